Source: an optimization exercise on an open RTL-to-GDS flow (aim: a short achievable clock period and few clock cycles). Production flows keep margins and buffers that such runs may drop.
The RTL was checked by simulation tests, not by an equivalence proof against the original design.
Order is by start time. A run may have started before the one above it ended, and the first run may already hold edits.
Some runs may be left out. An edit can pass the tests and still lose a function that they never use.
Power figures rest on the tool's default switching activity, not on a simulated workload.

==> design/flow/design.v <==
module alu(srca, srcb, alucontrol, aluresult, zero);
  input [31:0] srca, srcb;
  input [2:0] alucontrol;
  output reg[31:0] aluresult;
  output reg zero;
  reg [32:0] a, b, c;
  always @ (*) begin
    a = srca;
    b = srcb;
    a[32] = a[31];
    b[32] = b[31];
    c = a-b;
    case(alucontrol)
      0:aluresult = srca & srcb;
      1:aluresult = srca | srcb;
      2:aluresult = srca + srcb;
      4:aluresult = srca & (~srcb);
      5:aluresult = srca | (~srcb);
      6:aluresult = srca - srcb;
      7:aluresult = c[32];
      default:aluresult = srca + srcb;
    endcase
    zero = aluresult == 0 ? 1'b1:1'b0;
  end
endmodule
module control_unit(opcode, funct, memtoreg, memwrite, branch, alusrc, regdst, regwrite, alucontrol);
  input [5:0] opcode, funct;
  output reg memtoreg, memwrite, branch, alusrc, regdst, regwrite;
  output reg [2:0] alucontrol;
  always @ (*) begin
    regdst = 0;
    regwrite = 0;
    alusrc = 0;
    memwrite = 0;
    memtoreg = 0;
    branch = 0;
    alucontrol = 3'b010;
    case(opcode)
      6'b100011: begin
        regdst = 0;
        regwrite = 1;
        alusrc = 1;
        memwrite = 0;
        memtoreg = 1;
        branch = 0; 
        alucontrol = 3'b010;
      end
      6'b001000: begin
        regwrite = 1;  
        regdst = 0;  
        alusrc = 1;  
        branch = 0;  
        memwrite = 0;  
        memtoreg = 0;  
        alucontrol = 3'b010;  
      end
      6'b101011: begin
        regdst = 0;
        regwrite = 0;
        alusrc = 1;
        memwrite = 1;
        memtoreg = 0;
        branch = 0; 
      	alucontrol = 3'b010;
      end
      6'b000100: begin
        regdst = 0;
        regwrite = 0;
        alusrc = 0;
        memwrite = 0;
        memtoreg = 0;
        branch = 1; 
      	alucontrol = 3'b110;
      end
      6'b000000: begin
        regdst = 1;
        regwrite = 1;
        alusrc = 0;
        memwrite = 0;
        memtoreg = 0;
        branch = 0; 
        case(funct)
          6'b100000: alucontrol = 3'b010; 
          6'b100010: alucontrol = 3'b110; 
          6'b100100: alucontrol = 3'b000; 
          6'b100101: alucontrol = 3'b001; 
          6'b101010: alucontrol = 3'b111; 
          default: alucontrol = 3'b010;
        endcase
        end
    endcase
  end
endmodule
module sign_extend(in, out);
  input [15:0] in;
  output [31:0] out;
  assign out = {{16{in[15]}}, in};
endmodule
module shl_2(in, out);
  input [31:0] in;
  output [31:0] out;
  assign out = {in[29:0], 2'b00};
endmodule
module adder(a, b, out);
  input [31:0] a, b;
  output [31:0] out;
  assign out = a + b;
endmodule
module d_flop(d, clk, rst, q);
  input [31:0] d;
  input clk, rst;
  output reg [31:0] q;
  always @ (posedge clk)
    if (rst)
      q <= 32'b0;
    else
      q <= d;
endmodule
module mux2_32(d0, d1, a, out);
  input [31:0] d0, d1;
  input a;
  output [31:0] out;
  assign out = a ? d1 : d0;
endmodule
module mux2_5(d0, d1, a, out);
  input [4:0] d0, d1;
  input a;
  output [4:0] out;
  assign out = a ? d1 : d0;
endmodule
module register_file(clk, we3, a1, a2, a3, wd3, rd1, rd2);
  input clk, we3;
  input [4:0] a1, a2, a3;
  input [31:0] wd3;
  output reg [31:0] rd1, rd2;
  reg [31:0] adress[31:0];
  always @ (posedge clk) begin
    if(we3) begin
      adress[a3] <= wd3;
    end  
  end
  always @(*) begin
    rd1 = a1 ? adress[a1] : 0;
  end
  always @(*) begin
    rd2 = a2 ? adress[a2] : 0;
  end
endmodule
module mips_cpu(clk, rst, instruction_memory_a, instruction_memory_rd, data_memory_a, data_memory_rd, data_memory_we, data_memory_wd,
                register_a1, register_a2, register_a3, register_we3, register_wd3, register_rd1, register_rd2);
  input clk, rst;
  output data_memory_we;
  output wire [31:0] instruction_memory_a, data_memory_a, data_memory_wd;
    input [31:0] instruction_memory_rd, data_memory_rd;
  output register_we3;
  output wire [4:0] register_a1, register_a2, register_a3;
  output [31:0] register_wd3;
  input [31:0] register_rd1, register_rd2;
  wire [31:0] d, q;
  wire [31:0] pcplus4, pcbranch; 
  wire [31:0] four = 4;
  wire [31:0] sign_imm, shift_imm, srca, srcb, aluresult, result;
  wire memtoreg, memwrite, branch, alusrc, regdst, regwrite, zero, pcsrc;
  wire [2:0] alucontrol;
  wire [4:0] writereg;
  adder add4(four, q, pcplus4);
  sign_extend ext(instruction_memory_rd[15:0], sign_imm);
  shl_2 shift(sign_imm, shift_imm);
  adder add_branch(shift_imm, pcplus4, pcbranch);
  mux2_32 mux_d(pcplus4, pcbranch, pcsrc, d);
  d_flop flop(d, clk, rst, q);
  control_unit unit(instruction_memory_rd[31:26],instruction_memory_rd[5:0], memtoreg, memwrite, branch, alusrc, regdst, regwrite, alucontrol);
  assign register_we3 = regwrite;
  assign instruction_memory_a = q;
  assign register_a1 = instruction_memory_rd[25:21];
  assign register_a2 = instruction_memory_rd[20:16];
  mux2_5 mux_writereg(instruction_memory_rd[20:16], instruction_memory_rd[15:11], regdst, writereg);
  assign register_a3 = writereg;
  mux2_32 mux_res(aluresult, data_memory_rd, memtoreg, result);
  assign register_wd3 = result;
  assign data_memory_we = memwrite;
  assign data_memory_wd = register_rd2 ? register_rd2 : 0;
  assign data_memory_a = aluresult;
  assign srca = register_rd1 ? register_rd1 : 0;
  mux2_32 mux_srcb(register_rd2, sign_imm, alusrc, srcb);
  alu alu1(srca, srcb, alucontrol, aluresult, zero);
  assign pcsrc = branch & zero;
endmodule
module mips_top(clk, rst, imem_addr, imem_rdata, dmem_addr, dmem_we, dmem_wdata, dmem_rdata);
  input clk, rst;
  output [31:0] imem_addr;
  input [31:0] imem_rdata;
  output [31:0] dmem_addr;
  output dmem_we;
  output [31:0] dmem_wdata;
  input [31:0] dmem_rdata;
  wire [4:0] a1, a2, a3;
  wire we3;
  wire [31:0] wd3, rd1, rd2;
  mips_cpu cpu(clk, rst, imem_addr, imem_rdata, dmem_addr, dmem_rdata, dmem_we, dmem_wdata,
               a1, a2, a3, we3, wd3, rd1, rd2);
  register_file rf(clk, we3, a1, a2, a3, wd3, rd1, rd2);
endmodule
==> design/flow/run.sh <==
#!/bin/bash
# synth_recipe.tcl (not shown) runs the flow's synth.tcl, then flattens the netlist and writes it again
# the make line also repeats each setting of config.mk as NAME=value (left out here)
make -C /OpenROAD-flow-scripts/flow DESIGN_CONFIG=/design/flow/config.mk WORK_HOME=/design/flow/orfs CLKGATE_MAP_FILE= SYNTH_SCRIPT=/design/flow/synth_recipe.tcl finish
==> design/flow/config.mk <==
export PLATFORM = sky130hd
export DESIGN_NAME = mips_top
export DESIGN_NICKNAME = mips_top
export VERILOG_FILES = /design/flow/design.v
export SDC_FILE = /design/flow/constraint.sdc
export NUM_CORES = 4
export LEC_CHECK = 0
export CAP_MARGIN = 20
export CORE_MARGIN = 2
export CORE_UTILIZATION = 40
export PLACE_DENSITY = 0.6
export SLEW_MARGIN = 20
==> design/flow/constraint.sdc <==
create_clock -name core_clock -period 10.5 [get_ports {clk}]
set_input_delay 2.1000 -clock core_clock [delete_from_list [all_inputs] [get_ports {clk}]]
set_output_delay 2.1000 -clock core_clock [all_outputs]
set_load 0.01 [all_outputs]
==> results of run 1 <==
synth_stat cells, drive strengths merged (6+ instances only):
library cell,n,area (um2)
buf,162,1089
or3,18,117.6
nand2,175,656.9
a31oi,33,206.5
and4,10,87.58
nand3,67,340.3
a21oi,142,733.2
nor3,41,215.2
a221oi,32,286.5
xnor2,82,718.2
o211a,6,60.06
a31o,8,70.07
o21a,16,120.1
and3,29,181.4
ha,93,1164
mux2,77,870.8
o21bai,7,52.55
a22oi,114,855.8
a21o,44,330.3
a211oi,27,202.7
o22ai,49,306.5
clkbuf,95,357.8
xor2,40,350.3
o21ai,89,486.7
o31ai,10,75.07
nor2b,26,162.7
nand2b,22,137.6
inv,37,138.9
nor4,16,106.4
a22o,21,183.9
nand3b,12,90.09
o221ai,19,166.4
a211o,6,52.55
mux2i,340,3403
nor3b,10,75.07
nand4,39,244.0
or2,13,81.34
dfxtp,30,600.6
a2111oi,9,78.83
o211ai,17,127.6
mux4,374,8427
nor2,160,600.6
edfxtp,1024,30750
and2,36,227.7
layout make-up:
type                    instances  area share [%]
diodes                          4         0.01524
clock buffers                 133           4.258
clock inverters                64           1.052
inverters                      37          0.2115
multi-input cells            2400           36.25
flip-flops and latches       1054           47.74
well taps                    1876           3.574
repair buffers                498           6.904
critical path: cells and delay by family:
family,cells,cell delay (ps)
muxes,2,810
and+or+nand+nor,6,1590
AOI/OAI and AO/OA,9,2400
xor gates and xnor gates,1,150
buffers and inverters,2,740
adders and majority gates,1,310
placed cells by master (no fill, tap or decap), types with 30 or more instances in the layout:
master           count
a21o_1              44
a21oi_1            131
a22oi_1            113
and2_1              33
buf_4              311
clkbuf_16          110
clkdlybuf4s50_1    149
dfxtp_1             30
edfxtp_1          1024
ha_1                93
inv_1               36
mux2_2              76
mux2i_1            339
mux4_2             373
nand2_1            174
nand3_1             66
nand4_1             39
nor2_1             126
nor2_4              33
nor3_1              36
o21ai_0             69
o22ai_1             49
xnor2_1             82
xor2_1              40
how the worst max path moves through the flow:
stage / cells after the start / end / slack [ps] / startpoint
final: 21 / dmem_addr[25] / 250 / imem_rdata[16]
after global routing: 22 / dmem_addr[26] / 10 / imem_rdata[16]
after CTS: 23 / dmem_addr[30] / 90 / imem_rdata[16]
after detailed placement: 24 / dmem_addr[30] / 130 / imem_rdata[16]
after global placement: 22 / dmem_addr[25] / 130 / imem_rdata[16]
after floorplan: 24 / dmem_addr[25] / 1060 / imem_rdata[16]
cell families after synthesis:
logic type	after synthesis	synth area share, %
compound gates	687	8.460
xor+xnor	122	1.899
fa+ha+maj	98	2.192
buf+inv	294	2.817
flops	1054	55.71
mux	791	22.57
other cells	1	0.006664
simple gates	700	6.346
power groups by stage:
stage / Clock [W] / Combinational (W) / Sequential [W]
after floorplan: 0 / 0.00142 / 0.00544
after global placement: 0 / 0.00268 / 0.00544
after detailed placement: 0 / 0.00270 / 0.00544
after CTS: 0.00389 / 0.00271 / 0.00535
after global routing: 0.00404 / 0.00294 / 0.00535
final: 0.00385 / 0.00278 / 0.00535
what timing repair did:
item | CTS | global route
endpoints found under the setup margin | 0 | 9
setup buffers | 0 | 0
gates resized for setup | 0 | 27
metal layers:
layer / vias up / share of wire (%) / GRT usage, %
li1: 16059 / - / -
met1: 20259 / 38 / 37.86
met2: 2659 / 46 / 44.18
met3: 453 / 11 / 5.695
met4: 12 / 4.1 / 10.62
met5: - / 0.066 / 0.4117
stage by stage:
step | utilization, % | cells | total power (W) | cell area, um2
after floorplan | - | 3748 | 0.006854 | 56280
after global placement | 44.42 | 5863 | 0.008120 | 61980
after detailed placement | 44.43 | 5863 | 0.008142 | 61990
after CTS | 46.92 | 6060 | 0.01195 | 65470
after global routing | 47.06 | 6062 | 0.01233 | 65660
final | 47.07 | 6066 | 0.01198 | 65670
flip-flops by register name (all words and copies together), names as in the netlist:
| signal | flops |
|---|---|
| rf.adress | 1024 |
| cpu.flop.q | 30 |
==> impl_metrics.tcl, run 1 <==
set metrics [dict create \
    antenna_found_initial 15 \
    switching_share_pct 29.39 \
    cts_buffer_depth 3 \
    crit_top_cell "a31o_2" \
    ys.flop_type "edfxtp_1" \
    die_w_um 379.1 \
    syn_area_um2 56270 \
    ys_seq_elements 1054 \
    grt_use_total_pct 27.92 \
    max_stage_delay_ps 650 \
    rr_startpoint "rf.adress[11][8]$_DFFE_PP_" \
    worstSetupPathType "input pin to primary output" \
    tns_ps 0 \
    powerDensity_nw_per_um2 182.4 \
    nets 4259 \
    crit_fanout 19 \
    hp-start "cpu.flop.q[2]$_SDFF_PP0_" \
    first_pass_iters 8 \
    cp_data_required_time_ps 8400 \
    p_clk_share_pct 32.1 \
    rows 137 \
    drc_errors 0 \
    grt_max_degree 73 \
    share_comb_of_total_power_pct 23.2 \
    r2r-end "cpu.flop.q[24]$_SDFF_PP0_" \
    slew_headroom_pct 12.86 \
    cts_tree "done" \
    switching_power_w 0.003519 \
    seqPwrFrac_pct 44.7 \
    maxCapViolCount 0 \
    grt_pass1_vias 37544 \
    fill_cells 12075 \
    finalCritPeriodShare_pct 97.59 \
    cts_root_buffer "clkbuf_16" \
    first_iter_violations 5366 \
    cts-buffers-inserted 107 \
    r2r_cells 28 \
    hold_viol 0 \
    num_vias 39442 \
    routed_via_density 6.502 \
    finalCriticalPeriod_ps 10250 \
    worst_setup_path_start_kind "input pin" \
    cellLeakagePower_nw 22.57 \
    max_freq_ghz 0.09759 \
    drive_gt1_share_pct 25.63 \
    vdd_drop_max_mv 0.1639 \
    dpl_worst_slack_ps 125.8 \
    grt_pass1_wl_um 282500 \
    die_y_um 379.1 \
    cp_slowest_cell "or4b_2" \
    final-max-slew-violation-count 0 \
    crit_chain "buf_12 -> mux4_2 -> mux2_2 -> a221oi_1 -> o41a_1 -> o211a_1 -> nand4_1 -> nor2b_2 -> nor2_1 -> xor2_1 -> ha_1 -> a21o_1 -> a31o_2 -> a221o_1 -> or3_1 -> o21ai_2 -> o21ai_0 -> or4b_2 -> a31o_2 -> nand2_1 -> clkdlybuf4s50_1" \
    wire_per_inst_um 33.76 \
    grt-ovfl-total 0 \
    hold_ws_ps 599.2 \
    clkLatencyLatePin_ps 740 \
    finalWeightedCongestion 0.9292 \
    r2r_slack_ps 3060 \
    run_status "complete, no violations" \
    synthArstFlopShare_pct 0 \
    io_pins 163 \
    die_area_um2 143700 \
    seqCellArea_um2 31350 \
    syn_area_per_cell_um2 15.02 \
    crit_path_end_kind "primary output" \
    port_buffers 160 \
    area_growth_pct 16.70 \
    rsz0062_at_grt "no" \
    yosysWarningCount 4 \
    finalWorstSetupSlack_ps 252.9 \
    core-area_um2 139500 \
    hpwl_um 130900 \
    drt-total-wl_um 204800 \
    synth_edf_count 1024 \
    holdPathStages 1 \
    skew_ps 33.19 \
    crit_arrival_ps 8150 \
    clkSlewWorstSetupHoldPaths_ps 70 \
    seq_area_frac_synth_pct 55.71 \
    synth_cells 3747 \
    htree_num_levels 3 \
    tightest_slew_ps 1307 \
    start_util_pct 40.33 \
    setup_viol 0 \
    clock-sinks 1054 \
    internal_power_w 0.008457 \
    synthDistinctLibCells 102 \
    ant_nets 0 \
    hold_buffers 0 \
    worstHoldPathType "register to register" \
    hold-path-endpoint "cpu.flop.q[2]$_SDFF_PP0_" \
    multi_input_area_um2 23810 \
]
Testbench counts, summed over its fixed seeds: cycles 11,713.
==> run 2: changes to the inputs <==
==> design/flow/design.v (replaced) <==
module alu(srca, srcb, sub, sel_and, sel_or, sel_slt, aluresult);
  input [31:0] srca, srcb;
  input sub, sel_and, sel_or, sel_slt;
  output [31:0] aluresult;
  wire [31:0] sum = srca + (srcb ^ {32{sub}}) + {31'd0, sub};
  wire lt = (srca[31] ^ srcb[31]) ? srca[31] : sum[31];
  assign aluresult = sel_and ? (srca & srcb) :
                     sel_or  ? (srca | srcb) :
                     sel_slt ? {31'd0, lt} : sum;
endmodule
module control_unit(opcode, funct, is_r, is_addi, is_lw, is_sw, is_beq, sub, sel_and, sel_or, sel_slt);
  input [5:0] opcode, funct;
  output is_r, is_addi, is_lw, is_sw, is_beq;
  output sub, sel_and, sel_or, sel_slt;
  assign is_r    = opcode == 6'b000000;
  assign is_addi = opcode == 6'b001000;
  assign is_lw   = opcode == 6'b100011;
  assign is_sw   = opcode == 6'b101011;
  assign is_beq  = opcode == 6'b000100;
  assign sub     = is_r && (funct == 6'b100010 || funct == 6'b101010);
  assign sel_and = is_r && funct == 6'b100100;
  assign sel_or  = is_r && funct == 6'b100101;
  assign sel_slt = is_r && funct == 6'b101010;
endmodule
module register_file(clk, we3, a1, a2, a3, wd3, rd1, rd2);
  input clk, we3;
  input [4:0] a1, a2, a3;
  input [31:0] wd3;
  output [31:0] rd1, rd2;
  reg [31:0] regs [1:31];
  always @(posedge clk)
    if (we3 && a3 != 5'd0)
      regs[a3] <= wd3;
  assign rd1 = (a1 == 5'd0) ? 32'd0 : regs[a1];
  assign rd2 = (a2 == 5'd0) ? 32'd0 : regs[a2];
endmodule
module mips_cpu(clk, rst, instruction_memory_a, instruction_memory_rd, data_memory_a, data_memory_rd, data_memory_we, data_memory_wd,
                register_a1, register_a2, register_a3, register_we3, register_wd3, register_rd1, register_rd2);
  input clk, rst;
  output data_memory_we;
  output [31:0] instruction_memory_a, data_memory_a, data_memory_wd;
  input [31:0] instruction_memory_rd, data_memory_rd;
  output register_we3;
  output [4:0] register_a1, register_a2, register_a3;
  output [31:0] register_wd3;
  input [31:0] register_rd1, register_rd2;
  reg  [31:0] pc;
  wire [31:0] pc4 = pc + 32'd4;
  assign instruction_memory_a = pc;
  reg         v_d;
  reg  [31:0] ir_d;
  reg  [31:0] pc4_d;
  wire [4:0]  rs = ir_d[25:21], rt = ir_d[20:16], rd = ir_d[15:11];
  wire is_r, is_addi, is_lw, is_sw, is_beq, sub_d, and_d, or_d, slt_d;
  control_unit cu(ir_d[31:26], ir_d[5:0], is_r, is_addi, is_lw, is_sw, is_beq, sub_d, and_d, or_d, slt_d);
  wire [31:0] imm_d = {{16{ir_d[15]}}, ir_d[15:0]};
  wire [31:0] tgt_d = pc4_d + {imm_d[29:0], 2'b00};
  wire [4:0]  dst_d = is_r ? rd : rt;
  wire        wr_d  = v_d & (is_r | is_addi | is_lw) & (dst_d != 5'd0);
  wire        beq_static = v_d & is_beq & (rs == rt);
  wire        beq_dyn    = v_d & is_beq & (rs != rt);
  wire        use_rs = is_r | is_addi | is_lw | is_sw | (is_beq & (rs != rt));
  wire        use_rt = is_r | is_sw | (is_beq & (rs != rt));
  reg  [31:0] a_e, b_e, sd_e, tgt_e;
  reg         wr_e, ld_e, st_e, br_e, mem_e;
  reg  [4:0]  rd_e;
  reg         sub_e, and_e, or_e, slt_e;
  reg  [31:0] res_m, addr_m, sd_m;
  reg         wr_m, ld_m, st_m;
  reg  [4:0]  rd_m;
  wire [31:0] alu_e;
  alu alu1(a_e, b_e, sub_e, and_e, or_e, slt_e, alu_e);
  wire taken_e = br_e & (a_e == b_e);
  wire [31:0] res_m_val = ld_m ? data_memory_rd : res_m;
  assign data_memory_a  = addr_m;
  assign data_memory_wd = sd_m;
  assign data_memory_we = st_m;
  assign register_we3 = wr_m;
  assign register_a3  = rd_m;
  assign register_wd3 = res_m_val;
  assign register_a1 = rs;
  assign register_a2 = rt;
  wire [31:0] rs_val = (wr_e && rd_e == rs) ? alu_e :
                       (wr_m && rd_m == rs) ? res_m_val : register_rd1;
  wire [31:0] rt_val = (wr_e && rd_e == rt) ? alu_e :
                       (wr_m && rd_m == rt) ? res_m_val : register_rd2;
  wire stall = ld_e & wr_e & v_d & ((use_rs & rd_e == rs) | (use_rt & rd_e == rt));
  always @(posedge clk) begin
    if (rst) begin
      pc <= 32'd0;
      v_d <= 1'b0;
      wr_e <= 1'b0; ld_e <= 1'b0; st_e <= 1'b0; br_e <= 1'b0; mem_e <= 1'b0;
      wr_m <= 1'b0; ld_m <= 1'b0; st_m <= 1'b0;
    end else begin
      if (taken_e) begin
        pc <= tgt_e;
        v_d <= 1'b0;
      end else if (stall) begin
        pc <= pc;
      end else if (beq_static) begin
        pc <= tgt_d;
        v_d <= 1'b0;
      end else begin
        pc <= pc4;
        v_d <= 1'b1;
      end
      if (taken_e || stall) begin
        wr_e <= 1'b0; ld_e <= 1'b0; st_e <= 1'b0; br_e <= 1'b0; mem_e <= 1'b0;
      end else begin
        wr_e <= wr_d;
        ld_e <= v_d & is_lw;
        st_e <= v_d & is_sw;
        br_e <= beq_dyn;
        mem_e <= v_d & (is_lw | is_sw);
      end
      wr_m <= wr_e;
      ld_m <= ld_e;
      st_m <= st_e;
    end
  end
  always @(posedge clk) begin
    if (!stall) begin
      ir_d  <= instruction_memory_rd;
      pc4_d <= pc4;
    end
    a_e   <= rs_val;
    b_e   <= (is_addi | is_lw | is_sw) ? imm_d : rt_val;
    sd_e  <= rt_val;
    tgt_e <= tgt_d;
    rd_e  <= dst_d;
    sub_e <= sub_d | is_beq;
    and_e <= and_d;
    or_e  <= or_d;
    slt_e <= slt_d;
    res_m <= alu_e;
    rd_m  <= rd_e;
    sd_m  <= sd_e;
    if (mem_e) addr_m <= alu_e;
  end
endmodule
module mips_top(clk, rst, imem_addr, imem_rdata, dmem_addr, dmem_we, dmem_wdata, dmem_rdata);
  input clk, rst;
  output [31:0] imem_addr;
  input [31:0] imem_rdata;
  output [31:0] dmem_addr;
  output dmem_we;
  output [31:0] dmem_wdata;
  input [31:0] dmem_rdata;
  wire [4:0] a1, a2, a3;
  wire we3;
  wire [31:0] wd3, rd1, rd2;
  mips_cpu cpu(clk, rst, imem_addr, imem_rdata, dmem_addr, dmem_rdata, dmem_we, dmem_wdata,
               a1, a2, a3, we3, wd3, rd1, rd2);
  register_file rf(clk, we3, a1, a2, a3, wd3, rd1, rd2);
endmodule
--- a/design/flow/config.mk
+++ b/design/flow/config.mk
@@ -5,8 +5,10 @@
 export SDC_FILE = /design/flow/constraint.sdc
 export NUM_CORES = 4
 export LEC_CHECK = 0
+export ABC_CLOCK_PERIOD_IN_PS = 2500
 export CAP_MARGIN = 20
 export CORE_MARGIN = 2
 export CORE_UTILIZATION = 40
 export PLACE_DENSITY = 0.6
+export SETUP_SLACK_MARGIN = 5
 export SLEW_MARGIN = 20
==> run 2 against run 1 <==
Synthesized cell count rose by 4.5%. Largest power group unchanged. Sequential power is 24% higher. Fmax rose by 130%. Critical path type is now register to register. Still clean. Total power increased by 13%. Utilization shrank 1.2 points. Sequential cell count rose by 291. Clock power is 27% higher. Via count down 2.4%. Highest routed layer unchanged. Largest cell class unchanged.
==> impl_metrics.tcl, run 2 <==
set metrics [dict create \
    run_status "complete, no violations" \
    die_area_um2 161400 \
    tightest_slew_ps 1198 \
    crit_fanout 32 \
    crit_arrival_ps 5110 \
    cts_setup_buffers 0 \
    finalCriticalPeriod_ps 4393 \
    hold_viol 0 \
    routed_via_density 6.178 \
    hold-path-endpoint "cpu.sd_m[20]$_DFF_P_" \
    core-area_um2 156800 \
    setup_viol 0 \
    antenna_found_initial 2 \
    drive_gt1_share_pct 23.27 \
    port_buffers 162 \
    largest_reg_flops 992 \
    vdd_drop_max_mv 0.1807 \
    hold_buffers 0 \
    cts_buffer_depth 3 \
    ys_top_cells_by_count "edfxtp_1 (1088), mux4_2 (543), dfxtp_1 (257)" \
    worstHoldPathType "register to register" \
    finalCritPeriodShare_pct 41.84 \
    first_pass_iters 6 \
    tns_ps 0 \
    finalWeightedCongestion 0.9117 \
    final_cell_mix "edfxtp_1 (1088), mux4_2 (543), dfxtp_1 (244)" \
    start_util_pct 40.37 \
    r2r_slack_ps 6110 \
    rr_startpoint "cpu.sub_e$_DFF_P_" \
    syn_area_per_cell_um2 16.16 \
    synth_top_area_share_pct 51.63 \
    synth_edf_count 1088 \
    syn_area_um2 63280 \
    final-max-slew-violation-count 0 \
    skew_ps 31.11 \
    holdPathStages 0 \
    nets 4244 \
    dpl_worst_slack_ps 5923 \
    finalWorstSetupSlack_ps 6107 \
    maxCapViolCount 0 \
    drc_errors 0 \
    ys.flop_type "edfxtp_1" \
    grt_pass1_wl_um 275100 \
    synthArstFlopShare_pct 0 \
    yosysWarningCount 2 \
    die_w_um 401.8 \
    final_common_cell "edfxtp_1" \
    grt-ovfl-total 0 \
    grt_pass1_vias 38106 \
    synth.most_common_cell "edfxtp_1" \
    top_register "rf.regs" \
    clkLatencyLatePin_ps 790 \
    ant_nets 0 \
    yosys.area.top_type "edfxtp_1" \
    grt_max_degree 117 \
    clkSlewWorstSetupHoldPaths_ps 60 \
    grt_use_total_pct 23.58 \
    seq_area_frac_synth_pct 59.76 \
    cts_root_buffer "clkbuf_16" \
    power_w 0.01357 \
    cellLeakagePower_nw 24.47 \
    synthDistinctLibCells 89 \
    cts_resized 0 \
    powerDensity_nw_per_um2 188.7 \
    worstSetupPathType "register to register" \
    clock-sinks 1345 \
    synthTopCellsByArea "edfxtp_1 (52%), mux4_2 (19%), dfxtp_1 (8.1%)" \
    io_pins 163 \
    rsz0062_at_grt "no" \
    num_vias 38479 \
    wire_per_inst_um 30.84 \
    htree_num_levels 4 \
    hp-start "cpu.sd_e[20]$_DFF_P_" \
    ys_seq_elements 1345 \
    cts_tree "done" \
    synth_cells 3915 \
    hpwl_um 113200 \
    crit_path_end_kind "register" \
    r2r_cells 14 \
    area_growth_pct 13.70 \
    die_y_um 401.8 \
    drt-total-wl_um 192100 \
    worst_setup_path_start_kind "register" \
    rows 145 \
    first_iter_violations 4659 \
    slew_headroom_pct 19.27 \
    max_freq_ghz 0.2276 \
    cts-buffers-inserted 142 \
    cp_data_required_time_ps 11220 \
    r2r-end "cpu.b_e[30]$_DFF_P_" \
]
-- run 2: final cells by class --
type | count | area (um2)
clock buffer | 193 | 3869
sequential | 1345 | 37860
antenna | 1 | 2.502
timing repair buffer | 256 | 2410
inverter | 122 | 459.2
fill | 13441 | 84800
tap | 2058 | 2575
clock inverter | 69 | 619.3
multi-input combinational | 2184 | 24160
-- run 2: worst max-delay path by stage --
stage,end,depth (start not counted),startpoint,slack [ps]
2_1_floorplan,register,10,cpu.ir_d[19]$_DFFE_PN_,6420
3_3_place_gp,rf.regs[10][6]$_DFFE_PP_,3,dmem_rdata[6],5960
3_5_place_dp,rf.regs[13][6]$_DFFE_PP_,3,dmem_rdata[6],5920
4_1_cts,cpu.a_e[6]$_DFF_P_,7,register,6030
5_1_grt,cpu.a_e[6]$_DFF_P_,7,register,5820
6_report,cpu.b_e[30]$_DFF_P_,14,cpu.sub_e$_DFF_P_,6110
-- run 2: power breakdown --
part | total [W] | internal [W] | switching [W]
Clock | 0.00490 | 0.00277 | 0.00212
Sequential | 0.00665 | 0.00652 | 0.000134
Combinational | 0.00202 | 0.000629 | 0.00140
Total | 0.0136 | 0.00992 | 0.00365
-- run 2: cells by family (layout without fill, tap and decap cells) --
group | Yosys count | in the layout | synth area share [%]
simple gates | 550 | 550 | 4.014
mux | 760 | 760 | 22.87
compound gates | 613 | 613 | 6.477
flops | 1345 | 1345 | 59.76
other cells | 0 | 1 | 0
buf+inv | 386 | 640 | 2.489
fa+ha+maj | 127 | 127 | 2.535
xor+xnor | 134 | 134 | 1.855
-- run 2: critical path: stages, from the launching register on --
cell       delay, ps
dfxtp_2          310
buf_4            490
xor2_1           250
inv_1             80
fa_1             380
nor2b_1          230
o311ai_1         160
a21oi_1          300
o21a_1           300
o21ai_0          180
a2111oi_0        550
nor3_1            90
a21oi_1          580
o21a_1           280
a21o_1           120
-- run 2: metal layers --
| metal | wire length [um] | vias to the layer above | global-route usage, % |
|---|---|---|---|
| li1 | - | 16104 | - |
| met1 | 76790 | 20259 | 31.83 |
| met2 | 93120 | 1804 | 38.59 |
| met3 | 16530 | 310 | 4.638 |
| met4 | 5608 | 2 | 7.334 |
| met5 | 13 | - | 0 |
-- run 2: stage by stage --
| step | hold WS, ps | cells | utilization, % | cell area [um2] |
|---|---|---|---|---|
| after floorplan | 309.6 | 3915 | - | 63280 |
| after global placement | 312.6 | 5964 | 43.02 | 67430 |
| after detailed placement | 312.1 | 5964 | 43.02 | 67430 |
| after CTS | 325.5 | 6226 | 45.88 | 71920 |
| after global routing | 333.2 | 6227 | 45.90 | 71950 |
| final | 325.3 | 6228 | 45.90 | 71950 |
Testbench counts for the RTL of run 2, summed over its fixed seeds: cycles 13,220.
==> run 3: changes to the inputs <==
==> design/flow/flow/run.sh (new file) <==
#!/bin/bash
set -euo pipefail
MARGIN=$(cat flow/margin.txt)
bash standard.sh synth > synth_make.log 2>&1
bash standard.sh SETUP_SLACK_MARGIN=$MARGIN finish > layout_make.log 2>&1
==> design/flow/flow/margin.txt (new file) <==
7.0
==> design/flow/standard.sh (new file) <==
#!/bin/bash
# synth_recipe.tcl (not shown) runs the flow's synth.tcl, then flattens the netlist and writes it again
# the make line also repeats each setting of config.mk as NAME=value (left out here)
make -C /OpenROAD-flow-scripts/flow DESIGN_CONFIG=/design/flow/config.mk WORK_HOME=/design/flow/orfs CLKGATE_MAP_FILE= SYNTH_SCRIPT=/design/flow/synth_recipe.tcl "${@:-finish}"
removed: design/flow/run.sh
==> run 3 against run 2 <==
Register-to-register slack improved by 900 ps. Still clean. Synthesized area unchanged. Largest power group unchanged. Critical endpoint is now dmem_addr[15]. Synthesized cell count did not move. Critical path type is now register to primary output. Fmax increased by 23%. Worst setup slack better by 810 ps. Sequential power barely moved. Final area up 1.9%. Global-route usage increased by 1.1 points. Non-clock buffer count rose by 64. Highest routed layer unchanged. Clock power is 1% lower.
==> impl_metrics.tcl, run 3 <==
set metrics [dict create \
    maxCapViolCount 0 \
    synth-compound-area-share_pct 6.477 \
    first_pass_iters 6 \
    rows 145 \
    ant_nets 0 \
    finalWeightedCongestion 0.9124 \
    synth_edf_count 1088 \
    port_buffers 162 \
    vdd_drop_max_mv 0.1819 \
    ys_seq_elements 1345 \
    seq_area_frac_synth_pct 59.76 \
    hpwl_um 113000 \
    slew_headroom_pct 25.35 \
    worst-path-buf-inv 1 \
    dp_cells 5957 \
    die_w_um 401.8 \
    synthAdderAreaFrac_pct 2.535 \
    r2r_cells 14 \
    ys.flop_type "edfxtp_1" \
    cts-buffers-inserted 138 \
    final-max-slew-violation-count 0 \
    cp_slowest_cell "edfxtp_1" \
    antenna_found_initial 3 \
    r2r_slack_ps 7010 \
    r2r-end "cpu.b_e[26]$_DFF_P_" \
    rsz0062_at_grt "yes" \
    hp-start "cpu.sd_e[25]$_DFF_P_" \
    crit_chain "buf_2" \
    crit_family "flip-flops" \
    final_cell_mix "edfxtp_1 (1088), mux4_2 (543), dfxtp_1 (213)" \
    synth_top_area_share_pct 51.63 \
    synthTopCellsByArea "edfxtp_1 (52%), mux4_2 (19%), dfxtp_1 (8.1%)" \
    cp_data_required_time_ps 8400 \
    powerDensity_nw_per_um2 187.5 \
    syn_area_per_cell_um2 16.16 \
    ys_top_cells_by_count "edfxtp_1 (1088), mux4_2 (543), dfxtp_1 (257)" \
    finalCritPeriodShare_pct 34.09 \
    tightest_slew_ps 1117 \
    largest_reg_flops 992 \
    drc_errors 0 \
    hold_viol 0 \
    synthDistinctLibCells 89 \
    synth_xor_area_share_pct 1.855 \
    power_w 0.01374 \
    start_util_pct 40.37 \
    worstHoldPathType "register to register" \
    drive_gt1_share_pct 28.46 \
    die_area_um2 161400 \
    area_growth_pct 15.81 \
    nets 4306 \
    drt-total-wl_um 201300 \
    rr_startpoint "cpu.sub_e$_DFF_P_" \
    grt_pass1_wl_um 285700 \
    yosysWarningCount 2 \
    synth_top_family_by_area "multiplexers" \
    cts_buffer_depth 3 \
    hold-path-endpoint "cpu.sd_m[25]$_DFF_P_" \
    synth_cells 3915 \
    crit_path_end_kind "primary output" \
    core-area_um2 156800 \
    synth-simple-area-share_pct 4.014 \
    cts_tree "done" \
    grt_max_degree 71 \
    synth.most_common_cell "edfxtp_1" \
    synthArstFlopShare_pct 0 \
    io_pins 163 \
    num_vias 39414 \
    htree_num_levels 4 \
    max_stage_delay_ps 500 \
    clock-sinks 1345 \
    final_common_cell "edfxtp_1" \
    cts_root_buffer "clkbuf_16" \
    routed_via_density 6.274 \
    skew_ps 38.45 \
    grt-ovfl-total 0 \
    hold_buffers 0 \
    first_iter_violations 5036 \
    fin_util_pct 46.75 \
    grt_use_total_pct 24.63 \
    wire_per_inst_um 32.05 \
    muxShareOfSynthArea_pct 22.87 \
    grt_pass1_vias 38916 \
    worstSetupPathType "register to primary output" \
    top_register "rf.regs" \
    yosys.area.top_type "edfxtp_1" \
    run_status "complete, no violations" \
    hold_ws_ps 325.2 \
    die_y_um 401.8 \
    clkLatencyLatePin_ps 790 \
    cellLeakagePower_nw 25.15 \
    finalCriticalPeriod_ps 3579 \
    crit_arrival_ps 1480 \
    tns_ps 0 \
    syn_area_um2 63280 \
    max_freq_ghz 0.2794 \
    finalNonFillerCells 6282 \
    clkSlewWorstSetupHoldPaths_ps 60 \
    worst_setup_path_start_kind "register" \
    setup_viol 0 \
    crit_fanout 1 \
    holdPathStages 0 \
]
-- run 3: cell counts after synthesis --
No cell type changed its count.
-- run 3: worst max-delay path by stage --
stage	start	to	slack, ps	cells after the start
6_report	cpu.addr_m[15]$_DFFE_PP_	dmem_addr[15]	6920	1
5_1_grt	cpu.sub_e$_DFF_P_	cpu.b_e[26]$_DFF_P_	6900	14
4_1_cts	cpu.addr_m[15]$_DFFE_PP_	dmem_addr[15]	6900	1
3_5_place_dp	cpu.sub_e$_DFF_P_	cpu.b_e[28]$_DFF_P_	6000	13
3_3_place_gp	cpu.rd_m[4]$_DFF_P_	cpu.a_e[7]$_DFF_P_	5620	7
2_1_floorplan	cpu.wr_m$_SDFF_PP0_	rf.regs[5][0]$_DFFE_PP_	7000	3
-- run 3: final cells by class --
cell class,count,area [um2]
clock inverters,73,648.1
multi-input cells,2184,24630
inverters,122,478.0
flip-flops and latches,1345,37950
well taps,2058,2575
diodes,1,2.502
fillers,13361,83460
repair buffers,320,3241
repair inverters,2,15.01
clock buffers,177,3744
-- run 3: stage by stage --
step / cell area [um2] / setup slack [ps]
finish: 73290 / 6921
global route: 73290 / 6897
CTS: 72770 / 6895
detailed placement: 67490 / 5996
global placement: 67330 / 5618
floorplan: 63280 / 6998
-- run 3: repair_timing --
item	in CTS	in global routing
hold endpoints to repair	0	0
pin swaps	7	23
cloned	9	3
endpoints found under the setup margin	330	147
gates resized for setup	401	82
buffers inserted	34	28
-- run 3: worst reg2reg max path, cell delays in order, from the launching register on --
cell      delay [ps]
dfxtp_4          350
buf_12           150
buf_4            140
xor2_2           180
ha_4             250
a21o_1           160
a21o_1           200
a21o_1           200
o21a_2           250
o21a_1           240
or3_1            380
a311oi_2         280
a21oi_2          160
o21a_1           300
a21o_1           170
-- run 3: power by group --
part,total [W],internal [W],switching (W)
combinational,0.00225,0.000730,0.00152
sequential,0.00665,0.00651,0.000137
clock,0.00485,0.00275,0.00210
-- run 3: kinds of logic (layout without fill, tap and decap cells) --
group	after synthesis	in the layout
XOR/XNOR	134	134
multiplexers	760	760
AND/OR/NAND/NOR	550	550
adder cells (fa/ha/maj)	127	127
buffers and inverters	386	694
other	0	1
flip-flops	1345	1345
AO/OA/AOI/OAI	613	613
-- run 3: layer usage --
layer | vias to the layer above | share of wire (%) | wire (um) | track usage, %
met5 | - | 0.0065 | 13 | 0
met4 | 2 | 4.0 | 8055 | 9.412
li1 | 16197 | - | - | -
met2 | 2074 | 48 | 96020 | 40.03
met1 | 20716 | 39 | 79140 | 32.77
met3 | 425 | 9.0 | 18080 | 4.861
==> run 4: changes to the inputs <==
--- a/design/flow/design.v
+++ b/design/flow/design.v
@@ -47,6 +47,15 @@
   reg  [31:0] pc;
   wire [31:0] pc4 = pc + 32'd4;
   assign instruction_memory_a = pc;
+  wire [31:0] ins_f = instruction_memory_rd;
+  wire        static_f = (ins_f[31:26] == 6'b000100) && (ins_f[25:21] == ins_f[20:16]);
+  wire [16:0] lo_f = {1'b0, pc4[17:2]} + {1'b0, ins_f[15:0]};
+  wire [13:0] hi_f = pc4[31:18];
+  wire [13:0] hi_inc = hi_f + 14'd1;
+  wire [13:0] hi_dec = hi_f - 14'd1;
+  wire [13:0] hi_sel = (lo_f[16] & ~ins_f[15]) ? hi_inc :
+                       (~lo_f[16] & ins_f[15]) ? hi_dec : hi_f;
+  wire [31:0] tgt_f = {hi_sel, lo_f[15:0], 2'b00};
   reg         v_d;
   reg  [31:0] ir_d;
   reg  [31:0] pc4_d;
@@ -57,7 +66,6 @@
   wire [31:0] tgt_d = pc4_d + {imm_d[29:0], 2'b00};
   wire [4:0]  dst_d = is_r ? rd : rt;
   wire        wr_d  = v_d & (is_r | is_addi | is_lw) & (dst_d != 5'd0);
-  wire        beq_static = v_d & is_beq & (rs == rt);
   wire        beq_dyn    = v_d & is_beq & (rs != rt);
   wire        use_rs = is_r | is_addi | is_lw | is_sw | (is_beq & (rs != rt));
   wire        use_rt = is_r | is_sw | (is_beq & (rs != rt));
@@ -97,9 +105,9 @@
         v_d <= 1'b0;
       end else if (stall) begin
         pc <= pc;
-      end else if (beq_static) begin
-        pc <= tgt_d;
-        v_d <= 1'b0;
+      end else if (static_f) begin
+        pc <= tgt_f;
+        v_d <= 1'b1;
       end else begin
         pc <= pc4;
         v_d <= 1'b1;
@@ -135,7 +143,7 @@
     res_m <= alu_e;
     rd_m  <= rd_e;
     sd_m  <= sd_e;
-    if (mem_e) addr_m <= alu_e;
+    addr_m <= mem_e ? alu_e : 32'd0;
   end
 endmodule
 module mips_top(clk, rst, imem_addr, imem_rdata, dmem_addr, dmem_we, dmem_wdata, dmem_rdata);
==> design/flow/flow/margin.txt (replaced) <==
7.4
==> run 4 against run 3 <==
Fmax is 20% lower. Sequential cell count unchanged. Critical path type is now input pin to register. Critical path depth is 13 higher. Wire length grew 9.5%. Die area rose by 1.8%.
==> impl_metrics.tcl, run 4 <==
set metrics [dict create \
    cellLeakagePower_nw 27.73 \
    io_pins 163 \
    grt_pass1_wl_um 304900 \
    seq_area_frac_synth_pct 58.18 \
    grt_pass1_vias 41545 \
    final_common_cell "edfxtp_1" \
    worstHoldPathType "register to register" \
    htree_num_levels 4 \
    slew_headroom_pct 32.91 \
    finalCritPeriodShare_pct 42.51 \
    crit_fanout 3 \
    ys.flop_type "edfxtp_1" \
    crit_path_end_kind "register" \
    ys_top_cells_by_count "edfxtp_1 (1056), mux4_2 (539), dfxtp_1 (289)" \
    syn_area_per_cell_um2 15.37 \
    cp_slowest_cell "or4_4" \
    die_area_um2 164400 \
    drt-total-wl_um 220400 \
    ant_nets 0 \
    run_status "complete, no violations" \
    wire_per_inst_um 32.04 \
    synthDistinctLibCells 82 \
    synth.most_common_cell "edfxtp_1" \
    drc_errors 0 \
    die_y_um 405.4 \
    clock-sinks 1345 \
    maxCapViolCount 0 \
    synth_cells 4192 \
    cts_tree "done" \
    seqCellArea_um2 37740 \
    fill_cells 13199 \
    worst_setup_path_start_kind "input pin" \
    hold_ws_ps 324.3 \
    vdd_drop_max_mv 0.1766 \
    syn_area_um2 64450 \
    yosys.area.top_type "edfxtp_1" \
    start_util_pct 40.23 \
    first_iter_violations 5508 \
    synth_top_area_share_pct 49.20 \
    ys_seq_elements 1345 \
    rsz0062_at_grt "yes" \
    synthTopCellsByArea "edfxtp_1 (49%), mux4_2 (19%), dfxtp_1 (9.0%)" \
    crit_family "compound AO/OA/AOI/OAI gates" \
    grt_max_degree 72 \
    finalWeightedCongestion 0.9527 \
    core-area_um2 160200 \
    rows 147 \
    final-max-slew-violation-count 0 \
    crit_chain "buf_8 -> ha_4 -> inv_2 -> fa_2 -> and2b_2 -> o31ai_4 -> a211o_4 -> a211oi_4 -> o21ai_4 -> or4_4 -> a221o_1 -> o21bai_4 -> xnor2_1 -> o21a_1" \
    grt_use_total_pct 26.02 \
    hold_viol 0 \
    top_register "rf.regs" \
    num_vias 42966 \
    max_freq_ghz 0.2240 \
    antenna_found_initial 13 \
    nets 4810 \
    hold_buffers 0 \
    powerDensity_nw_per_um2 181.3 \
    setup_viol 0 \
    multi_input_area_um2 28320 \
    finalCriticalPeriod_ps 4464 \
    max_stage_delay_ps 490 \
    port_buffers 162 \
    cp_data_required_time_ps 11200 \
    cts-buffers-inserted 143 \
    hpwl_um 123500 \
    cts_buffer_depth 3 \
    first_pass_iters 7 \
    skew_ps 27.80 \
    synthArstFlopShare_pct 0 \
    clkLatencyLatePin_ps 810 \
    synth_edf_count 1056 \
    cts_root_buffer "clkbuf_16" \
    die_w_um 405.4 \
    worstSetupPathType "input pin to register" \
    clkSlewWorstSetupHoldPaths_ps 70 \
    tns_ps 0 \
    drive_gt1_share_pct 38.36 \
    area_growth_pct 23.48 \
    worst-path-buf-inv 2 \
    tightest_slew_ps 1004 \
    crit_arrival_ps 5160 \
    yosysWarningCount 2 \
    largest_reg_flops 992 \
    grt-ovfl-total 0 \
    routed_via_density 6.247 \
    final_cell_mix "edfxtp_1 (1056), mux4_2 (539), buf_4 (215)" \
]
run 4: cell types whose count changed after synthesis, sizes merged, moves of 19 or more:
cell / delta
nand2: +59
clkbuf: +33
a211oi: +27
xnor2: +24
dfxtp: +32
mux2i: -20
edfxtp: -32
nand3: +19
run 4: cell type report:
class,count,share of cell area (%)
Sequential cell,1345,47.42
Multi-Input combinational cell,2433,35.59
Timing Repair Buffer,529,7.281
Clock buffer,190,4.904
Tap cell,2160,3.396
Inverter,137,0.7012
Clock inverter,68,0.6100
Timing Repair inverter,9,0.08175
Antenna cell,7,0.02201
run 4: final timing paths:
kind / slack (ps) / from / to / depth (start not counted)
worst max-delay path: 6040 / imem_rdata[0] / cpu.pc[29]$_SDFFE_PP0P_ / 14
worst min-delay path: 320 / cpu.sd_e[1]$_DFF_P_ / cpu.sd_m[1]$_DFF_P_ / 0
worst max register to register: 6300 / cpu.pc[8]$_SDFFE_PP0P_ / cpu.pc[29]$_SDFFE_PP0P_ / 15
worst min register to register: 320 / cpu.sd_e[1]$_DFF_P_ / cpu.sd_m[1]$_DFF_P_ / 0
run 4: where the power goes:
part,switching [W],internal [W]
clock network,0.00217,0.00268
logic,0.00184,0.00114
registers,0.000139,0.00646
run 4: logic make-up (layout without fill, tap and decap cells):
group / Yosys count / after routing / share of synthesized area (%)
AND/OR/NAND/NOR: 712 / 712 / 5.288
AO/OA/AOI/OAI: 681 / 683 / 7.020
flip-flops: 1345 / 1345 / 58.18
other: 0 / 7 / 0
XOR/XNOR: 159 / 159 / 2.190
adder cells (fa/ha/maj): 146 / 146 / 2.869
buffers and inverters: 418 / 933 / 2.535
multiplexers: 731 / 733 / 21.92
run 4: routing by layer:
layer / share of wire (%) / vias to the layer above / GRT usage, %
met5: 0.017 / - / 0
met4: 4.8 / 6 / 11.40
met3: 9.8 / 517 / 5.672
met2: 47 / 2396 / 41.39
met1: 38 / 22438 / 34.40
li1: - / 17609 / -
run 4: metrics by stage:
| step | cell area, um2 | power [W] | instances | setup WS [ps] | utilization, % |
|---|---|---|---|---|---|
| after floorplan | 64850 | 0.007959 | 4192 | 5410 | - |
| after global placement | 68990 | 0.008785 | 6318 | 4535 | 43.06 |
| after detailed placement | 69010 | 0.008815 | 6319 | 4550 | 43.08 |
| after CTS | 77400 | 0.01408 | 6766 | 6018 | 48.31 |
| after global routing | 79580 | 0.01488 | 6877 | 6005 | 49.68 |
| final | 79590 | 0.01443 | 6878 | 6036 | 49.68 |
run 4: what timing repair did:
item                                    in CTS  in global routing
endpoints found under the hold margin        0                  0
endpoints found under the setup margin     651                437
pin swaps                                  129                155
gates resized for setup                   1070                288
cloned                                      30                 11
setup buffers                              159                 94
Testbench counts for the RTL of run 4, summed over its fixed seeds: cycles 12,311.
==> run 5: changes to the inputs <==
==> design/flow/run.sh (new file) <==
#!/bin/bash
# synth_recipe.tcl (not shown) runs the flow's synth.tcl, then flattens the netlist and writes it again
# the make line also repeats each setting of config.mk as NAME=value (left out here)
make -C /OpenROAD-flow-scripts/flow DESIGN_CONFIG=/design/flow/config.mk WORK_HOME=/design/flow/orfs CLKGATE_MAP_FILE= SYNTH_SCRIPT=/design/flow/synth_recipe.tcl finish
removed: design/flow/flow/run.sh
removed: design/flow/flow/margin.txt
removed: design/flow/standard.sh
==> run 5 against run 4 <==
First-iteration DRC count down 14%. Non-clock buffer count down 268. Clock skew up 4.9 ps. Die area unchanged. Wire length down 9.5%. Worst setup slack worse by 810 ps. Via count down 6.0%. Utilization down 3.8 points. Hold slack worse by 20 ps. Final cell count down 4.1%. Synthesized cell count unchanged. Critical path type unchanged. Largest power group unchanged.
==> impl_metrics.tcl, run 5 <==
set metrics [dict create \
    vdd_drop_max_mv 0.1473 \
    die_w_um 405.4 \
    clkLatencyLatePin_ps 810 \
    area_growth_pct 13.95 \
    die_y_um 405.4 \
    final-max-slew-violation-count 0 \
    syn_area_um2 64450 \
    synthArstFlopShare_pct 0 \
    crit_arrival_ps 5950 \
    worstHoldPathType "register to register" \
    max_freq_ghz 0.1898 \
    grt-ovfl-total 0 \
    top_register "rf.regs" \
    crit_start "imem_rdata[0]" \
    cts_tree "done" \
    drt-total-wl_um 199500 \
    synth_edf_count 1056 \
    synth_cells 4192 \
    final_common_cell "edfxtp_1" \
    finalWorstSetupSlack_ps 5230 \
    setup_viol 0 \
    clkSlewWorstSetupHoldPaths_ps 60 \
    cp_data_required_time_ps 11180 \
    cts_root_buffer "clkbuf_16" \
    die_area_um2 164400 \
    worst_setup_path_start_kind "input pin" \
    rsz0062_at_grt "no" \
    tns_ps 0 \
    crit_fanout 8 \
    seq_area_frac_synth_pct 58.18 \
    ant_nets 0 \
    syn_area_per_cell_um2 15.37 \
    ys.flop_type "edfxtp_1" \
    grt_use_total_pct 24.17 \
    dpl_worst_slack_ps 4336 \
    grt_pass1_vias 39754 \
    grt_pass1_wl_um 285800 \
    final_cell_mix "edfxtp_1 (1056), mux4_2 (539), dfxtp_1 (277)" \
    yosysWarningCount 2 \
    slew_headroom_pct 23.87 \
    r2r-end "cpu.pc[26]$_SDFFE_PP0P_" \
    synth.most_common_cell "edfxtp_1" \
    wire_per_inst_um 30.25 \
    htree_num_levels 4 \
    maxCapViolCount 0 \
    drc_errors 0 \
    tightest_slew_ps 1139 \
    synthDistinctLibCells 82 \
    cts_resized 0 \
    yosys.area.top_type "edfxtp_1" \
    r2r_cells 15 \
    drive_gt1_share_pct 21.74 \
    cts_buffer_depth 3 \
    finalCritPeriodShare_pct 50.19 \
    io_pins 163 \
    num_vias 40371 \
    cp-endpoint "cpu.pc[29]$_SDFFE_PP0P_" \
    clock-sinks 1345 \
    antenna_found_initial 10 \
    synth_top_area_share_pct 49.20 \
    powerDensity_nw_per_um2 188.2 \
    nets 4531 \
    skew_ps 32.75 \
    ys_seq_elements 1345 \
    r2r_slack_ps 5500 \
    ys_top_cells_by_count "edfxtp_1 (1056), mux4_2 (539), dfxtp_1 (289)" \
    rr_startpoint "cpu.pc[8]$_SDFFE_PP0P_" \
    hpwl_um 122600 \
    dp_cells 6330 \
    worstSetupPathType "input pin to register" \
    synthTopCellsByArea "edfxtp_1 (49%), mux4_2 (19%), dfxtp_1 (9.0%)" \
    rows 147 \
    port_buffers 162 \
    routed_via_density 6.120 \
    cts-buffers-inserted 145 \
    finalNonFillerCells 6597 \
    finalWeightedCongestion 0.9291 \
    holdPathStages 0 \
    crit_path_end_kind "register" \
    first_iter_violations 4728 \
    largest_reg_flops 992 \
    hold_viol 0 \
    finalCriticalPeriod_ps 5270 \
    cellLeakagePower_nw 25.15 \
    core-area_um2 160200 \
    grt_max_degree 108 \
    start_util_pct 40.23 \
    run_status "complete, no violations" \
    power_w 0.01382 \
    first_pass_iters 6 \
]
## run 5: cell counts after synthesis
Identical to the previous run, type by type.
## run 5: timing repair
item,4_1_cts,5_1_grt
hold buffers,0,0
buffers inserted,0,1
setup endpoints to repair,0,1
## run 5: worst max-delay path, cell delays in order
cell,delay (ps)
clkdlybuf4s50_1,470
ha_1,170
inv_1,60
fa_1,420
and2b_1,230
o31ai_1,130
a211o_1,390
a211o_1,350
a21oi_1,530
nand3_1,150
a221o_1,440
o21bai_1,190
xnor2_1,130
o21a_1,180
## run 5: cell families after synthesis
group	share of synthesized area, %
fa+ha+maj	2.869
xor+xnor	2.190
simple gates	5.288
compound gates	7.020
mux	21.92
flops	58.18
buf+inv	2.535
## run 5: power breakdown
group	internal, W	switching [W]
sequential	0.00647	0.000136
combinational	0.000667	0.00145
clock	0.00295	0.00215
## run 5: area by class of cell
| class | count | area [um2] |
|---|---|---|
| antenna | 7 | 17.52 |
| clock buffer | 182 | 3901 |
| clock inverter | 76 | 762.0 |
| fill | 13914 | 86750 |
| inverter | 137 | 514.2 |
| multi-input combinational | 2429 | 25590 |
| sequential | 1345 | 37540 |
| tap | 2160 | 2703 |
| timing repair buffer | 261 | 2422 |
## run 5: through the flow
| stage | hold WS (ps) | utilization, % | instance area, um2 |
|---|---|---|---|
| floorplan | 309.6 | - | 64450 |
| global placement | 310.7 | 42.90 | 68720 |
| detailed placement | 312.1 | 42.90 | 68720 |
| CTS | 304.9 | 45.81 | 73380 |
| global route | 312.9 | 45.84 | 73440 |
| finish | 304.4 | 45.85 | 73450 |
## run 5: worst min path at each step
stage / from / slack, ps / to
floorplan: cpu.sd_e[0]$_DFF_P_ / 310 / cpu.sd_m[0]$_DFF_P_
global placement: cpu.sd_e[0]$_DFF_P_ / 310 / cpu.sd_m[0]$_DFF_P_
detailed placement: cpu.sd_e[2]$_DFF_P_ / 310 / cpu.sd_m[2]$_DFF_P_
CTS: cpu.sd_e[8]$_DFF_P_ / 300 / cpu.sd_m[8]$_DFF_P_
global route: cpu.sd_e[8]$_DFF_P_ / 310 / cpu.sd_m[8]$_DFF_P_
finish: cpu.sd_e[8]$_DFF_P_ / 300 / cpu.sd_m[8]$_DFF_P_
## run 5: metal layers
metal  vias to the layer above  global-route usage (%)  part of all wire (%)
li1                      17041                       -                     -
met4                         2                   9.313                   4.0
met3                       373                   4.395                   7.8
met1                     21137                   32.84                    41
met2                      1818                   38.70                    47
met5                         -                       0                0.0065
==> run 6: changes to the inputs <==
--- a/design/flow/design.v
+++ b/design/flow/design.v
@@ -2,8 +2,8 @@
   input [31:0] srca, srcb;
   input sub, sel_and, sel_or, sel_slt;
   output [31:0] aluresult;
-  wire [31:0] sum = srca + (srcb ^ {32{sub}}) + {31'd0, sub};
-  wire lt = (srca[31] ^ srcb[31]) ? srca[31] : sum[31];
+  wire [31:0] sum = srca + srcb + {31'd0, sub};
+  wire lt = (srca[31] == srcb[31]) ? srca[31] : sum[31];
   assign aluresult = sel_and ? (srca & srcb) :
                      sel_or  ? (srca | srcb) :
                      sel_slt ? {31'd0, lt} : sum;
@@ -21,6 +21,22 @@
   assign sel_and = is_r && funct == 6'b100100;
   assign sel_or  = is_r && funct == 6'b100101;
   assign sel_slt = is_r && funct == 6'b101010;
+endmodule
+module hi_adjust(hi, hi_inc, hi_dec);
+  input  [13:0] hi;
+  output [13:0] hi_inc, hi_dec;
+  assign hi_inc = hi + 14'd1;
+  assign hi_dec = hi - 14'd1;
+endmodule
+module branch_target(pc, imm, hi_inc, hi_dec, tgt);
+  input  [31:2] pc;
+  input  [15:0] imm;
+  input  [13:0] hi_inc, hi_dec;
+  output [31:2] tgt;
+  wire [16:0] lo = {1'b0, pc[17:2]} + {1'b0, imm} + 17'd1;
+  wire up   = lo[16] & ~imm[15];
+  wire down = ~lo[16] & imm[15];
+  assign tgt = {up ? hi_inc : down ? hi_dec : pc[31:18], lo[15:0]};
 endmodule
 module register_file(clk, we3, a1, a2, a3, wd3, rd1, rd2);
   input clk, we3;
@@ -49,13 +65,10 @@
   assign instruction_memory_a = pc;
   wire [31:0] ins_f = instruction_memory_rd;
   wire        static_f = (ins_f[31:26] == 6'b000100) && (ins_f[25:21] == ins_f[20:16]);
-  wire [16:0] lo_f = {1'b0, pc4[17:2]} + {1'b0, ins_f[15:0]};
-  wire [13:0] hi_f = pc4[31:18];
-  wire [13:0] hi_inc = hi_f + 14'd1;
-  wire [13:0] hi_dec = hi_f - 14'd1;
-  wire [13:0] hi_sel = (lo_f[16] & ~ins_f[15]) ? hi_inc :
-                       (~lo_f[16] & ins_f[15]) ? hi_dec : hi_f;
-  wire [31:0] tgt_f = {hi_sel, lo_f[15:0], 2'b00};
+  wire [13:0] hi_inc, hi_dec;
+  wire [31:2] tgt_f;
+  hi_adjust hadj(pc[31:18], hi_inc, hi_dec);
+  branch_target btf(pc[31:2], ins_f[15:0], hi_inc, hi_dec, tgt_f);
   reg         v_d;
   reg  [31:0] ir_d;
   reg  [31:0] pc4_d;
@@ -106,7 +119,7 @@
       end else if (stall) begin
         pc <= pc;
       end else if (static_f) begin
-        pc <= tgt_f;
+        pc <= {tgt_f, 2'b00};
         v_d <= 1'b1;
       end else begin
         pc <= pc4;
@@ -132,11 +145,11 @@
       pc4_d <= pc4;
     end
     a_e   <= rs_val;
-    b_e   <= (is_addi | is_lw | is_sw) ? imm_d : rt_val;
+    b_e   <= ((is_addi | is_lw | is_sw) ? imm_d : rt_val) ^ {32{sub_d}};
     sd_e  <= rt_val;
     tgt_e <= tgt_d;
     rd_e  <= dst_d;
-    sub_e <= sub_d | is_beq;
+    sub_e <= sub_d;
     and_e <= and_d;
     or_e  <= or_d;
     slt_e <= slt_d;
==> design/flow/flow/run.sh (new file) <==
#!/bin/bash
set -euo pipefail
MARGIN=$(cat flow/margin.txt)
bash standard.sh synth > synth_make.log 2>&1
bash standard.sh SETUP_SLACK_MARGIN=$MARGIN finish > layout_make.log 2>&1
==> design/flow/flow/margin.txt (new file) <==
7.4
==> design/flow/standard.sh (new file) <==
#!/bin/bash
# synth_recipe.tcl (not shown) runs the flow's synth.tcl, then flattens the netlist and writes it again
# the make line also repeats each setting of config.mk as NAME=value (left out here)
make -C /OpenROAD-flow-scripts/flow DESIGN_CONFIG=/design/flow/config.mk WORK_HOME=/design/flow/orfs CLKGATE_MAP_FILE= SYNTH_SCRIPT=/design/flow/synth_recipe.tcl "${@:-finish}"
--- a/design/flow/config.mk
+++ b/design/flow/config.mk
@@ -12,3 +12,4 @@
 export PLACE_DENSITY = 0.6
 export SETUP_SLACK_MARGIN = 5
 export SLEW_MARGIN = 20
+export SYNTH_HIERARCHICAL = 1
removed: design/flow/run.sh
==> run 6 against run 5 <==
Sequential cell count shrank 10. Via count grew 16%. Still clean on timing, DRC and antenna. Global-route usage grew 2.8 points. Total power grew 2.1%. Non-clock buffer count grew 286.
==> impl_metrics.tcl, run 6 <==
set metrics [dict create \
    hold_buffers 0 \
    worst_setup_path_start_kind "input pin" \
    synth_cells 4724 \
    worstHoldPathType "register to register" \
    crit_top_cell "a211oi_2" \
    setup_viol 0 \
    synth_edf_count 1056 \
    cts_root_buffer "clkbuf_16" \
    cp_data_required_time_ps 11120 \
    crit_arrival_ps 4590 \
    grt_pass1_wl_um 326100 \
    ys.flop_type "edfxtp_1" \
    yosysWarningCount 8 \
    finalCritPeriodShare_pct 37.84 \
    crit_start "imem_rdata[7]" \
    ys_seq_elements 1335 \
    synthTopCellsByArea "edfxtp_1 (48%), mux4_2 (12%), dfxtp_1 (8.4%)" \
    maxCapViolCount 0 \
    r2r-end "cpu.b_e[26]$_DFF_P_" \
    cp_slowest_cell "ha_4" \
    vdd_drop_max_mv 0.1891 \
    grt-ovfl-total 0 \
    hold_viol 0 \
    hold_ws_ps 325.8 \
    wire_per_inst_um 32.06 \
    final-max-slew-violation-count 0 \
    final_cell_mix "edfxtp_1 (1056), mux2i_1 (369), mux4_2 (339)" \
    multi_input_area_um2 29240 \
    cts_buffer_depth 3 \
    first_iter_violations 6531 \
    num_vias 46724 \
    ant_nets 0 \
    die_area_um2 169200 \
    synthDistinctLibCells 101 \
    r2r_cells 14 \
    syn_area_per_cell_um2 14.05 \
    rr_startpoint "cpu.a_e[0]$_DFF_P_" \
    die_y_um 411.4 \
    rows 149 \
    seqCellArea_um2 37460 \
    finalCriticalPeriod_ps 3973 \
    synthArstFlopShare_pct 0 \
    synth.most_common_cell "edfxtp_1" \
    slew_headroom_pct 24.15 \
    grt_max_degree 65 \
    yosys.area.top_type "edfxtp_1" \
    synth_top_area_share_pct 47.77 \
    io_pins 163 \
    cts-buffers-inserted 141 \
    largest_reg_flops 992 \
    holdPathStages 0 \
    drt-total-wl_um 237400 \
    clock-sinks 1335 \
    syn_area_um2 66380 \
    finalNonFillerCells 7405 \
    grt_pass1_vias 45111 \
    finalWorstSetupSlack_ps 6527 \
    clkSlewWorstSetupHoldPaths_ps 60 \
    nets 5287 \
    rsz0062_at_grt "yes" \
    core-area_um2 164800 \
    drc_errors 0 \
    drive_gt1_share_pct 30.68 \
    ys_top_cells_by_count "edfxtp_1 (1056), mux2i_1 (381), mux4_2 (339)" \
    max_stage_delay_ps 340 \
    skew_ps 32.90 \
    final_common_cell "edfxtp_1" \
    r2r_slack_ps 6830 \
    routed_via_density 6.310 \
    crit_fanout 8 \
    tightest_slew_ps 1138 \
    crit_path_end_kind "register" \
    dr_wl_met3_um 24540 \
    first_pass_iters 7 \
    antenna_found_initial 1 \
    clkLatencyLatePin_ps 800 \
    fill_cells 14038 \
    crit_chain "dlygate4sd2_1 -> ha_4 -> nand2_1 -> o21ai_2 -> a41oi_4 -> buf_12 -> buf_8 -> o21bai_4 -> buf_4 -> a211oi_2 -> a311o_1 -> mux2i_1 -> mux2_4 -> a211oi_2" \
    cts_tree "done" \
    max_freq_ghz 0.2517 \
    tns_ps 0 \
    powerDensity_nw_per_um2 174.8 \
    cp-endpoint "cpu.pc[19]$_SDFFE_PP0P_" \
    seq_area_frac_synth_pct 56.18 \
    grt_use_total_pct 26.94 \
    die_w_um 411.4 \
    htree_num_levels 4 \
    run_status "complete, no violations" \
    top_layer_used "met5" \
    start_util_pct 40.28 \
    wl_met2_um 107300 \
    port_buffers 162 \
    fin_util_pct 49.01 \
    area_growth_pct 21.67 \
    dpl_worst_slack_ps 4990 \
    worstSetupPathType "input pin to register" \
    wl_met1_um 94150 \
    hpwl_um 133700 \
    top_register "rf.regs" \
    finalWeightedCongestion 0.9080 \
    dp_cells 6866 \
    cellLeakagePower_nw 29.28 \
]
[run 6: cell count changes in the layout (fill, tap and decap cells not counted), moves of 51 or more]
cell / delta
buf_6: +120
a211oi_1: -108
ha_1: -62
buf_4: +133
mux2i_1: +231
clkdlybuf4s50_1: -136
dfxtp_1: -76
mux2_4: +107
mux4_2: -200
nand2_1: +51
a22oi_1: +84
[run 6: logic make-up (layout without fill, tap and decap cells)]
logic type / Yosys count / after routing / share of synthesized area, %
AND/OR/NAND/NOR: 929 / 933 / 7.123
flip-flops: 1335 / 1335 / 56.18
AO/OA/AOI/OAI: 807 / 808 / 8.393
buffers and inverters: 458 / 932 / 3.278
adder cells (fa/ha/maj): 116 / 116 / 2.232
XOR/XNOR: 205 / 205 / 2.727
multiplexers: 874 / 886 / 20.06
other: 0 / 1 / 0
[run 6: worst max-delay path, delay by kind of cell]
kind	cells	cell delay [ps]
AOI/OAI and AO/OA	6	1000
adders and majority gates	1	340
buffers and inverters	4	740
muxes	2	320
and+or+nand+nor	1	90
[run 6: layout make-up]
type | instances | share of cell area, %
Sequential cell | 1335 | 46.38
Multi-Input combinational cell | 2948 | 36.21
Timing Repair Buffer | 547 | 7.992
Clock buffer | 188 | 4.829
Tap cell | 2189 | 3.391
Inverter | 131 | 0.6367
Clock inverter | 65 | 0.5546
Timing Repair inverter | 1 | 0.006197
Antenna cell | 1 | 0.003098
[run 6: how the worst min path moves through the flow]
| stage | start | slack (ps) | end |
|---|---|---|---|
| 6_report | cpu.sd_e[17]$_DFF_P_ | 330 | cpu.sd_m[17]$_DFF_P_ |
| 3_5_place_dp | cpu.sd_e[0]$_DFF_P_ | 310 | cpu.sd_m[0]$_DFF_P_ |
| 2_1_floorplan | cpu.sd_e[0]$_DFF_P_ | 310 | cpu.sd_m[0]$_DFF_P_ |
| 4_1_cts | cpu.sd_e[0]$_DFF_P_ | 310 | cpu.sd_m[0]$_DFF_P_ |
| 5_1_grt | cpu.sd_e[28]$_DFF_P_ | 330 | cpu.sd_m[28]$_DFF_P_ |
| 3_3_place_gp | cpu.sd_e[1]$_DFF_P_ | 310 | cpu.sd_m[1]$_DFF_P_ |
[run 6: metrics by stage]
step           total power (W)  cell area [um2]
3_5_place_dp          0.008804            70830
2_1_floorplan         0.007910            66920
6_report               0.01412            80770
4_1_cts                0.01388            79050
5_1_grt                0.01449            80770
3_3_place_gp          0.008775            70780
[run 6: layer usage]
metal	vias up	track usage (%)
met5	-	0.2826
met4	4	12.11
met3	500	5.018
met2	2882	41.50
met1	24046	37.05
li1	19292	-
[run 6: what timing repair did]
item,in CTS,in global routing
setup endpoints to repair,330,237
setup buffers,150,71
endpoints found under the hold margin,0,0
resized for setup,966,205
pin swaps,114,106
gates cloned,48,16
[run 6: where the power goes]
| group | total [W] | switching (W) | internal, W |
|---|---|---|---|
| combinational | 0.00278 | 0.00176 | 0.00103 |
| clock | 0.00481 | 0.00212 | 0.00269 |
| sequential | 0.00653 | 0.000129 | 0.00640 |
| total | 0.0141 | 0.00401 | 0.0101 |
[run 6: Yosys stat by module, one instance, submodules excluded, excerpt]
module	cells inside	times used	cell area, um2
control_unit	17	1	120.1
mips_cpu	1316	1	14430
hi_adjust	75	1	550.5
register_file	2601	1	46500
alu	510	1	3301
branch_target	205	1	1486
Testbench counts for the RTL of run 6, summed over its fixed seeds: cycles 12,311.
==> run 7: changes to the inputs <==
--- a/design/flow/design.v
+++ b/design/flow/design.v
@@ -22,21 +22,14 @@
   assign sel_or  = is_r && funct == 6'b100101;
   assign sel_slt = is_r && funct == 6'b101010;
 endmodule
-module hi_adjust(hi, hi_inc, hi_dec);
-  input  [13:0] hi;
-  output [13:0] hi_inc, hi_dec;
-  assign hi_inc = hi + 14'd1;
-  assign hi_dec = hi - 14'd1;
-endmodule
-module branch_target(pc, imm, hi_inc, hi_dec, tgt);
-  input  [31:2] pc;
+module branch_target(pc_lo, imm, tgt_lo, outside);
+  input  [15:0] pc_lo;
   input  [15:0] imm;
-  input  [13:0] hi_inc, hi_dec;
-  output [31:2] tgt;
-  wire [16:0] lo = {1'b0, pc[17:2]} + {1'b0, imm} + 17'd1;
-  wire up   = lo[16] & ~imm[15];
-  wire down = ~lo[16] & imm[15];
-  assign tgt = {up ? hi_inc : down ? hi_dec : pc[31:18], lo[15:0]};
+  output [15:0] tgt_lo;
+  output outside;
+  wire [16:0] lo = {1'b0, pc_lo} + {1'b0, imm} + 17'd1;
+  assign tgt_lo = lo[15:0];
+  assign outside = lo[16] ^ imm[15];
 endmodule
 module register_file(clk, we3, a1, a2, a3, wd3, rd1, rd2);
   input clk, we3;
@@ -65,11 +58,11 @@
   assign instruction_memory_a = pc;
   wire [31:0] ins_f = instruction_memory_rd;
   wire        static_f = (ins_f[31:26] == 6'b000100) && (ins_f[25:21] == ins_f[20:16]);
-  wire [13:0] hi_inc, hi_dec;
-  wire [31:2] tgt_f;
-  hi_adjust hadj(pc[31:18], hi_inc, hi_dec);
-  branch_target btf(pc[31:2], ins_f[15:0], hi_inc, hi_dec, tgt_f);
+  wire [15:0] tgt_lo_f;
+  wire        cross_f;
+  branch_target btf(pc[17:2], ins_f[15:0], tgt_lo_f, cross_f);
   reg         v_d;
+  reg         fix_d;    
   reg  [31:0] ir_d;
   reg  [31:0] pc4_d;
   wire [4:0]  rs = ir_d[25:21], rt = ir_d[20:16], rd = ir_d[15:11];
@@ -80,10 +73,11 @@
   wire [4:0]  dst_d = is_r ? rd : rt;
   wire        wr_d  = v_d & (is_r | is_addi | is_lw) & (dst_d != 5'd0);
   wire        beq_dyn    = v_d & is_beq & (rs != rt);
+  wire        sum_d      = is_addi | (is_r & (ir_d[5:0] == 6'b100000 || ir_d[5:0] == 6'b100010));
   wire        use_rs = is_r | is_addi | is_lw | is_sw | (is_beq & (rs != rt));
   wire        use_rt = is_r | is_sw | (is_beq & (rs != rt));
   reg  [31:0] a_e, b_e, sd_e, tgt_e;
-  reg         wr_e, ld_e, st_e, br_e, mem_e;
+  reg         wr_e, ld_e, st_e, br_e, mem_e, sum_e;
   reg  [4:0]  rd_e;
   reg         sub_e, and_e, or_e, slt_e;
   reg  [31:0] res_m, addr_m, sd_m;
@@ -92,6 +86,7 @@
   wire [31:0] alu_e;
   alu alu1(a_e, b_e, sub_e, and_e, or_e, slt_e, alu_e);
   wire taken_e = br_e & (a_e == b_e);
+  wire zero_e = ((a_e ^ b_e) == {a_e[30:0] | b_e[30:0], sub_e});
   wire [31:0] res_m_val = ld_m ? data_memory_rd : res_m;
   assign data_memory_a  = addr_m;
   assign data_memory_wd = sd_m;
@@ -105,33 +100,38 @@
                        (wr_m && rd_m == rs) ? res_m_val : register_rd1;
   wire [31:0] rt_val = (wr_e && rd_e == rt) ? alu_e :
                        (wr_m && rd_m == rt) ? res_m_val : register_rd2;
+  wire fast_d  = beq_dyn & wr_e & sum_e & (((rt == 5'd0) & (rs == rd_e)) | ((rs == 5'd0) & (rt == rd_e)));
+  wire taken_d = fast_d & zero_e;
   wire stall = ld_e & wr_e & v_d & ((use_rs & rd_e == rs) | (use_rt & rd_e == rt));
+  wire fix_now = v_d & fix_d;
+  wire take_f = static_f & ~rst & ~taken_e & ~stall & ~taken_d & ~fix_now;
+  wire [31:0] pc_other = rst ? 32'd0 :
+                         taken_e ? tgt_e :
+                         stall ? pc :
+                         (taken_d | fix_now) ? tgt_d : pc4;
+  wire [31:0] pc_next = take_f ? {pc[31:18], tgt_lo_f, 2'b00} : pc_other;
+  always @(posedge clk) pc <= pc_next;
   always @(posedge clk) begin
     if (rst) begin
-      pc <= 32'd0;
       v_d <= 1'b0;
-      wr_e <= 1'b0; ld_e <= 1'b0; st_e <= 1'b0; br_e <= 1'b0; mem_e <= 1'b0;
+      fix_d <= 1'b0;
+      wr_e <= 1'b0; ld_e <= 1'b0; st_e <= 1'b0; br_e <= 1'b0; mem_e <= 1'b0; sum_e <= 1'b0;
       wr_m <= 1'b0; ld_m <= 1'b0; st_m <= 1'b0;
     end else begin
-      if (taken_e) begin
-        pc <= tgt_e;
+      if (taken_e || taken_d || fix_now) begin
         v_d <= 1'b0;
-      end else if (stall) begin
-        pc <= pc;
-      end else if (static_f) begin
-        pc <= {tgt_f, 2'b00};
-        v_d <= 1'b1;
-      end else begin
-        pc <= pc4;
+      end else if (!stall) begin
         v_d <= 1'b1;
       end
+      fix_d <= take_f & cross_f;
       if (taken_e || stall) begin
-        wr_e <= 1'b0; ld_e <= 1'b0; st_e <= 1'b0; br_e <= 1'b0; mem_e <= 1'b0;
+        wr_e <= 1'b0; ld_e <= 1'b0; st_e <= 1'b0; br_e <= 1'b0; mem_e <= 1'b0; sum_e <= 1'b0;
       end else begin
         wr_e <= wr_d;
         ld_e <= v_d & is_lw;
         st_e <= v_d & is_sw;
-        br_e <= beq_dyn;
+        br_e <= beq_dyn & ~fast_d;
+        sum_e <= v_d & sum_d;
         mem_e <= v_d & (is_lw | is_sw);
       end
       wr_m <= wr_e;
==> run 7 against run 6 <==
Total power up 2.5%. Register-to-register slack better by 120 ps. Critical path depth up 2. Final cell count up 0.59%. Synthesized area down 0.33%. Final area about the same. Wire length up 1.0%. Clock-buffer cell count up 2. Sequential power up 0.6%.
==> impl_metrics.tcl, run 7 <==
set metrics [dict create \
    worst_setup_path_start_kind "register" \
    synthArstFlopShare_pct 0 \
    syn_area_um2 66160 \
    dpl_worst_slack_ps 5433 \
    cellLeakagePower_nw 29.31 \
    max_freq_ghz 0.2813 \
    hp-start "cpu.sd_e[25]$_DFF_P_" \
    busiest_layer "met2" \
    routed_via_density 6.266 \
    start_util_pct 40.19 \
    clock-sinks 1337 \
    slew_headroom_pct 28.93 \
    setup_viol 0 \
    maxCapViolCount 0 \
    place_area_um2 70480 \
    first_pass_iters 8 \
    multi_input_area_um2 28900 \
    port_buffers 162 \
    crit_path_end_kind "register" \
    yosys.area.top_type "edfxtp_1" \
    grt_use_total_pct 27.11 \
    ant_nets 0 \
    skew_ps 36.83 \
    die_area_um2 168700 \
    finalWeightedCongestion 0.9185 \
    largest_reg_flops 992 \
    cp_data_required_time_ps 11150 \
    drt-total-wl_um 239800 \
    crit_start "cpu.b_e[0]$_DFF_P_" \
    worstSetupPathType "register to register" \
    synth_cells 4713 \
    finalCriticalPeriod_ps 3555 \
    fin_area_um2 80750 \
    num_vias 46674 \
    cts_tree "done" \
    cts_root_buffer "clkbuf_16" \
    grt_max_degree 65 \
    yosysWarningCount 8 \
    finalCritPeriodShare_pct 33.86 \
    nets 5359 \
    htree_num_levels 4 \
    grt_use_met3_pct 5.811 \
    tightest_slew_ps 1064 \
    seq_area_frac_synth_pct 56.88 \
    synthDistinctLibCells 93 \
    fin_util_pct 49.05 \
    grt-ovfl-total 0 \
    ys_seq_elements 1337 \
    rsz0062_at_grt "yes" \
    wire_per_inst_um 32.19 \
    cts_buffer_depth 3 \
    hold_viol 0 \
    rr_startpoint "cpu.b_e[0]$_DFF_P_" \
    first_iter_violations 6453 \
    crit_fanout 3 \
    hold_ws_ps 325.4 \
    drc_errors 0 \
    synthTopCellsByArea "edfxtp_1 (49%), mux4_2 (12%), dfxtp_1 (7.6%)" \
    hpwl_um 135000 \
    die_w_um 410.7 \
    syn_area_per_cell_um2 14.04 \
    ys_top_cells_by_count "edfxtp_1 (1086), mux2i_1 (417), mux4_2 (339)" \
    clkLatencyLatePin_ps 790 \
    final_cell_mix "edfxtp_1 (1086), mux2i_1 (403), mux4_2 (339)" \
    cts-buffers-inserted 142 \
    fill_cells 14006 \
    synth_edf_count 1086 \
    tns_ps 0 \
    final_common_cell "edfxtp_1" \
    vdd_drop_max_mv 0.1784 \
    met2_usage_pct 41.49 \
    run_status "complete, no violations" \
    final-max-slew-violation-count 0 \
    core-area_um2 164600 \
    seqCellArea_um2 37740 \
    die_y_um 410.7 \
    grt_pass1_wl_um 326600 \
    antenna_found_initial 8 \
    ys.flop_type "edfxtp_1" \
    powerDensity_nw_per_um2 179.2 \
    clkSlewWorstSetupHoldPaths_ps 60 \
    finalWorstSetupSlack_ps 6945 \
    area_growth_pct 22.04 \
    rows 149 \
    synth.most_common_cell "edfxtp_1" \
    synth_top_area_share_pct 49.29 \
    top_register "rf.regs" \
    grt_pass1_vias 44407 \
    crit_arrival_ps 4200 \
    use_met1_pct 37.33 \
    worstHoldPathType "register to register" \
    drive_gt1_share_pct 30.16 \
    io_pins 163 \
]
run 7: cell count changes after synthesis, moves of 28 or more:
cell,previous run,this run
dfxtp_1,279,251
edfxtp_1,1056,1086
inv_1,130,185
ha_1,112,141
o21ai_0,101,155
mux2i_1,381,417
mux2_2,144,79
run 7: path summary, 6_finish.rpt:
path / end / slack [ps] / cells after the start
worst min-delay path: cpu.sd_m[25]$_DFF_P_ / 330 / 0
worst max register to register: cpu.b_e[26]$_DFF_P_ / 6950 / 16
worst max-delay path: cpu.b_e[26]$_DFF_P_ / 6950 / 16
worst min register to register: cpu.sd_m[25]$_DFF_P_ / 330 / 0
run 7: where the power goes:
| part | internal (W) | total [W] | switching, W |
|---|---|---|---|
| clock | 0.00290 | 0.00503 | 0.00213 |
| sequential | 0.00643 | 0.00657 | 0.000142 |
| combinational | 0.00101 | 0.00287 | 0.00186 |
run 7: worst max-delay path: stages, from the launching register on:
cell and delay (ps):
dfxtp_2 340, inv_2 70, fa_2 260, inv_2 50, fa_2 350, a21o_1 220, a221oi_4 370, o211ai_4 150
a2111oi_4 300, buf_4 200, nor3_4 50, or3_4 390, a31o_4 270, nand2_4 70, o21ai_4 90, o21ai_2 160
xnor2_1 90
run 7: Yosys stat by module, one instance, submodules excluded, excerpt:
module,copies in the design,flops+latches,area [um2],cells
control_unit,1,0,120.1,17
register_file,1,992,46500,2601
mips_cpu,1,345,15360,1467
branch_target,1,0,882.1,118
alu,1,0,3301,510
run 7: cell type report:
class,count,area share (%)
Antenna cell,2,0.006198
Timing Repair inverter,1,0.009297
Multi-Input combinational cell,2905,35.78
Clock inverter,64,0.7655
Tap cell,2189,3.392
Inverter,185,0.8848
Clock buffer,190,4.910
Timing Repair Buffer,576,7.514
Sequential cell,1337,46.73
run 7: cells by family after synthesis:
logic type | after synthesis | share of synthesized area [%]
flip-flops | 1337 | 56.88
AND/OR/NAND/NOR | 932 | 7.029
multiplexers | 845 | 19.57
AO/OA/AOI/OAI | 793 | 8.043
buffers and inverters | 486 | 3.362
XOR/XNOR | 175 | 2.328
adder cells (fa/ha/maj) | 145 | 2.787
run 7: what timing repair did:
item	in CTS	in global routing
cloned	44	14
endpoints found under the setup margin	454	358
pin swaps	114	106
setup buffers	152	119
hold buffers	0	0
gates resized for setup	886	248
run 7: per-stage QoR:
| step | std cells | total power (W) |
|---|---|---|
| after floorplan | 4713 | 0.007955 |
| final | 7449 | 0.01447 |
| after global placement | 6864 | 0.008866 |
| after CTS | 7314 | 0.01426 |
| after global routing | 7447 | 0.01485 |
| after detailed placement | 6864 | 0.008889 |
run 7: routing by layer:
metal  share of wire, %  vias to the layer above
li1                   -                    19301
met1                 40                    24127
met2                 45                     2721
met3                 11                      515
met4                4.7                       10
met5              0.030                        -
Testbench counts for the RTL of run 7, summed over its fixed seeds: cycles 12,158.
==> run 8: changes to the inputs <==
--- a/design/flow/config.mk
+++ b/design/flow/config.mk
@@ -8,8 +8,8 @@
 export ABC_CLOCK_PERIOD_IN_PS = 2500
 export CAP_MARGIN = 20
 export CORE_MARGIN = 2
-export CORE_UTILIZATION = 40
-export PLACE_DENSITY = 0.6
+export CORE_UTILIZATION = 60
+export PLACE_DENSITY = 0.7
 export SETUP_SLACK_MARGIN = 5
 export SLEW_MARGIN = 20
 export SYNTH_HIERARCHICAL = 1
==> run 8 against run 7 <==
Sequential power hardly changed. Die area fell by 33%. Clock power is 2% higher. Worst setup slack got worse by 130 ps. Largest power group unchanged. Combinational power is 7.7% lower. Non-clock buffer count decreased by 82. Sequential cell count stayed put. Global-route usage rose by 10 points. Highest routed layer is now met4. Via count down 1.9%. Synthesized cell count unchanged. Utilization rose by 23 points.
==> impl_metrics.tcl, run 8 <==
set metrics [dict create \
    worstSetupPathType "register to register" \
    routed_via_density 6.890 \
    r2r_slack_ps 6820 \
    tightest_slew_ps 1232 \
    clock-sinks 1337 \
    syn_area_per_cell_um2 14.04 \
    crit_chain "inv_2 -> fa_2 -> inv_2 -> fa_2 -> a21o_4 -> a221oi_4 -> o211ai_4 -> a2111oi_4 -> buf_4 -> nor3_2 -> or3_1 -> a31o_4 -> nand2_2 -> o21ai_2 -> o21ai_2 -> xnor2_1" \
    cp_slowest_cell "a221oi_4" \
    wl_met2_um 100900 \
    finalCriticalPeriod_ps 3682 \
    crit_arrival_ps 4300 \
    finalNonFillerCells 6647 \
    core-area_um2 109200 \
    seq_area_frac_synth_pct 56.88 \
    final_common_cell "edfxtp_1" \
    skew_ps 28.31 \
    num_vias 45801 \
    top_layer_used "met4" \
    synthTopCellsByArea "edfxtp_1 (49%), mux4_2 (12%), dfxtp_1 (7.6%)" \
    yosys.area.top_type "edfxtp_1" \
    worst-path-buf-inv 3 \
    cp-endpoint "cpu.b_e[26]$_DFF_P_" \
    first_iter_violations 5997 \
    r2r_cells 16 \
    wl_met1_um 77040 \
    final_cell_mix "edfxtp_1 (1086), mux2i_1 (415), mux4_2 (339)" \
    ys.flop_type "edfxtp_1" \
    worstHoldPathType "register to register" \
    seqCellArea_um2 37690 \
    hpwl_um 122900 \
    synthDistinctLibCells 93 \
    crit_family "compound AO/OA/AOI/OAI gates" \
    dr_wl_met3_um 22930 \
    max_stage_delay_ps 390 \
    io_pins 163 \
    cp_data_required_time_ps 11120 \
    largest_reg_flops 992 \
    ys_seq_elements 1337 \
    grt_max_degree 73 \
    crit_path_end_kind "register" \
    slew_headroom_pct 17.81 \
    dp_cells 6143 \
    hold_buffers 0 \
    clkLatencyLatePin_ps 770 \
    cts_root_buffer "clkbuf_16" \
    drc_errors 0 \
    syn_area_um2 66160 \
    tns_ps 0 \
    hp-start "cpu.sd_e[25]$_DFF_P_" \
    synth_edf_count 1086 \
    multi_input_area_um2 28430 \
    cp.depth 16 \
    cellLeakagePower_nw 28.70 \
    ys_top_cells_by_count "edfxtp_1 (1086), mux2i_1 (417), mux4_2 (339)" \
    yosysWarningCount 8 \
    synthArstFlopShare_pct 0 \
    holdPathStages 0 \
    max_freq_ghz 0.2716 \
    htree_num_levels 4 \
    maxCapViolCount 0 \
    rr_startpoint "cpu.b_e[0]$_DFF_P_" \
    grt_use_total_pct 37.29 \
    rows 121 \
    cts_tree "done" \
    cts_buffer_depth 3 \
    die_y_um 336.1 \
    antenna_found_initial 1 \
    drive_gt1_share_pct 27.69 \
    cts-buffers-inserted 140 \
    area_growth_pct 18.76 \
    first_pass_iters 5 \
    hold_viol 0 \
    worst_setup_path_start_kind "register" \
    place_area_um2 69500 \
    port_buffers 162 \
    fill_cells 7121 \
    finalCritPeriodShare_pct 35.07 \
    fin_area_um2 78580 \
    top_register "rf.regs" \
    finalWeightedCongestion 0.9397 \
    rsz0062_at_grt "yes" \
    grt-ovfl-total 0 \
    ant_nets 0 \
    run_status "complete, no violations" \
    grt_pass1_vias 44470 \
    powerDensity_nw_per_um2 182.0 \
    crit_start "cpu.b_e[0]$_DFF_P_" \
    crit_fanout 4 \
    r2r-end "cpu.b_e[26]$_DFF_P_" \
    start_util_pct 60.61 \
    setup_viol 0 \
    synth_top_area_share_pct 49.29 \
    wire_per_inst_um 32.47 \
    final-max-slew-violation-count 0 \
    die_area_um2 112900 \
    grt_pass1_wl_um 300900 \
    clkSlewWorstSetupHoldPaths_ps 60 \
    nets 5270 \
    synth_cells 4713 \
    die_w_um 336.1 \
    drt-total-wl_um 215800 \
    vdd_drop_max_mv 0.1440 \
    synth.most_common_cell "edfxtp_1" \
]
## run 8: Yosys stat by module, one instance, submodules excluded, excerpt
| module | flip-flops and latches | area (um2) | cells inside | copies in the design |
|---|---|---|---|---|
| register_file | 992 | 46500 | 2601 | 1 |
| alu | 0 | 3301 | 510 | 1 |
| mips_cpu | 345 | 15360 | 1467 | 1 |
| branch_target | 0 | 882.1 | 118 | 1 |
| control_unit | 0 | 120.1 | 17 | 1 |
## run 8: per-stage QoR
stage / total power [W] / utilization [%] / setup WS, ps / hold WS [ps]
2_1_floorplan: 0.007955 / - / 6359 / 309.6
3_3_place_gp: 0.008786 / 63.66 / 5575 / 312.5
3_5_place_dp: 0.008818 / 63.67 / 5555 / 312.1
4_1_cts: 0.01405 / 70.29 / 6877 / 325.9
5_1_grt: 0.01465 / 71.98 / 6703 / 327.4
6_report: 0.01430 / 71.99 / 6818 / 326.1
## run 8: how the worst min path moves through the flow
stage	to	slack, ps
3_5_place_dp	cpu.sd_m[23]$_DFF_P_	310
5_1_grt	cpu.sd_m[9]$_DFF_P_	330
3_3_place_gp	cpu.sd_m[23]$_DFF_P_	310
4_1_cts	cpu.sd_m[25]$_DFF_P_	330
6_report	cpu.sd_m[25]$_DFF_P_	330
2_1_floorplan	cpu.sd_m[0]$_DFF_P_	310
## run 8: power by group
group | switching, W | internal [W]
Sequential | 0.000118 | 0.00643
Combinational | 0.00174 | 0.000904
Clock | 0.00210 | 0.00301
## run 8: area by class of cell
cell class / count / share of cell area [%]
tap: 1476 / 2.350
timing repair inverter: 2 / 0.01911
sequential: 1337 / 47.97
antenna: 3 / 0.009554
clock inverter: 73 / 0.9952
multi-input combinational: 2899 / 36.18
clock buffer: 178 / 4.984
timing repair buffer: 494 / 6.575
inverter: 185 / 0.9140
## run 8: repair_timing
item,CTS,global route
endpoints found under the hold margin,0,0
pin swaps,78,93
gates cloned,28,14
setup endpoints to repair,350,418
setup buffers,123,85
gates resized for setup,734,230
## run 8: kinds of logic (layout without fill, tap and decap cells)
kind of cell | count (synthesis) | in the layout | share of synthesized area, %
adders and majority gates | 145 | 145 | 2.787
AOI/OAI and AO/OA | 793 | 793 | 8.043
other | 0 | 3 | 0
xor gates and xnor gates | 175 | 175 | 2.328
DFF | 1337 | 1337 | 56.88
and+or+nand+nor | 932 | 936 | 7.029
buffers and inverters | 486 | 932 | 3.362
muxes | 845 | 850 | 19.57
## run 8: layer usage
metal | GRT usage (%) | up-vias
li1 | - | 19082
met4 | 22.79 | 0
met2 | 58.88 | 2922
met3 | 7.313 | 691
met5 | 0 | -
met1 | 48.08 | 23106
==> run 9: changes to the inputs <==
--- a/design/flow/design.v
+++ b/design/flow/design.v
@@ -1,12 +1,13 @@
-module alu(srca, srcb, sub, sel_and, sel_or, sel_slt, aluresult);
+module alu(srca, srcb, sub, sel_sum, sel_and, sel_or, sel_slt, aluresult);
   input [31:0] srca, srcb;
-  input sub, sel_and, sel_or, sel_slt;
+  input sub, sel_sum, sel_and, sel_or, sel_slt;
   output [31:0] aluresult;
   wire [31:0] sum = srca + srcb + {31'd0, sub};
   wire lt = (srca[31] == srcb[31]) ? srca[31] : sum[31];
-  assign aluresult = sel_and ? (srca & srcb) :
-                     sel_or  ? (srca | srcb) :
-                     sel_slt ? {31'd0, lt} : sum;
+  assign aluresult = ({32{sel_sum}} & sum) |
+                     ({32{sel_and}} & (srca & srcb)) |
+                     ({32{sel_or}}  & (srca | srcb)) |
+                     {31'd0, sel_slt & lt};
 endmodule
 module control_unit(opcode, funct, is_r, is_addi, is_lw, is_sw, is_beq, sub, sel_and, sel_or, sel_slt);
   input [5:0] opcode, funct;
@@ -22,12 +23,12 @@
   assign sel_or  = is_r && funct == 6'b100101;
   assign sel_slt = is_r && funct == 6'b101010;
 endmodule
-module branch_target(pc_lo, imm, tgt_lo, outside);
-  input  [15:0] pc_lo;
+module branch_target(pc4_lo, imm, tgt_lo, outside);
+  input  [15:0] pc4_lo;
   input  [15:0] imm;
   output [15:0] tgt_lo;
   output outside;
-  wire [16:0] lo = {1'b0, pc_lo} + {1'b0, imm} + 17'd1;
+  wire [16:0] lo = {1'b0, pc4_lo} + {1'b0, imm};
   assign tgt_lo = lo[15:0];
   assign outside = lo[16] ^ imm[15];
 endmodule
@@ -60,7 +61,7 @@
   wire        static_f = (ins_f[31:26] == 6'b000100) && (ins_f[25:21] == ins_f[20:16]);
   wire [15:0] tgt_lo_f;
   wire        cross_f;
-  branch_target btf(pc[17:2], ins_f[15:0], tgt_lo_f, cross_f);
+  branch_target btf(pc4[17:2], ins_f[15:0], tgt_lo_f, cross_f);
   reg         v_d;
   reg         fix_d;    
   reg  [31:0] ir_d;
@@ -79,12 +80,12 @@
   reg  [31:0] a_e, b_e, sd_e, tgt_e;
   reg         wr_e, ld_e, st_e, br_e, mem_e, sum_e;
   reg  [4:0]  rd_e;
-  reg         sub_e, and_e, or_e, slt_e;
+  reg         sub_e, and_e, or_e, slt_e, add_e;
   reg  [31:0] res_m, addr_m, sd_m;
   reg         wr_m, ld_m, st_m;
   reg  [4:0]  rd_m;
   wire [31:0] alu_e;
-  alu alu1(a_e, b_e, sub_e, and_e, or_e, slt_e, alu_e);
+  alu alu1(a_e, b_e, sub_e, add_e, and_e, or_e, slt_e, alu_e);
   wire taken_e = br_e & (a_e == b_e);
   wire zero_e = ((a_e ^ b_e) == {a_e[30:0] | b_e[30:0], sub_e});
   wire [31:0] res_m_val = ld_m ? data_memory_rd : res_m;
@@ -96,10 +97,15 @@
   assign register_wd3 = res_m_val;
   assign register_a1 = rs;
   assign register_a2 = rt;
-  wire [31:0] rs_val = (wr_e && rd_e == rs) ? alu_e :
-                       (wr_m && rd_m == rs) ? res_m_val : register_rd1;
-  wire [31:0] rt_val = (wr_e && rd_e == rt) ? alu_e :
-                       (wr_m && rd_m == rt) ? res_m_val : register_rd2;
+  wire        fwd_e_rs = wr_e && rd_e == rs;
+  wire        fwd_e_rt = wr_e && rd_e == rt;
+  wire [31:0] rs_old = (wr_m && rd_m == rs) ? res_m_val : register_rd1;
+  wire [31:0] rt_old = (wr_m && rd_m == rt) ? res_m_val : register_rd2;
+  wire        use_imm = is_addi | is_lw | is_sw;
+  wire [31:0] a_next  = fwd_e_rs ? alu_e : rs_old;
+  wire [31:0] sd_next = fwd_e_rt ? alu_e : rt_old;
+  wire [31:0] b_other = (use_imm ? imm_d : rt_old) ^ {32{sub_d}};
+  wire [31:0] b_next  = (fwd_e_rt & ~use_imm) ? (alu_e ^ {32{sub_d}}) : b_other;
   wire fast_d  = beq_dyn & wr_e & sum_e & (((rt == 5'd0) & (rs == rd_e)) | ((rs == 5'd0) & (rt == rd_e)));
   wire taken_d = fast_d & zero_e;
   wire stall = ld_e & wr_e & v_d & ((use_rs & rd_e == rs) | (use_rt & rd_e == rt));
@@ -107,9 +113,9 @@
   wire take_f = static_f & ~rst & ~taken_e & ~stall & ~taken_d & ~fix_now;
   wire [31:0] pc_other = rst ? 32'd0 :
                          taken_e ? tgt_e :
-                         stall ? pc :
+                         stall ? pc4_d :    
                          (taken_d | fix_now) ? tgt_d : pc4;
-  wire [31:0] pc_next = take_f ? {pc[31:18], tgt_lo_f, 2'b00} : pc_other;
+  wire [31:0] pc_next = take_f ? {pc4[31:18], tgt_lo_f, 2'b00} : pc_other;
   always @(posedge clk) pc <= pc_next;
   always @(posedge clk) begin
     if (rst) begin
@@ -144,15 +150,16 @@
       ir_d  <= instruction_memory_rd;
       pc4_d <= pc4;
     end
-    a_e   <= rs_val;
-    b_e   <= ((is_addi | is_lw | is_sw) ? imm_d : rt_val) ^ {32{sub_d}};
-    sd_e  <= rt_val;
+    a_e   <= a_next;
+    b_e   <= b_next;
+    sd_e  <= sd_next;
     tgt_e <= tgt_d;
     rd_e  <= dst_d;
     sub_e <= sub_d;
     and_e <= and_d;
     or_e  <= or_d;
     slt_e <= slt_d;
+    add_e <= ~(and_d | or_d | slt_d);
     res_m <= alu_e;
     rd_m  <= rd_e;
     sd_m  <= sd_e;
--- a/design/flow/config.mk
+++ b/design/flow/config.mk
@@ -8,8 +8,8 @@
 export ABC_CLOCK_PERIOD_IN_PS = 2500
 export CAP_MARGIN = 20
 export CORE_MARGIN = 2
-export CORE_UTILIZATION = 60
-export PLACE_DENSITY = 0.7
+export CORE_UTILIZATION = 40
+export PLACE_DENSITY = 0.6
 export SETUP_SLACK_MARGIN = 5
 export SLEW_MARGIN = 20
 export SYNTH_HIERARCHICAL = 1
==> run 9 against run 8 <==
Clock power decreased by 2%. Synthesized area down 1.2%. Wire length up 9.4%. Combinational power up 4%. Sequential share of layout area shrank 1.0 points. Total power fell by 0.20%. First-iteration DRC count up 3.7%. Utilization shrank 23 points. Clock-buffer cell count up 15. Critical endpoint is now cpu.b_e[31]$_DFF_P_.
==> impl_metrics.tcl, run 9 <==
set metrics [dict create \
    run_status "complete, no violations" \
    synthArstFlopShare_pct 0 \
    seq_area_frac_synth_pct 57.13 \
    hold-path-endpoint "cpu.sd_m[23]$_DFF_P_" \
    setup_viol 0 \
    nets 5238 \
    tightest_slew_ps 1090 \
    cp_data_required_time_ps 11130 \
    largest_reg_flops 992 \
    cts_tree "done" \
    max_stage_delay_ps 430 \
    slew_headroom_pct 27.15 \
    synth-simple-area-share_pct 6.782 \
    synth.most_common_cell "edfxtp_1" \
    ys.flop_type "edfxtp_1" \
    drive_gt1_share_pct 30.34 \
    drc_errors 0 \
    ys_top_cells_by_count "edfxtp_1 (1056), mux2i_1 (407), mux4_2 (339)" \
    synthDistinctLibCells 97 \
    ant_nets 0 \
    holdPathStages 0 \
    fin_area_um2 79980 \
    skew_ps 38.21 \
    syn_area_per_cell_um2 14.13 \
    synth_top_family_by_area "multiplexers" \
    port_buffers 162 \
    worst-path-buf-inv 1 \
    grt_use_total_pct 27.54 \
    ys_seq_elements 1338 \
    synth_cells 4627 \
    worst_setup_path_start_kind "register" \
    drt-total-wl_um 236100 \
    start_util_pct 40.22 \
    r2r_slack_ps 6980 \
    htree_num_levels 4 \
    n_antenna_cell 0 \
    synthTopCellsByArea "edfxtp_1 (48%), mux4_2 (12%), dfxtp_1 (8.6%)" \
    synth-compound-area-share_pct 8.033 \
    area_growth_pct 22.32 \
    clkSlewWorstSetupHoldPaths_ps 60 \
    grt-ovfl-total 0 \
    crit_family "compound AO/OA/AOI/OAI gates" \
    hold_buffers 0 \
    core-area_um2 162600 \
    die_y_um 408.3 \
    tns_ps 0 \
    rr_startpoint "cpu.a_e[0]$_DFF_P_" \
    rows 148 \
    r2r_cells 14 \
    routed_via_density 6.233 \
    vdd_drop_max_mv 0.1993 \
    final_common_cell "edfxtp_1" \
    yosysWarningCount 8 \
    hpwl_um 126100 \
    num_vias 45608 \
    crit_path_end_kind "register" \
    r2r-end "cpu.b_e[31]$_DFF_P_" \
    finalWeightedCongestion 0.8845 \
    yosys.area.top_type "edfxtp_1" \
    synth_xor_area_share_pct 2.438 \
    powerDensity_nw_per_um2 178.5 \
    final_cell_mix "edfxtp_1 (1056), mux2i_1 (397), mux4_2 (339)" \
    die_w_um 408.3 \
    die_area_um2 166700 \
    cellLeakagePower_nw 28.98 \
    power_w 0.01427 \
    cts_root_buffer "clkbuf_16" \
    rsz0062_at_grt "yes" \
    syn_area_um2 65380 \
    wire_per_inst_um 32.27 \
    crit_arrival_ps 4150 \
    crit_fanout 4 \
    cts-buffers-inserted 141 \
    synthAdderAreaFrac_pct 2.821 \
    grt_pass1_vias 44219 \
    cp_slowest_cell "fa_2" \
    maxCapViolCount 0 \
    cts_buffer_depth 3 \
    top_register "rf.regs" \
    grt_pass1_wl_um 329000 \
    synth_top_area_share_pct 48.50 \
    max_freq_ghz 0.2840 \
    final-max-slew-violation-count 0 \
    fin_util_pct 49.19 \
    place_area_um2 69640 \
    worstSetupPathType "register to register" \
    clock-sinks 1338 \
    finalCriticalPeriod_ps 3521 \
    grt_max_degree 65 \
    first_iter_violations 6219 \
    hp-start "cpu.sd_e[23]$_DFF_P_" \
    antenna_found_initial 4 \
    io_pins 163 \
    muxShareOfSynthArea_pct 19.54 \
    hold_viol 0 \
    clkLatencyLatePin_ps 790 \
    first_pass_iters 6 \
    synth_edf_count 1056 \
    worstHoldPathType "register to register" \
    finalCritPeriodShare_pct 33.53 \
    crit_chain "fa_2 -> a211oi_2 -> o211ai_1 -> a31o_4 -> o21a_1 -> o31a_1 -> a311oi_4 -> buf_6 -> xor2_2 -> o221ai_2 -> nand2_1 -> o21ai_2 -> o21ai_1 -> xnor2_1" \
]
run 9: cell types whose count changed in the layout (fill, tap and decap cells not counted), sizes merged, moves of 13 or more:
cell,previous run,this run
o221ai,4,29
a21oi,180,154
nand2,253,266
inv,188,165
edfxtp,1086,1056
o21ai,194,178
xnor2,96,132
xor2,79,50
nand4,49,33
dfxtp,251,282
buf,408,459
run 9: routing by layer:
| layer | up-vias | GRT usage, % | part of all wire (%) |
|---|---|---|---|
| li1 | 18907 | - | - |
| met1 | 23476 | 36.94 | 39 |
| met2 | 2696 | 43.99 | 46 |
| met3 | 527 | 4.562 | 9.6 |
| met4 | 2 | 12.40 | 5.3 |
| met5 | - | 0 | 0.0047 |
run 9: worst max-delay path by stage:
stage | cells past startpoint | endpoint | start
2_1_floorplan | 8 | cpu.fix_d$_SDFF_PP0_ | imem_rdata[0]
3_3_place_gp | 8 | cpu.pc[12]$_DFF_P_ | imem_rdata[29]
6_report | 14 | cpu.b_e[31]$_DFF_P_ | cpu.a_e[0]$_DFF_P_
3_5_place_dp | 8 | cpu.pc[12]$_DFF_P_ | imem_rdata[29]
4_1_cts | 15 | cpu.b_e[20]$_DFF_P_ | cpu.sub_e$_DFF_P_
5_1_grt | 15 | cpu.b_e[31]$_DFF_P_ | cpu.b_e[5]$_DFF_P_
run 9: kinds of logic (layout without fill, tap and decap cells):
logic type	Yosys count	after routing
multiplexers	828	836
AO/OA/AOI/OAI	770	770
buffers and inverters	458	964
flip-flops	1338	1338
AND/OR/NAND/NOR	906	907
adder cells (fa/ha/maj)	145	145
XOR/XNOR	182	182
run 9: through the flow:
step	instances	setup slack [ps]	hold slack (ps)
finish	7317	6979	326.8
global route	7317	6914	331.6
CTS	7236	7030	326.4
detailed placement	6773	5566	312.1
global placement	6773	5579	311.3
floorplan	4627	6615	309.6
run 9: repair_timing:
| item | CTS | global route |
|---|---|---|
| setup endpoints to repair | 345 | 339 |
| setup buffers | 160 | 76 |
| pin swaps | 98 | 97 |
| resized for setup | 976 | 234 |
| cloned | 45 | 4 |
run 9: cell type report:
| cell class | instances | area, um2 |
|---|---|---|
| sequential | 1338 | 37560 |
| inverter | 158 | 623.1 |
| multi-input combinational | 2840 | 28090 |
| tap | 2175 | 2721 |
| timing repair buffer | 548 | 6401 |
| clock inverter | 65 | 573.1 |
| clock buffer | 193 | 4001 |
| fill | 13801 | 82610 |
run 9: report_power, final:
group	total [W]	internal (W)	switching, W
Sequential	0.00653	0.00640	0.000127
Combinational	0.00275	0.00101	0.00174
Clock	0.00499	0.00283	0.00216
run 9: worst register-to-register path: cells and delay by family, from the launching register on:
kind	cells	cell delay, ps
flip-flops	1	360
XOR/XNOR	2	250
buffers and inverters	1	170
AND/OR/NAND/NOR	1	100
AO/OA/AOI/OAI	9	2070
adder cells (fa/ha/maj)	1	430
run 9: Yosys stat by module (local to each module, per instance), a selection:
module	area, um2	flops+latches	cells
register_file	46500	992	2601
mips_cpu	15050	346	1465
alu	2872	0	429
branch_target	844.6	0	115
control_unit	120.1	0	17
Testbench counts for the RTL of run 9, summed over its fixed seeds: cycles 12,158.
==> run 10: changes to the inputs <==
--- a/design/flow/design.v
+++ b/design/flow/design.v
@@ -2,7 +2,24 @@
   input [31:0] srca, srcb;
   input sub, sel_sum, sel_and, sel_or, sel_slt;
   output [31:0] aluresult;
-  wire [31:0] sum = srca + srcb + {31'd0, sub};
+  reg [31:0] g, p, gn, pn, sum;
+  integer i, d;
+  always @(*) begin
+    p = srca ^ srcb;
+    g = srca & srcb;
+    g[0] = g[0] | (p[0] & sub);
+    for (d = 1; d < 32; d = d * 2) begin
+      gn = g;
+      pn = p;
+      for (i = d; i < 32; i = i + 1) begin
+        gn[i] = g[i] | (p[i] & g[i - d]);
+        pn[i] = p[i] & p[i - d];
+      end
+      g = gn;
+      p = pn;
+    end
+    sum = (srca ^ srcb) ^ {g[30:0], sub};
+  end
   wire lt = (srca[31] == srcb[31]) ? srca[31] : sum[31];
   assign aluresult = ({32{sel_sum}} & sum) |
                      ({32{sel_and}} & (srca & srcb)) |
==> run 10 against run 9 <==
Utilization shrank 0.30 points. Sequential share of layout area increased by 0.26 points. Clock skew is 8.3 ps lower. Sequential power barely moved. Register-to-register slack improved by 160 ps. Critical path depth fell by 6. Clock power increased by 2%. Combinational power shrank 3%. Hold slack barely moved. Worst setup slack improved by 130 ps. Die area about the same. Sequential cell count is the same. Critical endpoint is now cpu.fix_d$_SDFF_PP0_. Largest power group unchanged.
==> impl_metrics.tcl, run 10 <==
set metrics [dict create \
    synth.most_common_cell "edfxtp_1" \
    yosys.area.top_type "edfxtp_1" \
    clkLatencyLatePin_ps 810 \
    synthDistinctLibCells 100 \
    syn_area_um2 65440 \
    die_area_um2 166800 \
    ys_top_cells_by_count "edfxtp_1 (1056), mux2i_1 (407), mux4_2 (339)" \
    slew_headroom_pct 14.49 \
    synth_cells 4635 \
    die_w_um 408.5 \
    worstSetupPathType "input pin to register" \
    maxCapViolCount 0 \
    fill_cells 13878 \
    finalWorstSetupSlack_ps 7105 \
    cts_root_buffer "clkbuf_16" \
    cts_tree "done" \
    crit_path_end_kind "register" \
    clock-sinks 1338 \
    clkSlewWorstSetupHoldPaths_ps 60 \
    drc_errors 0 \
    io_pins 163 \
    hold_buffers 0 \
    hpwl_um 129100 \
    synth_top_area_share_pct 48.46 \
    grt-ovfl-total 0 \
    tightest_slew_ps 1283 \
    final_common_cell "edfxtp_1" \
    synth_top_family_by_area "multiplexers" \
    htree_num_levels 4 \
    muxShareOfSynthArea_pct 19.52 \
    finalWeightedCongestion 0.9496 \
    first_pass_iters 6 \
    cts-buffers-inserted 144 \
    grt_pass1_wl_um 321800 \
    port_buffers 162 \
    routed_via_density 6.210 \
    final_cell_mix "edfxtp_1 (1056), mux2i_1 (399), mux4_2 (339)" \
    crit_arrival_ps 4120 \
    cellLeakagePower_nw 28.58 \
    wire_per_inst_um 31.78 \
    drive_gt1_share_pct 29.57 \
    place_area_um2 69590 \
    nets 5205 \
    synth-simple-area-share_pct 6.853 \
    run_status "complete, no violations" \
    tns_ps 0 \
    synthArstFlopShare_pct 0 \
    drt-total-wl_um 231700 \
    grt_use_total_pct 26.77 \
    final-max-slew-violation-count 0 \
    ys.flop_type "edfxtp_1" \
    synth-compound-area-share_pct 7.912 \
    start_util_pct 40.25 \
    core-area_um2 162600 \
    die_y_um 408.5 \
    ys_seq_elements 1338 \
    max_freq_ghz 0.2946 \
    rsz0062_at_grt "yes" \
    area_growth_pct 21.47 \
    largest_reg_flops 992 \
    hold_ws_ps 326.7 \
    synth_xor_area_share_pct 2.476 \
    ant_nets 0 \
    vdd_drop_max_mv 0.1775 \
    cts_buffer_depth 3 \
    hold_viol 0 \
    setup_viol 0 \
    synth_edf_count 1056 \
    synthTopCellsByArea "edfxtp_1 (48%), mux4_2 (12%), dfxtp_1 (8.6%)" \
    num_vias 45271 \
    fin_area_um2 79490 \
    yosysWarningCount 9 \
    grt_pass1_vias 43730 \
    worst_setup_path_start_kind "input pin" \
    syn_area_per_cell_um2 14.12 \
    antenna_found_initial 6 \
    grt_max_degree 82 \
    crit_fanout 8 \
    worstHoldPathType "register to register" \
    seq_area_frac_synth_pct 57.09 \
    fin_util_pct 48.89 \
    powerDensity_nw_per_um2 179.6 \
    top_register "rf.regs" \
    synthAdderAreaFrac_pct 2.818 \
    skew_ps 29.91 \
    cp_data_required_time_ps 11230 \
    rows 148 \
    dpl_worst_slack_ps 5416 \
    first_iter_violations 5998 \
    finalCritPeriodShare_pct 32.33 \
    finalCriticalPeriod_ps 3395 \
]
==> run 10: changes by cell type in the layout (fill, tap and decap cells not counted), moves of 8 or more <==
| cell | delta |
|---|---|
| buf_2 | +12 |
| buf_16 | -10 |
| nand2_1 | +9 |
| buf_6 | -38 |
| nand4_1 | +10 |
| o21ai_1 | -8 |
| o21ai_0 | +13 |
| nand2_2 | -8 |
==> run 10: area by class of cell <==
type	count	area [um2]	share of cell area (%)
Tap cell	2175	2721	3.424
Clock inverter	69	625.6	0.7871
Inverter	155	594.3	0.7477
Antenna cell	2	5.005	0.006296
Sequential cell	1338	37540	47.23
Clock buffer	196	4026	5.065
Timing Repair Buffer	508	5747	7.230
Multi-Input combinational cell	2847	28230	35.51
==> run 10: critical path: stages <==
cell             delay (ps)
clkdlybuf4s50_1         450
ha_2                    420
a21oi_1                 120
o21ai_2                 200
mux2i_1                 210
o211ai_1                110
a311oi_2                310
and3_1                  200
==> run 10: what timing repair did <==
action / CTS / global route
gates resized for setup: 907 / 219
buffers inserted: 131 / 72
pin swaps: 82 / 74
endpoints found under the hold margin: 0 / 0
setup endpoints to repair: 322 / 278
cloned: 45 / 9
==> run 10: where the power goes <==
part           total (W)  internal (W)  leakage [nW]  switching [W]
clock            0.00507       0.00290          2.28        0.00217
combinational    0.00266      0.000952          14.3        0.00171
sequential       0.00655       0.00641          12.0       0.000136
total             0.0143        0.0103          28.6        0.00401
==> run 10: cell families after synthesis <==
| family | Yosys count |
|---|---|
| mux | 828 |
| fa+ha+maj | 145 |
| compound gates | 760 |
| flops | 1338 |
| buf+inv | 468 |
| xor+xnor | 185 |
| simple gates | 911 |
==> run 10: final timing paths <==
| path | depth (start not counted) | endpoint | startpoint | slack [ps] |
|---|---|---|---|---|
| max | 8 | cpu.fix_d$_SDFF_PP0_ | imem_rdata[13] | 7110 |
| min | 0 | cpu.sd_m[30]$_DFF_P_ | cpu.sd_e[30]$_DFF_P_ | 330 |
| max reg2reg | 16 | cpu.addr_m[25]$_SDFF_PN0_ | cpu.b_e[0]$_DFF_P_ | 7140 |
| min reg2reg | 0 | cpu.sd_m[30]$_DFF_P_ | cpu.sd_e[30]$_DFF_P_ | 330 |
==> run 10: modules after synthesis, one instance, submodules excluded, a selection <==
module	cells inside	cell area, um2
branch_target	115	844.6
register_file	2601	46500
control_unit	17	120.1
alu	437	2925
mips_cpu	1465	15050
==> run 10: routing by layer <==
metal / vias to the layer above / track usage, % / part of all wire [%]
met2: 2615 / 42.74 / 46
met5: - / 0 / 0.015
met4: 6 / 11.58 / 5.1
met3: 563 / 5.036 / 9.8
li1: 18814 / - / -
met1: 23273 / 35.69 / 39
==> run 10: metrics by stage <==
step	power [W]	instances
CTS	0.01408	7207
global placement	0.008730	6765
global route	0.01467	7288
detailed placement	0.008760	6766
floorplan	0.007910	4635
finish	0.01428	7290
Testbench counts for the RTL of run 10, summed over its fixed seeds: cycles 12,158.
==> run 11: changes to the inputs <==
--- a/design/flow/design.v
+++ b/design/flow/design.v
@@ -1,31 +1,3 @@
-module alu(srca, srcb, sub, sel_sum, sel_and, sel_or, sel_slt, aluresult);
-  input [31:0] srca, srcb;
-  input sub, sel_sum, sel_and, sel_or, sel_slt;
-  output [31:0] aluresult;
-  reg [31:0] g, p, gn, pn, sum;
-  integer i, d;
-  always @(*) begin
-    p = srca ^ srcb;
-    g = srca & srcb;
-    g[0] = g[0] | (p[0] & sub);
-    for (d = 1; d < 32; d = d * 2) begin
-      gn = g;
-      pn = p;
-      for (i = d; i < 32; i = i + 1) begin
-        gn[i] = g[i] | (p[i] & g[i - d]);
-        pn[i] = p[i] & p[i - d];
-      end
-      g = gn;
-      p = pn;
-    end
-    sum = (srca ^ srcb) ^ {g[30:0], sub};
-  end
-  wire lt = (srca[31] == srcb[31]) ? srca[31] : sum[31];
-  assign aluresult = ({32{sel_sum}} & sum) |
-                     ({32{sel_and}} & (srca & srcb)) |
-                     ({32{sel_or}}  & (srca | srcb)) |
-                     {31'd0, sel_slt & lt};
-endmodule
 module control_unit(opcode, funct, is_r, is_addi, is_lw, is_sw, is_beq, sub, sel_and, sel_or, sel_slt);
   input [5:0] opcode, funct;
   output is_r, is_addi, is_lw, is_sw, is_beq;
@@ -40,13 +12,15 @@
   assign sel_or  = is_r && funct == 6'b100101;
   assign sel_slt = is_r && funct == 6'b101010;
 endmodule
-module branch_target(pc4_lo, imm, tgt_lo, outside);
+module branch_target(pc4_lo, imm, take, other_lo, next_lo, outside);
   input  [15:0] pc4_lo;
   input  [15:0] imm;
-  output [15:0] tgt_lo;
+  input         take;
+  input  [15:0] other_lo;
+  output [15:0] next_lo;
   output outside;
   wire [16:0] lo = {1'b0, pc4_lo} + {1'b0, imm};
-  assign tgt_lo = lo[15:0];
+  assign next_lo = take ? lo[15:0] : other_lo;
   assign outside = lo[16] ^ imm[15];
 endmodule
 module register_file(clk, we3, a1, a2, a3, wd3, rd1, rd2);
@@ -76,9 +50,8 @@
   assign instruction_memory_a = pc;
   wire [31:0] ins_f = instruction_memory_rd;
   wire        static_f = (ins_f[31:26] == 6'b000100) && (ins_f[25:21] == ins_f[20:16]);
-  wire [15:0] tgt_lo_f;
+  wire [15:0] next_lo;
   wire        cross_f;
-  branch_target btf(pc4[17:2], ins_f[15:0], tgt_lo_f, cross_f);
   reg         v_d;
   reg         fix_d;    
   reg  [31:0] ir_d;
@@ -101,8 +74,12 @@
   reg  [31:0] res_m, addr_m, sd_m;
   reg         wr_m, ld_m, st_m;
   reg  [4:0]  rd_m;
-  wire [31:0] alu_e;
-  alu alu1(a_e, b_e, sub_e, add_e, and_e, or_e, slt_e, alu_e);
+  wire [31:0] add_sum_e = a_e + b_e + {31'd0, sub_e};
+  wire lt_e = (a_e[31] == b_e[31]) ? a_e[31] : add_sum_e[31];
+  wire [31:0] alu_e = ({32{add_e}} & add_sum_e) |
+                     ({32{and_e}} & (a_e & b_e)) |
+                     ({32{or_e}}  & (a_e | b_e)) |
+                     {31'd0, slt_e & lt_e};
   wire taken_e = br_e & (a_e == b_e);
   wire zero_e = ((a_e ^ b_e) == {a_e[30:0] | b_e[30:0], sub_e});
   wire [31:0] res_m_val = ld_m ? data_memory_rd : res_m;
@@ -132,7 +109,8 @@
                          taken_e ? tgt_e :
                          stall ? pc4_d :    
                          (taken_d | fix_now) ? tgt_d : pc4;
-  wire [31:0] pc_next = take_f ? {pc4[31:18], tgt_lo_f, 2'b00} : pc_other;
+  branch_target btf(pc4[17:2], ins_f[15:0], take_f, pc_other[17:2], next_lo, cross_f);
+  wire [31:0] pc_next = {take_f ? pc4[31:18] : pc_other[31:18], next_lo, pc_other[1:0]};
   always @(posedge clk) pc <= pc_next;
   always @(posedge clk) begin
     if (rst) begin
--- a/design/flow/config.mk
+++ b/design/flow/config.mk
@@ -9,6 +9,8 @@
 export CAP_MARGIN = 20
 export CORE_MARGIN = 2
 export CORE_UTILIZATION = 40
+export CTS_CLUSTER_DIAMETER = 100
+export CTS_CLUSTER_SIZE = 30
 export PLACE_DENSITY = 0.6
 export SETUP_SLACK_MARGIN = 5
 export SLEW_MARGIN = 20
==> run 11 against run 10 <==
Still clean. Worst setup slack worse by 83 ps. Largest cell class unchanged. Clock power is 45% lower. Synthesized area is 0.14% higher. Non-clock buffer count increased by 88. Critical endpoint is now cpu.b_e[26]$_DFF_P_. Highest routed layer unchanged. Combinational power rose by 9.8%. Via count rose by 0.66%. Final area fell by 0.94%. Die area rose by 0.14%. Clock skew grew 52 ps. Clock-buffer cell count is 124 lower. Critical path type is now register to register.
==> impl_metrics.tcl, run 11 <==
set metrics [dict create \
    run_status "complete, no violations" \
    finalWeightedCongestion 0.9130 \
    worstSetupPathType "register to register" \
    rr_startpoint "cpu.ir_d[16]$_DFFE_PN_" \
    wire_per_inst_um 33.45 \
    clkSlewWorstSetupHoldPaths_ps 120 \
    htree_num_levels 2 \
    cp_slowest_cell "edfxtp_1" \
    synth.most_common_cell "edfxtp_1" \
    cts_buffer_depth 3 \
    tns_ps 0 \
    max_stage_delay_ps 480 \
    synthArstFlopShare_pct 0 \
    cts-buffers-inserted 54 \
    finalCritPeriodShare_pct 33.12 \
    nets 5182 \
    drc_errors 0 \
    drive_gt1_share_pct 30.99 \
    worstHoldPathType "register to register" \
    synth_top_area_share_pct 48.39 \
    area_growth_pct 20.15 \
    synth_cells 4639 \
    slew_headroom_pct 33.27 \
    crit_start "cpu.ir_d[16]$_DFFE_PN_" \
    worst_setup_path_start_kind "register" \
    dpl_worst_slack_ps 5026 \
    antenna_found_initial 11 \
    fin_util_pct 48.37 \
    setup_viol 0 \
    clock-sinks 1338 \
    grt-ovfl-total 0 \
    final_cell_mix "edfxtp_1 (1056), mux2i_1 (395), mux4_2 (339)" \
    finalWorstSetupSlack_ps 7022 \
    rows 148 \
    r2r_slack_ps 7020 \
    core-area_um2 162800 \
    num_vias 45568 \
    crit_chain "buf_12 -> buf_6 -> buf_12 -> clkbuf_16 -> nor3_4 -> nor3_4 -> buf_4 -> o21ai_1 -> nand4_1 -> mux2i_2 -> nor2_2 -> a2111oi_2 -> nor3_1 -> xor2_1" \
    hpwl_um 128700 \
    finalNonFillerCells 7207 \
    crit_fanout 16 \
    powerDensity_nw_per_um2 155.4 \
    hold-path-endpoint "cpu.sd_m[9]$_DFF_P_" \
    vdd_drop_max_mv 0.1260 \
    tightest_slew_ps 997.2 \
    die_w_um 408.8 \
    crit_arrival_ps 4090 \
    finalCriticalPeriod_ps 3478 \
    holdPathStages 0 \
    crit_path_end_kind "register" \
    syn_area_per_cell_um2 14.13 \
    rsz0062_at_grt "yes" \
    max_freq_ghz 0.2875 \
    synthTopCellsByArea "edfxtp_1 (48%), mux4_2 (12%), dfxtp_1 (8.6%)" \
    hp-start "cpu.sd_e[9]$_DFF_P_" \
    cellLeakagePower_nw 27.99 \
    maxCapViolCount 0 \
    ys_seq_elements 1338 \
    synth_edf_count 1056 \
    top_register "rf.regs" \
    start_util_pct 40.26 \
    seq_area_frac_synth_pct 57.01 \
    die_y_um 408.8 \
    cts_tree "done" \
    fill_cells 13867 \
    port_buffers 162 \
    yosys.area.top_type "edfxtp_1" \
    io_pins 163 \
    r2r-end "cpu.b_e[26]$_DFF_P_" \
    ant_nets 0 \
    grt_use_total_pct 27.28 \
    grt_max_degree 61 \
    routed_via_density 6.323 \
    first_pass_iters 8 \
    synthDistinctLibCells 104 \
    dp_cells 6762 \
    cp_data_required_time_ps 11120 \
    clkLatencyLatePin_ps 750 \
    grt_pass1_wl_um 327700 \
    final-max-slew-violation-count 0 \
    yosysWarningCount 8 \
    r2r_cells 14 \
    final_common_cell "edfxtp_1" \
    die_area_um2 167100 \
    ys.flop_type "edfxtp_1" \
    ys_top_cells_by_count "edfxtp_1 (1056), mux2i_1 (417), mux4_2 (339)" \
    syn_area_um2 65530 \
    drt-total-wl_um 241000 \
    hold_viol 0 \
    grt_pass1_vias 44026 \
    cts_root_buffer "clkbuf_16" \
    first_iter_violations 5839 \
    largest_reg_flops 992 \
    skew_ps 82.12 \
]
[run 11: changes by cell type after synthesis, moves of 12 or more]
cell,change
xor2_1,+33
ha_1,-31
nor2b_1,+13
a21o_1,+25
buf_2,+15
o221ai_1,-12
clkbuf_1,-23
nor3_1,-19
inv_1,-35
xnor2_1,-50
[run 11: cells by family (layout without fill, tap and decap cells)]
family	after synthesis	in the layout	synth area share [%]
multiplexers	844	864	19.74
XOR/XNOR	169	169	2.270
AND/OR/NAND/NOR	926	928	6.967
other	0	2	0
buffers and inverters	441	808	3.259
flip-flops	1338	1338	57.01
AO/OA/AOI/OAI	807	809	8.535
adder cells (fa/ha/maj)	114	114	2.223
[run 11: per-stage QoR]
| stage | cell area [um2] | total power, W | hold WS, ps |
|---|---|---|---|
| 6_report | 78740 | 0.01223 | 333.3 |
| 5_1_grt | 78730 | 0.01252 | 341.1 |
| 4_1_cts | 76120 | 0.01193 | 333.4 |
| 3_5_place_dp | 69680 | 0.008772 | 312.1 |
| 3_3_place_gp | 69670 | 0.008743 | 312.8 |
| 2_1_floorplan | 65830 | 0.007897 | 309.6 |
[run 11: what timing repair did]
action | in CTS | in global routing
resized for setup | 1021 | 315
setup buffers | 152 | 121
endpoints found under the setup margin | 369 | 257
cloned | 62 | 24
pin swaps | 84 | 137
hold buffers | 0 | 0
[run 11: cell type report]
cell class / instances / area, um2 / share of cell area [%]
Clock buffer: 72 / 1514 / 1.923
Antenna cell: 2 / 5.005 / 0.006356
Sequential cell: 1338 / 37540 / 47.68
Timing Repair inverter: 5 / 55.05 / 0.06992
Multi-Input combinational cell: 2884 / 29140 / 37.01
Inverter: 123 / 496.7 / 0.6309
Timing Repair Buffer: 596 / 7076 / 8.986
Clock inverter: 12 / 186.4 / 0.2368
Tap cell: 2175 / 2721 / 3.456
[run 11: where the power goes]
group          internal, W  switching (W)  total, W
Combinational      0.00105        0.00186   0.00292
Clock              0.00105        0.00172   0.00278
Sequential         0.00638       0.000161   0.00654
[run 11: worst max path at each step]
stage	to	slack (ps)	depth (start not counted)
global placement	cpu.pc[17]$_DFF_P_	4980	11
floorplan	cpu.pc[17]$_DFF_P_	6650	8
global route	cpu.pc[17]$_DFF_P_	7040	14
finish	cpu.b_e[26]$_DFF_P_	7020	14
CTS	imem_addr[12]	7100	1
detailed placement	cpu.pc[17]$_DFF_P_	5030	11
[run 11: metal layers]
| layer | GRT usage [%] | vias to the layer above | part of all wire [%] |
|---|---|---|---|
| li1 | - | 18816 | - |
| met1 | 36.77 | 23627 | 39 |
| met2 | 43.59 | 2589 | 46 |
| met3 | 3.360 | 524 | 8.8 |
| met4 | 13.64 | 12 | 6.9 |
| met5 | 0 | - | 0.030 |
[run 11: modules after synthesis, one instance, submodules excluded, excerpt]
| module | times used | flip-flops and latches |
|---|---|---|
| control_unit | 1 | 0 |
| branch_target | 1 | 0 |
| mips_cpu | 1 | 346 |
| register_file | 1 | 992 |
[run 11: critical path: cells and delay by family, from the launching register on]
kind	cells	cell delay [ps]
flops	1	480
buf+inv	5	880
simple gates	5	900
compound gates	2	470
xor+xnor	1	190
mux	1	370
Testbench counts for the RTL of run 11, summed over its fixed seeds: cycles 12,158.
==> run 12: changes to the inputs <==
--- a/design/flow/design.v
+++ b/design/flow/design.v
@@ -74,7 +74,24 @@
   reg  [31:0] res_m, addr_m, sd_m;
   reg         wr_m, ld_m, st_m;
   reg  [4:0]  rd_m;
-  wire [31:0] add_sum_e = a_e + b_e + {31'd0, sub_e};
+  reg [31:0] ks_g, ks_p, ks_gn, ks_pn, add_sum_e;
+  integer ks_i, ks_d;
+  always @(*) begin
+    ks_p = a_e ^ b_e;
+    ks_g = a_e & b_e;
+    ks_g[0] = ks_g[0] | (ks_p[0] & sub_e);
+    for (ks_d = 1; ks_d < 32; ks_d = ks_d * 2) begin
+      ks_gn = ks_g;
+      ks_pn = ks_p;
+      for (ks_i = ks_d; ks_i < 32; ks_i = ks_i + 1) begin
+        ks_gn[ks_i] = ks_g[ks_i] | (ks_p[ks_i] & ks_g[ks_i - ks_d]);
+        ks_pn[ks_i] = ks_p[ks_i] & ks_p[ks_i - ks_d];
+      end
+      ks_g = ks_gn;
+      ks_p = ks_pn;
+    end
+    add_sum_e = (a_e ^ b_e) ^ {ks_g[30:0], sub_e};
+  end
   wire lt_e = (a_e[31] == b_e[31]) ? a_e[31] : add_sum_e[31];
   wire [31:0] alu_e = ({32{add_e}} & add_sum_e) |
                      ({32{and_e}} & (a_e & b_e)) |
==> run 12 against run 11 <==
Sequential cell count did not move. Worst setup slack worse by 65 ps. Hold slack better by 0.83 ps. First-iteration DRC count up 18%. Final area decreased by 0.77%. Critical endpoint is now cpu.pc[17]$_DFF_P_. Global-route usage increased by 0.061 points.
==> impl_metrics.tcl, run 12 <==
set metrics [dict create \
    syn_area_um2 65680 \
    synth_top_area_share_pct 48.28 \
    clock-sinks 1338 \
    vdd_drop_max_mv 0.1267 \
    synthTopCellsByArea "edfxtp_1 (48%), mux4_2 (12%), dfxtp_1 (8.6%)" \
    synth_top_family_by_area "multiplexers" \
    die_w_um 409.2 \
    syn_area_per_cell_um2 14.01 \
    ys.flop_type "edfxtp_1" \
    synthAdderAreaFrac_pct 2.217 \
    rows 148 \
    cts_buffer_depth 3 \
    tightest_slew_ps 1027 \
    hold_ws_ps 334.1 \
    cts-buffers-inserted 52 \
    clkSlewWorstSetupHoldPaths_ps 110 \
    synth-compound-area-share_pct 8.706 \
    largest_reg_flops 992 \
    nets 5205 \
    max_stage_delay_ps 480 \
    crit_arrival_ps 4160 \
    grt_use_met3_pct 4.470 \
    fin_area_um2 78130 \
    powerDensity_nw_per_um2 156.3 \
    finalCriticalPeriod_ps 3543 \
    first_pass_iters 6 \
    num_vias 46109 \
    synthArstFlopShare_pct 0 \
    worst-path-buf-inv 2 \
    crit_chain "inv_1 -> ha_2 -> xor2_1 -> nand4_1 -> nor4_4 -> a32o_2 -> buf_12 -> mux2i_1 -> nor2_1 -> a211oi_1 -> nor3_1 -> nor2b_1 -> or4b_1" \
    final_cell_mix "edfxtp_1 (1056), mux2i_1 (378), mux4_2 (339)" \
    antenna_found_initial 9 \
    clkLatencyLatePin_ps 750 \
    synth-simple-area-share_pct 7.273 \
    core-area_um2 163000 \
    skew_ps 41.84 \
    ys_top_cells_by_count "edfxtp_1 (1056), mux2i_1 (402), mux4_2 (339)" \
    drive_gt1_share_pct 29.95 \
    power_w 0.01222 \
    crit_path_end_kind "register" \
    drc_errors 0 \
    worst_setup_path_start_kind "register" \
    internal_power_w 0.008495 \
    crit_fanout 10 \
    first_iter_violations 6907 \
    tns_ps 0 \
    met2_usage_pct 43.15 \
    cp_slowest_cell "nor4_4" \
    busiest_layer "met2" \
    grt-ovfl-total 0 \
    routed_via_density 6.379 \
    die_y_um 409.2 \
    cellLeakagePower_nw 27.71 \
    ys_seq_elements 1338 \
    cts_tree "done" \
    wire_per_inst_um 33.58 \
    r2r_slack_ps 6960 \
    area_growth_pct 18.95 \
    synth_xor_area_share_pct 2.160 \
    htree_num_levels 2 \
    max_freq_ghz 0.2823 \
    finalWeightedCongestion 0.9390 \
    place_area_um2 69880 \
    slew_headroom_pct 31.54 \
    hold_viol 0 \
    ant_nets 0 \
    synth_edf_count 1056 \
    p_clk_share_pct 21.9 \
    run_status "complete, no violations" \
    fin_util_pct 47.94 \
    drt-total-wl_um 242700 \
    grt_pass1_wl_um 330100 \
    grt_pass1_vias 44063 \
    setup_viol 0 \
    rsz0062_at_grt "yes" \
    start_util_pct 40.30 \
    crit_family "simple AND/OR/NAND/NOR gates" \
    switching_power_w 0.003720 \
    grt_use_total_pct 27.34 \
    top_register "rf.regs" \
    hpwl_um 133200 \
    hold_buffers 0 \
    grt_max_degree 58 \
    worstSetupPathType "register to register" \
    cp_data_required_time_ps 11120 \
    finalCritPeriodShare_pct 33.74 \
    fill_cells 14054 \
    final_common_cell "edfxtp_1" \
    use_met1_pct 37.26 \
    synth_cells 4687 \
    final-max-slew-violation-count 0 \
    worstHoldPathType "register to register" \
    switching_share_pct 30.45 \
    port_buffers 162 \
    yosys.area.top_type "edfxtp_1" \
    yosysWarningCount 8 \
    muxShareOfSynthArea_pct 19.48 \
    die_area_um2 167500 \
    synthDistinctLibCells 98 \
    maxCapViolCount 0 \
    seqPwrFrac_pct 53.5 \
    synth.most_common_cell "edfxtp_1" \
    cts_root_buffer "clkbuf_16" \
    share_comb_of_total_power_pct 24.6 \
    io_pins 163 \
    seq_area_frac_synth_pct 56.88 \
]
-- run 12: cell types whose count changed after synthesis, sizes merged, moves of 13 or more --
| cell | before | now |
|---|---|---|
| xor2 | 86 | 49 |
| o211ai | 14 | 44 |
| xnor2 | 83 | 113 |
| clkbuf | 129 | 149 |
| nor2 | 223 | 241 |
| nand2b | 8 | 25 |
| mux2i | 417 | 402 |
| a21o | 56 | 42 |
| buf | 189 | 176 |
-- run 12: per-layer routing --
| metal | routed length [um] | vias to the layer above | share of wire, % |
|---|---|---|---|
| li1 | - | 18953 | - |
| met2 | 110600 | 2868 | 46 |
| met4 | 13250 | 2 | 5.5 |
| met5 | 14 | - | 0.0058 |
| met1 | 93990 | 23777 | 39 |
| met3 | 24850 | 509 | 10 |
-- run 12: Yosys stat by module, one instance, submodules excluded, a selection --
module	cell area, um2	copies in the design	cells inside	flip-flops and latches
register_file	46500	1	2601	992
mips_cpu	17970	1	1916	346
branch_target	1086	1	153	0
control_unit	120.1	1	17	0
-- run 12: through the flow --
step / setup slack (ps) / std cells
floorplan: 6785 / 4687
global placement: 5182 / 6803
detailed placement: 5311 / 6805
CTS: 7000 / 7083
global route: 6899 / 7227
finish: 6957 / 7228
-- run 12: area by class of cell --
type	instances	area, um2	share of cell area (%)
Multi-Input combinational cell	2916	28990	37.11
Tap cell	2175	2721	3.483
Antenna cell	2	5.005	0.006406
Clock buffer	69	1396	1.787
Inverter	125	519.2	0.6646
Timing Repair inverter	6	48.80	0.06246
Clock inverter	11	145.1	0.1858
Sequential cell	1338	37560	48.08
Timing Repair Buffer	586	6741	8.629
-- run 12: path summary, 6_finish.rpt --
kind / end / startpoint / depth (start not counted)
worst max-delay path: cpu.pc[17]$_DFF_P_ / cpu.b_e[19]$_DFF_P_ / 13
worst min-delay path: cpu.sd_m[4]$_DFF_P_ / cpu.sd_e[4]$_DFF_P_ / 0
worst max register to register: cpu.pc[17]$_DFF_P_ / cpu.b_e[19]$_DFF_P_ / 13
worst min register to register: cpu.sd_m[4]$_DFF_P_ / cpu.sd_e[4]$_DFF_P_ / 0
-- run 12: cells by family (layout without fill, tap and decap cells) --
group	count (synthesis)	in the layout
multiplexers	830	845
AND/OR/NAND/NOR	973	975
buffers and inverters	450	797
flip-flops	1338	1338
adder cells (fa/ha/maj)	114	114
XOR/XNOR	162	162
other	0	2
AO/OA/AOI/OAI	820	820
-- run 12: repair_timing --
item	CTS	global route
gates resized for setup	995	256
setup buffers	140	126
pin swaps	102	125
cloned	58	17
hold endpoints to repair	0	0
endpoints found under the setup margin	542	328
-- run 12: power groups by stage --
stage          Clock, W  Combinational [W]  Sequential, W
3_5_place_dp          0            0.00225        0.00659
4_1_cts         0.00270            0.00268        0.00651
3_3_place_gp          0            0.00222        0.00659
6_report        0.00268            0.00301        0.00653
2_1_floorplan         0            0.00141        0.00656
5_1_grt         0.00285            0.00312        0.00654
-- run 12: worst reg2reg max path: stages (launching register included) --
cell and delay (ps):
dfxtp_1 360, inv_1 50, ha_2 440, xor2_1 310, nand4_1 230, nor4_4 480, a32o_2 330, buf_12 150
mux2i_1 180, nor2_1 50, a211oi_1 170, nor3_1 100, nor2b_1 140, or4b_1 450
Testbench counts for the RTL of run 12, summed over its fixed seeds: cycles 12,158.
==> run 13: changes to the inputs <==
--- a/design/flow/design.v
+++ b/design/flow/design.v
@@ -45,9 +45,10 @@
   output [4:0] register_a1, register_a2, register_a3;
   output [31:0] register_wd3;
   input [31:0] register_rd1, register_rd2;
-  reg  [31:0] pc;
+  reg  [31:0] pc_out, pc_n;
+  wire [31:0] pc = ~pc_n;
   wire [31:0] pc4 = pc + 32'd4;
-  assign instruction_memory_a = pc;
+  assign instruction_memory_a = pc_out;
   wire [31:0] ins_f = instruction_memory_rd;
   wire        static_f = (ins_f[31:26] == 6'b000100) && (ins_f[25:21] == ins_f[20:16]);
   wire [15:0] next_lo;
@@ -128,7 +129,10 @@
                          (taken_d | fix_now) ? tgt_d : pc4;
   branch_target btf(pc4[17:2], ins_f[15:0], take_f, pc_other[17:2], next_lo, cross_f);
   wire [31:0] pc_next = {take_f ? pc4[31:18] : pc_other[31:18], next_lo, pc_other[1:0]};
-  always @(posedge clk) pc <= pc_next;
+  always @(posedge clk) begin
+    pc_out <= pc_next;
+    pc_n   <= ~pc_next;
+  end
   always @(posedge clk) begin
     if (rst) begin
       v_d <= 1'b0;
--- a/design/flow/config.mk
+++ b/design/flow/config.mk
@@ -9,8 +9,6 @@
 export CAP_MARGIN = 20
 export CORE_MARGIN = 2
 export CORE_UTILIZATION = 40
-export CTS_CLUSTER_DIAMETER = 100
-export CTS_CLUSTER_SIZE = 30
 export PLACE_DENSITY = 0.6
 export SETUP_SLACK_MARGIN = 5
 export SLEW_MARGIN = 20
==> run 13 against run 12 <==
Critical endpoint is now cpu.pc_n[13]$_DFF_P_. Sequential share of layout area decreased by 1.9 points. Clock-buffer cell count is 136 higher. Die area up 0.37%. Highest routed layer unchanged. Combinational power decreased by 3%. First-iteration DRC count increased by 2.8%. Final area increased by 5.6%. Hold slack lost 15 ps. Largest power group unchanged. Utilization is 2.6 points higher. Clock skew grew 8.7 ps. Wire length is 1.4% higher. Global-route usage rose by 0.25 points. Via count up 1.6%.
==> impl_metrics.tcl, run 13 <==
set metrics [dict create \
    port_buffers 162 \
    core-area_um2 163100 \
    hpwl_um 133100 \
    drive_gt1_share_pct 32.32 \
    cts-buffers-inserted 147 \
    drc_errors 0 \
    grt_max_degree 53 \
    area_growth_pct 25.18 \
    clkSlewWorstSetupHoldPaths_ps 70 \
    ys_seq_elements 1370 \
    hold_viol 0 \
    cts_tree "done" \
    worstHoldPathType "register to register" \
    grt_pass1_vias 44928 \
    grt_use_total_pct 27.58 \
    tns_ps 0 \
    seq_area_frac_synth_pct 57.64 \
    hold_ws_ps 319.1 \
    ys_top_cells_by_count "edfxtp_1 (1056), mux2i_1 (394), mux4_2 (339)" \
    synthTopCellsByArea "edfxtp_1 (48%), mux4_2 (12%), dfxtp_1 (9.5%)" \
    wire_per_inst_um 33.12 \
    use_met1_pct 36.52 \
    finalCriticalPeriod_ps 3509 \
    hold_buffers 0 \
    grt_pass1_wl_um 331900 \
    busiest_layer "met2" \
    first_pass_iters 6 \
    synth_cells 4672 \
    final_cell_mix "edfxtp_1 (1056), mux2i_1 (372), mux4_2 (339)" \
    slew_headroom_pct 24.28 \
    fill_cells 13448 \
    synth.most_common_cell "edfxtp_1" \
    crit_arrival_ps 4210 \
    start_util_pct 40.41 \
    maxCapViolCount 0 \
    ant_nets 0 \
    vdd_drop_max_mv 0.1850 \
    worstSetupPathType "input pin to register" \
    synthDistinctLibCells 102 \
    htree_num_levels 4 \
    skew_ps 50.56 \
    nets 5313 \
    r2r_slack_ps 7010 \
    clkLatencyLatePin_ps 810 \
    rsz0062_at_grt "yes" \
    yosysWarningCount 8 \
    ys.flop_type "edfxtp_1" \
    crit_fanout 6 \
    syn_area_per_cell_um2 14.11 \
    largest_reg_flops 992 \
    fin_util_pct 50.58 \
    r2r_cells 15 \
    synth_edf_count 1056 \
    yosys.area.top_type "edfxtp_1" \
    die_w_um 410.0 \
    drt-total-wl_um 246200 \
    num_vias 46865 \
    grt-ovfl-total 0 \
    powerDensity_nw_per_um2 178.9 \
    tightest_slew_ps 1136 \
    cp_data_required_time_ps 11200 \
    worst_setup_path_start_kind "input pin" \
    rows 148 \
    met2_usage_pct 43.55 \
    die_area_um2 168100 \
    finalWeightedCongestion 0.9156 \
    top_register "rf.regs" \
    final-max-slew-violation-count 0 \
    setup_viol 0 \
    holdPathStages 0 \
    io_pins 163 \
    crit_path_end_kind "register" \
    finalCritPeriodShare_pct 33.42 \
    final_common_cell "edfxtp_1" \
    max_freq_ghz 0.2850 \
    antenna_found_initial 13 \
    clock-sinks 1370 \
    routed_via_density 6.305 \
    run_status "complete, no violations" \
    first_iter_violations 7100 \
    cellLeakagePower_nw 29.91 \
    cts_buffer_depth 3 \
    synth_top_area_share_pct 48.10 \
    syn_area_um2 65920 \
    cts_root_buffer "clkbuf_16" \
    synthArstFlopShare_pct 0 \
    grt_use_met3_pct 5.398 \
    die_y_um 410.0 \
]
-- run 13: Yosys stat by module, one instance, submodules excluded, excerpt --
module / cells / flip-flops and latches
register_file: 2601 / 992
branch_target: 153 / 0
control_unit: 17 / 0
mips_cpu: 1901 / 378
-- run 13: cells by family (layout without fill, tap and decap cells) --
logic type      count (synthesis)  count (layout)  share of synthesized area, %
compound gates                821             823                         8.693
xor+xnor                      173             173                         2.298
fa+ha+maj                     114             114                         2.209
buf+inv                       466            1038                         3.282
flops                        1370            1370                         57.64
mux                           812             818                         19.14
other cells                     0               2                             0
simple gates                  916             920                         6.740
-- run 13: path summary, 6_finish.rpt --
check,end,startpoint
hold / removal,cpu.sd_m[10]$_DFF_P_,cpu.sd_e[10]$_DFF_P_
setup reg to reg,cpu.b_e[24]$_DFF_P_,cpu.a_e[0]$_DFF_P_
setup / recovery,cpu.pc_n[13]$_DFF_P_,imem_rdata[30]
hold reg to reg,cpu.sd_m[10]$_DFF_P_,cpu.sd_e[10]$_DFF_P_
-- run 13: layout make-up --
cell class | instances | area (um2) | share of cell area, %
Sequential cell | 1370 | 38120 | 46.19
Multi-Input combinational cell | 2848 | 28760 | 34.85
Timing Repair Buffer | 611 | 7468 | 9.050
Clock buffer | 205 | 4126 | 5.000
Tap cell | 2175 | 2721 | 3.298
Clock inverter | 67 | 670.6 | 0.8127
Inverter | 147 | 593.1 | 0.7187
Timing Repair inverter | 8 | 60.06 | 0.07278
Antenna cell | 2 | 5.005 | 0.006065
-- run 13: report_power, final --
group / internal, W / leakage [nW] / switching [W]
sequential: 0.00651 / 12.3 / 0.000108
clock: 0.00295 / 2.33 / 0.00226
combinational: 0.00108 / 15.3 / 0.00185
total: 0.0105 / 29.9 / 0.00422
-- run 13: per-stage QoR --
| stage | instance area, um2 | setup slack, ps | total power (W) | cells |
|---|---|---|---|---|
| 6_report | 82520 | 6991 | 0.01476 | 7433 |
| 5_1_grt | 82520 | 6912 | 0.01511 | 7433 |
| 4_1_cts | 79560 | 7028 | 0.01439 | 7268 |
| 3_5_place_dp | 70060 | 5469 | 0.008809 | 6801 |
| 3_3_place_gp | 70050 | 5453 | 0.008788 | 6801 |
| 2_1_floorplan | 66110 | 6366 | 0.007954 | 4672 |
-- run 13: worst max-delay path, cell delays in order --
cell and delay (ps):
buf_6 90, or4b_4 540, nor3_4 160, nand4_1 110, nor3_2 160, and3_4 230, buf_12 140, clkinvlp_4 120
buf_6 140, a211o_1 270, o221ai_2 70, inv_1 50
-- run 13: layer usage --
metal | vias up | part of all wire [%] | wire (um)
met5 | - | 0.032 | 78
met4 | 12 | 5.8 | 14190
met3 | 627 | 11 | 25880
met2 | 3072 | 46 | 112200
met1 | 24017 | 38 | 93840
li1 | 19137 | - | -
-- run 13: what timing repair did --
action,4_1_cts,5_1_grt
setup buffers,138,139
pin swaps,116,110
endpoints found under the setup margin,593,384
endpoints found under the hold margin,0,0
cloned,57,24
gates resized for setup,1051,319
Testbench counts for the RTL of run 13, summed over its fixed seeds: cycles 12,158.
==> run 14: changes to the inputs <==
--- a/design/flow/design.v
+++ b/design/flow/design.v
@@ -1,3 +1,31 @@
+module alu(srca, srcb, sub, sel_sum, sel_and, sel_or, sel_slt, aluresult);
+  input [31:0] srca, srcb;
+  input sub, sel_sum, sel_and, sel_or, sel_slt;
+  output [31:0] aluresult;
+  reg [31:0] g, p, gn, pn, sum;
+  integer i, d;
+  always @(*) begin
+    p = srca ^ srcb;
+    g = srca & srcb;
+    g[0] = g[0] | (p[0] & sub);
+    for (d = 1; d < 32; d = d * 2) begin
+      gn = g;
+      pn = p;
+      for (i = d; i < 32; i = i + 1) begin
+        gn[i] = g[i] | (p[i] & g[i - d]);
+        pn[i] = p[i] & p[i - d];
+      end
+      g = gn;
+      p = pn;
+    end
+    sum = (srca ^ srcb) ^ {g[30:0], sub};
+  end
+  wire lt = (srca[31] == srcb[31]) ? srca[31] : sum[31];
+  assign aluresult = ({32{sel_sum}} & sum) |
+                     ({32{sel_and}} & (srca & srcb)) |
+                     ({32{sel_or}}  & (srca | srcb)) |
+                     {31'd0, sel_slt & lt};
+endmodule
 module control_unit(opcode, funct, is_r, is_addi, is_lw, is_sw, is_beq, sub, sel_and, sel_or, sel_slt);
   input [5:0] opcode, funct;
   output is_r, is_addi, is_lw, is_sw, is_beq;
@@ -23,17 +51,25 @@
   assign next_lo = take ? lo[15:0] : other_lo;
   assign outside = lo[16] ^ imm[15];
 endmodule
-module register_file(clk, we3, a1, a2, a3, wd3, rd1, rd2);
+module register_file(clk, we3, sel1, sel2, a3, wd3, rd1, rd2);
   input clk, we3;
-  input [4:0] a1, a2, a3;
+  input [31:0] sel1, sel2;
+  input [4:0] a3;
   input [31:0] wd3;
-  output [31:0] rd1, rd2;
+  output reg [31:0] rd1, rd2;
   reg [31:0] regs [1:31];
+  integer i;
   always @(posedge clk)
     if (we3 && a3 != 5'd0)
       regs[a3] <= wd3;
-  assign rd1 = (a1 == 5'd0) ? 32'd0 : regs[a1];
-  assign rd2 = (a2 == 5'd0) ? 32'd0 : regs[a2];
+  always @(*) begin
+    rd1 = 32'd0;
+    rd2 = 32'd0;
+    for (i = 1; i < 32; i = i + 1) begin
+      rd1 = rd1 | ({32{sel1[i]}} & regs[i]);
+      rd2 = rd2 | ({32{sel2[i]}} & regs[i]);
+    end
+  end
 endmodule
 module mips_cpu(clk, rst, instruction_memory_a, instruction_memory_rd, data_memory_a, data_memory_rd, data_memory_we, data_memory_wd,
                 register_a1, register_a2, register_a3, register_we3, register_wd3, register_rd1, register_rd2);
@@ -42,7 +78,8 @@
   output [31:0] instruction_memory_a, data_memory_a, data_memory_wd;
   input [31:0] instruction_memory_rd, data_memory_rd;
   output register_we3;
-  output [4:0] register_a1, register_a2, register_a3;
+  output [31:0] register_a1, register_a2;    
+  output [4:0] register_a3;
   output [31:0] register_wd3;
   input [31:0] register_rd1, register_rd2;
   reg  [31:0] pc_out, pc_n;
@@ -75,29 +112,8 @@
   reg  [31:0] res_m, addr_m, sd_m;
   reg         wr_m, ld_m, st_m;
   reg  [4:0]  rd_m;
-  reg [31:0] ks_g, ks_p, ks_gn, ks_pn, add_sum_e;
-  integer ks_i, ks_d;
-  always @(*) begin
-    ks_p = a_e ^ b_e;
-    ks_g = a_e & b_e;
-    ks_g[0] = ks_g[0] | (ks_p[0] & sub_e);
-    for (ks_d = 1; ks_d < 32; ks_d = ks_d * 2) begin
-      ks_gn = ks_g;
-      ks_pn = ks_p;
-      for (ks_i = ks_d; ks_i < 32; ks_i = ks_i + 1) begin
-        ks_gn[ks_i] = ks_g[ks_i] | (ks_p[ks_i] & ks_g[ks_i - ks_d]);
-        ks_pn[ks_i] = ks_p[ks_i] & ks_p[ks_i - ks_d];
-      end
-      ks_g = ks_gn;
-      ks_p = ks_pn;
-    end
-    add_sum_e = (a_e ^ b_e) ^ {ks_g[30:0], sub_e};
-  end
-  wire lt_e = (a_e[31] == b_e[31]) ? a_e[31] : add_sum_e[31];
-  wire [31:0] alu_e = ({32{add_e}} & add_sum_e) |
-                     ({32{and_e}} & (a_e & b_e)) |
-                     ({32{or_e}}  & (a_e | b_e)) |
-                     {31'd0, slt_e & lt_e};
+  wire [31:0] alu_e;
+  alu alu1(a_e, b_e, sub_e, add_e, and_e, or_e, slt_e, alu_e);
   wire taken_e = br_e & (a_e == b_e);
   wire zero_e = ((a_e ^ b_e) == {a_e[30:0] | b_e[30:0], sub_e});
   wire [31:0] res_m_val = ld_m ? data_memory_rd : res_m;
@@ -107,8 +123,6 @@
   assign register_we3 = wr_m;
   assign register_a3  = rd_m;
   assign register_wd3 = res_m_val;
-  assign register_a1 = rs;
-  assign register_a2 = rt;
   wire        fwd_e_rs = wr_e && rd_e == rs;
   wire        fwd_e_rt = wr_e && rd_e == rt;
   wire [31:0] rs_old = (wr_m && rd_m == rs) ? res_m_val : register_rd1;
@@ -121,6 +135,17 @@
   wire fast_d  = beq_dyn & wr_e & sum_e & (((rt == 5'd0) & (rs == rd_e)) | ((rs == 5'd0) & (rt == rd_e)));
   wire taken_d = fast_d & zero_e;
   wire stall = ld_e & wr_e & v_d & ((use_rs & rd_e == rs) | (use_rt & rd_e == rt));
+  reg  [31:0] sel1_d, sel2_d;
+  wire [4:0]  rs_f = stall ? rs : ins_f[25:21];
+  wire [4:0]  rt_f = stall ? rt : ins_f[20:16];
+  integer k;
+  always @(posedge clk)
+    for (k = 0; k < 32; k = k + 1) begin
+      sel1_d[k] <= (k != 0) && (rs_f == k);
+      sel2_d[k] <= (k != 0) && (rt_f == k);
+    end
+  assign register_a1 = sel1_d;
+  assign register_a2 = sel2_d;
   wire fix_now = v_d & fix_d;
   wire take_f = static_f & ~rst & ~taken_e & ~stall & ~taken_d & ~fix_now;
   wire [31:0] pc_other = rst ? 32'd0 :
@@ -190,10 +215,11 @@
   output dmem_we;
   output [31:0] dmem_wdata;
   input [31:0] dmem_rdata;
-  wire [4:0] a1, a2, a3;
+  wire [31:0] s1, s2;
+  wire [4:0] a3;
   wire we3;
   wire [31:0] wd3, rd1, rd2;
   mips_cpu cpu(clk, rst, imem_addr, imem_rdata, dmem_addr, dmem_rdata, dmem_we, dmem_wdata,
-               a1, a2, a3, we3, wd3, rd1, rd2);
-  register_file rf(clk, we3, a1, a2, a3, wd3, rd1, rd2);
-endmodule
+               s1, s2, a3, we3, wd3, rd1, rd2);
+  register_file rf(clk, we3, s1, s2, a3, wd3, rd1, rd2);
+endmodule
==> run 14 against run 13 <==
Still clean on timing, DRC and antenna. Register-to-register slack better by 70 ps. Hold slack better by 6.1 ps. Sequential share of layout area is 4.5 points higher. Clock power is 1% lower. Global-route usage is 1.4 points lower. Clock skew is 18 ps lower.
==> impl_metrics.tcl, run 14 <==
set metrics [dict create \
    cts-buffers-inserted 148 \
    top_register "rf.regs" \
    syn_area_um2 62690 \
    r2r_slack_ps 7080 \
    drc_errors 0 \
    setup_viol 0 \
    rsz0062_at_grt "yes" \
    worstSetupPathType "input pin to register" \
    synth_cells 4897 \
    crit_family "simple AND/OR/NAND/NOR gates" \
    vdd_drop_max_mv 0.1745 \
    ant_nets 0 \
    worstHoldPathType "register to register" \
    skew_ps 32.81 \
    multi_input_area_um2 24740 \
    area_growth_pct 23.99 \
    cp_data_required_time_ps 11160 \
    fill_cells 13153 \
    r2r-end "cpu.b_e[0]$_DFF_P_" \
    antenna_found_initial 3 \
    rows 145 \
    final_common_cell "edfxtp_1" \
    port_buffers 162 \
    clock-sinks 1432 \
    die_area_um2 159900 \
    crit_arrival_ps 4120 \
    crit_top_cell "buf_6" \
    cp_slowest_cell "or4b_4" \
    grt_pass1_wl_um 307500 \
    syn_area_per_cell_um2 12.80 \
    die_w_um 399.9 \
    routed_via_density 6.326 \
    core-area_um2 155800 \
    grt_max_degree 65 \
    yosysWarningCount 9 \
    run_status "complete, no violations" \
    holdPathStages 0 \
    worst-path-buf-inv 5 \
    r2r_cells 16 \
    max_freq_ghz 0.2885 \
    seqCellArea_um2 39410 \
    crit_start "imem_rdata[30]" \
    io_pins 163 \
    hold_viol 0 \
    grt_use_total_pct 26.18 \
    finalWeightedCongestion 0.9199 \
    start_util_pct 40.23 \
    finalCritPeriodShare_pct 33.01 \
    cts_tree "done" \
    grt-ovfl-total 0 \
    tns_ps 0 \
    drive_gt1_share_pct 27.19 \
    htree_num_levels 4 \
    cellLeakagePower_nw 27.07 \
    crit_fanout 7 \
    cp-endpoint "cpu.pc_out[9]$_DFF_P_" \
    crit_chain "buf_6 -> or4b_4 -> nor3_4 -> nand3_2 -> nor2_4 -> buf_12 -> buf_6 -> buf_6 -> buf_8 -> mux2_4" \
    nets 5532 \
    first_iter_violations 6092 \
    cts_root_buffer "clkbuf_16" \
    grt_pass1_vias 45414 \
    cts_buffer_depth 3 \
    maxCapViolCount 0 \
    clkSlewWorstSetupHoldPaths_ps 60 \
    power_w 0.01503 \
    num_vias 47403 \
    wire_per_inst_um 29.74 \
    cp.depth 10 \
    worst_setup_path_start_kind "input pin" \
    die_y_um 399.9 \
    rr_startpoint "cpu.b_e[0]$_DFF_P_" \
    powerDensity_nw_per_um2 193.4 \
    final_cell_mix "edfxtp_1 (1056), a22oi_1 (770), buf_4 (292)" \
    hpwl_um 131700 \
    drt-total-wl_um 222900 \
    slew_headroom_pct 29.61 \
    max_stage_delay_ps 540 \
    tightest_slew_ps 1053 \
    clkLatencyLatePin_ps 800 \
    finalCriticalPeriod_ps 3466 \
    final-max-slew-violation-count 0 \
    first_pass_iters 9 \
    crit_path_end_kind "register" \
    largest_reg_flops 992 \
]
[run 14: cell type report]
class / count / area share, %
Antenna cell: 2 / 0.006439
Multi-Input combinational cell: 2941 / 31.83
Timing Repair inverter: 25 / 0.2527
Clock inverter: 67 / 0.7855
Inverter: 222 / 1.222
Timing Repair Buffer: 551 / 6.693
Tap cell: 2058 / 3.313
Sequential cell: 1432 / 50.69
Clock buffer: 195 / 5.206
[run 14: worst min-delay path by stage]
stage,from,endpoint,slack [ps]
2_1_floorplan,cpu.sd_e[0]$_DFF_P_,cpu.sd_m[0]$_DFF_P_,310
3_3_place_gp,cpu.sd_e[7]$_DFF_P_,cpu.sd_m[7]$_DFF_P_,310
3_5_place_dp,cpu.sd_e[18]$_DFF_P_,cpu.sd_m[18]$_DFF_P_,310
4_1_cts,cpu.sd_e[18]$_DFF_P_,cpu.sd_m[18]$_DFF_P_,330
5_1_grt,cpu.sd_e[13]$_DFF_P_,cpu.sd_m[13]$_DFF_P_,330
6_report,cpu.sd_e[7]$_DFF_P_,cpu.sd_m[7]$_DFF_P_,330
[run 14: repair_timing]
item / 4_1_cts / 5_1_grt
gates cloned: 14 / 22
pin swaps: 127 / 123
resized for setup: 976 / 386
hold buffers: 0 / 0
endpoints found under the setup margin: 595 / 859
buffers inserted: 144 / 113
[run 14: power breakdown]
part	leakage (nW)	internal (W)	switching [W]
clock network	2.27	0.00291	0.00223
logic	12.0	0.00102	0.00193
registers	12.8	0.00683	0.000115
total	27.1	0.0108	0.00427
[run 14: per-layer routing]
metal  wire length, um  track usage [%]
met1             84410            34.45
met2            105300            41.96
met3             20020            3.953
met4             13150            13.51
met5                 0                0
[run 14: worst register-to-register path, delay by kind of cell (launching register included)]
| family | cells | cell delay, ps |
|---|---|---|
| adders and majority gates | 1 | 420 |
| and+or+nand+nor | 2 | 120 |
| DFF | 1 | 350 |
| AOI/OAI and AO/OA | 6 | 1240 |
| buffers and inverters | 4 | 510 |
| muxes | 2 | 360 |
| xor gates and xnor gates | 1 | 300 |
[run 14: stage by stage]
step	util, %	std cells	hold WS (ps)	area (um2)	setup slack (ps)
after floorplan	-	4897	309.6	62890	6553
after global placement	43.01	6935	312.9	67020	5045
after detailed placement	43.01	6935	312.1	67020	5018
after CTS	48.09	7355	326.3	74940	7080
after global routing	49.88	7492	331.1	77730	6968
final	49.88	7493	325.3	77730	7034
Testbench counts for the RTL of run 14, summed over its fixed seeds: cycles 12,158.
==> run 15: changes to the inputs <==
--- a/design/flow/design.v
+++ b/design/flow/design.v
@@ -146,12 +146,49 @@
     end
   assign register_a1 = sel1_d;
   assign register_a2 = sel2_d;
+  reg  [3:0]  bt_v;
+  reg  [31:2] bt_pc [0:3];    
+  reg  [31:2] bt_tgt [0:3];
+  reg  [1:0]  bt_ptr;
+  reg         bt_ins;      
+  reg  [31:2] pc_prev;     
+  reg  [3:0]  hit4, hitc;
+  reg  [31:2] skip_tgt_r;
+  integer j;
+  wire [31:2] pc_m4 = pc[31:2] - 30'd1;
+  always @(*) begin
+    skip_tgt_r = 30'd0;
+    for (j = 0; j < 4; j = j + 1) begin
+      hit4[j] = bt_v[j] && bt_pc[j] == pc[31:2];
+      hitc[j] = bt_v[j] && bt_pc[j] == pc_m4;
+      skip_tgt_r = skip_tgt_r | ({30{hit4[j]}} & bt_tgt[j]);
+    end
+  end
+  wire        skip_hit = |hit4;
+  wire [31:0] skip_tgt = {skip_tgt_r, 2'b00};
+  always @(posedge clk) begin
+    pc_prev <= pc[31:2];
+    if (rst) begin
+      bt_v <= 4'd0;
+      bt_ins <= 1'b0;
+      bt_ptr <= 2'd0;
+    end else begin
+      bt_ins <= take_f & ~(|hitc);
+      if (bt_ins && !fix_d) begin
+        bt_v[bt_ptr] <= 1'b1;
+        bt_pc[bt_ptr] <= pc_prev - 30'd1;
+        bt_tgt[bt_ptr] <= pc[31:2];
+        bt_ptr <= bt_ptr + 2'd1;
+      end
+    end
+  end
   wire fix_now = v_d & fix_d;
   wire take_f = static_f & ~rst & ~taken_e & ~stall & ~taken_d & ~fix_now;
   wire [31:0] pc_other = rst ? 32'd0 :
                          taken_e ? tgt_e :
                          stall ? pc4_d :    
-                         (taken_d | fix_now) ? tgt_d : pc4;
+                         (taken_d | fix_now) ? tgt_d :
+                         skip_hit ? skip_tgt : pc4;
   branch_target btf(pc4[17:2], ins_f[15:0], take_f, pc_other[17:2], next_lo, cross_f);
   wire [31:0] pc_next = {take_f ? pc4[31:18] : pc_other[31:18], next_lo, pc_other[1:0]};
   always @(posedge clk) begin
==> run 15 against run 14 <==
Sequential power grew 18%. Clock skew is 50 ps higher. Clock-buffer cell count rose by 57. Total power increased by 18%. Fmax down 2.7%. Die area grew 20%. Critical path type unchanged. Largest cell class unchanged. Largest power group unchanged.
==> impl_metrics.tcl, run 15 <==
set metrics [dict create \
    run_status "complete, no violations" \
    final_cell_mix "edfxtp_1 (1296), a22oi_1 (795), buf_4 (266)" \
    worstHoldPathType "register to register" \
    rsz0062_at_grt "yes" \
    cp_data_required_time_ps 11190 \
    final_common_cell "edfxtp_1" \
    hp-start "cpu.sd_e[30]$_DFF_P_" \
    slew_headroom_pct 18.68 \
    crit_fanout 7 \
    max_stage_delay_ps 580 \
    powerDensity_nw_per_um2 193.9 \
    grt_pass1_vias 54110 \
    share_comb_of_total_power_pct 17.5 \
    num_vias 56335 \
    max_freq_ghz 0.2808 \
    crit_arrival_ps 4250 \
    wl_met2_um 138200 \
    rows 159 \
    start_util_pct 40.19 \
    grt_pass1_wl_um 408900 \
    setup_viol 0 \
    place_area_um2 80050 \
    cp_slowest_cell "or4_4" \
    tns_ps 0 \
    vdd_drop_max_mv 0.2229 \
    wl_met1_um 105800 \
    io_pins 163 \
    ant_nets 0 \
    die_area_um2 191800 \
    first_pass_iters 12 \
    wire_per_inst_um 34.09 \
    rr_startpoint "cpu.ir_d[26]$_DFFE_PN_" \
    clock-sinks 1709 \
    crit_start "imem_rdata[30]" \
    htree_num_levels 4 \
    clkLatencyLatePin_ps 850 \
    seqCellArea_um2 47470 \
    synth_cells 5823 \
    multi_input_area_um2 29320 \
    finalCriticalPeriod_ps 3561 \
    worst-path-buf-inv 2 \
    cts_root_buffer "clkbuf_16" \
    routed_via_density 6.386 \
    port_buffers 162 \
    finalWorstSetupSlack_ps 6939 \
    yosysWarningCount 9 \
    fin_area_um2 91300 \
    clkSlewWorstSetupHoldPaths_ps 60 \
    p_clk_share_pct 36.1 \
    cellLeakagePower_nw 31.42 \
    dp_cells 8244 \
    drive_gt1_share_pct 23.09 \
    switching_power_w 0.005036 \
    drc_errors 0 \
    power_w 0.01770 \
    dpl_worst_slack_ps 4733 \
    drt-total-wl_um 300700 \
    final-max-slew-violation-count 0 \
    worst_setup_path_start_kind "input pin" \
    area_growth_pct 21.22 \
    dr_wl_met3_um 27150 \
    hold_viol 0 \
    crit_family "simple AND/OR/NAND/NOR gates" \
    worstSetupPathType "input pin to register" \
    first_iter_violations 8343 \
    fill_cells 16258 \
    die_y_um 437.9 \
    core-area_um2 187400 \
    largest_reg_flops 992 \
    hold_buffers 0 \
    cts_buffer_depth 3 \
    cts-buffers-inserted 179 \
    switching_share_pct 28.45 \
    seqPwrFrac_pct 46.5 \
    internal_power_w 0.01266 \
    top_register "rf.regs" \
    finalNonFillerCells 8821 \
    tightest_slew_ps 1220 \
    grt_max_degree 65 \
    crit_chain "buf_6 -> nor4b_4 -> nand2_2 -> or4_4 -> nor2_4 -> o2111a_2 -> buf_12 -> nor2_4 -> o21a_1 -> o211a_1 -> a221o_1" \
    nets 6372 \
    finalCritPeriodShare_pct 33.91 \
    crit_path_end_kind "register" \
    cts_tree "done" \
    maxCapViolCount 0 \
    grt-ovfl-total 0 \
    grt_use_total_pct 29.89 \
    die_w_um 437.9 \
    syn_area_per_cell_um2 12.93 \
    finalWeightedCongestion 0.9722 \
    syn_area_um2 75320 \
    top_layer_used "met5" \
    top_regs "rf.regs x992, cpu.bt_pc x120, cpu.bt_tgt x120" \
    antenna_found_initial 26 \
    hpwl_um 179600 \
    skew_ps 82.39 \
    crit_top_cell "nor2_4" \
]
[run 15: layout make-up]
| type | count | area share [%] |
|---|---|---|
| tap | 2495 | 3.419 |
| sequential | 1709 | 51.99 |
| timing repair buffer | 491 | 4.996 |
| clock buffer | 252 | 5.451 |
| timing repair inverter | 2 | 0.02467 |
| multi-input combinational | 3554 | 32.12 |
| antenna | 19 | 0.05207 |
| clock inverter | 81 | 0.9963 |
| inverter | 218 | 0.9524 |
[run 15: power groups by stage]
stage | Combinational (W) | Clock, W | Sequential [W]
after floorplan | 0.00132 | 0 | 0.00823
after global placement | 0.00232 | 0 | 0.00828
after detailed placement | 0.00235 | 0 | 0.00829
after CTS | 0.00271 | 0.00642 | 0.00819
after global routing | 0.00317 | 0.00671 | 0.00822
final | 0.00309 | 0.00639 | 0.00822
[run 15: path summary, 6_finish.rpt]
| kind | end | slack, ps | cells after the start |
|---|---|---|---|
| worst max register to register | cpu.pc_out[17]$_DFF_P_ | 7040 | 12 |
| worst max-delay path | cpu.pc_out[27]$_DFF_P_ | 6940 | 11 |
| worst min-delay path | cpu.sd_m[30]$_DFF_P_ | 320 | 0 |
| worst min register to register | cpu.sd_m[30]$_DFF_P_ | 320 | 0 |
[run 15: metal layers]
layer / vias to the layer above / GRT usage, %
li1: 23602 / -
met1: 28019 / 35.59
met2: 3704 / 46.97
met3: 996 / 6.100
met4: 14 / 24.40
met5: - / 0
[run 15: per-stage QoR]
step,hold WS [ps],util [%]
floorplan,309.6,-
global placement,312.2,42.72
detailed placement,312.8,42.72
CTS,324.5,47.48
global route,329.4,48.71
finish,324.2,48.72
[run 15: repair_timing]
action / 4_1_cts / 5_1_grt
gates resized for setup: 1013 / 316
endpoints found under the setup margin: 694 / 405
cloned: 20 / 12
pin swaps: 106 / 118
buffers inserted: 109 / 84
hold endpoints to repair: 0 / 0
Testbench counts for the RTL of run 15, summed over its fixed seeds: cycles 11,662.
==> run 16: changes to the inputs <==
--- a/design/flow/design.v
+++ b/design/flow/design.v
@@ -40,16 +40,19 @@
   assign sel_or  = is_r && funct == 6'b100101;
   assign sel_slt = is_r && funct == 6'b101010;
 endmodule
-module branch_target(pc4_lo, imm, take, other_lo, next_lo, outside);
-  input  [15:0] pc4_lo;
-  input  [15:0] imm;
-  input         take;
-  input  [15:0] other_lo;
-  output [15:0] next_lo;
-  output outside;
-  wire [16:0] lo = {1'b0, pc4_lo} + {1'b0, imm};
-  assign next_lo = take ? lo[15:0] : other_lo;
-  assign outside = lo[16] ^ imm[15];
+module branch_target(ins, pc4, allow, other, next, take, outside);
+  input  [31:0] ins;
+  input  [31:2] pc4;
+  input         allow;
+  input  [31:2] other;
+  output [31:2] next;
+  output        take;
+  output        outside;
+  wire always_taken = (ins[31:26] == 6'b000100) && (ins[25:21] == ins[20:16]);
+  assign take = always_taken & allow;
+  wire [16:0] lo = {1'b0, pc4[17:2]} + {1'b0, ins[15:0]};
+  assign next = take ? {pc4[31:18], lo[15:0]} : other;
+  assign outside = lo[16] ^ ins[15];
 endmodule
 module register_file(clk, we3, sel1, sel2, a3, wd3, rd1, rd2);
   input clk, we3;
@@ -87,8 +90,8 @@
   wire [31:0] pc4 = pc + 32'd4;
   assign instruction_memory_a = pc_out;
   wire [31:0] ins_f = instruction_memory_rd;
-  wire        static_f = (ins_f[31:26] == 6'b000100) && (ins_f[25:21] == ins_f[20:16]);
-  wire [15:0] next_lo;
+  wire [31:2] next_f;
+  wire        take_f;
   wire        cross_f;
   reg         v_d;
   reg         fix_d;    
@@ -183,14 +186,14 @@
     end
   end
   wire fix_now = v_d & fix_d;
-  wire take_f = static_f & ~rst & ~taken_e & ~stall & ~taken_d & ~fix_now;
+  wire allow_f = ~rst & ~taken_e & ~stall & ~taken_d & ~fix_now;
   wire [31:0] pc_other = rst ? 32'd0 :
                          taken_e ? tgt_e :
                          stall ? pc4_d :    
                          (taken_d | fix_now) ? tgt_d :
                          skip_hit ? skip_tgt : pc4;
-  branch_target btf(pc4[17:2], ins_f[15:0], take_f, pc_other[17:2], next_lo, cross_f);
-  wire [31:0] pc_next = {take_f ? pc4[31:18] : pc_other[31:18], next_lo, pc_other[1:0]};
+  branch_target btf(ins_f, pc4[31:2], allow_f, pc_other[31:2], next_f, take_f, cross_f);
+  wire [31:0] pc_next = {next_f, 2'b00};
   always @(posedge clk) begin
     pc_out <= pc_next;
     pc_n   <= ~pc_next;
==> run 16 against run 15 <==
Still clean. Sequential power decreased by 0.7%. Sequential share of layout area decreased by 1.4 points. Register-to-register slack improved by 40 ps. Sequential cell count decreased by 8. Total power increased by 2.4%. Non-clock buffer count increased by 80. Worst setup slack improved by 120 ps. Synthesized cell count decreased by 0.19%. Die area decreased by 0.46%. Utilization increased by 1.6 points. First-iteration DRC count decreased by 1.7%. Critical endpoint is now rf.regs[30][8]$_DFFE_PP_. Highest routed layer unchanged.
==> impl_metrics.tcl, run 16 <==
set metrics [dict create \
    first_iter_violations 8197 \
    synth_cells 5812 \
    die_y_um 436.9 \
    powerDensity_nw_per_um2 193.7 \
    port_buffers 160 \
    die_area_um2 190900 \
    tightest_slew_ps 1142 \
    finalWeightedCongestion 0.9820 \
    final-max-slew-violation-count 0 \
    grt_use_total_pct 29.46 \
    worstHoldPathType "register to register" \
    place_area_um2 79520 \
    cts-buffers-inserted 176 \
    cellLeakagePower_nw 32.47 \
    crit_fanout 16 \
    cp_slowest_cell "clkinvlp_4" \
    max_freq_ghz 0.2909 \
    finalCritPeriodShare_pct 32.74 \
    r2r_slack_ps 7080 \
    cts_root_buffer "clkbuf_16" \
    clkLatencyLatePin_ps 830 \
    htree_num_levels 4 \
    first_pass_iters 10 \
    final_common_cell "edfxtp_1" \
    cts_tree "done" \
    rr_startpoint "cpu.a_e[24]$_DFF_P_" \
    grt_pass1_vias 55660 \
    worst-path-buf-inv 2 \
    skew_ps 40.67 \
    slew_headroom_pct 23.89 \
    hold_ws_ps 325.4 \
    io_pins 163 \
    run_status "complete, no violations" \
    fin_area_um2 93530 \
    syn_area_um2 74970 \
    syn_area_per_cell_um2 12.90 \
    largest_reg_flops 992 \
    start_util_pct 40.34 \
    worstSetupPathType "input pin to register" \
    finalWorstSetupSlack_ps 7063 \
    grt_max_degree 65 \
    crit_path_end_kind "register" \
    top_register "rf.regs" \
    hpwl_um 173000 \
    r2r-end "cpu.pc_out[29]$_DFF_P_" \
    drt-total-wl_um 296000 \
    yosysWarningCount 9 \
    clock-sinks 1701 \
    nets 6446 \
    rows 158 \
    wire_per_inst_um 33.37 \
    max_stage_delay_ps 660 \
    hp-start "cpu.sd_e[30]$_DFF_P_" \
    cp_data_required_time_ps 10880 \
    crit_family "buffers and inverters" \
    dpl_worst_slack_ps 5816 \
    num_vias 57177 \
    tns_ps 0 \
    holdPathStages 0 \
    crit_arrival_ps 3820 \
    hold-path-endpoint "cpu.sd_m[30]$_DFF_P_" \
    routed_via_density 6.446 \
    grt-ovfl-total 0 \
    clkSlewWorstSetupHoldPaths_ps 60 \
    cts_buffer_depth 3 \
    die_w_um 436.9 \
    top_regs "rf.regs x992, cpu.bt_pc x120, cpu.bt_tgt x120" \
    maxCapViolCount 0 \
    worst_setup_path_start_kind "input pin" \
    vdd_drop_max_mv 0.1503 \
    area_growth_pct 24.76 \
    antenna_found_initial 10 \
    setup_viol 0 \
    r2r_cells 15 \
    grt_pass1_wl_um 404700 \
    hold_viol 0 \
    rsz0062_at_grt "yes" \
    drc_errors 0 \
    crit_chain "clkdlybuf4s50_1 -> mux2i_2 -> clkinvlp_4" \
    core-area_um2 185800 \
    final_cell_mix "edfxtp_1 (1294), a22oi_1 (784), buf_4 (301)" \
    finalCriticalPeriod_ps 3437 \
    drive_gt1_share_pct 27.54 \
    ant_nets 0 \
]
[run 16: repair_timing]
item                                    CTS  global route
setup buffers                           169            93
hold buffers                              0             0
endpoints found under the hold margin     0             0
pin swaps                               201           162
setup endpoints to repair              1269           877
gates cloned                             39            18
resized for setup                      1271           343
[run 16: per-layer routing]
layer | vias up | wire length (um) | GRT usage [%]
met5 | - | 29 | 0
met4 | 4 | 23930 | 20.24
met2 | 3960 | 137400 | 46.92
li1 | 23613 | - | -
met1 | 28625 | 104300 | 35.76
met3 | 975 | 30210 | 6.351
[run 16: worst max path at each step]
stage / from / endpoint / cells after the start
2_1_floorplan: imem_rdata[0] / cpu.fix_d$_SDFF_PP0_ / 9
3_3_place_gp: imem_rdata[0] / cpu.fix_d$_SDFF_PP0_ / 10
3_5_place_dp: imem_rdata[0] / cpu.fix_d$_SDFF_PP0_ / 10
4_1_cts: cpu.pc_out[19]$_DFF_P_ / imem_addr[19] / 1
5_1_grt: cpu.pc_out[19]$_DFF_P_ / imem_addr[19] / 1
6_report: dmem_rdata[8] / rf.regs[30][8]$_DFFE_PP_ / 3
[run 16: power by group]
part / switching (W) / internal, W
clock: 0.00275 / 0.00381
sequential: 0.000152 / 0.00801
combinational: 0.00221 / 0.00119
[run 16: through the flow]
| stage | cells | utilization [%] | power (W) |
|---|---|---|---|
| 2_1_floorplan | 5813 | - | 0.009518 |
| 3_3_place_gp | 8212 | 42.79 | 0.01053 |
| 3_5_place_dp | 8212 | 42.79 | 0.01056 |
| 4_1_cts | 8748 | 48.98 | 0.01768 |
| 5_1_grt | 8863 | 50.32 | 0.01855 |
| 6_report | 8870 | 50.33 | 0.01812 |
[run 16: final cells by class]
type | count | area (um2)
inverter | 253 | 1072
clock buffer | 241 | 4995
clock inverter | 87 | 1101
fill | 15762 | 92300
sequential | 1701 | 47310
tap | 2480 | 3103
timing repair buffer | 571 | 5851
antenna | 11 | 27.53
multi-input combinational | 3503 | 29900
timing repair inverter | 23 | 167.7
Testbench counts for the RTL of run 16, summed over its fixed seeds: cycles 11,662.
==> run 17: changes to the inputs <==
--- a/design/flow/design.v
+++ b/design/flow/design.v
@@ -96,6 +96,7 @@
   reg         v_d;
   reg         fix_d;    
   reg  [31:0] ir_d;
+  reg  [31:0] ir_dn;    
   reg  [31:0] pc4_d;
   wire [4:0]  rs = ir_d[25:21], rt = ir_d[20:16], rd = ir_d[15:11];
   wire is_r, is_addi, is_lw, is_sw, is_beq, sub_d, and_d, or_d, slt_d;
@@ -126,10 +127,9 @@
   assign register_we3 = wr_m;
   assign register_a3  = rd_m;
   assign register_wd3 = res_m_val;
-  wire        fwd_e_rs = wr_e && rd_e == rs;
-  wire        fwd_e_rt = wr_e && rd_e == rt;
-  wire [31:0] rs_old = (wr_m && rd_m == rs) ? res_m_val : register_rd1;
-  wire [31:0] rt_old = (wr_m && rd_m == rt) ? res_m_val : register_rd2;
+  reg         fwd_e_rs, fwd_e_rt, fwd_m_rs, fwd_m_rt;
+  wire [31:0] rs_old = fwd_m_rs ? res_m_val : register_rd1;
+  wire [31:0] rt_old = fwd_m_rt ? res_m_val : register_rd2;
   wire        use_imm = is_addi | is_lw | is_sw;
   wire [31:0] a_next  = fwd_e_rs ? alu_e : rs_old;
   wire [31:0] sd_next = fwd_e_rt ? alu_e : rt_old;
@@ -149,6 +149,12 @@
     end
   assign register_a1 = sel1_d;
   assign register_a2 = sel2_d;
+  always @(posedge clk) begin
+    fwd_e_rs <= ~stall & ~taken_e & wr_d & (dst_d == rs_f);
+    fwd_e_rt <= ~stall & ~taken_e & wr_d & (dst_d == rt_f);
+    fwd_m_rs <= wr_e & (rd_e == rs_f);
+    fwd_m_rt <= wr_e & (rd_e == rt_f);
+  end
   reg  [3:0]  bt_v;
   reg  [31:2] bt_pc [0:3];    
   reg  [31:2] bt_tgt [0:3];
@@ -227,10 +233,10 @@
     end
   end
   always @(posedge clk) begin
-    if (!stall) begin
-      ir_d  <= instruction_memory_rd;
+    ir_d  <= stall ? ~ir_dn : instruction_memory_rd;
+    ir_dn <= stall ? ir_dn : ~instruction_memory_rd;
+    if (!stall)
       pc4_d <= pc4;
-    end
     a_e   <= a_next;
     b_e   <= b_next;
     sd_e  <= sd_next;
==> run 17 against run 16 <==
Still clean on timing, DRC and antenna. Global-route usage increased by 0.23 points. Hold slack got worse by 2.7 ps. Clock-buffer cell count decreased by 5. Die area increased by 1.7%. First-iteration DRC count increased by 2.0%. Critical path depth decreased by 2. Wire length increased by 2.5%. Non-clock buffer count decreased by 42. Synthesized cell count increased by 3.9%. Critical endpoint is now imem_addr[30].
==> impl_metrics.tcl, run 17 <==
set metrics [dict create \
    crit_path_end_kind "primary output" \
    cp_slowest_cell "dfxtp_4" \
    hpwl_um 181300 \
    hold_buffers 0 \
    tightest_slew_ps 1122 \
    num_vias 58211 \
    routed_via_density 6.414 \
    dp_cells 8462 \
    crit_family "flip-flops" \
    die_area_um2 194200 \
    antenna_found_initial 30 \
    cp_data_required_time_ps 8400 \
    port_buffers 160 \
    powerDensity_nw_per_um2 195.7 \
    switching_share_pct 29.24 \
    finalNonFillerCells 9075 \
    first_pass_iters 10 \
    nets 6619 \
    first_iter_violations 8363 \
    share_comb_of_total_power_pct 19.2 \
    clkSlewWorstSetupHoldPaths_ps 60 \
    hold_viol 0 \
    die_y_um 440.6 \
    grt_use_total_pct 29.69 \
    internal_power_w 0.01297 \
    cts-buffers-inserted 179 \
    syn_area_um2 76260 \
    crit_fanout 1 \
    fin_util_pct 49.37 \
    hold_ws_ps 322.7 \
    seqPwrFrac_pct 45.2 \
    rows 160 \
    max_stage_delay_ps 410 \
    final_cell_mix "edfxtp_1 (1294), a22oi_1 (781), nand2_1 (323)" \
    skew_ps 60.79 \
    seqCellArea_um2 48050 \
    setup_viol 0 \
    largest_reg_flops 992 \
    rsz0062_at_grt "yes" \
    fill_cells 16222 \
    crit_chain "buf_6" \
    grt-ovfl-total 0 \
    r2r-end "cpu.pc_n[26]$_DFF_P_" \
    drive_gt1_share_pct 25.08 \
    vdd_drop_max_mv 0.1742 \
    worst-path-buf-inv 1 \
    io_pins 163 \
    max_freq_ghz 0.2910 \
    top_regs "rf.regs x992, cpu.bt_pc x120, cpu.bt_tgt x120" \
    cp.depth 1 \
    ant_nets 0 \
    tns_ps 0 \
    htree_num_levels 4 \
    clkLatencyLatePin_ps 840 \
    cellLeakagePower_nw 32.17 \
    clock-sinks 1737 \
    multi_input_area_um2 29870 \
    crit_arrival_ps 1340 \
    cp-endpoint "imem_addr[30]" \
    drc_errors 0 \
    p_clk_share_pct 35.6 \
    r2r_cells 13 \
    worstSetupPathType "register to primary output" \
    finalCritPeriodShare_pct 32.73 \
    run_status "complete, no violations" \
    top_register "rf.regs" \
    grt_pass1_vias 55533 \
    maxCapViolCount 0 \
    cts_tree "done" \
    yosysWarningCount 9 \
    grt_pass1_wl_um 411900 \
    worstHoldPathType "register to register" \
    cts_buffer_depth 3 \
    area_growth_pct 22.87 \
    worst_setup_path_start_kind "register" \
    crit_start "cpu.pc_out[30]$_DFF_P_" \
    finalWeightedCongestion 0.9699 \
    final_common_cell "edfxtp_1" \
    cts_root_buffer "clkbuf_16" \
    final-max-slew-violation-count 0 \
    grt_max_degree 65 \
    wire_per_inst_um 33.43 \
    finalCriticalPeriod_ps 3436 \
    r2r_slack_ps 7080 \
    switching_power_w 0.005362 \
    slew_headroom_pct 25.21 \
    rr_startpoint "cpu.pc_n[30]$_DFF_P_" \
    syn_area_per_cell_um2 12.62 \
    synth_cells 6041 \
    core-area_um2 189800 \
    die_w_um 440.6 \
    start_util_pct 40.18 \
    drt-total-wl_um 303400 \
]
## run 17: stage by stage
| stage | area (um2) | total power [W] | setup WS, ps |
|---|---|---|---|
| floorplan | 76490 | 0.009642 | 6647 |
| detailed placement | 80710 | 0.01078 | 5674 |
| finish | 93700 | 0.01834 | 7064 |
| global placement | 80710 | 0.01075 | 5672 |
| global route | 93680 | 0.01874 | 6934 |
| CTS | 90150 | 0.01771 | 7023 |
## run 17: routing by layer
layer | vias to the layer above | part of all wire, % | global-route usage [%]
met5 | - | 0.076 | 0.04963
met4 | 34 | 9.0 | 21.88
met3 | 1167 | 10 | 6.881
met2 | 3950 | 45 | 46.66
met1 | 28830 | 35 | 35.69
li1 | 24230 | - | -
## run 17: area by class of cell
cell class                      instances  area share (%)
Timing Repair inverter                 30          0.2444
Antenna cell                            9         0.02403
Clock buffer                          236           5.242
Sequential cell                      1737           51.28
Multi-Input combinational cell       3643           31.87
Inverter                              282           1.283
Tap cell                             2511           3.353
Timing Repair Buffer                  529           5.533
Clock inverter                         98           1.166
## run 17: power by group through the flow
| stage | Sequential, W | Combinational [W] | Clock [W] |
|---|---|---|---|
| floorplan | 0.00836 | 0.00128 | 0 |
| global placement | 0.00843 | 0.00232 | 0 |
| detailed placement | 0.00843 | 0.00235 | 0 |
| CTS | 0.00828 | 0.00288 | 0.00655 |
| global route | 0.00830 | 0.00361 | 0.00682 |
| finish | 0.00829 | 0.00352 | 0.00652 |
## run 17: how the worst min path moves through the flow
stage / from / to / slack, ps / cells past startpoint
6_report: cpu.sd_e[2]$_DFF_P_ / cpu.sd_m[2]$_DFF_P_ / 320 / 0
5_1_grt: cpu.sd_e[11]$_DFF_P_ / cpu.sd_m[11]$_DFF_P_ / 330 / 0
4_1_cts: cpu.sd_e[2]$_DFF_P_ / cpu.sd_m[2]$_DFF_P_ / 320 / 0
3_5_place_dp: cpu.sd_e[22]$_DFF_P_ / cpu.sd_m[22]$_DFF_P_ / 310 / 0
3_3_place_gp: cpu.sd_e[25]$_DFF_P_ / cpu.sd_m[25]$_DFF_P_ / 310 / 0
2_1_floorplan: cpu.sd_e[0]$_DFF_P_ / cpu.sd_m[0]$_DFF_P_ / 310 / 0
## run 17: repair_timing
item,in CTS,in global routing
setup buffers,97,118
gates resized for setup,1070,531
pin swaps,114,177
setup endpoints to repair,1173,956
cloned,35,18
Testbench counts for the RTL of run 17, summed over its fixed seeds: cycles 11,662.
==> run 18: changes to the inputs <==
--- a/design/flow/design.v
+++ b/design/flow/design.v
@@ -96,7 +96,6 @@
   reg         v_d;
   reg         fix_d;    
   reg  [31:0] ir_d;
-  reg  [31:0] ir_dn;    
   reg  [31:0] pc4_d;
   wire [4:0]  rs = ir_d[25:21], rt = ir_d[20:16], rd = ir_d[15:11];
   wire is_r, is_addi, is_lw, is_sw, is_beq, sub_d, and_d, or_d, slt_d;
@@ -127,9 +126,10 @@
   assign register_we3 = wr_m;
   assign register_a3  = rd_m;
   assign register_wd3 = res_m_val;
-  reg         fwd_e_rs, fwd_e_rt, fwd_m_rs, fwd_m_rt;
-  wire [31:0] rs_old = fwd_m_rs ? res_m_val : register_rd1;
-  wire [31:0] rt_old = fwd_m_rt ? res_m_val : register_rd2;
+  wire        fwd_e_rs = wr_e && rd_e == rs;
+  wire        fwd_e_rt = wr_e && rd_e == rt;
+  wire [31:0] rs_old = (wr_m && rd_m == rs) ? res_m_val : register_rd1;
+  wire [31:0] rt_old = (wr_m && rd_m == rt) ? res_m_val : register_rd2;
   wire        use_imm = is_addi | is_lw | is_sw;
   wire [31:0] a_next  = fwd_e_rs ? alu_e : rs_old;
   wire [31:0] sd_next = fwd_e_rt ? alu_e : rt_old;
@@ -149,12 +149,6 @@
     end
   assign register_a1 = sel1_d;
   assign register_a2 = sel2_d;
-  always @(posedge clk) begin
-    fwd_e_rs <= ~stall & ~taken_e & wr_d & (dst_d == rs_f);
-    fwd_e_rt <= ~stall & ~taken_e & wr_d & (dst_d == rt_f);
-    fwd_m_rs <= wr_e & (rd_e == rs_f);
-    fwd_m_rt <= wr_e & (rd_e == rt_f);
-  end
   reg  [3:0]  bt_v;
   reg  [31:2] bt_pc [0:3];    
   reg  [31:2] bt_tgt [0:3];
@@ -233,10 +227,10 @@
     end
   end
   always @(posedge clk) begin
-    ir_d  <= stall ? ~ir_dn : instruction_memory_rd;
-    ir_dn <= stall ? ir_dn : ~instruction_memory_rd;
-    if (!stall)
+    if (!stall) begin
+      ir_d  <= instruction_memory_rd;
       pc4_d <= pc4;
+    end
     a_e   <= a_next;
     b_e   <= b_next;
     sd_e  <= sd_next;
==> design/flow/run.sh (new file) <==
#!/bin/bash
# synth_recipe.tcl (not shown) runs the flow's synth.tcl, then flattens the netlist and writes it again
# the make line also repeats each setting of config.mk as NAME=value (left out here)
make -C /OpenROAD-flow-scripts/flow DESIGN_CONFIG=/design/flow/config.mk WORK_HOME=/design/flow/orfs CLKGATE_MAP_FILE= SYNTH_SCRIPT=/design/flow/synth_recipe.tcl finish
removed: design/flow/flow/run.sh
removed: design/flow/flow/margin.txt
removed: design/flow/standard.sh
==> run 18 against run 17 <==
Final area decreased by 9.1%. Final cell count decreased by 5.8%. Critical path depth increased by 11.
==> impl_metrics.tcl, run 18 <==
set metrics [dict create \
    nets 6135 \
    htree_num_levels 4 \
    die_area_um2 190900 \
    final-max-slew-violation-count 0 \
    finalWeightedCongestion 0.9405 \
    tightest_slew_ps 1141 \
    grt_use_total_pct 27.86 \
    cts_root_buffer "clkbuf_16" \
    grt_pass1_wl_um 385000 \
    slew_headroom_pct 21.73 \
    r2r_cells 12 \
    syn_area_um2 74970 \
    clkSlewWorstSetupHoldPaths_ps 60 \
    maxCapViolCount 0 \
    crit_start "cpu.ir_d[26]$_DFFE_PN_" \
    drive_gt1_share_pct 10.42 \
    final_common_cell "edfxtp_1" \
    use_met1_pct 35.25 \
    finalCritPeriodShare_pct 47.00 \
    vdd_drop_max_mv 0.1548 \
    finalCriticalPeriod_ps 4935 \
    wire_per_inst_um 32.01 \
    grt_use_met3_pct 5.923 \
    crit_path_end_kind "register" \
    r2r-end "cpu.pc_out[10]$_DFF_P_" \
    cp_data_required_time_ps 11230 \
    grt-ovfl-total 0 \
    syn_area_per_cell_um2 12.90 \
    powerDensity_nw_per_um2 196.6 \
    met2_usage_pct 43.74 \
    worstHoldPathType "register to register" \
    switching_share_pct 27.53 \
    max_freq_ghz 0.2026 \
    crit_fanout 47 \
    run_status "complete, no violations" \
    cts_tree "done" \
    die_y_um 436.9 \
    start_util_pct 40.34 \
    cp-endpoint "cpu.pc_out[10]$_DFF_P_" \
    top_register "rf.regs" \
    skew_ps 72.66 \
    yosysWarningCount 9 \
    hold_buffers 0 \
    antenna_found_initial 7 \
    rows 158 \
    clkLatencyLatePin_ps 870 \
    io_pins 163 \
    setup_viol 0 \
    cts_setup_buffers 0 \
    cellLeakagePower_nw 29.10 \
    largest_reg_flops 992 \
    busiest_layer "met2" \
    cts-buffers-inserted 176 \
    hpwl_um 170500 \
    grt_max_degree 62 \
    core-area_um2 185800 \
    routed_via_density 6.330 \
    switching_power_w 0.004610 \
    cts_resized 0 \
    tns_ps 0 \
    area_growth_pct 13.65 \
    cts_buffer_depth 3 \
    internal_power_w 0.01214 \
    die_w_um 436.9 \
    rr_startpoint "cpu.ir_d[26]$_DFFE_PN_" \
    rsz0062_at_grt "no" \
    hold_viol 0 \
    drt-total-wl_um 273700 \
    crit_arrival_ps 5660 \
    num_vias 54129 \
    top_regs "rf.regs x992, cpu.bt_pc x120, cpu.bt_tgt x120" \
    seqPwrFrac_pct 48.8 \
    grt_pass1_vias 52975 \
    p_clk_share_pct 37.5 \
    worstSetupPathType "register to register" \
    finalNonFillerCells 8551 \
    first_pass_iters 10 \
    r2r_slack_ps 5570 \
    drc_errors 0 \
    synth_cells 5812 \
    worst_setup_path_start_kind "register" \
    port_buffers 160 \
    ant_nets 0 \
    dp_cells 8220 \
    share_comb_of_total_power_pct 13.7 \
    clock-sinks 1701 \
    first_iter_violations 8148 \
    final_cell_mix "edfxtp_1 (1294), a22oi_1 (789), dfxtp_1 (399)" \
]
==> run 18: worst min-delay path by stage <==
| stage | start | end | cells past startpoint | slack [ps] |
|---|---|---|---|---|
| after floorplan | cpu.sd_e[0]$_DFF_P_ | cpu.sd_m[0]$_DFF_P_ | 0 | 310 |
| after global placement | cpu.sd_e[23]$_DFF_P_ | cpu.sd_m[23]$_DFF_P_ | 0 | 310 |
| after detailed placement | cpu.sd_e[21]$_DFF_P_ | cpu.sd_m[21]$_DFF_P_ | 0 | 310 |
| after CTS | cpu.sd_e[22]$_DFF_P_ | cpu.sd_m[22]$_DFF_P_ | 0 | 330 |
| after global routing | cpu.sd_e[22]$_DFF_P_ | cpu.sd_m[22]$_DFF_P_ | 0 | 330 |
| final | cpu.sd_e[26]$_DFF_P_ | cpu.sd_m[26]$_DFF_P_ | 0 | 330 |
==> run 18: final cells by class <==
cell class / instances / area [um2]
antenna: 3 / 7.507
sequential: 1701 / 47020
clock buffer: 251 / 4878
inverter: 253 / 952.2
multi-input combinational: 3491 / 25700
timing repair buffer: 295 / 2615
fill: 16532 / 100600
tap: 2480 / 3103
clock inverter: 77 / 920.9
==> run 18: stage by stage <==
stage	total power [W]	area [um2]	worst slack (ps)	hold WS (ps)	util (%)
2_1_floorplan	0.009513	74970	6175	309.6	-
3_3_place_gp	0.01049	79380	5677	311.0	42.72
3_5_place_dp	0.01053	79380	5624	314.3	42.72
4_1_cts	0.01674	85180	5627	328.0	45.84
5_1_grt	0.01723	85190	5259	331.4	45.84
6_report	0.01675	85200	5565	326.1	45.85
==> run 18: critical path, cell delays in order, from the launching register on <==
cell	delay, ps
edfxtp_1	380
or4_1	680
nor3_1	790
nor2_1	200
a31oi_4	210
buf_4	490
inv_4	220
buf_4	360
and3_1	250
nand4bb_1	160
or4_1	150
buf_4	440
mux2_2	420
==> run 18: per-layer routing <==
layer  wire length (um)  up-vias
li1                   -    22916
met1             103000    26924
met2             124300     3492
met3              27550      793
met4              18870        4
met5                 26        -
==> run 18: power groups by stage <==
stage	clock, W	combinational, W	sequential [W]
floorplan	0	0.00130	0.00821
global placement	0	0.00219	0.00830
detailed placement	0	0.00223	0.00830
CTS	0.00635	0.00223	0.00816
global route	0.00661	0.00244	0.00818
finish	0.00628	0.00230	0.00817
Testbench counts for the RTL of run 18, summed over its fixed seeds: cycles 11,662.
==> run 19: changes to the inputs <==
==> design/flow/flow/run.sh (new file) <==
#!/bin/bash
set -euo pipefail
MARGIN=$(cat flow/margin.txt)
bash standard.sh synth > synth_make.log 2>&1
bash standard.sh SETUP_SLACK_MARGIN=$MARGIN finish > layout_make.log 2>&1
==> design/flow/flow/margin.txt (new file) <==
7.4
==> design/flow/standard.sh (new file) <==
#!/bin/bash
# synth_recipe.tcl (not shown) runs the flow's synth.tcl, then flattens the netlist and writes it again
# the make line also repeats each setting of config.mk as NAME=value (left out here)
make -C /OpenROAD-flow-scripts/flow DESIGN_CONFIG=/design/flow/config.mk WORK_HOME=/design/flow/orfs CLKGATE_MAP_FILE= SYNTH_SCRIPT=/design/flow/synth_recipe.tcl "${@:-finish}"
--- a/design/flow/config.mk
+++ b/design/flow/config.mk
@@ -8,8 +8,8 @@
 export ABC_CLOCK_PERIOD_IN_PS = 2500
 export CAP_MARGIN = 20
 export CORE_MARGIN = 2
-export CORE_UTILIZATION = 40
-export PLACE_DENSITY = 0.6
+export CORE_UTILIZATION = 60
+export PLACE_DENSITY = 0.7
 export SETUP_SLACK_MARGIN = 5
 export SLEW_MARGIN = 20
 export SYNTH_HIERARCHICAL = 1
removed: design/flow/run.sh
==> run 19 against run 18 <==
Hold slack lost 2.7 ps. Largest cell class unchanged. Clock skew down 42 ps. First-iteration DRC count increased by 13%. Largest power group unchanged. Critical path type unchanged.
==> impl_metrics.tcl, run 19 <==
set metrics [dict create \
    run_status "complete, no violations" \
    tns_ps 0 \
    grt-ovfl-total 0 \
    routed_via_density 7.129 \
    die_y_um 357.5 \
    finalWeightedCongestion 0.9846 \
    antenna_found_initial 13 \
    first_pass_iters 10 \
    final_cell_mix "edfxtp_1 (1294), a22oi_1 (789), buf_4 (316)" \
    yosysWarningCount 9 \
    skew_ps 30.95 \
    grt_pass1_wl_um 380700 \
    place_area_um2 78450 \
    dp_cells 7366 \
    hold_buffers 0 \
    maxCapViolCount 0 \
    htree_num_levels 4 \
    die_w_um 357.5 \
    final_common_cell "edfxtp_1" \
    worstSetupPathType "register to register" \
    top_regs "rf.regs x992, cpu.bt_pc x120, cpu.bt_tgt x120" \
    max_freq_ghz 0.2883 \
    crit_fanout 5 \
    port_buffers 160 \
    num_vias 57068 \
    cellLeakagePower_nw 31.82 \
    grt_pass1_vias 54374 \
    area_growth_pct 21.03 \
    start_util_pct 60.56 \
    rows 129 \
    finalCriticalPeriod_ps 3469 \
    wire_per_inst_um 34.22 \
    cp_data_required_time_ps 11190 \
    io_pins 163 \
    final-max-slew-violation-count 0 \
    drc_errors 0 \
    cts-buffers-inserted 171 \
    ant_nets 0 \
    cts_root_buffer "clkbuf_16" \
    hold_ws_ps 323.4 \
    clkSlewWorstSetupHoldPaths_ps 60 \
    fin_area_um2 90730 \
    slew_headroom_pct 16.42 \
    synth_cells 5812 \
    drive_gt1_share_pct 26.02 \
    finalNonFillerCells 8005 \
    cts_tree "done" \
    crit_path_end_kind "register" \
    hold_viol 0 \
    crit_arrival_ps 4160 \
    clkLatencyLatePin_ps 830 \
    powerDensity_nw_per_um2 192.6 \
    core-area_um2 123800 \
    fill_cells 8038 \
    first_iter_violations 9245 \
    nets 6449 \
    grt_max_degree 65 \
    hpwl_um 167900 \
    finalCritPeriodShare_pct 33.04 \
    clock-sinks 1701 \
    die_area_um2 127800 \
    cts_buffer_depth 3 \
    largest_reg_flops 992 \
    rsz0062_at_grt "yes" \
    syn_area_um2 74970 \
    grt_use_total_pct 41.68 \
    worstHoldPathType "register to register" \
    top_register "rf.regs" \
    setup_viol 0 \
    vdd_drop_max_mv 0.1882 \
    drt-total-wl_um 273900 \
    tightest_slew_ps 1254 \
    worst_setup_path_start_kind "register" \
    syn_area_per_cell_um2 12.90 \
]
==> run 19: changes by cell type in the layout (fill, tap and decap cells not counted), moves of 33 or more <==
cell             delta
ha_4               +34
nand2_1            -43
clkdlybuf4s50_1   -123
clkinvlp_4         +52
xor2_1             -33
inv_1              -34
dfxtp_2           +108
o21ai_2            +36
ha_1               -41
buf_4             +181
buf_6             +117
dfxtp_4            +40
o21ai_0            -43
dfxtp_1           -148
==> run 19: final timing paths <==
check,from,end,slack [ps],cells after the start
min reg2reg,cpu.sd_e[8]$_DFF_P_,cpu.sd_m[8]$_DFF_P_,320,0
max reg2reg,cpu.ir_d[25]$_DFFE_PN_,cpu.pc_out[14]$_DFF_P_,7030,15
max,cpu.ir_d[25]$_DFFE_PN_,cpu.pc_out[14]$_DFF_P_,7030,15
min,cpu.sd_e[8]$_DFF_P_,cpu.sd_m[8]$_DFF_P_,320,0
==> run 19: power breakdown <==
part	switching, W	total [W]	leakage (nW)	internal (W)
clock network	0.00263	0.00595	2.63	0.00332
registers	0.000133	0.00814	15.2	0.00801
logic	0.00223	0.00339	14.0	0.00116
total	0.00499	0.0175	31.8	0.0125
==> run 19: repair_timing <==
action                                  in CTS  in global routing
resized for setup                         1113                330
hold endpoints to repair                     0                  0
gates cloned                                41                 10
setup buffers                              198                 80
pin swaps                                  160                157
endpoints found under the setup margin    1199                597
==> run 19: layer usage <==
layer | track usage [%] | up-vias | part of all wire [%] | wire [um]
met4 | 29.57 | 16 | 8.6 | 23580
met1 | 53.21 | 27875 | 35 | 95360
met5 | 0 | - | 0.037 | 100
met3 | 10.72 | 1088 | 12 | 33370
li1 | - | 23541 | - | -
met2 | 62.32 | 4548 | 44 | 121500
==> run 19: cell type report <==
class	instances	area (um2)	share of cell area (%)
Timing Repair inverter	27	202.7	0.2234
Clock inverter	72	630.6	0.6950
Timing Repair Buffer	574	5451	6.008
Multi-Input combinational cell	3504	29270	32.26
Tap cell	1637	2048	2.257
Sequential cell	1701	47310	52.14
Antenna cell	3	7.507	0.008274
Clock buffer	234	4748	5.233
Inverter	253	1071	1.180
==> run 19: critical path, cell delays in order (launching register included) <==
cell	delay [ps]
edfxtp_1	470
buf_6	170
xor2_1	160
nor3_2	210
nand4_1	400
a21oi_2	390
a32oi_4	180
buf_6	150
buf_6	100
buf_6	120
buf_16	140
o21ai_2	120
a31oi_1	70
a211oi_2	270
nor3_2	90
mux2_4	290
==> run 19: metrics by stage <==
step                      total power (W)  utilization, %  setup WS (ps)
after floorplan                  0.009518               -           6647
after global placement            0.01054           63.36           5419
after detailed placement          0.01057           63.37           5703
after CTS                         0.01699           71.46           7020
after global routing              0.01784           73.29           6951
final                             0.01748           73.29           7031
==> run 20: changes to the inputs <==
--- a/design/flow/config.mk
+++ b/design/flow/config.mk
@@ -8,8 +8,10 @@
 export ABC_CLOCK_PERIOD_IN_PS = 2500
 export CAP_MARGIN = 20
 export CORE_MARGIN = 2
-export CORE_UTILIZATION = 60
-export PLACE_DENSITY = 0.7
+export CORE_UTILIZATION = 40
+export CTS_CLUSTER_DIAMETER = 60
+export CTS_CLUSTER_SIZE = 20
+export PLACE_DENSITY = 0.6
 export SETUP_SLACK_MARGIN = 5
 export SLEW_MARGIN = 20
 export SYNTH_HIERARCHICAL = 1
==> run 20 against run 19 <==
Final area shrank 0.49%. Via count shrank 1.6%. First-iteration DRC count shrank 13%. Sequential cell count is the same. Synthesized cell count is the same. Worst setup slack lost 2.6 ps. Total power shrank 6.5%. Fmax is essentially flat. Sequential power is essentially flat. Final cell count grew 9.0%. Synthesized area is the same.
==> impl_metrics.tcl, run 20 <==
set metrics [dict create \
    hold_buffers 0 \
    skew_ps 70.20 \
    io_pins 163 \
    finalCritPeriodShare_pct 33.06 \
    powerDensity_nw_per_um2 181.0 \
    worst_setup_path_start_kind "register" \
    die_w_um 436.9 \
    top_register "rf.regs" \
    core-area_um2 185800 \
    switching_power_w 0.004884 \
    worstHoldPathType "register to register" \
    clkLatencyLatePin_ps 830 \
    grt_pass1_vias 54386 \
    start_util_pct 40.34 \
    area_growth_pct 20.44 \
    syn_area_um2 74970 \
    crit_fanout 6 \
    fin_area_um2 90290 \
    cts_tree "done" \
    final_cell_mix "edfxtp_1 (1294), a22oi_1 (788), buf_4 (298)" \
    drt-total-wl_um 290700 \
    setup_viol 0 \
    antenna_found_initial 7 \
    final_common_cell "edfxtp_1" \
    syn_area_per_cell_um2 12.90 \
    top_regs "rf.regs x992, cpu.bt_pc x120, cpu.bt_tgt x120" \
    crit_arrival_ps 4170 \
    grt-ovfl-total 0 \
    max_freq_ghz 0.2881 \
    grt_use_total_pct 29.01 \
    rows 158 \
    share_comb_of_total_power_pct 20.4 \
    rsz0062_at_grt "yes" \
    final-max-slew-violation-count 0 \
    hold_viol 0 \
    drive_gt1_share_pct 25.53 \
    maxCapViolCount 0 \
    slew_headroom_pct 25.49 \
    place_area_um2 79520 \
    htree_num_levels 3 \
    cts_root_buffer "clkbuf_16" \
    rr_startpoint "cpu.b_e[11]$_DFF_P_" \
    die_area_um2 190900 \
    cp_data_required_time_ps 11200 \
    grt_max_degree 65 \
    cellLeakagePower_nw 31.06 \
    cts-buffers-inserted 118 \
    largest_reg_flops 992 \
    drc_errors 0 \
    finalWeightedCongestion 0.9820 \
    hpwl_um 173000 \
    die_y_um 436.9 \
    internal_power_w 0.01146 \
    finalNonFillerCells 8729 \
    tightest_slew_ps 1118 \
    dp_cells 8212 \
    crit_path_end_kind "register" \
    wire_per_inst_um 33.30 \
    yosysWarningCount 9 \
    fill_cells 16107 \
    cts_buffer_depth 3 \
    p_clk_share_pct 29.7 \
    finalCriticalPeriod_ps 3472 \
    clock-sinks 1701 \
    vdd_drop_max_mv 0.1800 \
    switching_share_pct 29.89 \
    multi_input_area_um2 29270 \
    first_iter_violations 8041 \
    routed_via_density 6.435 \
    r2r-end "cpu.pc_n[8]$_DFF_P_" \
    grt_pass1_wl_um 398600 \
    tns_ps 0 \
    seqCellArea_um2 47320 \
    port_buffers 160 \
    first_pass_iters 12 \
    hold_ws_ps 318.5 \
    holdPathStages 0 \
    seqPwrFrac_pct 49.9 \
    hold-path-endpoint "cpu.sd_m[21]$_DFF_P_" \
    nets 6368 \
    clkSlewWorstSetupHoldPaths_ps 80 \
    hp-start "cpu.sd_e[21]$_DFF_P_" \
    run_status "complete, no violations" \
    synth_cells 5812 \
    ant_nets 0 \
    worstSetupPathType "register to register" \
    r2r_cells 14 \
    num_vias 56170 \
    r2r_slack_ps 7030 \
]
==> run 20: repair_timing <==
item,4_1_cts,5_1_grt
gates resized for setup,1077,394
setup buffers,117,135
pin swaps,121,162
setup endpoints to repair,1262,776
gates cloned,36,11
==> run 20: stage by stage <==
stage | util [%] | power, W | setup slack, ps
after global placement | 42.79 | 0.01053 | 5852
after CTS | 47.03 | 0.01589 | 7033
after floorplan | - | 0.009518 | 6647
after global routing | 48.59 | 0.01676 | 7011
after detailed placement | 42.79 | 0.01056 | 5816
final | 48.59 | 0.01634 | 7028
==> run 20: layout make-up <==
cell class                 instances  share of cell area [%]
antenna                            2                0.005543
clock buffer                     143                   3.491
clock inverter                    73                  0.8938
inverter                         253                   1.158
multi-input combinational       3503                   32.42
sequential                      1701                   52.41
tap                             2480                   3.437
timing repair buffer             554                   6.027
timing repair inverter            20                  0.1635
==> run 20: layer usage <==
| metal | vias up | GRT usage, % | part of all wire [%] |
|---|---|---|---|
| met5 | - | 0 | 0.0083 |
| met4 | 4 | 19.94 | 8.4 |
| met3 | 964 | 5.236 | 9.8 |
| met2 | 3728 | 46.20 | 46 |
| met1 | 28103 | 35.86 | 36 |
| li1 | 23371 | - | - |
==> run 20: worst max path at each step <==
stage | to | startpoint | cells after the start
2_1_floorplan | cpu.fix_d$_SDFF_PP0_ | imem_rdata[0] | 9
3_3_place_gp | cpu.fix_d$_SDFF_PP0_ | imem_rdata[0] | 10
3_5_place_dp | cpu.fix_d$_SDFF_PP0_ | imem_rdata[0] | 10
4_1_cts | imem_addr[19] | cpu.pc_out[19]$_DFF_P_ | 1
5_1_grt | cpu.pc_n[8]$_DFF_P_ | cpu.b_e[11]$_DFF_P_ | 14
6_report | cpu.pc_n[8]$_DFF_P_ | cpu.b_e[11]$_DFF_P_ | 14
==> run 20: critical path, stage by stage, from the launching register on <==
cell,delay [ps]
dfxtp_1,360
inv_1,60
ha_1,320
xnor2_2,200
nor4_2,60
nand4_1,260
nor3_4,100
a32oi_4,330
buf_12,180
and3_4,180
nand4bb_4,190
buf_6,180
or4_4,640
o31ai_4,230
inv_1,60
==> run 20: power by group through the flow <==
stage                     clock, W  combinational (W)  sequential [W]
final                      0.00486            0.00333         0.00815
after global placement           0            0.00223         0.00830
after detailed placement         0            0.00226         0.00830
after floorplan                  0            0.00130         0.00821
after CTS                  0.00489            0.00285         0.00815
after global routing       0.00515            0.00345         0.00816
==> run 21: changes to the inputs <==
==> design/flow/flow/margin.txt (replaced) <==
7.2
--- a/design/flow/config.mk
+++ b/design/flow/config.mk
@@ -9,8 +9,6 @@
 export CAP_MARGIN = 20
 export CORE_MARGIN = 2
 export CORE_UTILIZATION = 40
-export CTS_CLUSTER_DIAMETER = 60
-export CTS_CLUSTER_SIZE = 20
 export PLACE_DENSITY = 0.6
 export SETUP_SLACK_MARGIN = 5
 export SLEW_MARGIN = 20
==> run 21 against run 20 <==
Sequential cell count unchanged. Clock-buffer cell count increased by 89. Final area increased by 0.67%. Wire length decreased by 0.25%. Critical path depth decreased by 13. Via count decreased by 0.62%. Sequential share of layout area decreased by 0.36 points. First-iteration DRC count decreased by 1.1%. Hold slack got worse by 25 ps. Clock power increased by 31%. Combinational power decreased by 13%. Global-route usage decreased by 0.087 points. Critical endpoint is now imem_addr[20].
==> impl_metrics.tcl, run 21 <==
set metrics [dict create \
    fill_cells 16025 \
    max_freq_ghz 0.2912 \
    finalCriticalPeriod_ps 3434 \
    switching_share_pct 28.13 \
    cp_slowest_cell "dfxtp_4" \
    drt-total-wl_um 289900 \
    hpwl_um 173900 \
    worst_setup_path_start_kind "register" \
    clkSlewWorstSetupHoldPaths_ps 70 \
    cp.depth 1 \
    hold_viol 0 \
    vdd_drop_max_mv 0.1479 \
    grt_pass1_wl_um 396800 \
    rows 158 \
    dpl_worst_slack_ps 5764 \
    area_growth_pct 21.24 \
    internal_power_w 0.01255 \
    r2r_slack_ps 7150 \
    routed_via_density 6.361 \
    finalCritPeriodShare_pct 32.70 \
    crit_fanout 1 \
    worstSetupPathType "register to primary output" \
    cellLeakagePower_nw 31.42 \
    start_util_pct 40.34 \
    top_regs "rf.regs x992, cpu.bt_pc x120, cpu.bt_tgt x120" \
    io_pins 163 \
    final_common_cell "edfxtp_1" \
    tightest_slew_ps 1134 \
    tns_ps 0 \
    yosysWarningCount 9 \
    cts_tree "done" \
    syn_area_um2 74970 \
    rr_startpoint "cpu.a_e[21]$_DFF_P_" \
    cp_data_required_time_ps 8400 \
    max_stage_delay_ps 390 \
    grt_use_met3_pct 5.883 \
    largest_reg_flops 992 \
    fin_util_pct 48.91 \
    clkLatencyLatePin_ps 860 \
    maxCapViolCount 0 \
    skew_ps 47.59 \
    drc_errors 0 \
    dp_cells 8213 \
    rsz0062_at_grt "yes" \
    switching_power_w 0.004910 \
    crit_chain "buf_6" \
    final_cell_mix "edfxtp_1 (1294), a22oi_1 (789), buf_4 (274)" \
    die_area_um2 190900 \
    wire_per_inst_um 33.04 \
    top_register "rf.regs" \
    core-area_um2 185800 \
    r2r-end "cpu.pc_n[16]$_DFF_P_" \
    crit_arrival_ps 1330 \
    r2r_cells 13 \
    hold_buffers 0 \
    holdPathStages 0 \
    setup_viol 0 \
    port_buffers 160 \
    worst-path-buf-inv 1 \
    cts-buffers-inserted 175 \
    htree_num_levels 4 \
    grt_use_total_pct 28.92 \
    finalWorstSetupSlack_ps 7066 \
    antenna_found_initial 12 \
    first_pass_iters 7 \
    die_y_um 436.9 \
    finalNonFillerCells 8775 \
    p_clk_share_pct 36.6 \
    seqPwrFrac_pct 46.8 \
    run_status "complete, no violations" \
    nets 6351 \
    worstHoldPathType "register to register" \
    clock-sinks 1701 \
    num_vias 55822 \
    met2_usage_pct 45.90 \
    final-max-slew-violation-count 0 \
    grt_pass1_vias 54272 \
    ant_nets 0 \
    powerDensity_nw_per_um2 192.0 \
    crit_family "flip-flops" \
    cts_root_buffer "clkbuf_16" \
    hp-start "cpu.sd_e[16]$_DFF_P_" \
    syn_area_per_cell_um2 12.90 \
    finalWeightedCongestion 0.9558 \
    power_w 0.01746 \
    cts_buffer_depth 3 \
    first_iter_violations 7953 \
    share_comb_of_total_power_pct 16.6 \
    busiest_layer "met2" \
    drive_gt1_share_pct 23.72 \
    grt-ovfl-total 0 \
    hold-path-endpoint "cpu.sd_m[16]$_DFF_P_" \
    grt_max_degree 74 \
    synth_cells 5812 \
    slew_headroom_pct 24.32 \
    die_w_um 436.9 \
    crit_path_end_kind "primary output" \
    use_met1_pct 34.99 \
]
-- run 21: timing repair --
item,CTS,global route
gates resized for setup,943,345
cloned,25,13
pin swaps,99,137
setup endpoints to repair,826,365
setup buffers,94,92
-- run 21: final cells by class --
class,count,area [um2],share of cell area [%]
sequential,1701,47310,52.05
multi-input combinational,3505,28810,31.70
timing repair inverter,10,67.56,0.07434
clock buffer,232,4856,5.342
antenna,9,22.52,0.02478
clock inverter,97,1091,1.200
inverter,253,998.5,1.099
timing repair buffer,488,4632,5.096
tap,2480,3103,3.414
-- run 21: layer usage --
metal  up-vias  routed length [um]
met2      3661              132600
met4        10               25200
li1      23397                   -
met1     27800              104100
met3       954               27990
met5         -                  57
-- run 21: per-stage QoR --
step	hold WS, ps	cell area (um2)
after floorplan	309.6	75250
after global placement	311.2	79530
after detailed placement	312.8	79530
after CTS	294.0	88260
after global routing	313.5	90880
final	293.1	90890
-- run 21: power by group through the flow --
| stage | clock network [W] | logic (W) | registers (W) |
|---|---|---|---|
| after floorplan | 0 | 0.00130 | 0.00821 |
| after global placement | 0 | 0.00224 | 0.00830 |
| after detailed placement | 0 | 0.00228 | 0.00830 |
| after CTS | 0.00644 | 0.00261 | 0.00816 |
| after global routing | 0.00672 | 0.00302 | 0.00817 |
| final | 0.00639 | 0.00290 | 0.00816 |
-- run 21: worst max path at each step --
stage | startpoint | endpoint | slack, ps
after CTS | cpu.pc_out[18]$_DFF_P_ | imem_addr[18] | 7040
after global placement | rst | cpu.bt_pc[2][2]$_DFFE_PP_ | 5790
final | cpu.pc_out[20]$_DFF_P_ | imem_addr[20] | 7070
after global routing | cpu.ir_d[0]$_DFFE_PN_ | cpu.pc_n[16]$_DFF_P_ | 6960
after detailed placement | rst | cpu.bt_pc[2][2]$_DFFE_PP_ | 5760
after floorplan | imem_rdata[0] | cpu.fix_d$_SDFF_PP0_ | 6650
==> run 22: changes to the inputs <==
==> design/flow/flow/margin.txt (replaced) <==
7.4
--- a/design/flow/config.mk
+++ b/design/flow/config.mk
@@ -13,3 +13,4 @@
 export SETUP_SLACK_MARGIN = 5
 export SLEW_MARGIN = 20
 export SYNTH_HIERARCHICAL = 1
+export TNS_END_PERCENT = 10
==> run 22 against run 21 <==
Synthesized area stayed put. Critical path type is now input pin to register. Sequential cell count stayed put. Sequential share of layout area rose by 0.23 points. Largest cell class unchanged. Clock skew is 7.7 ps lower.
==> impl_metrics.tcl, run 22 <==
set metrics [dict create \
    grt_pass1_vias 54766 \
    largest_reg_flops 992 \
    first_iter_violations 8436 \
    run_status "complete, no violations" \
    grt-ovfl-total 0 \
    worstHoldPathType "register to register" \
    crit_path_end_kind "register" \
    die_w_um 436.9 \
    slew_headroom_pct 21.32 \
    worstSetupPathType "input pin to register" \
    syn_area_um2 74970 \
    clkLatencyLatePin_ps 830 \
    crit_arrival_ps 3850 \
    area_growth_pct 20.52 \
    worst_setup_path_start_kind "input pin" \
    vdd_drop_max_mv 0.1295 \
    clkSlewWorstSetupHoldPaths_ps 60 \
    ant_nets 0 \
    wire_per_inst_um 33.27 \
    num_vias 56198 \
    hold_viol 0 \
    drive_gt1_share_pct 22.82 \
    max_freq_ghz 0.2862 \
    rows 158 \
    top_register "rf.regs" \
    tightest_slew_ps 1179 \
    grt_max_degree 62 \
    grt_pass1_wl_um 400000 \
    start_util_pct 40.34 \
    io_pins 163 \
    first_pass_iters 9 \
    nets 6346 \
    final_common_cell "edfxtp_1" \
    drt-total-wl_um 291500 \
    top_regs "rf.regs x992, cpu.bt_pc x120, cpu.bt_tgt x120" \
    maxCapViolCount 0 \
    die_area_um2 190900 \
    drc_errors 0 \
    cts_tree "done" \
    tns_ps 0 \
    antenna_found_initial 8 \
    port_buffers 160 \
    clock-sinks 1701 \
    hpwl_um 171300 \
    finalCritPeriodShare_pct 33.28 \
    skew_ps 39.86 \
    final_cell_mix "edfxtp_1 (1294), a22oi_1 (789), dfxtp_1 (301)" \
    finalCriticalPeriod_ps 3495 \
    rsz0062_at_grt "yes" \
    grt_use_total_pct 29.10 \
    crit_fanout 31 \
    setup_viol 0 \
    final-max-slew-violation-count 0 \
    power_w 0.01729 \
    cts-buffers-inserted 174 \
    cellLeakagePower_nw 31.37 \
    syn_area_per_cell_um2 12.90 \
    core-area_um2 185800 \
    powerDensity_nw_per_um2 191.4 \
    fin_util_pct 48.62 \
    cts_buffer_depth 3 \
    cts_root_buffer "clkbuf_16" \
    die_y_um 436.9 \
    cp_data_required_time_ps 10850 \
    yosysWarningCount 9 \
    fill_cells 16138 \
    synth_cells 5812 \
    htree_num_levels 4 \
    finalWeightedCongestion 0.9434 \
    routed_via_density 6.414 \
]
run 22: power by group:
group	switching, W	leakage (nW)	internal (W)
clock	0.00276	2.81	0.00355
sequential	0.000149	15.2	0.00802
combinational	0.00191	13.3	0.000904
total	0.00482	31.4	0.0125
run 22: final timing paths:
check                                                end  slack, ps           startpoint  depth (start not counted)
worst max-delay path            rf.regs[25][4]$_DFFE_PP_       7010        dmem_rdata[4]                          3
worst min-delay path                 cpu.sd_m[7]$_DFF_P_        310  cpu.sd_e[7]$_DFF_P_                          0
worst max register to register       cpu.b_e[26]$_DFF_P_       7010   cpu.a_e[0]$_DFF_P_                         14
worst min register to register       cpu.sd_m[7]$_DFF_P_        310  cpu.sd_e[7]$_DFF_P_                          0
run 22: worst max-delay path: stages:
cell	delay [ps]
clkdlybuf4s50_1	440
mux2i_1	590
inv_1	700
run 22: final cells by class:
cell class	instances	area (um2)	area share, %
inverter	253	1007	1.115
timing repair buffer	495	4305	4.765
antenna	2	5.005	0.005539
tap	2480	3103	3.434
clock buffer	232	4811	5.325
clock inverter	95	968.4	1.072
sequential	1701	47240	52.29
timing repair inverter	4	26.28	0.02908
multi-input combinational	3500	28880	31.97
run 22: metrics by stage:
stage | cell area [um2] | hold slack (ps) | std cells | setup slack, ps
final | 90350 | 314.2 | 8762 | 7005
after global routing | 90350 | 332.4 | 8760 | 6923
after CTS | 87750 | 321.6 | 8661 | 7032
after detailed placement | 79500 | 312.1 | 8217 | 5862
after global placement | 79490 | 313.7 | 8216 | 5871
after floorplan | 75170 | 309.6 | 5813 | 6647
run 22: per-layer routing:
metal | up-vias | part of all wire, % | wire (um) | global-route usage (%)
li1 | 23357 | - | - | -
met1 | 27921 | 36 | 105200 | 35.83
met2 | 3935 | 45 | 131800 | 45.88
met3 | 983 | 10 | 30450 | 6.263
met4 | 2 | 8.3 | 24070 | 19.76
met5 | - | 0.0045 | 13 | 0
run 22: timing repair:
| item | CTS | global route |
|---|---|---|
| hold buffers | 0 | 0 |
| endpoints found under the setup margin | 1088 | 1189 |
| gates cloned | 17 | 9 |
| pin swaps | 86 | 124 |
| setup buffers | 100 | 90 |
| gates resized for setup | 805 | 364 |
==> run 23: changes to the inputs <==
==> design/flow/flow/margin.txt (replaced) <==
7.0
--- a/design/flow/config.mk
+++ b/design/flow/config.mk
@@ -13,4 +13,3 @@
 export SETUP_SLACK_MARGIN = 5
 export SLEW_MARGIN = 20
 export SYNTH_HIERARCHICAL = 1
-export TNS_END_PERCENT = 10
==> run 23 against run 22 <==
Still clean on timing, DRC and antenna. Critical path depth rose by 12. Worst setup slack worse by 88 ps. Utilization is 1.5 points lower. Global-route usage decreased by 1.4 points. Non-clock buffer count shrank 101. Total power decreased by 2.0%. Synthesized area unchanged. Sequential cell count unchanged. Largest cell class unchanged.
==> impl_metrics.tcl, run 23 <==
set metrics [dict create \
    finalWorstSetupSlack_ps 6918 \
    cts_buffer_depth 3 \
    drt-total-wl_um 275000 \
    dpl_worst_slack_ps 5455 \
    yosysWarningCount 9 \
    first_iter_violations 7483 \
    core-area_um2 185800 \
    port_buffers 160 \
    nets 6243 \
    rr_startpoint "cpu.a_e[27]$_DFF_P_" \
    crit_family "simple AND/OR/NAND/NOR gates" \
    clkSlewWorstSetupHoldPaths_ps 70 \
    crit_fanout 9 \
    tightest_slew_ps 1168 \
    cp.depth 15 \
    wire_per_inst_um 31.77 \
    io_pins 163 \
    routed_via_density 6.344 \
    cp_data_required_time_ps 11200 \
    htree_num_levels 4 \
    r2r_cells 15 \
    syn_area_per_cell_um2 12.90 \
    crit_chain "inv_1 -> ha_4 -> xnor2_1 -> nor4_2 -> nand4_1 -> nor3_4 -> a32oi_4 -> buf_12 -> buf_4 -> buf_4 -> o21ai_0 -> a31oi_1 -> a211oi_1 -> nor3_1 -> mux2_2" \
    cts_tree "done" \
    final_common_cell "edfxtp_1" \
    hp-start "cpu.sd_e[24]$_DFF_P_" \
    max_stage_delay_ps 440 \
    final-max-slew-violation-count 0 \
    maxCapViolCount 0 \
    die_w_um 436.9 \
    crit_top_cell "buf_4" \
    ant_nets 0 \
    crit_arrival_ps 4290 \
    top_regs "rf.regs x992, cpu.bt_pc x120, cpu.bt_tgt x120" \
    slew_headroom_pct 22.06 \
    die_area_um2 190900 \
    clkLatencyLatePin_ps 840 \
    finalCriticalPeriod_ps 3582 \
    cp_slowest_cell "nor4_2" \
    grt_pass1_vias 53516 \
    cellLeakagePower_nw 30.32 \
    cts_root_buffer "clkbuf_16" \
    synth_cells 5812 \
    largest_reg_flops 992 \
    holdPathStages 0 \
    dp_cells 8218 \
    grt_pass1_wl_um 383400 \
    drc_errors 0 \
    worst_setup_path_start_kind "register" \
    grt-ovfl-total 0 \
    antenna_found_initial 17 \
    hpwl_um 169900 \
    hold_viol 0 \
    r2r-end "cpu.pc_out[14]$_DFF_P_" \
    finalNonFillerCells 8658 \
    powerDensity_nw_per_um2 193.4 \
    run_status "complete, no violations" \
    syn_area_um2 74970 \
    r2r_slack_ps 6920 \
    power_w 0.01695 \
    skew_ps 74.82 \
    grt_max_degree 67 \
    vdd_drop_max_mv 0.1435 \
    final_cell_mix "edfxtp_1 (1294), a22oi_1 (789), dfxtp_1 (327)" \
    die_y_um 436.9 \
    num_vias 54925 \
    fin_util_pct 47.15 \
    drive_gt1_share_pct 17.91 \
    area_growth_pct 16.88 \
    max_freq_ghz 0.2792 \
    top_register "rf.regs" \
    tns_ps 0 \
    cts-buffers-inserted 173 \
    hold-path-endpoint "cpu.sd_m[24]$_DFF_P_" \
    worstHoldPathType "register to register" \
    worstSetupPathType "register to register" \
    hold_buffers 0 \
    first_pass_iters 8 \
    finalWeightedCongestion 0.9658 \
    crit_path_end_kind "register" \
    rows 158 \
    rsz0062_at_grt "yes" \
    grt_use_total_pct 27.73 \
    clock-sinks 1701 \
    start_util_pct 40.34 \
    setup_viol 0 \
    finalCritPeriodShare_pct 34.12 \
    worst-path-buf-inv 4 \
]
==> run 23: metal layers <==
metal  global-route usage, %  part of all wire [%]  vias to the layer above
met4                   19.52                   8.5                        4
met1                   33.76                    37                    27307
met5                       0                0.0098                        -
met2                   44.80                    46                     3497
li1                        -                     -                    23166
met3                   4.674                   8.6                      951
==> run 23: metrics by stage <==
step	area, um2	hold slack (ps)
2_1_floorplan	75200	309.6
3_3_place_gp	79510	311.7
3_5_place_dp	79540	312.8
4_1_cts	86270	327.5
5_1_grt	87610	328.9
6_report	87620	326.5
==> run 23: worst max-delay path by stage <==
stage,startpoint,slack [ps],end
global route,cpu.b_e[30]$_DFF_P_,6840,cpu.pc_n[14]$_DFF_P_
detailed placement,rst,5450,cpu.bt_tgt[3][16]$_DFFE_PP_
CTS,cpu.a_e[19]$_DFF_P_,6930,cpu.pc_n[6]$_DFF_P_
global placement,rst,5480,cpu.bt_tgt[3][28]$_DFFE_PP_
floorplan,imem_rdata[0],6650,cpu.pc_n[16]$_DFF_P_
finish,cpu.a_e[27]$_DFF_P_,6920,cpu.pc_out[14]$_DFF_P_
==> run 23: cell type report <==
type,instances,area [um2]
fill,16356,98200
sequential,1701,47150
multi-input combinational,3498,27320
clock buffer,250,5052
timing repair buffer,394,3269
tap,2480,3103
inverter,253,1006
clock inverter,70,674.4
timing repair inverter,5,36.28
antenna,7,17.52
==> run 23: repair_timing <==
item                       CTS  global route
setup endpoints to repair  608           252
pin swaps                   44            77
gates cloned                11             4
buffers inserted            47            51
gates resized for setup    560           202
==> run 23: where the power goes <==
part | internal, W | switching [W]
registers | 0.00802 | 0.000131
logic | 0.000735 | 0.00186
clock network | 0.00350 | 0.00270
==> run 24: changes to the inputs <==
--- a/design/flow/design.v
+++ b/design/flow/design.v
@@ -96,6 +96,7 @@
   reg         v_d;
   reg         fix_d;    
   reg  [31:0] ir_d;
+  reg  [31:0] ir_dn;    
   reg  [31:0] pc4_d;
   wire [4:0]  rs = ir_d[25:21], rt = ir_d[20:16], rd = ir_d[15:11];
   wire is_r, is_addi, is_lw, is_sw, is_beq, sub_d, and_d, or_d, slt_d;
@@ -126,10 +127,9 @@
   assign register_we3 = wr_m;
   assign register_a3  = rd_m;
   assign register_wd3 = res_m_val;
-  wire        fwd_e_rs = wr_e && rd_e == rs;
-  wire        fwd_e_rt = wr_e && rd_e == rt;
-  wire [31:0] rs_old = (wr_m && rd_m == rs) ? res_m_val : register_rd1;
-  wire [31:0] rt_old = (wr_m && rd_m == rt) ? res_m_val : register_rd2;
+  reg         fwd_e_rs, fwd_e_rt, fwd_m_rs, fwd_m_rt;
+  wire [31:0] rs_old = fwd_m_rs ? res_m_val : register_rd1;
+  wire [31:0] rt_old = fwd_m_rt ? res_m_val : register_rd2;
   wire        use_imm = is_addi | is_lw | is_sw;
   wire [31:0] a_next  = fwd_e_rs ? alu_e : rs_old;
   wire [31:0] sd_next = fwd_e_rt ? alu_e : rt_old;
@@ -149,6 +149,12 @@
     end
   assign register_a1 = sel1_d;
   assign register_a2 = sel2_d;
+  always @(posedge clk) begin
+    fwd_e_rs <= ~stall & ~taken_e & wr_d & (dst_d == rs_f);
+    fwd_e_rt <= ~stall & ~taken_e & wr_d & (dst_d == rt_f);
+    fwd_m_rs <= wr_e & (rd_e == rs_f);
+    fwd_m_rt <= wr_e & (rd_e == rt_f);
+  end
   reg  [3:0]  bt_v;
   reg  [31:2] bt_pc [0:3];    
   reg  [31:2] bt_tgt [0:3];
@@ -227,10 +233,10 @@
     end
   end
   always @(posedge clk) begin
-    if (!stall) begin
-      ir_d  <= instruction_memory_rd;
+    ir_d  <= stall ? ~ir_dn : instruction_memory_rd;
+    ir_dn <= stall ? ir_dn : ~instruction_memory_rd;
+    if (!stall)
       pc4_d <= pc4;
-    end
     a_e   <= a_next;
     b_e   <= b_next;
     sd_e  <= sd_next;
==> design/flow/flow/margin.txt (replaced) <==
7.2
==> run 24 against run 23 <==
Sequential power increased by 2%. Clock-buffer cell count decreased by 6. Total power rose by 5.5%. Die area up 1.7%. Via count rose by 4.1%. Clock skew rose by 17 ps. Synthesized cell count grew 3.9%. Still clean. Combinational power rose by 17%. Synthesized area is 1.7% higher.
==> impl_metrics.tcl, run 24 <==
set metrics [dict create \
    crit_start "imem_rdata[20]" \
    top_regs "rf.regs x992, cpu.bt_pc x120, cpu.bt_tgt x120" \
    tightest_slew_ps 1253 \
    syn_area_per_cell_um2 12.62 \
    dpl_worst_slack_ps 5643 \
    area_growth_pct 20.16 \
    final_common_cell "edfxtp_1" \
    drc_errors 0 \
    finalWeightedCongestion 0.9635 \
    cp-endpoint "cpu.pc_n[4]$_DFF_P_" \
    fill_cells 16402 \
    cellLeakagePower_nw 31.49 \
    max_freq_ghz 0.2748 \
    finalCritPeriodShare_pct 34.66 \
    clock-sinks 1737 \
    maxCapViolCount 0 \
    grt_pass1_vias 55297 \
    die_y_um 440.6 \
    nets 6482 \
    top_register "rf.regs" \
    place_area_um2 80640 \
    powerDensity_nw_per_um2 195.2 \
    finalCriticalPeriod_ps 3639 \
    hpwl_um 180900 \
    cts_tree "done" \
    io_pins 163 \
    drt-total-wl_um 294300 \
    worstSetupPathType "input pin to register" \
    worst_setup_path_start_kind "input pin" \
    tns_ps 0 \
    r2r_slack_ps 6900 \
    largest_reg_flops 992 \
    rsz0062_at_grt "yes" \
    final-max-slew-violation-count 0 \
    skew_ps 91.94 \
    finalWorstSetupSlack_ps 6861 \
    cts-buffers-inserted 179 \
    first_iter_violations 8606 \
    r2r_cells 15 \
    slew_headroom_pct 16.35 \
    antenna_found_initial 22 \
    vdd_drop_max_mv 0.1752 \
    hold_ws_ps 326.1 \
    crit_arrival_ps 4360 \
    fin_area_um2 91630 \
    yosysWarningCount 9 \
    routed_via_density 6.390 \
    cts_root_buffer "clkbuf_16" \
    htree_num_levels 4 \
    rr_startpoint "cpu.a_e[29]$_DFF_P_" \
    start_util_pct 40.18 \
    synth_cells 6041 \
    setup_viol 0 \
    rows 160 \
    power_w 0.01788 \
    grt_use_total_pct 29.25 \
    wire_per_inst_um 32.89 \
    crit_path_end_kind "register" \
    port_buffers 160 \
    ant_nets 0 \
    grt_max_degree 65 \
    core-area_um2 189800 \
    drive_gt1_share_pct 21.49 \
    first_pass_iters 9 \
    final_cell_mix "edfxtp_1 (1294), a22oi_1 (781), nand2_1 (327)" \
    clkSlewWorstSetupHoldPaths_ps 60 \
    hold_buffers 0 \
    crit_fanout 6 \
    cp_data_required_time_ps 11220 \
    die_w_um 440.6 \
    grt_pass1_wl_um 406500 \
    cts_buffer_depth 3 \
    r2r-end "cpu.pc_n[4]$_DFF_P_" \
    die_area_um2 194200 \
    hold_viol 0 \
    run_status "complete, no violations" \
    num_vias 57185 \
    clkLatencyLatePin_ps 850 \
    grt-ovfl-total 0 \
    worstHoldPathType "register to register" \
    syn_area_um2 76260 \
]
[run 24: worst min-delay path by stage]
stage | start | endpoint | slack (ps) | cells after the start
floorplan | cpu.sd_e[0]$_DFF_P_ | cpu.sd_m[0]$_DFF_P_ | 310 | 0
global placement | cpu.sd_e[17]$_DFF_P_ | cpu.sd_m[17]$_DFF_P_ | 310 | 0
detailed placement | cpu.sd_e[25]$_DFF_P_ | cpu.sd_m[25]$_DFF_P_ | 310 | 0
CTS | cpu.sd_e[15]$_DFF_P_ | cpu.sd_m[15]$_DFF_P_ | 330 | 0
global route | cpu.sd_e[20]$_DFF_P_ | cpu.sd_m[20]$_DFF_P_ | 330 | 0
finish | cpu.sd_e[15]$_DFF_P_ | cpu.sd_m[15]$_DFF_P_ | 330 | 0
[run 24: per-stage QoR]
step	cells	util, %
6_report	8949	48.28
5_1_grt	8943	48.27
4_1_cts	8860	46.96
3_5_place_dp	8453	42.49
3_3_place_gp	8451	42.48
2_1_floorplan	6042	-
[run 24: power breakdown]
| group | switching (W) | internal [W] |
|---|---|---|
| clock | 0.00286 | 0.00370 |
| sequential | 0.000127 | 0.00817 |
| combinational | 0.00209 | 0.000938 |
| total | 0.00508 | 0.0128 |
[run 24: what timing repair did]
| action | CTS | global route |
|---|---|---|
| pin swaps | 86 | 131 |
| setup endpoints to repair | 618 | 480 |
| setup buffers | 56 | 63 |
| resized for setup | 918 | 410 |
| cloned | 14 | 6 |
[run 24: layout make-up]
type	instances	area, um2	share of cell area [%]
diodes	17	42.54	0.04643
multi-input cells	3639	29050	31.70
flip-flops and latches	1737	48080	52.47
repair buffers	420	4045	4.415
repair inverters	6	46.29	0.05052
clock inverters	93	1172	1.279
clock buffers	244	4945	5.396
inverters	282	1109	1.210
well taps	2511	3142	3.429
[run 24: routing by layer]
layer	wire length [um]	share of wire (%)	global-route usage, %
met1	105300	36	35.61
met3	29710	10	6.238
met4	23940	8.1	19.33
met5	195	0.066	0
met2	135100	46	46.88
[run 24: worst max-delay path, stage by stage]
cell and delay [ps]:
clkdlybuf4s50_1 710, xnor2_1 160, nand3_1 180, or4_4 620, buf_12 180, buf_16 160, o21ai_4 160, inv_1 60
Testbench counts for the RTL of run 24, summed over its fixed seeds: cycles 11,662.

[port drivers added, routing unchanged]
No port has a modelled driver above. Below, the same layouts with a new extraction and two added sets of constraints. Step 1 assumes that a clkbuf_16 drives the clock port and a buf_2 every other input. Step 2 moves the port delays by t, midway between the first and last clock arrival at a register: inputs arrive t later, outputs are due t later. That takes back most of the time a late clock gives input paths. Three values: no drivers, after step 1, after step 2; two values: the first two.
run | t, ns | setup WS [ns] | worst hold slack (ns) | worst setup path at the end
run 1 | 0.803 | 0.253 / 0.190 / 0.190 | 0.599 / 0.599 / 0.599 | input to output
run 2 | 0.865 | 6.107 / 6.107 / 5.980 | 0.325 / 0.325 / 0.325 | input to register
run 3 | 0.861 | 6.921 / 6.829 / 6.191 | 0.325 / 0.325 / 0.325 | input to register
run 4 | 0.883 | 6.036 / 6.074 / 5.192 | 0.324 / 0.324 / 0.324 | input to register
run 5 | 0.869 | 5.230 / 5.283 / 4.414 | 0.304 / 0.304 / 0.304 | input to register
run 6 | 0.870 | 6.526 / 6.572 / 5.702 | 0.326 / 0.326 / 0.326 | input to register
run 7 | 0.853 | 6.945 / 6.881 / 6.188 | 0.325 / 0.325 / 0.325 | input to register
run 8 | 0.841 | 6.818 / 6.818 / 6.161 | 0.326 / 0.326 / 0.326 | input to register
run 9 | 0.853 | 6.979 / 6.979 / 6.313 | 0.327 / 0.327 / 0.327 | input to register
run 10 | 0.867 | 7.105 / 7.035 / 6.289 | 0.327 / 0.327 / 0.327 | input to register
run 11 | 0.795 | 7.022 / 7.022 / 6.413 | 0.333 / 0.333 / 0.333 | input to register
run 12 | 0.809 | 6.957 / 6.957 / 6.413 | 0.334 / 0.334 / 0.334 | input to register
run 13 | 0.861 | 6.991 / 7.012 / 6.170 | 0.319 / 0.319 / 0.319 | input to register
run 14 | 0.867 | 7.034 / 7.048 / 6.220 | 0.325 / 0.325 / 0.325 | input to register
run 15 | 0.894 | 6.939 / 6.866 / 5.972 | 0.324 / 0.324 / 0.324 | input to register
run 16 | 0.899 | 7.063 / 6.988 / 6.189 | 0.325 / 0.325 / 0.325 | input to register
run 17 | 0.901 | 7.064 / 6.975 / 6.074 | 0.323 / 0.323 / 0.323 | input to register
run 18 | 0.912 | 5.565 / 5.565 / 5.565 | 0.326 / 0.326 / 0.326 | register to register
run 19 | 0.895 | 7.031 / 6.965 / 6.228 | 0.323 / 0.323 / 0.323 | input to register
run 20 | 0.877 | 7.028 / 6.974 / 6.228 | 0.319 / 0.319 / 0.319 | input to register
run 21 | 0.919 | 7.066 / 6.982 / 6.245 | 0.293 / 0.293 / 0.293 | input to register
run 22 | 0.903 | 7.005 / 6.974 / 6.162 | 0.314 / 0.314 / 0.314 | input to register
run 23 | 0.886 | 6.918 / 6.918 / 6.100 | 0.326 / 0.326 / 0.326 | input to register
run 24 | 0.899 | 6.861 / 6.863 / 5.963 | 0.326 / 0.326 / 0.326 | input to register
After both steps setup and hold are still met in every run listed. The setup slack of run 17, which loses most, moves by -0.089 ns with the drivers and by -0.990 ns with both steps.
